Context: an optimization exercise on an open-source flow, tuned for small area. The choices shown serve that exercise and are no tape-out recipe.
At most, simulation tests tie the RTL to the original design; equivalence was not proved.
Order is by start time. A run may have started before the one above it ended, and the first run may already hold edits.
Some runs may be left out. An edit can pass the tests and still lose a function that they never use.
Only the layout flow was run in runs 1 and 4 to 6; the RTL was not checked for function there.

==> flow/design.v <==
module LFSR(
  input clk,
  input audio_clk_en,
  input I_RSTn,
  output reg [7:0] LFSR    
);
wire feedback = LFSR[7];
always @(posedge clk, negedge I_RSTn) begin
  if(!I_RSTn)begin
    LFSR <= 255;
  end else if(audio_clk_en) begin
    LFSR[0] <= feedback;
    LFSR[1] <= LFSR[0];
    LFSR[2] <= LFSR[1] ^ feedback;
    LFSR[3] <= LFSR[2] ^ feedback;
    LFSR[4] <= LFSR[3] ^ feedback;
    LFSR[5] <= LFSR[4];
    LFSR[6] <= LFSR[5];
    LFSR[7] <= LFSR[6];
  end
end
endmodule
module Log2highacc
(
	input [23:0]	DIN_8_shifted,
	input			clk,
	output	[11:0]	DOUT_8_shifted
);
reg	[3:0]	priencout1;
reg	[3:0]	priencout2;
reg	[3:0]	priencout3;
reg	[5:0]	barrelout;
reg	[20:0]	barrelin;
reg	[7:0]	LUTout;
assign	DOUT_8_shifted	=	{priencout3, LUTout};	 
always @(posedge clk) 					
begin
	priencout2	<=	priencout1;
	priencout3	<=	priencout2;
	barrelin	<=	DIN_8_shifted[22:2];
end
wire [20:0] tmp1 =	(barrelin <<< ~priencout1);	 
always @(posedge clk)
begin
	barrelout	<=	tmp1[20:15];
end
wire	[15:0]	priencin = DIN_8_shifted[23:8];
always @(posedge clk)						 
casex (priencin)
	16'b1xxxxxxxxxxxxxxx:	priencout1	<=	15;
	16'b01xxxxxxxxxxxxxx:	priencout1	<=	14;
	16'b001xxxxxxxxxxxxx:	priencout1	<=	13;	
	16'b0001xxxxxxxxxxxx:	priencout1	<=	12;	
	16'b00001xxxxxxxxxxx:	priencout1	<=	11;	
	16'b000001xxxxxxxxxx:	priencout1	<=	10;	
	16'b0000001xxxxxxxxx:	priencout1	<=	9;	
	16'b00000001xxxxxxxx:	priencout1	<=	8;	
	16'b000000001xxxxxxx:	priencout1	<=	7;	
	16'b0000000001xxxxxx:	priencout1	<=	6;	
	16'b00000000001xxxxx:	priencout1	<=	5;	
	16'b000000000001xxxx:	priencout1	<=	4;	
	16'b0000000000001xxx:	priencout1	<=	3;	
	16'b00000000000001xx:	priencout1	<=	2;	
	16'b000000000000001x:	priencout1	<=	1;	
	16'b000000000000000x:	priencout1	<=	0;
endcase
always @(posedge clk)
case (barrelout)
	0:	LUTout	<=	0;
	1:	LUTout	<=	6;
	2:	LUTout	<=	11;
	3:	LUTout	<=	17;
	4:	LUTout	<=	22;
	5:	LUTout	<=	28;
	6:	LUTout	<=	33;
	7:	LUTout	<=	38;
	8:	LUTout	<=	44;
	9:	LUTout	<=	49;
	10:	LUTout	<=	54;
	11:	LUTout	<=	59;
	12:	LUTout	<=	63;
	13:	LUTout	<=	68;
	14:	LUTout	<=	73;
	15:	LUTout	<=	78;
	16:	LUTout	<=	82;
	17:	LUTout	<=	87;
	18:	LUTout	<=	92;
	19:	LUTout	<=	96;
	20:	LUTout	<=	100;
	21:	LUTout	<=	105;
	22:	LUTout	<=	109;
	23:	LUTout	<=	113;
	24:	LUTout	<=	118;
	25:	LUTout	<=	122;
	26:	LUTout	<=	126;
	27:	LUTout	<=	130;
	28:	LUTout	<=	134;
	29:	LUTout	<=	138;
	30:	LUTout	<=	142;
	31:	LUTout	<=	146;
	32:	LUTout	<=	150;
	33:	LUTout	<=	154;
	34:	LUTout	<=	157;
	35:	LUTout	<=	161;
	36:	LUTout	<=	165;
	37:	LUTout	<=	169;
	38:	LUTout	<=	172;
	39:	LUTout	<=	176;
	40:	LUTout	<=	179;
	41:	LUTout	<=	183;
	42:	LUTout	<=	186;
	43:	LUTout	<=	190;
	44:	LUTout	<=	193;
	45:	LUTout	<=	197;
	46:	LUTout	<=	200;
	47:	LUTout	<=	203;
	48:	LUTout	<=	207;
	49:	LUTout	<=	210;
	50:	LUTout	<=	213;
	51:	LUTout	<=	216;
	52:	LUTout	<=	220;
	53:	LUTout	<=	223;
	54:	LUTout	<=	226;
	55:	LUTout	<=	229;
	56:	LUTout	<=	232;
	57:	LUTout	<=	235;
	58:	LUTout	<=	238;
	59:	LUTout	<=	241;
	60:	LUTout	<=	244;
	61:	LUTout	<=	247;
	62:	LUTout	<=	250;
	63:	LUTout	<=	253;
endcase
endmodule
module natural_log(input clk, input[23:0] in_8_shifted, input I_RSTn, output reg[11:0] out_8_shifted);
    localparam RATIO_16_SHIFTED = 45426;  
    wire[11:0] log2_x;
    Log2highacc log2(
        .DIN_8_shifted(in_8_shifted < 24'h104 ? 24'h104 : in_8_shifted),  
        .clk(clk),
        .DOUT_8_shifted(log2_x)
    );
    always_ff @( posedge clk, negedge I_RSTn ) begin : blockName
        if(!I_RSTn)begin
            out_8_shifted <= 0;
        end else if(log2_x)begin
            out_8_shifted <= RATIO_16_SHIFTED * log2_x >>> 16; 
        end
    end
endmodule
module rate_of_change_limiter #(
    parameter VCC = 12,
    parameter SAMPLE_RATE = 48000,
    parameter MAX_CHANGE_RATE = 950  
) (
    input clk,
    input I_RSTn,
    input audio_clk_en,
    input signed[15:0] in,
    output reg signed[15:0] out
);
    localparam longint MAX_CHANGE_PER_SAMPLE = (MAX_CHANGE_RATE <<< 14) / VCC / SAMPLE_RATE;
    wire signed[16:0] difference;
    assign difference = in - out;
    always@(posedge clk, negedge I_RSTn) begin
        if(!I_RSTn)begin
            out <= 0;
        end else if(audio_clk_en) begin
            if(difference < -MAX_CHANGE_PER_SAMPLE)begin
                out <= out - MAX_CHANGE_PER_SAMPLE;
            end else if(difference > MAX_CHANGE_PER_SAMPLE) begin
                out <= out + MAX_CHANGE_PER_SAMPLE;
            end else begin
                out <= in; 
            end
        end
    end
endmodule
module invertor_square_wave_oscilator#(
    parameter longint CLOCK_RATE = 50000000,
    parameter SAMPLE_RATE = 48000,
    parameter R1 = 4300,
    parameter C_MICROFARADS_16_SHIFTED = 655360,  
    parameter VCC = 5,
    parameter V_SIGNAL = 5
) (
    input clk,
    input I_RSTn,
    input audio_clk_en,
    output signed[15:0] out
);
    localparam longint R1_K_OHM_16_SHIFTED = R1 * 16777 >>> 8;  
    localparam longint CONSTANT_RATIO_16_SHIFTED = 14895;  
    localparam longint FREQUENCY_16_SHIFTED = CONSTANT_RATIO_16_SHIFTED * (R1_K_OHM_16_SHIFTED * C_MICROFARADS_16_SHIFTED) >>> 32;
    localparam longint RATE_OF_CHANGE = 1000;
    localparam longint INVERTOR_SWITCHING_SLOWNESS = (CLOCK_RATE <<< 16) / ((RATE_OF_CHANGE <<< 16) / (V_SIGNAL * 2));
    localparam longint WAVE_LENGTH = (CLOCK_RATE <<< 16) / FREQUENCY_16_SHIFTED + INVERTOR_SWITCHING_SLOWNESS;
    localparam longint output_volume = (V_SIGNAL <<< 14) / VCC; 
    localparam HALF_WAVE_LENGTH = WAVE_LENGTH >>> 1;
    reg [63:0] wave_length_counter;
    reg signed[15:0] unfiltered_out;
    rate_of_change_limiter #(
        .SAMPLE_RATE(SAMPLE_RATE),
        .MAX_CHANGE_RATE(RATE_OF_CHANGE),
        .VCC(VCC)
    ) slew_rate (
        .clk(clk),
        .I_RSTn(I_RSTn),
        .audio_clk_en(audio_clk_en),
        .in(unfiltered_out),
        .out(out)
    );
    always@(posedge clk, negedge I_RSTn) begin
        if(!I_RSTn)begin
            wave_length_counter <= 0;
            unfiltered_out <= 0;
        end else begin
            if(wave_length_counter < WAVE_LENGTH)begin
                wave_length_counter <= wave_length_counter + 1;
            end else begin 
                wave_length_counter <= 0;
            end
            if (audio_clk_en) begin
                unfiltered_out <=  wave_length_counter < HALF_WAVE_LENGTH ? output_volume : 0;
            end
        end
    end
endmodule
module WalkEnAstable555 
( 
    input clk, 
    input audio_clk_en, 
    input I_RSTn, 
    input signed[0:15] walk_en,
    input signed[0:15] square_wave,
    output signed[0:15] v_control
);
    wire signed[0:28] tmp0;
    wire signed[0:28] tmp1;
    wire signed[0:28] tmp2;
    wire signed[0:28] tmp3;
    wire signed[0:28] tmp4;
    wire signed[0:28] tmp5;
    wire signed[0:28] tmp6;
    wire signed[0:16] walk_en_denormalized;  
    assign walk_en_denormalized = walk_en * 5 >> 2;
    wire signed[0:16] square_wave_denormalized;  
    assign square_wave_denormalized = square_wave * 5 >> 2;
    localparam signed[0:16] vcc_denormalized = 5 << 12;  
    reg signed[0:40] tmp_circ_4;   
    assign tmp0 = tmp_circ_4 * 4091 >> 12;   
    assign tmp1 = walk_en_denormalized * 2169 >> 12;   
    assign tmp2 = vcc_denormalized * 2646 >> 12;   
    assign tmp3 = square_wave_denormalized * 3615 >> 12;   
    assign tmp4 = tmp0 + ({ tmp1, { 1{'0} } });  
    assign tmp5 = ({ tmp2, { 2{'0} } }) + tmp3;  
    assign tmp6 = tmp4 + tmp5;  
    always @(posedge clk) begin
        if (~I_RSTn) begin
            tmp_circ_4 <= 17'b0;
        end else if (audio_clk_en) begin
            tmp_circ_4 <= tmp6 >> 0;
        end
    end
    assign v_control = tmp_circ_4 * 3276 >> 24;   
endmodule
module astable_555_vco#(
    parameter CLOCK_RATE = 50000000,
    parameter longint SAMPLE_RATE = 48000,
    parameter R1 = 47000,
    parameter R2 = 27000,
    parameter C_35_SHIFTED = 1134  
) (
    input clk,
    input I_RSTn,
    input audio_clk_en,
    input signed[15:0] v_control,
    output signed[15:0] out
);
    localparam VCC = 16384;
    localparam ln2_16_SHIFTED = 45426;
    localparam[63:0] C_R2_ln2_27_SHIFTED = C_35_SHIFTED * R2 * ln2_16_SHIFTED >>> 24;
    localparam[63:0] C_R1_R2_35_SHIFTED = C_35_SHIFTED * (R1 + R2);
    localparam[31:0] CYCLES_LOW = C_R2_ln2_27_SHIFTED * CLOCK_RATE >>> 27;
    localparam[31:0] CLOCK_RATE_C_R1_R2 = C_R1_R2_35_SHIFTED * CLOCK_RATE >>> 35;
    wire signed[15:0] v_control_safe;
    reg[15:0] v_control_divided_two_vcc_minus_vcontrol;
    reg[15:0] two_vcc_minus_vcontrol;
    wire [11:0] ln_vc_vcc_vc_8_shifted;
    reg[23:0] to_log_8_shifted;
    natural_log natlog(
        .in_8_shifted(to_log_8_shifted),
        .I_RSTn(I_RSTn),
        .clk(clk),
        .out_8_shifted(ln_vc_vcc_vc_8_shifted)
    );
    wire[32:0] WAVE_LENGTH;
    reg[31:0] CYCLES_HIGH;
    assign v_control_safe = v_control < 32767 ? (v_control > 0 ? v_control : 1) : 32766;
    assign WAVE_LENGTH = CYCLES_HIGH + CYCLES_LOW;
    reg[63:0] wave_length_counter;
    reg signed[15:0] unfiltered_out;
    rate_of_change_limiter #(
        .SAMPLE_RATE(SAMPLE_RATE),
        .MAX_CHANGE_RATE(200000)
    ) slew_rate (
        clk,
        I_RSTn,
        audio_clk_en,
        unfiltered_out,
        out
    );
    always @(posedge clk, negedge I_RSTn) begin
        if(!I_RSTn)begin
            unfiltered_out <= 0;
            to_log_8_shifted <= 0;
            wave_length_counter <= 0;
            CYCLES_HIGH <= 1000;
            v_control_divided_two_vcc_minus_vcontrol <= 3000;
            two_vcc_minus_vcontrol <= 3000;
        end else begin
            v_control_divided_two_vcc_minus_vcontrol <= v_control_safe / (two_vcc_minus_vcontrol >>> 8);
            two_vcc_minus_vcontrol <= (VCC <<< 1) - (v_control_safe <<< 1);
            to_log_8_shifted <= (1 <<< 8) + v_control_divided_two_vcc_minus_vcontrol;
            CYCLES_HIGH <= ((CLOCK_RATE_C_R1_R2 >> 4) * ln_vc_vcc_vc_8_shifted) >> 4;  
            if(wave_length_counter < WAVE_LENGTH)begin
            wave_length_counter <= wave_length_counter + 1;
            end else begin 
                wave_length_counter <= 0;
            end
            if(audio_clk_en)begin
                unfiltered_out <= wave_length_counter < CYCLES_HIGH ? 16384 : 0;
            end
        end
    end
endmodule
module resistor_capacitor_high_pass_filter #(
    parameter SAMPLE_RATE = 48000,
    parameter R = 47000,
    parameter C_35_SHIFTED = 1615  
) ( 
    input clk,
    input I_RSTn,
    input audio_clk_en,
    input signed[15:0] in,
    output reg signed[15:0] out
);
    /*verilator lint_off WIDTH*/
    localparam longint DELTA_T_32_SHIFTED = (1 <<< 32) / SAMPLE_RATE;
    localparam longint R_C_32_SHIFTED = R * C_35_SHIFTED >>> 3;
    localparam int SMOOTHING_FACTOR_ALPHA_16_SHIFTED = (R_C_32_SHIFTED <<< 16) / (R_C_32_SHIFTED + DELTA_T_32_SHIFTED);
    wire[7:0] random_number;
    LFSR lfsr(
        .clk(clk),
        .audio_clk_en(audio_clk_en),
        .I_RSTn(I_RSTn),
        .LFSR(random_number)
    );
    reg signed[15:0] last_in;
    always@(posedge clk, negedge I_RSTn) begin
        if(!I_RSTn)begin
            out <= 0;
            last_in <= 0;
        end else if(audio_clk_en)begin
            out <= SMOOTHING_FACTOR_ALPHA_16_SHIFTED * (out + in - last_in) >>> 16;
            last_in <= in + ((random_number >>> 6) - 2);  
        end
    end
endmodule
module resistor_capacitor_low_pass_filter #(
    /*verilator lint_off WIDTH*/
    parameter[63:0] SAMPLE_RATE = 48000 * 2,
    parameter R = 47000,
    parameter C_35_SHIFTED = 1615  
) ( 
    input clk,
    input I_RSTn,
    input audio_clk_en,
    input signed[15:0] in,
    output reg signed[15:0] out
);
    localparam longint DELTA_T_32_SHIFTED = (1 <<< 32) / SAMPLE_RATE;
    localparam longint R_C_32_SHIFTED = R * C_35_SHIFTED >>> 3;
    localparam longint LONG_SMOOTHING_FACTOR = (DELTA_T_32_SHIFTED <<< 16) / (R_C_32_SHIFTED + DELTA_T_32_SHIFTED);
    localparam signed [29:0] SMOOTHING_FACTOR_ALPHA_16_SHIFTED = {1'b0, LONG_SMOOTHING_FACTOR[28:0]};
    reg signed[15:0] difference_in_out;
    /*verilator lint_off UNUSED*/
    reg signed[29:0] smoothed;
    always@(posedge clk, negedge I_RSTn) begin
        if(!I_RSTn)begin
            out <= 0;
            difference_in_out <= 0;
            smoothed <= 0;
        end else if(audio_clk_en)begin
            out <= out + {smoothed[29], smoothed[14:0]};
        end else begin
            difference_in_out  <= in - out;
            smoothed  <= (SMOOTHING_FACTOR_ALPHA_16_SHIFTED * difference_in_out >>> 16);
        end
    end
endmodule 
module dk_walk #(
    parameter CLOCK_RATE = 1000000,
    parameter SAMPLE_RATE = 96000
)(
    input clk,
    input I_RSTn,
    input audio_clk_en,
    input walk_en,
    output reg signed[15:0] out
);
    localparam signed[15:0] VCC = 1 << 14;  
    wire signed[15:0] square_osc_out;
    wire signed[15:0] v_control;
    wire signed[15:0] mixer_input[1:0];
    wire signed[15:0] walk_en_5volts;
    wire signed[15:0] walk_en_5volts_filtered;
    assign walk_en_5volts =  walk_en ? 0 : VCC;
    rate_of_change_limiter #(
        .SAMPLE_RATE(SAMPLE_RATE),
        .MAX_CHANGE_RATE(1300)
    ) slew_rate (
        .clk(clk),
        .I_RSTn(I_RSTn),
        .audio_clk_en(audio_clk_en),
        .in(walk_en_5volts),
        .out(walk_en_5volts_filtered)
    );
    invertor_square_wave_oscilator#(
        .CLOCK_RATE(CLOCK_RATE),
        .SAMPLE_RATE(SAMPLE_RATE),
        .R1(4300),
        .C_MICROFARADS_16_SHIFTED(655360)
    ) square (
        .clk(clk),
        .I_RSTn(I_RSTn),
        .audio_clk_en(audio_clk_en),
        .out(square_osc_out)
    );
    WalkEnAstable555 walk_en_astable (
        .clk(clk),
        .audio_clk_en(audio_clk_en),
        .I_RSTn(I_RSTn),
        .walk_en(walk_en_5volts_filtered),
        .square_wave(square_osc_out),
        .v_control(v_control)
    );
    wire signed[15:0] astable_555_out;
    astable_555_vco #(
        .CLOCK_RATE(CLOCK_RATE),
        .SAMPLE_RATE(SAMPLE_RATE),
        .R1(47000),
        .R2(27000),
        .C_35_SHIFTED(1134)  
    ) vco (
        .clk(clk),
        .I_RSTn(I_RSTn),
        .audio_clk_en(audio_clk_en),
        .v_control(v_control),
        .out(astable_555_out)
    );
    wire signed[15:0] walk_en_high_passed;
    resistor_capacitor_high_pass_filter #(
        .SAMPLE_RATE(SAMPLE_RATE),
        .R(10000),  
        .C_35_SHIFTED(113387)  
    ) filter7 (
        .clk(clk),
        .I_RSTn(I_RSTn),
        .audio_clk_en(audio_clk_en),
        .in(walk_en_5volts_filtered),
        .out(walk_en_high_passed)
    );
    wire signed[15:0] walk_en_rectified;
    assign walk_en_rectified = walk_en_high_passed > 0 ? walk_en_high_passed : walk_en_high_passed >> 9;
    wire signed[15:0] walk_en_oscilated;
    assign walk_en_oscilated = astable_555_out > 820 ? walk_en_rectified : 0;
    wire signed[15:0] walk_en_oscilated_high_passed;
    resistor_capacitor_high_pass_filter #(
        .SAMPLE_RATE(SAMPLE_RATE),
        .R(5600),  
        .C_35_SHIFTED(161491)  
    ) filter8 (
        .clk(clk),
        .I_RSTn(I_RSTn),
        .audio_clk_en(audio_clk_en),
        .in(walk_en_oscilated <<< 1),  
        .out(walk_en_oscilated_high_passed)
    );
    wire signed[15:0] walk_en_oscilated_band_passed;
    resistor_capacitor_low_pass_filter #(
        .SAMPLE_RATE(SAMPLE_RATE),
        .R(5600),  
        .C_35_SHIFTED(1614)  
    ) filter3 (
        .clk(clk),
        .I_RSTn(I_RSTn),
        .audio_clk_en(audio_clk_en),
        .in(walk_en_oscilated_high_passed),
        .out(walk_en_oscilated_band_passed)
    );
    always @(posedge clk, negedge I_RSTn) begin
        if(!I_RSTn)begin
            out <= 0;
        end else if(audio_clk_en)begin
            out <= walk_en_oscilated_band_passed;
        end
    end
endmodule
==> flow/run.sh <==
#!/bin/bash
# synth_recipe.tcl (not shown) runs the flow's synth.tcl, then flattens the netlist and writes it again
# the make line also repeats each setting of config.mk as NAME=value (left out here)
make -C /OpenROAD-flow-scripts/flow DESIGN_CONFIG=/design/flow/config.mk WORK_HOME=/design/flow/orfs CLKGATE_MAP_FILE= SYNTH_SCRIPT=/design/flow/synth_recipe.tcl finish
==> flow/config.mk <==
export PLATFORM = sky130hd
export DESIGN_NAME = dk_walk
export DESIGN_NICKNAME = dk_walk
export VERILOG_FILES = /design/flow/design.v
export SDC_FILE = /design/flow/constraint.sdc
export NUM_CORES = 4
export LEC_CHECK = 0
export CAP_MARGIN = 20
export CORE_MARGIN = 2
export CORE_UTILIZATION = 40
export SLEW_MARGIN = 20
==> flow/constraint.sdc <==
create_clock -name core_clock -period 30.0 [get_ports {clk}]
set_input_delay 6.0000 -clock core_clock [delete_from_list [all_inputs] [get_ports {clk}]]
set_output_delay 6.0000 -clock core_clock [all_outputs]
set_load 0.01 [all_outputs]
==> key figures, run 1 <==
Logic synthesis
  – Synth Area in Adders: 0.451
  – Post-synth EDFFs: 0
  – Register area share after synthesis: 0.153
  – Compound-cell area share of the yosys netlist: 0.118
  – Warnings, synthesis: 13
  – Flops & latches, synth: 450
  – Syn Inst Count: 7,751
  – Synth unique cells: 121
  – Syn_area_per_cell: 9.26 um2
  – Synthesized area: 0.0718 mm2
  – Largest family of logic cells by synthesized area: adder cells
  – XOR/XNOR share of the synthesized area: 0.0522
  – Predominant post-synthesis flop cell: dfrtp_1
  – Synth async-reset ratio: 0.844
  – Multiplexer share of the synthesized area: 0.0224
  – Synth Area in Simple Gates: 0.0992

Layout
  – Commonest non-fill, non-tap cell in the layout: inv_1
  – Fill cells: 17,400
  – P&R area growth vs syn: 8.15%
  – Most frequent cells in the layout: 1,797 x inv_1, 1,024 x ha_1, 972 x fa_1, 380 x nor2_1, 355 x nand2_1
  – Fin cells: 10,200
  – Nets: 9,852
  – Share of cells above drive strength 1: 0.0581
  – Fin area: 0.0776 mm2

Floorplan
  – Die Y: 428 um
  – Die area: 0.183 mm2
  – CORE AREA: 0.178 mm2
  – I/O pins: 20
  – Rows: 155
  – Die W: 428 um
  – Starting Density: 0.402

GRT
  – Total GRT Usage: 0.178
  – Initial antenna violation count: 1
  – GRT overflow: 0
  – Pin count of the biggest net entering global routing: 108
  – Vias in the first global route: 53,400
  – First-pass GRT wire length: 269,000 um

Timing
  – Setup TNS: 0 ns
  – Final worst path period need: 28.28 ns
  – Max_slew headroom: 0.246
  – Final Worst Setup Slack: 1.72 ns
  – FMAX: 35.4 MHz
  – Final worst-path cycle share: 0.943
  – Final Max Tran Viols: 0
  – Clk_skew: 0.0532 ns
  – Slew @ Worst Pin: 1.12 ns
  – Final-report hold violation count: 0
  – Finish-stage setup viols: 0

Worst setup path
  – Worst Path Arrival: 28.81 ns
  – Slowest cell on crit path: fa_1
  – CP Class: reg -> reg
  – Setup crit start kind: flip-flop
  – CP endpoint kind: flip-flop
  – Critical path's largest stage delay: 0.53 ns
  – CP required: 30.53 ns
  – WP buf/inv: 13
  – Kind of cell adding the most delay to the critical path: compound AO/OA/AOI/OAI gates
  – Most used cell, CP: o21a_1
  – CP max FO: 10

Detailed routing
  – Pre-Repair DR Iteration Count: 6
  – Iter 0 DRT Violations: 2,219
  – Antenna-violating nets left: 0
  – Final WL: 158,000 um
  – Vias per cell: 5.01
  – DR WL/cell: 15.4 um
  – Via count: 51,300
  – # DRC: 0

Place
  – Placed Cells: 10,100
  – Post-DP Area: 0.0751 mm2
  – Pre-CTS setup slack: -0.177 ns
  – Gpl congestion: 0.883
  – Port bufs: 19
  – Hpwl dp: 132,000 um

Clocking
  – Hold_buf cts: 0
  – Clock sinks: 450
  – Skew-Pair Late Insertion Delay: 0.67 ns
  – Root Buffer: clkbuf_16
  – CTS max path bufs: 3
  – Clock H-tree levels: 2
  – CTS tree: yes
  – CTS buffer count: 55
  – Clock Pin Slew Worst Setup and Hold Paths: 0.06 ns

Min path
  – Hold crit path type: reg -> reg

Flow run
  – Max cap viols: 0

Run status
  – Status: complete, no violations
==> sequential cells by signal, summed over array words and instances, names as in the netlist, 14 cells and up <==
name                                          flops
vco.natlog.log2.barrelin                         15
vco.v_control_divided_two_vcc_minus_vcontrol     14
filter8.out                                      16
vco.slew_rate.out                                14
out                                              16
square.wave_length_counter                       64
filter7.last_in                                  16
slew_rate.out                                    15
vco.wave_length_counter                          64
vco.CYCLES_HIGH                                  16
filter3.difference_in_out                        16
square.slew_rate.out                             15
walk_en_astable.tmp_circ_4                       29
filter7.out                                      16
filter8.last_in                                  16
filter3.out                                      16
vco.to_log_8_shifted                             15
==> synth_stat cells (13+ instances only) <==
cell,count,share of area
a211oi_1,29,0.0030
a21boi_0,33,0.0035
a21o_1,106,0.011
a21oi_1,304,0.021
a31o_2,16,0.0020
a31oi_1,36,0.0031
and2_1,47,0.0041
and3_1,55,0.0048
buf_1,16,0.00084
clkbuf_1,129,0.0067
dfrtp_1,348,0.12
dfstp_2,32,0.012
dfxtp_1,70,0.020
fa_1,972,0.27
ha_1,1035,0.18
inv_1,1799,0.094
mux2_2,73,0.011
mux2i_1,49,0.0068
nand2_1,356,0.019
nand2b_1,46,0.0040
nand3_1,98,0.0068
nand3b_1,19,0.0020
nand4_1,43,0.0037
nor2_1,382,0.020
nor2b_1,75,0.0065
nor3_1,144,0.010
nor3b_1,13,0.0014
nor4_1,44,0.0038
o211ai_1,29,0.0030
o21a_1,94,0.0098
o21ai_0,342,0.024
o21bai_1,58,0.0061
o22ai_1,45,0.0039
o31ai_1,47,0.0049
o41ai_1,15,0.0018
or2_2,30,0.0026
or3_1,44,0.0038
xnor2_1,296,0.036
xor2_1,132,0.016
==> final timing paths <==
kind / from / endpoint / slack, ns / depth (start not counted)
max: walk_en_astable.tmp_circ_4[37] / vco.v_control_divided_two_vcc_minus_vcontrol[2] / 1.72 / 141
min: vco.natlog.log2.priencout2[3] / vco.natlog.log2.priencout3[3] / 0.33 / 0
max reg2reg: walk_en_astable.tmp_circ_4[37] / vco.v_control_divided_two_vcc_minus_vcontrol[2] / 1.72 / 141
min reg2reg: vco.natlog.log2.priencout2[3] / vco.natlog.log2.priencout3[3] / 0.33 / 0
max in group asynchronous: I_RSTn / out[5] / 22.33 / 3
min in group asynchronous: I_RSTn / vco.v_control_divided_two_vcc_minus_vcontrol[10] / 5.44 / 1
==> area by class of cell <==
cell class / instances / area, um2 / share of cell area
diodes: 1 / 2.50 / 0.0000322
clock buffers: 67 / 1470 / 0.0190
clock inverters: 36 / 577 / 0.00743
inverters: 1806 / 6790 / 0.0874
multi-input cells: 5430 / 54100 / 0.696
flip-flops and latches: 450 / 11000 / 0.142
well taps: 2355 / 2950 / 0.0380
repair buffers: 98 / 793 / 0.0102
==> per-layer routing <==
layer / GRT usage / wire [um] / vias up
met3: 0.0127 / 3760 / 164
met2: 0.316 / 78500 / 634
li1: - / - / 25200
met5: 0 / 0 / -
met4: 0.0378 / 3200 / 0
met1: 0.238 / 72400 / 25300
==> cell families (layout without fill, tap and decap cells) <==
family                     after synthesis  after routing
and+or+nand+nor                       1449           1449
other                                    2             97
xor gates and xnor gates               428            428
DFF                                    450            450
muxes                                  138            138
adders and majority gates             2007           2007
AOI/OAI and AO/OA                     1312           1312
buffers and inverters                 1965           2007
==> repair_timing <==
| action | in CTS | in global routing |
|---|---|---|
| buffers inserted | 0 | 23 |
| pin swaps | 0 | 12 |
| resized for setup | 6 | 75 |
| endpoints found under the setup margin | 1 | 2 |
| cloned | 0 | 0 |
| endpoints found under the hold margin | 0 | 0 |
==> worst register-to-register path, delay by kind of cell, from the launching register on <==
kind | cells | cell delay (ns)
AOI/OAI and AO/OA | 72 | 13.88
adders and majority gates | 19 | 6.49
and+or+nand+nor | 34 | 5.56
buffers and inverters | 13 | 1.16
muxes | 3 | 0.64
DFF | 1 | 0.40
==> metrics by stage <==
step                       util  hold WS, ns
after detailed placement  0.421        0.312
after global routing      0.435        0.330
final                     0.435        0.326
after global placement    0.421        0.311
after floorplan               -        0.310
after CTS                 0.432        0.325
Power of run 1 is left out: the tool's default activity adds up to more than one toggle a clock period on the data nets, which glitch-free logic cannot reach.
==> run 2: changes to the inputs <==
==> flow/design.v (replaced) <==
module dkw_add #(parameter W = 8) (
    input  [W-1:0] a,
    input  [W-1:0] b,
    input          ci,
    output [W-1:0] s,
    output         co
);
    wire [W:0] c;
    assign c[0] = ci;
    genvar i;
    generate for (i = 0; i < W; i = i + 1) begin : g
        assign s[i] = a[i] ^ b[i] ^ c[i];
        assign c[i+1] = (a[i] & b[i]) | (a[i] & c[i]) | (b[i] & c[i]);
    end endgenerate
    assign co = c[W];
endmodule
module dkw_inc #(parameter W = 8) (
    input  [W-1:0] a,
    input          ci,
    output [W-1:0] s
);
    wire [W:0] c;
    assign c[0] = ci;
    genvar i;
    generate for (i = 0; i < W; i = i + 1) begin : g
        assign s[i] = a[i] ^ c[i];
        assign c[i+1] = a[i] & c[i];
    end endgenerate
endmodule
module dk_walk #(
    parameter CLOCK_RATE = 1000000,
    parameter SAMPLE_RATE = 96000
)(
    input clk,
    input I_RSTn,
    input audio_clk_en,
    input walk_en,
    output reg signed[15:0] out
);
    wire en = audio_clk_en;
    reg [7:0] lfsr;
    always @(posedge clk, negedge I_RSTn) begin
        if (!I_RSTn) lfsr <= 8'd255;
        else if (en) lfsr <= {lfsr[6:4], lfsr[3] ^ lfsr[7], lfsr[2] ^ lfsr[7], lfsr[1] ^ lfsr[7], lfsr[0], lfsr[7]};
    end
    wire [2:0] noise = {1'b0, lfsr[7:6]} - 3'd2;    
    reg [13:0] w2;
    wire w_up = !walk_en;                      
    wire w_lt = w2 < 14'd8183;                 
    wire w_gt = w2 > 14'd9;                    
    wire [13:0] w2_pm;
    dkw_add #(14) u_wpm(.a(w2), .b(w_up ? 14'd9 : 14'h3ff7), .ci(1'b0), .s(w2_pm), .co());
    wire w_sat = w_up ? !w_lt : !w_gt;
    wire [13:0] w2_next = !w_sat ? w2_pm : (w_up ? 14'd8192 : 14'd0);
    wire [4:0] nw2 = -w2[4:0];
    wire [4:0] step_h = !w_sat ? (w_up ? 5'd9 : 5'h17) : nw2;    
    always @(posedge clk, negedge I_RSTn) begin
        if (!I_RSTn) w2 <= 14'd0;
        else if (en) w2 <= w2_next;
    end
    reg [16:0] sq_cnt;
    reg sq_unf;
    reg [13:0] sq2;
    wire [16:0] sq_cnt_inc;
    dkw_inc #(17) u_sqc(.a(sq_cnt), .ci(1'b1), .s(sq_cnt_inc));
    wire sq_wrap = sq_cnt == 17'd112323;
    wire sq_lt = sq2 < 14'd8175;               
    wire sq_gt = sq2 > 14'd17;                 
    wire [13:0] sq2_pm;
    dkw_add #(14) u_sqpm(.a(sq2), .b(sq_unf ? 14'd17 : 14'h3fef), .ci(1'b0), .s(sq2_pm), .co());
    wire sq_sat = sq_unf ? !sq_lt : !sq_gt;
    wire [13:0] sq2_next = !sq_sat ? sq2_pm : (sq_unf ? 14'd8192 : 14'd0);
    always @(posedge clk, negedge I_RSTn) begin
        if (!I_RSTn) begin
            sq_cnt <= 17'd0;
            sq_unf <= 1'b0;
            sq2 <= 14'd0;
        end else begin
            sq_cnt <= sq_wrap ? 17'd0 : sq_cnt_inc;
            if (en) begin
                sq_unf <= sq_cnt < 17'd56161;
                sq2 <= sq2_next;
            end
        end
    end
    reg [26:0] t;
    wire [14:0] wd;                            
    wire wd_c;
    dkw_add #(14) u_wd(.a({w2[12:0], 1'b0}), .b({1'b0, w2[13:1]}), .ci(1'b0), .s(wd[13:0]), .co(wd_c));
    assign wd[14] = wd_c | w2[13];
    wire [17:0] w9;                            
    dkw_add #(15) u_w9(.a(wd), .b({wd[11:0], 3'b0}), .ci(1'b0), .s(w9[14:0]), .co(w9[15]));
    wire [2:0] w9_hi;
    dkw_inc #(3) u_w9h(.a(wd[14:12]), .ci(w9[15]), .s(w9_hi));
    wire [17:0] w9f = {w9_hi, w9[14:0]};
    wire [25:0] w_a;                           
    dkw_add #(26) u_wa(.a({w9f, 8'd0}), .b({8'd0, w9f}), .ci(1'b0), .s(w_a), .co());
    wire [25:0] w_p;                           
    dkw_add #(26) u_wp(.a(w_a), .b(~{4'd0, w9f, 4'd0}), .ci(1'b1), .s(w_p), .co());
    wire [13:0] tmp1 = w_p[25:12];
    wire [14:0] sd;
    wire sd_c;
    dkw_add #(14) u_sd(.a({sq2[12:0], 1'b0}), .b({1'b0, sq2[13:1]}), .ci(1'b0), .s(sd[13:0]), .co(sd_c));
    assign sd[14] = sd_c | sq2[13];
    wire [18:0] s15;                           
    dkw_add #(19) u_s15(.a({sd, 4'd0}), .b(~{4'd0, sd}), .ci(1'b1), .s(s15), .co());
    wire [26:0] s_a;                           
    dkw_add #(27) u_sa(.a({s15, 8'd0}), .b({8'd0, s15}), .ci(1'b0), .s(s_a), .co());
    wire [26:0] s_p;                           
    dkw_add #(27) u_sp(.a(s_a), .b(~{4'd0, s15, 4'd0}), .ci(1'b1), .s(s_p), .co());
    wire [14:0] tmp3 = s_p[26:12];
    wire [15:0] c_a;
    wire c_a_c;
    dkw_add #(15) u_ca(.a({tmp1, 1'b0}), .b(tmp3), .ci(1'b0), .s(c_a[14:0]), .co(c_a_c));
    assign c_a[15] = c_a_c;
    wire [16:0] c_k;
    dkw_add #(17) u_ck(.a({1'b0, c_a}), .b(17'd52920), .ci(1'b0), .s(c_k), .co());
    wire [28:0] t5;
    dkw_add #(29) u_t5(.a({t, 2'b0}), .b({2'b0, t}), .ci(1'b0), .s(t5), .co());
    wire [16:0] H = t5[28:12];
    wire z = (t[11:0] == 12'd0);
    wire [26:0] t_u;
    dkw_add #(27) u_tu(.a(t), .b(~{10'd0, H}), .ci(z), .s(t_u), .co());
    wire [26:0] t_next;
    dkw_add #(27) u_tn(.a(t_u), .b({10'd0, c_k}), .ci(1'b0), .s(t_next), .co());
    always @(posedge clk) begin
        if (!I_RSTn) t <= 27'd0;
        else if (en) t <= t_next;
    end
    wire [28:0] t3;
    dkw_add #(28) u_t3(.a({t, 1'b0}), .b({1'b0, t}), .ci(1'b0), .s(t3[27:0]), .co(t3[28]));
    wire [36:0] t3a;                           
    dkw_add #(33) u_t3a(.a({t3, 4'd0}), .b({4'd0, t3}), .ci(1'b0), .s(t3a[32:0]), .co(t3a[33]));
    assign t3a[36:34] = 3'd0;
    wire [36:0] t819;                          
    dkw_add #(37) u_t819(.a(t3a), .b({t3, 8'd0}), .ci(1'b0), .s(t819), .co());
    wire [13:0] v_next = t819[35:22];
    reg [13:0] V;
    reg [6:0] D;
    wire d_dec = (V[6:0] == 7'd0) & (V[13:7] != 7'd0);
    wire [6:0] D_next;
    dkw_inc #(7) u_dn(.a(~V[13:7]), .ci(d_dec), .s(D_next));
    always @(posedge clk, negedge I_RSTn) begin
        if (!I_RSTn) begin
            V <= 14'd14849;                    
            D <= 7'd0;                         
        end else begin
            V <= v_next;
            D <= D_next;
        end
    end
    wire [11:0] N = V[13:2];
    wire [7:0] dr [0:9];
    wire [8:0] q4;
    assign dr[0] = {4'd0, N[11:8]};
    genvar gi;
    generate for (gi = 0; gi < 9; gi = gi + 1) begin : dv
        wire [7:0] a = (gi == 0) ? dr[0] : {dr[gi][6:0], N[8-gi]};
        wire [7:0] df;
        wire co;
        dkw_add #(8) u_s(.a(a), .b(~{1'b0, D}), .ci(1'b1), .s(df), .co(co));
        assign q4[8-gi] = co;
        assign dr[gi+1] = co ? df : a;
    end endgenerate
    wire [6:0] q4m48 = q4[8:2] - 7'd48;
    reg [7:0] code_next;
    always @* begin
        if (D == 7'd0)             code_next = {2'd3, 6'd37};    
        else if (q4[8:6] == 3'd0)  code_next = {2'd0, (q4[5:0] == 6'd0) ? 6'd1 : q4[5:0]};
        else if (q4 < 9'd192)      code_next = {2'd1, q4[7], q4[5:1]};
        else                       code_next = {2'd2, q4m48[5:0]};
    end
    reg [7:0] c2, c3, c4, c5, c6, c7;
    always @(posedge clk, negedge I_RSTn) begin
        if (!I_RSTn) begin
            c2 <= {2'd0, 6'd1};     
            c6 <= 8'd0;             
            c7 <= {2'd3, 6'd0};     
        end else begin
            c2 <= code_next;
            c6 <= c5;
            c7 <= c6;
        end
    end
    always @(posedge clk) begin
        c3 <= c2;
        c4 <= c3;
        c5 <= c4;
    end
    reg [12:0] ch;
    always @* begin
        case (c7)
            8'd0: ch = 13'd0;
            8'd1: ch = 13'd38;
            8'd2: ch = 13'd66;
            8'd3: ch = 13'd104;
            8'd4: ch = 13'd142;
            8'd5: ch = 13'd180;
            8'd6: ch = 13'd209;
            8'd7: ch = 13'd247;
            8'd8: ch = 13'd285;
            8'd9: ch = 13'd313;
            8'd10: ch = 13'd351;
            8'd11: ch = 13'd380;
            8'd12: ch = 13'd408;
            8'd13: ch = 13'd446;
            8'd14: ch = 13'd475;
            8'd15: ch = 13'd513;
            8'd16: ch = 13'd532;
            8'd17: ch = 13'd570;
            8'd18: ch = 13'd598;
            8'd19: ch = 13'd627;
            8'd20: ch = 13'd655;
            8'd21: ch = 13'd684;
            8'd22: ch = 13'd712;
            8'd23: ch = 13'd741;
            8'd24: ch = 13'd769;
            8'd25: ch = 13'd798;
            8'd26: ch = 13'd826;
            8'd27: ch = 13'd855;
            8'd28: ch = 13'd874;
            8'd29: ch = 13'd902;
            8'd30: ch = 13'd931;
            8'd31: ch = 13'd959;
            8'd32: ch = 13'd978;
            8'd33: ch = 13'd1007;
            8'd34: ch = 13'd1026;
            8'd35: ch = 13'd1054;
            8'd36: ch = 13'd1083;
            8'd37: ch = 13'd1111;
            8'd38: ch = 13'd1130;
            8'd39: ch = 13'd1149;
            8'd40: ch = 13'd1178;
            8'd41: ch = 13'd1197;
            8'd42: ch = 13'd1216;
            8'd43: ch = 13'd1244;
            8'd44: ch = 13'd1263;
            8'd45: ch = 13'd1292;
            8'd46: ch = 13'd1311;
            8'd47: ch = 13'd1330;
            8'd48: ch = 13'd1358;
            8'd49: ch = 13'd1377;
            8'd50: ch = 13'd1396;
            8'd51: ch = 13'd1415;
            8'd52: ch = 13'd1444;
            8'd53: ch = 13'd1463;
            8'd54: ch = 13'd1482;
            8'd55: ch = 13'd1501;
            8'd56: ch = 13'd1520;
            8'd57: ch = 13'd1539;
            8'd58: ch = 13'd1558;
            8'd59: ch = 13'd1586;
            8'd60: ch = 13'd1605;
            8'd61: ch = 13'd1624;
            8'd62: ch = 13'd1643;
            8'd63: ch = 13'd1662;
            8'd64: ch = 13'd1681;
            8'd65: ch = 13'd1719;
            8'd66: ch = 13'd1757;
            8'd67: ch = 13'd1795;
            8'd68: ch = 13'd1824;
            8'd69: ch = 13'd1862;
            8'd70: ch = 13'd1900;
            8'd71: ch = 13'd1928;
            8'd72: ch = 13'd1966;
            8'd73: ch = 13'd2004;
            8'd74: ch = 13'd2033;
            8'd75: ch = 13'd2071;
            8'd76: ch = 13'd2099;
            8'd77: ch = 13'd2128;
            8'd78: ch = 13'd2166;
            8'd79: ch = 13'd2194;
            8'd80: ch = 13'd2223;
            8'd81: ch = 13'd2251;
            8'd82: ch = 13'd2289;
            8'd83: ch = 13'd2308;
            8'd84: ch = 13'd2337;
            8'd85: ch = 13'd2375;
            8'd86: ch = 13'd2394;
            8'd87: ch = 13'd2422;
            8'd88: ch = 13'd2460;
            8'd89: ch = 13'd2489;
            8'd90: ch = 13'd2508;
            8'd91: ch = 13'd2536;
            8'd92: ch = 13'd2565;
            8'd93: ch = 13'd2593;
            8'd94: ch = 13'd2612;
            8'd95: ch = 13'd2641;
            8'd96: ch = 13'd2669;
            8'd97: ch = 13'd2698;
            8'd98: ch = 13'd2717;
            8'd99: ch = 13'd2745;
            8'd100: ch = 13'd2764;
            8'd101: ch = 13'd2793;
            8'd102: ch = 13'd2812;
            8'd103: ch = 13'd2840;
            8'd104: ch = 13'd2859;
            8'd105: ch = 13'd2888;
            8'd106: ch = 13'd2907;
            8'd107: ch = 13'd2935;
            8'd108: ch = 13'd2954;
            8'd109: ch = 13'd2973;
            8'd110: ch = 13'd3002;
            8'd111: ch = 13'd3021;
            8'd112: ch = 13'd3040;
            8'd113: ch = 13'd3068;
            8'd114: ch = 13'd3087;
            8'd115: ch = 13'd3106;
            8'd116: ch = 13'd3125;
            8'd117: ch = 13'd3154;
            8'd118: ch = 13'd3173;
            8'd119: ch = 13'd3192;
            8'd120: ch = 13'd3211;
            8'd121: ch = 13'd3230;
            8'd122: ch = 13'd3249;
            8'd123: ch = 13'd3268;
            8'd124: ch = 13'd3287;
            8'd125: ch = 13'd3306;
            8'd126: ch = 13'd3325;
            8'd127: ch = 13'd3344;
            8'd128: ch = 13'd3363;
            8'd129: ch = 13'd3410;
            8'd130: ch = 13'd3439;
            8'd131: ch = 13'd3477;
            8'd132: ch = 13'd3515;
            8'd133: ch = 13'd3553;
            8'd134: ch = 13'd3581;
            8'd135: ch = 13'd3619;
            8'd136: ch = 13'd3657;
            8'd137: ch = 13'd3686;
            8'd138: ch = 13'd3724;
            8'd139: ch = 13'd3752;
            8'd140: ch = 13'd3781;
            8'd141: ch = 13'd3819;
            8'd142: ch = 13'd3847;
            8'd143: ch = 13'd3876;
            8'd144: ch = 13'd3904;
            8'd145: ch = 13'd3942;
            8'd146: ch = 13'd3971;
            8'd147: ch = 13'd3999;
            8'd148: ch = 13'd4028;
            8'd149: ch = 13'd4056;
            8'd150: ch = 13'd4085;
            8'd151: ch = 13'd4113;
            8'd152: ch = 13'd4142;
            8'd153: ch = 13'd4170;
            8'd154: ch = 13'd4199;
            8'd155: ch = 13'd4218;
            8'd156: ch = 13'd4246;
            8'd157: ch = 13'd4275;
            8'd192: ch = 13'd1000;
            8'd229: ch = 13'd6165;
            default: ch = 13'd0;
        endcase
    end
    reg [12:0] vco_cnt;
    wire [13:0] S;
    dkw_add #(13) u_S(.a(ch), .b(~vco_cnt), .ci(1'b0), .s(S[12:0]), .co(S[13]));
    wire vco_lt_ch = S[13];
    wire vco_lt_wl = S >= 14'd7575;
    wire [12:0] vco_cnt_inc;
    dkw_inc #(13) u_vc(.a(vco_cnt), .ci(1'b1), .s(vco_cnt_inc));
    reg vco_unf;
    reg vco_c;           
    reg [2:0] vco_k;
    always @(posedge clk, negedge I_RSTn) begin
        if (!I_RSTn) begin
            vco_cnt <= 13'd0;
            vco_unf <= 1'b0;
            vco_c <= 1'b0;
            vco_k <= 3'd0;
        end else begin
            vco_cnt <= vco_lt_wl ? vco_cnt_inc : 13'd0;
            if (en) begin
                vco_unf <= vco_lt_ch;
                if (vco_unf != vco_c) begin
                    if (vco_k == 3'd5) begin vco_c <= vco_unf; vco_k <= 3'd0; end
                    else vco_k <= vco_k + 3'd1;
                end else if (vco_k != 3'd0) vco_k <= vco_k - 3'd1;
            end
        end
    end
    wire vco_on = vco_c | (vco_k != 3'd0);     
    reg signed [15:0] h7;
    reg signed [5:0] r7;
    wire [16:0] x7;                            
    wire x7_c;
    dkw_add #(16) u_x7(.a(h7), .b({{10{r7[5]}}, r7}), .ci(1'b0), .s(x7[15:0]), .co(x7_c));
    assign x7[16] = h7[15] ^ r7[5] ^ x7_c;
    wire [21:0] x7e = {{5{x7[16]}}, x7};
    wire [21:0] x7_5;                          
    dkw_add #(22) u_x75(.a(x7e), .b({x7e[19:0], 2'b0}), .ci(1'b0), .s(x7_5), .co());
    wire [21:0] x7_21;                         
    dkw_add #(22) u_x721(.a(x7_5), .b({x7e[17:0], 4'b0}), .ci(1'b0), .s(x7_21), .co());
    wire [5:0] y7 = x7_21[21:16];              
    wire nz7 = (x7[15:0] != 16'd0);            
    wire [15:0] h7_next;                       
    dkw_add #(16) u_h7(.a(x7[15:0]), .b(~{{10{y7[5]}}, y7}), .ci(!nz7), .s(h7_next), .co());
    wire [5:0] r7_next = {step_h, 1'b0} - {{3{noise[2]}}, noise};
    always @(posedge clk, negedge I_RSTn) begin
        if (!I_RSTn) begin
            h7 <= 16'sd0;
            r7 <= 6'sd0;
        end else if (en) begin
            h7 <= h7_next;
            r7 <= r7_next;
        end
    end
    wire [15:0] rect = (h7 > 16'sd0) ? h7 : {9'd0, h7[15:9]};
    wire [15:0] in8 = vco_on ? {rect[14:0], 1'b0} : 16'd0;
    reg signed [15:0] h8;
    reg [15:0] last8;
    wire [17:0] x8a;                           
    dkw_add #(18) u_x8a(.a({{2{h8[15]}}, h8}), .b({{2{in8[15]}}, in8}), .ci(1'b0), .s(x8a), .co());
    wire [17:0] x8;                            
    dkw_add #(18) u_x8(.a(x8a), .b(~{{2{last8[15]}}, last8}), .ci(1'b1), .s(x8), .co());
    wire [22:0] x8e = {{5{x8[17]}}, x8};
    wire [22:0] x8_13a;                        
    dkw_add #(23) u_x813a(.a(x8e), .b({x8e[20:0], 2'b0}), .ci(1'b0), .s(x8_13a), .co());
    wire [22:0] x8_13;                         
    dkw_add #(23) u_x813(.a(x8_13a), .b({x8e[19:0], 3'b0}), .ci(1'b0), .s(x8_13), .co());
    wire [6:0] y8f = x8_13[21:15];             
    wire nz8 = (x8[14:0] != 15'd0);            
    wire [15:0] h8_next;
    dkw_add #(16) u_h8(.a(x8[15:0]), .b(~{{9{y8f[6]}}, y8f}), .ci(!nz8), .s(h8_next), .co());
    wire [15:0] last8_next = in8 + {{13{noise[2]}}, noise};
    always @(posedge clk, negedge I_RSTn) begin
        if (!I_RSTn) begin
            h8 <= 16'sd0;
            last8 <= 16'd0;
        end else if (en) begin
            h8 <= h8_next;
            last8 <= last8_next;
        end
    end
    reg signed [15:0] lp;
    reg signed [11:0] g, sm;
    wire [15:0] dlp;
    dkw_add #(16) u_dlp(.a(h8), .b(~lp), .ci(1'b1), .s(dlp), .co());
    wire [21:0] dle = {{6{dlp[15]}}, dlp};
    wire [21:0] d40;                           
    dkw_add #(22) u_d40(.a({dle[16:0], 5'b0}), .b({dle[18:0], 3'b0}), .ci(1'b0), .s(d40), .co());
    wire [21:0] d39;                           
    dkw_add #(22) u_d39(.a(d40), .b(~dle), .ci(1'b1), .s(d39), .co());
    wire [15:0] lp_next;
    dkw_add #(16) u_lp(.a(lp), .b({{4{sm[11]}}, sm}), .ci(1'b0), .s(lp_next), .co());
    always @(posedge clk, negedge I_RSTn) begin
        if (!I_RSTn) begin
            lp <= 16'sd0;
            g <= 12'sd0;
            sm <= 12'sd0;
        end else if (en) begin
            lp <= lp_next;
        end else begin
            g <= d39[21:10];
            sm <= g;
        end
    end
    always @(posedge clk, negedge I_RSTn) begin
        if (!I_RSTn) out <= 16'sd0;
        else if (en) out <= lp;
    end
endmodule
==> run 2 against run 1 <==
  * Still clean
  * Utilization increased by 0.28 points
  * Non-clock buffer count fell by 68
  * Hold slack got worse by 0.022 ns
  * Flip-flop and latch count is 173 lower
  * Global-route usage fell by 0.076 points
  * Highest routed layer unchanged
  * Critical path depth shrank 54
  * Clock-buffer cell count shrank 17
  * Clock skew fell by 0.016 ns
  * Die area down 62%
  * Cell count down 66%
  * Worst setup slack gained 1.9 ns
  * Via count down 64%
==> key figures, run 2 <==
Clocking
  – CTS tree: yes
  – Skew-Pair Late Insertion Delay: 0.56 ns (-0.11 ns)
  – Clock Pin Slew Worst Setup and Hold Paths: 0.06 ns (about the same)
  – Resize count post-CTS: 0 (-6)
  – CTS max path bufs: 3 (unchanged)
  – CTS buffer count: 36 (-35%)
  – Clock H-tree levels: 2 (unchanged)
  – Hold_buf cts: 0 (unchanged)
  – Clock sinks: 277 (-38%)
  – Setup Fix Bufs, Post-CTS: 0 (unchanged)
  – Root Buffer: clkbuf_16

Logic synthesis
  – Synth top area cells: fa_1 33%, dfrtp_1 19%, ha_1 8.0%
  – Synthesized area: 0.0273 mm2 (-62%)
  – Largest family of logic cells by synthesized area: adder cells
  – Predominant post-synthesis flop cell: dfrtp_1
  – Commonest cells in the netlist: 452 x fa_1, 424 x inv_1, 210 x dfrtp_1
  – Warnings, synthesis: 1 (-12)
  – Syn Inst Count: 2,585 (-67%)
  – XOR/XNOR share of the synthesized area: 0.0154 (-0.0368)
  – Register area share after synthesis: 0.245 (+0.0927)
  – Post-synth top area share: 0.331 (+0.0603)
  – Syn_area_per_cell: 10.6 um2 (+14%)
  – Synth async-reset ratio: 0.816 (-0.0286)
  – Flops & latches, synth: 277 (-38%)
  – Post-synth EDFFs: 0 (unchanged)
  – Multiplexer share of the synthesized area: 0.0427 (+0.0202)
  – Synth unique cells: 90 (-26%)
  – Synth Area in Adders: 0.426 (-0.0258)
  – Most frequent cell after synthesis: fa_1
  – Largest area contributor in the netlist: fa_1
  – Compound-cell area share of the yosys netlist: 0.108 (-0.0101)
  – Synth Area in Simple Gates: 0.0889 (-0.0102)

Timing
  – Final Max Tran Viols: 0 (unchanged)
  – Max_slew headroom: 0.296 (+0.0499)
  – Setup TNS: 0 ns (unchanged)
  – FMAX: 38.0 MHz (+7.4%)
  – Finish-stage setup viols: 0 (unchanged)
  – Final-report hold violation count: 0 (unchanged)
  – Slew @ Worst Pin: 1.05 ns (-0.0614 ns)
  – Final Worst Setup Slack: 3.66 ns (+1.94 ns)
  – RSZ-0062 raised after global routing: no
  – Final worst-path cycle share: 0.878 (-0.0647)
  – Clk_skew: 0.0371 ns (-0.0161 ns)
  – Final worst path period need: 26.34 ns (-1.94 ns)

Floorplan
  – CORE AREA: 0.0674 mm2 (-62%)
  – I/O pins: 20 (unchanged)
  – Die Y: 265 um (-38%)
  – Die area: 0.0704 mm2 (-62%)
  – Starting Density: 0.405 (+0.00287)
  – Rows: 95 (-39%)
  – Die W: 265 um (-38%)

Min path
  – Hold path start: c5[4]
  – Hold crit path type: reg -> reg
  – Hold path cells: 0 (unchanged)
  – Hold EP: c6[4]

Layout
  – Max reg flops: 27
  – Most frequent cells in the layout: 452 x fa_1, 424 x inv_1, 207 x dfrtp_1, 175 x ha_1, 150 x nand2_1
  – Fin cells: 3,457 (-66%)
  – Top reg by flops: t
  – Regs by FF count: t x27, sq_cnt x17
  – Ant diodes: 0 (-1)
  – Commonest non-fill, non-tap cell in the layout: fa_1
  – Share of cells above drive strength 1: 0.0716 (+0.0135)
  – P&R area growth vs syn: 8.07% (about the same)
  – Nets: 3,187 (-68%)

Worst setup path
  – Most used cell, CP: fa_1
  – Worst R2R Setup Slack: 3.66 ns (+1.94 ns)
  – CP max FO: 22 (+12)
  – Slowest cell on crit path: dfrtp_1
  – WP depth: 87 (-38%)
  – CP Class: reg -> reg
  – Worst Path Arrival: 26.80 ns (-2.01 ns)
  – Setup crit start kind: flip-flop
  – WP buf/inv: 9 (-4)
  – Kind of cell adding the most delay to the critical path: adder cells
  – Crit Reg-Reg Endpoint: c2[0]
  – CP endpoint kind: flip-flop
  – Critical path's largest stage delay: 0.81 ns (+0.28 ns)
  – Reg2Reg Depth: 87 (-38%)
  – CP required: 30.46 ns (-0.07 ns)
  – Reg2reg start: D[1]

Place
  – Pre-CTS setup slack: 3.73 ns (+3.90 ns)
  – Port bufs: 19 (unchanged)
  – Placed Cells: 3,391 (-66%)
  – Gpl congestion: 0.905 (+2.4%)
  – Hpwl dp: 45,600 um (-65%)

Detailed routing
  – Pre-Repair DR Iteration Count: 5 (-1)
  – DR WL/cell: 17.2 um (+11%)
  – Iter 0 DRT Violations: 1,295 (-42%)
  – Final WL: 59,400 um (-62%)
  – Antenna-violating nets left: 0 (unchanged)
  – Via count: 18,200 (-64%)
  – # DRC: 0 (unchanged)
  – Vias per cell: 5.27 (+5.2%)

Run status
  – Status: complete, no violations

GRT
  – M2 GR Usage: 0.293 (-0.0228)
  – Total GRT Usage: 0.177 (-0.000760)
  – GRT overflow: 0 (unchanged)
  – First-pass GRT wire length: 102,000 um (-62%)
  – Met3 usage: 0.0223 (+0.00958)
  – Grt met1 use: 0.248 (+0.00959)
  – Pin count of the biggest net entering global routing: 151 (+40%)
  – Top Usage Layer GRT: met2
  – Initial antenna violation count: 0 (-1)
  – Vias in the first global route: 19,600 (-63%)

Flow run
  – Max cap viols: 0 (unchanged)
## run 2: worst reg2reg max path: cells and delay by family, from the launching register on
family | cells | cell delay (ns)
fa+ha+maj | 50 | 18.12
buf+inv | 9 | 0.87
flops | 1 | 0.81
compound gates | 17 | 3.33
simple gates | 8 | 2.05
mux | 3 | 0.99
## run 2: logic make-up after synthesis
group,after synthesis
buffers and inverters,524
DFF,277
AOI/OAI and AO/OA,461
xor gates and xnor gates,48
and+or+nand+nor,503
muxes,107
adders and majority gates,665
## run 2: worst max-delay path by stage
stage / start / end
detailed placement: D[1] / c2[0]
global placement: D[1] / c2[0]
CTS: D[1] / c2[0]
finish: D[1] / c2[0]
floorplan: D[1] / c2[0]
global route: D[1] / c2[0]
## run 2: through the flow
step                      utilization  hold WS (ns)  area, um2
after global routing            0.438         0.306      29500
after floorplan                     -         0.310      27300
after detailed placement        0.420         0.312      28300
after CTS                       0.438         0.297      29500
after global placement          0.420         0.312      28300
final                           0.438         0.304      29500
## run 2: layer usage
layer | vias up | wire, um
met5 | - | 0
met4 | 0 | 1340
met1 | 9230 | 26600
met3 | 99 | 2690
li1 | 8466 | -
met2 | 415 | 28700
## run 2: cell type report
cell class	instances	area [um2]
inverters	427	1610
multi-input cells	1784	18600
repair buffers	30	295
flip-flops and latches	277	6700
well taps	873	1090
fillers	6339	37900
clock buffers	50	1030
clock inverters	16	185
Power of run 2 is left out for the same reason.
==> run 3: changes to the inputs <==
==> flow/design.v (replaced) <==
module dkw_add #(parameter W = 8) (
    input  [W-1:0] a,
    input  [W-1:0] b,
    input          ci,
    output [W-1:0] s,
    output         co
);
    wire [W:0] c;
    assign c[0] = ci;
    genvar i;
    generate for (i = 0; i < W; i = i + 1) begin : g
        assign s[i] = a[i] ^ b[i] ^ c[i];
        assign c[i+1] = (a[i] & b[i]) | (a[i] & c[i]) | (b[i] & c[i]);
    end endgenerate
    assign co = c[W];
endmodule
module dkw_inc #(parameter W = 8) (
    input  [W-1:0] a,
    input          ci,
    output [W-1:0] s
);
    wire [W:0] c;
    assign c[0] = ci;
    genvar i;
    generate for (i = 0; i < W; i = i + 1) begin : g
        assign s[i] = a[i] ^ c[i];
        assign c[i+1] = a[i] & c[i];
    end endgenerate
endmodule
module dk_walk #(
    parameter CLOCK_RATE = 1000000,
    parameter SAMPLE_RATE = 96000
)(
    input clk,
    input I_RSTn,
    input audio_clk_en,
    input walk_en,
    output reg signed[15:0] out
);
    wire en = audio_clk_en;
    reg [7:0] lfsr;
    always @(posedge clk, negedge I_RSTn) begin
        if (!I_RSTn) lfsr <= 8'd255;
        else if (en) lfsr <= {lfsr[6:4], lfsr[3] ^ lfsr[7], lfsr[2] ^ lfsr[7], lfsr[1] ^ lfsr[7], lfsr[0], lfsr[7]};
    end
    wire [2:0] noise = {1'b0, lfsr[7:6]} - 3'd2;    
    reg [25:0] P1;
    reg w1;
    wire w_up = !walk_en;                                
    wire w_sat = w_up ? (P1 >= 26'd44371233)             
                      : (P1 <= 26'd47718);               
    wire [25:0] P1_add = w_up ? (w1 ? 26'd49887 : 26'd47718)
                              : (w1 ? -26'd47718 : -26'd49887);
    wire [25:0] P1_step;
    dkw_add #(26) u_p1(.a(P1_add), .b(P1), .ci(1'b0), .s(P1_step), .co());
    reg [4:0] step_h;
    always @* begin
        if (!w_sat)    step_h = w_up ? 5'd9 : 5'h17;
        else if (w_up) step_h = P1[0] ? (P1[1] ? 5'd2 : 5'd9) : 5'd0;
        else           step_h = P1[1] ? 5'h17 : (P1[0] ? 5'h1e : 5'd0);
    end
    always @(posedge clk, negedge I_RSTn) begin
        if (!I_RSTn) begin
            P1 <= 26'd0;
            w1 <= 1'b0;
        end else if (en) begin
            P1 <= w_sat ? (w_up ? 26'd44421120 : 26'd0) : P1_step;
            w1 <= !w_sat & !w1;
        end
    end
    wire [13:0] tmp1 = P1[25:12];              
    reg [16:0] sq_cnt;
    reg sq_unf;
    reg [26:0] P3;
    reg s1;
    wire [16:0] sq_cnt_inc;
    dkw_inc #(17) u_sqc(.a(sq_cnt), .ci(1'b1), .s(sq_cnt_inc));
    wire sq_wrap = sq_cnt == 17'd112323;
    wire sq_sat = sq_unf ? (P3 >= 27'd73879755)          
                         : (P3 <= 27'd151830);           
    wire [26:0] P3_add = sq_unf ? (s1 ? 27'd155445 : 27'd151830)
                                : (s1 ? -27'd151830 : -27'd155445);
    wire [26:0] P3_step;
    dkw_add #(27) u_p3(.a(P3_add), .b(P3), .ci(1'b0), .s(P3_step), .co());
    always @(posedge clk, negedge I_RSTn) begin
        if (!I_RSTn) begin
            sq_cnt <= 17'd0;
            sq_unf <= 1'b0;
            P3 <= 27'd0;
            s1 <= 1'b0;
        end else begin
            sq_cnt <= sq_wrap ? 17'd0 : sq_cnt_inc;
            if (en) begin
                sq_unf <= sq_cnt < 17'd56161;
                P3 <= sq_sat ? (sq_unf ? 27'd74035200 : 27'd0) : P3_step;
                s1 <= !sq_sat & !s1;
            end
        end
    end
    wire [14:0] tmp3 = P3[26:12];              
    reg [26:0] t;
    wire [15:0] c_a;                           
    dkw_add #(15) u_ca(.a({tmp1, 1'b0}), .b(tmp3), .ci(1'b0), .s(c_a[14:0]), .co(c_a[15]));
    wire [16:0] c_k;                           
    dkw_add #(17) u_ck(.a(17'd52920), .b({1'b0, c_a}), .ci(1'b0), .s(c_k), .co());
    wire [28:0] t5;
    dkw_add #(29) u_t5(.a({t, 2'b0}), .b({2'b0, t}), .ci(1'b0), .s(t5), .co());
    wire [16:0] H = t5[28:12];
    wire z = (t[11:0] == 12'd0);
    wire [26:0] t_u;
    dkw_add #(27) u_tu(.a({10'd0, c_k}), .b(t), .ci(z), .s(t_u), .co());
    wire [26:0] t_next;
    dkw_add #(27) u_tn(.a(~{10'd0, H}), .b(t_u), .ci(1'b0), .s(t_next), .co());
    always @(posedge clk) begin
        if (!I_RSTn) t <= 27'd0;
        else if (en) t <= t_next;
    end
    wire [28:0] t3;
    dkw_add #(28) u_t3(.a({t, 1'b0}), .b({1'b0, t}), .ci(1'b0), .s(t3[27:0]), .co(t3[28]));
    wire [36:0] t3a;                           
    dkw_add #(33) u_t3a(.a({t3, 4'd0}), .b({4'd0, t3}), .ci(1'b0), .s(t3a[32:0]), .co(t3a[33]));
    assign t3a[36:34] = 3'd0;
    wire [36:0] t819;                          
    dkw_add #(37) u_t819(.a({t3, 8'd0}), .b(t3a), .ci(1'b0), .s(t819), .co());
    wire [13:0] v_next = t819[35:22];
    reg [13:0] V;
    reg [6:0] E;
    wire e_dec = (V[6:0] == 7'd0) & (V[13:7] != 7'd0);
    wire [6:0] E_next = V[13:7] - {6'd0, e_dec};
    always @(posedge clk, negedge I_RSTn) begin
        if (!I_RSTn) begin
            V <= 14'd0;
            E <= 7'd0;
        end else begin
            V <= v_next;
            E <= E_next;
        end
    end
    wire [11:0] N = V[13:2];
    wire [6:0] dr [0:9];
    wire [8:0] q4;
    assign dr[0] = {3'd0, N[11:8]};
    genvar gi;
    generate for (gi = 0; gi < 9; gi = gi + 1) begin : dv
        wire [7:0] a = (gi == 0) ? {1'b0, dr[0]} : {dr[gi], N[8-gi]};
        wire [7:0] sm;
        dkw_add #(8) u_s(.a({1'b0, E}), .b(a), .ci(1'b1), .s(sm), .co());
        assign q4[8-gi] = sm[7];
        assign dr[gi+1] = sm[7] ? sm[6:0] : a[6:0];
    end endgenerate
    wire [6:0] q4m48 = q4[8:2] - 7'd48;
    reg [7:0] code_next;
    always @* begin
        if (q4[8:6] == 3'd0)  code_next = {2'd0, (q4[5:0] == 6'd0) ? 6'd1 : q4[5:0]};
        else if (q4 < 9'd192) code_next = {2'd1, q4[7], q4[5:1]};
        else                  code_next = {2'd2, q4m48[5:0]};
    end
    reg [7:0] c2, c3, c4, c5, c6, c7;
    always @(posedge clk, negedge I_RSTn) begin
        if (!I_RSTn) begin
            c2 <= {2'd0, 6'd1};     
            c6 <= 8'd0;             
            c7 <= {2'd0, 6'd1};     
        end else begin
            c2 <= code_next;
            c6 <= c5;
            c7 <= c6;
        end
    end
    always @(posedge clk) begin
        c3 <= c2;
        c4 <= c3;
        c5 <= c4;
    end
    reg [7:0] t0;
    always @* begin
        case (c7[5:0])
            6'd0: t0 = 8'd0;
            6'd1: t0 = 8'd4;
            6'd2: t0 = 8'd7;
            6'd3: t0 = 8'd11;
            6'd4: t0 = 8'd15;
            6'd5: t0 = 8'd19;
            6'd6: t0 = 8'd22;
            6'd7: t0 = 8'd26;
            6'd8: t0 = 8'd30;
            6'd9: t0 = 8'd33;
            6'd10: t0 = 8'd37;
            6'd11: t0 = 8'd40;
            6'd12: t0 = 8'd43;
            6'd13: t0 = 8'd47;
            6'd14: t0 = 8'd50;
            6'd15: t0 = 8'd54;
            6'd16: t0 = 8'd56;
            6'd17: t0 = 8'd60;
            6'd18: t0 = 8'd63;
            6'd19: t0 = 8'd66;
            6'd20: t0 = 8'd69;
            6'd21: t0 = 8'd72;
            6'd22: t0 = 8'd75;
            6'd23: t0 = 8'd78;
            6'd24: t0 = 8'd81;
            6'd25: t0 = 8'd84;
            6'd26: t0 = 8'd87;
            6'd27: t0 = 8'd90;
            6'd28: t0 = 8'd92;
            6'd29: t0 = 8'd95;
            6'd30: t0 = 8'd98;
            6'd31: t0 = 8'd101;
            6'd32: t0 = 8'd103;
            6'd33: t0 = 8'd106;
            6'd34: t0 = 8'd108;
            6'd35: t0 = 8'd111;
            6'd36: t0 = 8'd114;
            6'd37: t0 = 8'd117;
            6'd38: t0 = 8'd119;
            6'd39: t0 = 8'd121;
            6'd40: t0 = 8'd124;
            6'd41: t0 = 8'd126;
            6'd42: t0 = 8'd128;
            6'd43: t0 = 8'd131;
            6'd44: t0 = 8'd133;
            6'd45: t0 = 8'd136;
            6'd46: t0 = 8'd138;
            6'd47: t0 = 8'd140;
            6'd48: t0 = 8'd143;
            6'd49: t0 = 8'd145;
            6'd50: t0 = 8'd147;
            6'd51: t0 = 8'd149;
            6'd52: t0 = 8'd152;
            6'd53: t0 = 8'd154;
            6'd54: t0 = 8'd156;
            6'd55: t0 = 8'd158;
            6'd56: t0 = 8'd160;
            6'd57: t0 = 8'd162;
            6'd58: t0 = 8'd164;
            6'd59: t0 = 8'd167;
            6'd60: t0 = 8'd169;
            6'd61: t0 = 8'd171;
            6'd62: t0 = 8'd173;
            6'd63: t0 = 8'd175;
        endcase
    end
    reg bb;
    always @* begin
        case (c7)
            8'd66,
            8'd67,
            8'd70,
            8'd73,
            8'd75,
            8'd76,
            8'd78,
            8'd80,
            8'd82,
            8'd85,
            8'd88,
            8'd89,
            8'd92,
            8'd93,
            8'd96,
            8'd97,
            8'd98,
            8'd99,
            8'd103,
            8'd105,
            8'd106,
            8'd107,
            8'd108,
            8'd110,
            8'd111,
            8'd113,
            8'd114,
            8'd115,
            8'd117,
            8'd118,
            8'd119,
            8'd120,
            8'd121,
            8'd122,
            8'd129,
            8'd130,
            8'd131,
            8'd132,
            8'd133,
            8'd134,
            8'd135,
            8'd136,
            8'd137,
            8'd138,
            8'd139,
            8'd140,
            8'd141,
            8'd142,
            8'd144,
            8'd145,
            8'd146,
            8'd147,
            8'd148,
            8'd149,
            8'd150,
            8'd151,
            8'd152,
            8'd153,
            8'd154,
            8'd156,
            8'd157: bb = 1'b1;
            default: bb = 1'b0;
        endcase
    end
    wire [8:0] c177 = c7[7] ? 9'd354 : (c7[6] ? 9'd177 : 9'd0);
    wire [8:0] lnv;
    dkw_add #(9) u_ln(.a(c177), .b({1'b0, t0}), .ci(bb), .s(lnv), .co());
    reg [9:0] qc;
    reg [4:0] rc;
    wire [10:0] dq;                            
    dkw_add #(11) u_dq(.a(~{1'b0, qc}), .b({2'b0, lnv}), .ci(1'b1), .s(dq), .co());
    wire dq_zero = (dq == 11'd0);
    wire vco_lt_ch = !dq[10] & (!dq_zero | (rc == 5'd0));
    wire vco_lt_wl = !dq[10] | (dq[9:6] == 4'b1111);
    wire rc_wrap = rc >= 5'd17;
    wire [9:0] qc_inc;
    dkw_inc #(10) u_qc(.a(qc), .ci(rc_wrap), .s(qc_inc));
    reg vco_unf;
    reg vco_c;           
    reg [2:0] vco_k;
    always @(posedge clk, negedge I_RSTn) begin
        if (!I_RSTn) begin
            qc <= 10'd0;
            rc <= 5'd2;
            vco_unf <= 1'b0;
            vco_c <= 1'b0;
            vco_k <= 3'd0;
        end else begin
            if (vco_lt_wl) begin
                qc <= qc_inc;
                rc <= rc_wrap ? rc - 5'd17 : rc + 5'd2;
            end else begin
                qc <= 10'd0;
                rc <= 5'd2;
            end
            if (en) begin
                vco_unf <= vco_lt_ch;
                if (vco_unf != vco_c) begin
                    if (vco_k == 3'd5) begin vco_c <= vco_unf; vco_k <= 3'd0; end
                    else vco_k <= vco_k + 3'd1;
                end else if (vco_k != 3'd0) vco_k <= vco_k - 3'd1;
            end
        end
    end
    wire vco_on = vco_c | (vco_k != 3'd0);     
    reg signed [15:0] h7;
    reg signed [5:0] r7;
    wire [16:0] x7;                            
    wire x7_c;
    dkw_add #(16) u_x7(.a(h7), .b({{10{r7[5]}}, r7}), .ci(1'b0), .s(x7[15:0]), .co(x7_c));
    assign x7[16] = h7[15] ^ r7[5] ^ x7_c;
    wire [21:0] x7e = {{5{x7[16]}}, x7};
    wire [21:0] x7_5;                          
    dkw_add #(22) u_x75(.a(x7e), .b({x7e[19:0], 2'b0}), .ci(1'b0), .s(x7_5), .co());
    wire [21:0] x7_21;                         
    dkw_add #(22) u_x721(.a(x7_5), .b({x7e[17:0], 4'b0}), .ci(1'b0), .s(x7_21), .co());
    wire [5:0] y7 = x7_21[21:16];              
    wire nz7 = (x7[15:0] != 16'd0);            
    wire [15:0] h7_next;                       
    dkw_add #(16) u_h7(.a(x7[15:0]), .b(~{{10{y7[5]}}, y7}), .ci(!nz7), .s(h7_next), .co());
    wire [5:0] r7_next = {step_h, 1'b0} - {{3{noise[2]}}, noise};
    always @(posedge clk, negedge I_RSTn) begin
        if (!I_RSTn) begin
            h7 <= 16'sd0;
            r7 <= 6'sd0;
        end else if (en) begin
            h7 <= h7_next;
            r7 <= r7_next;
        end
    end
    wire [15:0] rect = (h7 > 16'sd0) ? h7 : {9'd0, h7[15:9]};
    wire [15:0] in8 = vco_on ? {rect[14:0], 1'b0} : 16'd0;
    reg signed [15:0] h8;
    reg [15:0] last8;
    wire [17:0] x8a;                           
    dkw_add #(18) u_x8a(.a({{2{h8[15]}}, h8}), .b({{2{in8[15]}}, in8}), .ci(1'b0), .s(x8a), .co());
    wire [17:0] x8;                            
    dkw_add #(18) u_x8(.a(x8a), .b(~{{2{last8[15]}}, last8}), .ci(1'b1), .s(x8), .co());
    wire [22:0] x8e = {{5{x8[17]}}, x8};
    wire [22:0] x8_13a;                        
    dkw_add #(23) u_x813a(.a(x8e), .b({x8e[20:0], 2'b0}), .ci(1'b0), .s(x8_13a), .co());
    wire [22:0] x8_13;                         
    dkw_add #(23) u_x813(.a(x8_13a), .b({x8e[19:0], 3'b0}), .ci(1'b0), .s(x8_13), .co());
    wire [6:0] y8f = x8_13[21:15];             
    wire nz8 = (x8[14:0] != 15'd0);            
    wire [15:0] h8_next;
    dkw_add #(16) u_h8(.a(x8[15:0]), .b(~{{9{y8f[6]}}, y8f}), .ci(!nz8), .s(h8_next), .co());
    wire [15:0] last8_next = in8 + {{13{noise[2]}}, noise};
    always @(posedge clk, negedge I_RSTn) begin
        if (!I_RSTn) begin
            h8 <= 16'sd0;
            last8 <= 16'd0;
        end else if (en) begin
            h8 <= h8_next;
            last8 <= last8_next;
        end
    end
    reg signed [15:0] lp;
    reg signed [11:0] g, sm;
    wire [15:0] dlp;
    dkw_add #(16) u_dlp(.a(h8), .b(~lp), .ci(1'b1), .s(dlp), .co());
    wire [21:0] dle = {{6{dlp[15]}}, dlp};
    wire [21:0] d40;                           
    dkw_add #(22) u_d40(.a({dle[16:0], 5'b0}), .b({dle[18:0], 3'b0}), .ci(1'b0), .s(d40), .co());
    wire [21:0] d39;                           
    dkw_add #(22) u_d39(.a(d40), .b(~dle), .ci(1'b1), .s(d39), .co());
    wire [15:0] lp_next;
    dkw_add #(16) u_lp(.a(lp), .b({{4{sm[11]}}, sm}), .ci(1'b0), .s(lp_next), .co());
    always @(posedge clk, negedge I_RSTn) begin
        if (!I_RSTn) begin
            lp <= 16'sd0;
            g <= 12'sd0;
            sm <= 12'sd0;
        end else if (en) begin
            lp <= lp_next;
        end else begin
            g <= d39[21:10];
            sm <= g;
        end
    end
    always @(posedge clk, negedge I_RSTn) begin
        if (!I_RSTn) out <= 16'sd0;
        else if (en) out <= lp;
    end
endmodule
==> run 3 against run 2 <==
  * Critical path depth up 10
  * Flip-flop and latch count up 29
  * Clock-buffer cell count up 6
  * First-iteration DRC count down 33%
  * Wire length down 15%
  * Sequential share of layout area up 3.7 points
  * Non-clock buffer count up 9
  * Register-to-register slack worse by 2.1 ns
==> key figures, run 3 <==
GRT
  – Total GRT Usage: 0.163 (-0.0142)
  – Vias in the first global route: 17,900 (-8.3%)
  – Top Usage Layer GRT: met2
  – GRT overflow: 0 (unchanged)
  – First-pass GRT wire length: 89,500 um (-12%)
  – Initial antenna violation count: 1 (+1)
  – Pin count of the biggest net entering global routing: 171 (+13%)
  – M2 GR Usage: 0.274 (-0.0188)
  – Grt met1 use: 0.222 (-0.0253)
  – Met3 usage: 0.0211 (-0.00123)

Timing
  – Max_slew headroom: 0.258 (-0.0383)
  – Final-report hold violation count: 0 (unchanged)
  – RSZ-0062 raised after global routing: no
  – FMAX: 35.1 MHz (-7.4%)
  – Finish-stage setup viols: 0 (unchanged)
  – Final worst-path cycle share: 0.948 (+0.0705)
  – Final Worst Setup Slack: 1.55 ns (-2.11 ns)
  – Final Max Tran Viols: 0 (unchanged)
  – Clk_skew: 0.0407 ns (+0.00355 ns)
  – Setup TNS: 0 ns (unchanged)
  – Slew @ Worst Pin: 1.11 ns (+0.0586 ns)
  – Final worst path period need: 28.45 ns (+2.11 ns)

Min path
  – Hold crit path type: reg -> reg
  – Hold path cells: 0 (unchanged)
  – Hold path start: c6[1]
  – Hold EP: c7[1]

Floorplan
  – Die area: 0.0662 mm2 (-6.0%)
  – I/O pins: 20 (unchanged)
  – Starting Density: 0.406 (+0.000777)
  – CORE AREA: 0.0632 mm2 (-6.2%)
  – Rows: 92 (-3.2%)
  – Die Y: 257 um (-3.0%)
  – Die W: 257 um (-3.0%)

Logic synthesis
  – Commonest cells in the netlist: 395 x fa_1, 388 x inv_1, 244 x dfrtp_1
  – Syn_area_per_cell: 10.9 um2 (+3.1%)
  – Register area share after synthesis: 0.289 (+0.0438)
  – Most frequent cell after synthesis: fa_1
  – Post-synth top area share: 0.308 (-0.0231)
  – Synthesized area: 0.0257 mm2 (-6.1%)
  – Warnings, synthesis: 1 (unchanged)
  – Synth async-reset ratio: 0.833 (+0.0174)
  – Syn Inst Count: 2,355 (-8.9%)
  – Post-synth EDFFs: 0 (unchanged)
  – Synth top area cells: fa_1 31%, dfrtp_1 24%, ha_1 6.7%
  – Flops & latches, synth: 306 (+10%)
  – Synth unique cells: 87 (-3.3%)
  – Largest area contributor in the netlist: fa_1
  – Predominant post-synthesis flop cell: dfrtp_1

Layout
  – Fill cells: 5,923 (-6.6%)
  – Fin cells: 3,240 (-6.3%)
  – Regs by FF count: P3 x27, t x27, P1 x26
  – Nets: 2,901 (-9.0%)
  – Ant diodes: 0 (unchanged)
  – Commonest non-fill, non-tap cell in the layout: fa_1
  – Area of the multi-input gates: 0.0165 mm2 (-11%)
  – P&R area growth vs syn: 9.66%
  – Most frequent cells in the layout: 395 x fa_1, 388 x inv_1, 243 x dfrtp_1, 144 x nand2_1, 138 x ha_1
  – Share of cells above drive strength 1: 0.0835 (+0.0119)
  – Register area: 0.00742 mm2 (+11%)

Detailed routing
  – Pre-Repair DR Iteration Count: 5 (unchanged)
  – Via count: 16,400 (-10%)
  – Antenna-violating nets left: 0 (unchanged)
  – Final WL: 50,700 um (-15%)
  – Iter 0 DRT Violations: 873 (-33%)
  – DR WL/cell: 15.6 um (-8.9%)
  – Vias per cell: 5.06 (-4.0%)
  – # DRC: 0 (unchanged)

Worst setup path
  – WP buf/inv: 13 (+4)
  – Reg2reg start: E[0]
  – Kind of cell adding the most delay to the critical path: adder cells
  – CP endpoint kind: flip-flop
  – CP required: 30.47 ns (about the same)
  – Slowest cell on crit path: fa_1
  – Setup crit start kind: flip-flop
  – WP depth: 97 (+11%)
  – Most used cell, CP: fa_1
  – Reg2Reg Depth: 97 (+11%)
  – Crit Reg-Reg Endpoint: c2[0]
  – CP max FO: 19 (-14%)
  – Worst R2R Setup Slack: 1.55 ns (-2.11 ns)
  – CP Class: reg -> reg
  – Worst Path Arrival: 28.92 ns (+2.12 ns)
  – Critical path's largest stage delay: 0.67 ns (-0.14 ns)

Place
  – Hpwl dp: 39,100 um (-14%)
  – Gpl congestion: 0.863 (-4.6%)
  – Port bufs: 19 (unchanged)
  – Placed Cells: 3,163 (-6.7%)
  – Pre-CTS setup slack: 1.04 ns (-2.69 ns)

Clocking
  – Clock sinks: 306 (+10%)
  – Root Buffer: clkbuf_16
  – Hold_buf cts: 0 (unchanged)
  – Skew-Pair Late Insertion Delay: 0.58 ns (+0.02 ns)
  – Clock Pin Slew Worst Setup and Hold Paths: 0.06 ns (about the same)
  – CTS buffer count: 38 (+5.6%)
  – CTS max path bufs: 3 (unchanged)
  – Clock H-tree levels: 2 (unchanged)
  – CTS tree: yes

Run status
  – Status: complete, no violations

Flow run
  – Max cap viols: 0 (unchanged)
run 3: changes by cell type in the layout (fill, tap and decap cells not counted), moves of 15 or more:
cell	before	now
fa_1	452	395
mux2i_1	44	23
inv_1	424	388
ha_1	175	138
nor2b_1	38	23
o211a_1	4	25
dfrtp_1	207	243
nor2_1	133	108
run 3: repair_timing:
item	in CTS	in global routing
setup endpoints to repair	0	1
resized for setup	0	4
buffers inserted	0	7
run 3: kinds of logic (layout without fill, tap and decap cells):
| group | count (synthesis) | count (layout) | share of synthesized area |
|---|---|---|---|
| adder cells (fa/ha/maj) | 574 | 574 | 0.392 |
| buffers and inverters | 461 | 500 | 0.0676 |
| AND/OR/NAND/NOR | 445 | 445 | 0.0840 |
| AO/OA/AOI/OAI | 422 | 422 | 0.109 |
| flip-flops | 306 | 306 | 0.289 |
| multiplexers | 94 | 94 | 0.0403 |
| XOR/XNOR | 53 | 53 | 0.0181 |
run 3: through the flow:
stage / hold slack (ns) / cell area [um2] / utilization
after global placement: 0.311 / 26800 / 0.423
after floorplan: 0.310 / 25700 / -
after detailed placement: 0.314 / 26800 / 0.423
after CTS: 0.299 / 28100 / 0.444
after global routing: 0.306 / 28100 / 0.445
final: 0.313 / 28100 / 0.445
run 3: how the worst max path moves through the flow:
stage | startpoint | slack [ns] | to
floorplan | E[1] | 2.97 | c2[0]
CTS | E[1] | 1.04 | c2[0]
finish | E[0] | 1.55 | c2[0]
global route | E[0] | 0.003 | c2[0]
global placement | E[1] | 1.72 | c2[0]
detailed placement | E[1] | 1.04 | c2[0]
run 3: metal layers:
metal / vias to the layer above / routed length (um) / part of all wire
met4: 2 / 1050 / 0.021
met1: 8336 / 23300 / 0.46
met5: - / 18 / 0.00036
met2: 224 / 24700 / 0.49
met3: 73 / 1640 / 0.032
li1: 7748 / - / -
run 3: area by class of cell:
type	count	area share
Clock inverter	14	0.00516
Sequential cell	306	0.264
Clock buffer	56	0.0413
Timing Repair Buffer	39	0.0129
Multi-Input combinational cell	1588	0.587
Tap cell	846	0.0376
Inverter	391	0.0522
run 3: worst register-to-register path, delay by kind of cell, from the launching register on:
kind / cells / cell delay (ns)
mux: 2 / 0.41
simple gates: 12 / 2.33
compound gates: 19 / 3.92
flops: 1 / 0.37
xor+xnor: 1 / 0.44
buf+inv: 13 / 1.75
fa+ha+maj: 50 / 19.24
Power of run 3 is left out for the same reason.
==> run 4: changes to the inputs <==
--- a/flow/design.v
+++ b/flow/design.v
@@ -51,3 +51,4 @@
                       : (P1 <= 26'd47718);               
-    wire [25:0] P1_add = w_up ? (w1 ? 26'd49887 : 26'd47718)
+    wire [25:0] P1_add = !en ? 26'd0
+                       : w_up ? (w1 ? 26'd49887 : 26'd47718)
                               : (w1 ? -26'd47718 : -26'd49887);
@@ -65,5 +66,5 @@
             w1 <= 1'b0;
-        end else if (en) begin
-            P1 <= w_sat ? (w_up ? 26'd44421120 : 26'd0) : P1_step;
-            w1 <= !w_sat & !w1;
+        end else begin
+            P1 <= (en & w_sat) ? (w_up ? 26'd44421120 : 26'd0) : P1_step;
+            if (en) w1 <= !w_sat & !w1;
         end
@@ -80,3 +81,4 @@
                          : (P3 <= 27'd151830);           
-    wire [26:0] P3_add = sq_unf ? (s1 ? 27'd155445 : 27'd151830)
+    wire [26:0] P3_add = !en ? 27'd0
+                       : sq_unf ? (s1 ? 27'd155445 : 27'd151830)
                                 : (s1 ? -27'd151830 : -27'd155445);
@@ -92,5 +94,5 @@
             sq_cnt <= sq_wrap ? 17'd0 : sq_cnt_inc;
+            P3 <= (en & sq_sat) ? (sq_unf ? 27'd74035200 : 27'd0) : P3_step;
             if (en) begin
                 sq_unf <= sq_cnt < 17'd56161;
-                P3 <= sq_sat ? (sq_unf ? 27'd74035200 : 27'd0) : P3_step;
                 s1 <= !sq_sat & !s1;
@@ -110,16 +112,13 @@
     wire [26:0] t_u;
-    dkw_add #(27) u_tu(.a({10'd0, c_k}), .b(t), .ci(z), .s(t_u), .co());
+    dkw_add #(27) u_tu(.a({10'd0, c_k & {17{en}}}), .b(t), .ci(z & en), .s(t_u), .co());
     wire [26:0] t_next;
-    dkw_add #(27) u_tn(.a(~{10'd0, H}), .b(t_u), .ci(1'b0), .s(t_next), .co());
+    dkw_add #(27) u_tn(.a(~{10'd0, H} & {27{en}}), .b(t_u), .ci(1'b0), .s(t_next), .co());
     always @(posedge clk) begin
         if (!I_RSTn) t <= 27'd0;
-        else if (en) t <= t_next;
+        else t <= t_next;
     end
-    wire [28:0] t3;
-    dkw_add #(28) u_t3(.a({t, 1'b0}), .b({1'b0, t}), .ci(1'b0), .s(t3[27:0]), .co(t3[28]));
-    wire [36:0] t3a;                           
-    dkw_add #(33) u_t3a(.a({t3, 4'd0}), .b({4'd0, t3}), .ci(1'b0), .s(t3a[32:0]), .co(t3a[33]));
-    assign t3a[36:34] = 3'd0;
-    wire [36:0] t819;                          
-    dkw_add #(37) u_t819(.a({t3, 8'd0}), .b(t3a), .ci(1'b0), .s(t819), .co());
+    wire [29:0] t13;                           
+    dkw_add #(30) u_t13(.a({t, 3'b0}), .b({1'b0, t5}), .ci(1'b0), .s(t13), .co());
+    wire [35:0] t819;                          
+    dkw_add #(36) u_t819(.a(~{6'd0, t13}), .b({t13, 6'd0}), .ci(1'b1), .s(t819), .co());
     wire [13:0] v_next = t819[35:22];
@@ -355,4 +354,5 @@
     wire x7_c;
-    dkw_add #(16) u_x7(.a(h7), .b({{10{r7[5]}}, r7}), .ci(1'b0), .s(x7[15:0]), .co(x7_c));
-    assign x7[16] = h7[15] ^ r7[5] ^ x7_c;
+    wire [5:0] r7g = r7 & {6{en}};            
+    dkw_add #(16) u_x7(.a({{10{r7g[5]}}, r7g}), .b(h7), .ci(1'b0), .s(x7[15:0]), .co(x7_c));
+    assign x7[16] = h7[15] ^ r7g[5] ^ x7_c;
     wire [21:0] x7e = {{5{x7[16]}}, x7};
@@ -365,3 +365,3 @@
     wire [15:0] h7_next;                       
-    dkw_add #(16) u_h7(.a(x7[15:0]), .b(~{{10{y7[5]}}, y7}), .ci(!nz7), .s(h7_next), .co());
+    dkw_add #(16) u_h7(.a(~{{10{y7[5]}}, y7} & {16{en}}), .b(x7[15:0]), .ci(!nz7 & en), .s(h7_next), .co());
     wire [5:0] r7_next = {step_h, 1'b0} - {{3{noise[2]}}, noise};
@@ -371,5 +371,5 @@
             r7 <= 6'sd0;
-        end else if (en) begin
+        end else begin
             h7 <= h7_next;
-            r7 <= r7_next;
+            if (en) r7 <= r7_next;
         end
@@ -379,3 +379,3 @@
     reg signed [15:0] h8;
-    reg [15:0] last8;
+    reg [15:0] nl8;                            
     wire [17:0] x8a;                           
@@ -383,3 +383,3 @@
     wire [17:0] x8;                            
-    dkw_add #(18) u_x8(.a(x8a), .b(~{{2{last8[15]}}, last8}), .ci(1'b1), .s(x8), .co());
+    dkw_add #(18) u_x8(.a({{2{nl8[15]}}, nl8}), .b(x8a), .ci(1'b1), .s(x8), .co());
     wire [22:0] x8e = {{5{x8[17]}}, x8};
@@ -393,3 +393,3 @@
     dkw_add #(16) u_h8(.a(x8[15:0]), .b(~{{9{y8f[6]}}, y8f}), .ci(!nz8), .s(h8_next), .co());
-    wire [15:0] last8_next = in8 + {{13{noise[2]}}, noise};
+    wire [15:0] nl8_next = ~(in8 + {{13{noise[2]}}, noise});
     always @(posedge clk, negedge I_RSTn) begin
@@ -397,6 +397,6 @@
             h8 <= 16'sd0;
-            last8 <= 16'd0;
+            nl8 <= 16'hffff;
         end else if (en) begin
             h8 <= h8_next;
-            last8 <= last8_next;
+            nl8 <= nl8_next;
         end
@@ -413,3 +413,3 @@
     wire [15:0] lp_next;
-    dkw_add #(16) u_lp(.a(lp), .b({{4{sm[11]}}, sm}), .ci(1'b0), .s(lp_next), .co());
+    dkw_add #(16) u_lp(.a({{4{sm[11]}}, sm} & {16{en}}), .b(lp), .ci(1'b0), .s(lp_next), .co());
     always @(posedge clk, negedge I_RSTn) begin
@@ -419,7 +419,8 @@
             sm <= 12'sd0;
-        end else if (en) begin
-            lp <= lp_next;
         end else begin
-            g <= d39[21:10];
-            sm <= g;
+            lp <= lp_next;
+            if (!en) begin
+                g <= d39[21:10];
+                sm <= g;
+            end
         end
--- a/flow/config.mk
+++ b/flow/config.mk
@@ -9,3 +9,6 @@
 export CORE_MARGIN = 2
-export CORE_UTILIZATION = 40
+export CORE_UTILIZATION = 65
+export CTS_BUF_LIST = sky130_fd_sc_hd__clkbuf_16
+export CTS_CLUSTER_DIAMETER = 100
+export CTS_CLUSTER_SIZE = 30
 export SLEW_MARGIN = 20
==> run 4 against run 3 <==
  * Register-to-register slack improved by 0.47 ns
  * Utilization up 24 points
  * Final area decreased by 7.9%
  * Non-clock buffer count is 10 lower
  * Wire length fell by 7.4%
  * Sequential share of layout area up 2.4 points
  * Worst setup slack better by 0.47 ns
  * Synthesized area is 3.8% lower
  * Critical path depth down 16
  * Global-route usage rose by 9.7 points
  * Synthesized cell count decreased by 3.0%
  * Critical path type unchanged
  * Critical endpoint unchanged
==> key figures, run 4 <==
Worst setup path
  – Crit Reg-Reg Endpoint: c2[0]
  – Setup crit start kind: flip-flop
  – Slowest cell on crit path: ha_1
  – Most used cell, CP: fa_1
  – Reg2Reg Depth: 81 (-16%)
  – CP Class: reg -> reg
  – Launch point of the critical path: E[1]
  – Worst Path Arrival: 28.45 ns (-0.47 ns)
  – CP max FO: 30 (+11)
  – CP required: 30.47 ns (about the same)
  – CP endpoint kind: flip-flop
  – Critical path's largest stage delay: 0.78 ns (+0.11 ns)
  – Reg2reg start: E[1]
  – Worst R2R Setup Slack: 2.02 ns (+0.47 ns)

Logic synthesis
  – Predominant post-synthesis flop cell: dfrtp_1
  – Synth async-reset ratio: 0.834 (about the same)
  – Post-synth top area share: 0.315 (+0.00641)
  – Synthesized area: 0.0247 mm2 (-3.8%)
  – Register area share after synthesis: 0.302 (+0.0132)
  – Syn Inst Count: 2,285 (-3.0%)
  – Flops & latches, synth: 307 (+0.33%)
  – Post-synth EDFFs: 0 (unchanged)
  – Warnings, synthesis: 1 (unchanged)
  – Synth unique cells: 80 (-8.0%)
  – Synth top area cells: fa_1 31%, dfrtp_1 23%, inv_1 6.5%
  – Most frequent cell after synthesis: inv_1
  – Largest area contributor in the netlist: fa_1
  – Syn_area_per_cell: 10.8 um2 (-0.83%)
  – Commonest cells in the netlist: 425 x inv_1, 388 x fa_1, 229 x dfrtp_1

Floorplan
  – CORE AREA: 0.0376 mm2 (-41%)
  – Die area: 0.0396 mm2 (-40%)
  – Die W: 199 um (-23%)
  – I/O pins: 20 (unchanged)
  – Starting Density: 0.657 (+0.251)
  – Rows: 71 (-23%)
  – Die Y: 199 um (-23%)

Clocking
  – Clock sinks: 307 (+0.33%)
  – Resize count post-CTS: 0 (unchanged)
  – Clock Pin Slew Worst Setup and Hold Paths: 0.10 ns (+0.04 ns)
  – CTS max path bufs: 3 (unchanged)
  – Setup Fix Bufs, Post-CTS: 0 (unchanged)
  – CTS tree: yes
  – Clock H-tree levels: 1 (-1)
  – Skew-Pair Late Insertion Delay: 0.54 ns (-0.04 ns)
  – CTS buffer count: 16 (-58%)
  – Hold_buf cts: 0 (unchanged)
  – Root Buffer: clkbuf_16

GRT
  – Total GRT Usage: 0.261 (+0.0974)
  – First-pass GRT wire length: 81,700 um (-8.7%)
  – Vias in the first global route: 16,500 (-7.9%)
  – GRT overflow: 0 (unchanged)
  – Pin count of the biggest net entering global routing: 102 (-40%)
  – Initial antenna violation count: 0 (-1)

Detailed routing
  – Pre-Repair DR Iteration Count: 5 (unchanged)
  – Final WL: 46,900 um (-7.4%)
  – DR WL/cell: 16.8 um (+7.4%)
  – Iter 0 DRT Violations: 798 (-8.6%)
  – Vias per cell: 5.46 (+7.9%)
  – Via count: 15,200 (-7.0%)
  – Antenna-violating nets left: 0 (unchanged)
  – # DRC: 0 (unchanged)

Place
  – Hpwl dp: 37,100 um (-5.0%)
  – Post-DP Area: 0.0254 mm2 (-5.2%)
  – Gpl congestion: 0.927 (+7.4%)
  – Port bufs: 19 (unchanged)

Timing
  – Setup TNS: 0 ns (unchanged)
  – FMAX: 35.7 MHz (+1.7%)
  – Finish-stage setup viols: 0 (unchanged)
  – Final worst path period need: 27.98 ns (-0.469 ns)
  – Final Max Tran Viols: 0 (unchanged)
  – Clk_skew: 0.0276 ns (-0.0130 ns)
  – Slew @ Worst Pin: 1.01 ns (-0.100 ns)
  – Final worst-path cycle share: 0.933 (-0.0156)
  – RSZ-0062 raised after global routing: no
  – Final-report hold violation count: 0 (unchanged)
  – Max_slew headroom: 0.324 (+0.0666)

Min path
  – Hold crit path type: reg -> reg
  – Hold EP: c6[6]
  – Hold path cells: 0 (unchanged)
  – Hold path start: c5[6]

Run status
  – Status: complete, no violations

Layout
  – Nets: 2,785 (-4.0%)
  – Fin area: 0.0259 mm2 (-7.9%)
  – Final Core Density: 0.689 (+0.244)
  – P&R area growth vs syn: 4.94%
  – Most frequent cells in the layout: 428 x inv_1, 388 x fa_1, 229 x dfrtp_1, 144 x nand2_1, 133 x nor2_1
  – Regs by FF count: P3 x27, t x27, P1 x26
  – Share of cells above drive strength 1: 0.0635 (-0.0200)
  – Ant diodes: 0 (unchanged)
  – Commonest non-fill, non-tap cell in the layout: inv_1

Flow run
  – Max cap viols: 0 (unchanged)
run 4: worst max-delay path by stage:
stage / endpoint / cells past startpoint
after global routing: c2[0] / 80
after floorplan: c2[0] / 90
final: c2[0] / 81
after global placement: c2[0] / 80
after detailed placement: c2[0] / 80
after CTS: c2[0] / 80
run 4: layout make-up:
class                   instances  area [um2]
fillers                      2929       11700
multi-input cells            1490       15400
well taps                     511         639
flip-flops and latches        307        7460
repair buffers                 29         272
inverters                     428        1610
clock buffers                  17         425
clock inverters                11         111
run 4: per-stage QoR:
stage,hold slack [ns],std cells,setup slack (ns)
floorplan,0.310,2285,4.57
global placement,0.314,2765,2.72
detailed placement,0.314,2765,2.21
CTS,0.336,2793,2.14
global route,0.339,2793,0.561
finish,0.335,2793,2.02
run 4: cells by family (layout without fill, tap and decap cells):
| kind of cell | after synthesis | after routing | share of synthesized area |
|---|---|---|---|
| AOI/OAI and AO/OA | 306 | 306 | 0.0785 |
| and+or+nand+nor | 516 | 516 | 0.103 |
| buffers and inverters | 488 | 485 | 0.0751 |
| muxes | 63 | 63 | 0.0283 |
| DFF | 307 | 307 | 0.302 |
| adders and majority gates | 544 | 544 | 0.390 |
| xor gates and xnor gates | 61 | 61 | 0.0227 |
run 4: routing by layer:
| metal | part of all wire | track usage | vias up | routed length, um |
|---|---|---|---|---|
| met5 | 0 | 0 | - | 0 |
| met1 | 0.46 | 0.372 | 7758 | 21700 |
| met3 | 0.033 | 0.0275 | 50 | 1530 |
| li1 | - | - | 7226 | - |
| met4 | 0.017 | 0.0605 | 0 | 807 |
| met2 | 0.49 | 0.437 | 205 | 22900 |
run 4: worst max-delay path: cells and delay by family (launching register included):
family / cells / cell delay (ns)
AND/OR/NAND/NOR: 4 / 1.11
buffers and inverters: 7 / 0.91
multiplexers: 5 / 1.30
AO/OA/AOI/OAI: 12 / 2.06
XOR/XNOR: 5 / 2.26
flip-flops: 1 / 0.73
adder cells (fa/ha/maj): 48 / 19.49
Power of run 4 is left out for the same reason.
==> run 5: changes to the inputs <==
--- a/flow/config.mk
+++ b/flow/config.mk
@@ -10,5 +10,5 @@
 export CORE_UTILIZATION = 65
-export CTS_BUF_LIST = sky130_fd_sc_hd__clkbuf_16
-export CTS_CLUSTER_DIAMETER = 100
-export CTS_CLUSTER_SIZE = 30
+export CTS_BUF_LIST = sky130_fd_sc_hd__clkbuf_8
+export CTS_CLUSTER_DIAMETER = 60
+export CTS_CLUSTER_SIZE = 16
 export SLEW_MARGIN = 20
==> run 5 against run 4 <==
  * Worst setup slack gained 0.00073 ns
  * Critical path depth shrank 1
  * Clock skew grew 0.019 ns
  * Utilization grew 0.28 points
  * Non-clock buffer count is the same
  * Largest cell class unchanged
==> key figures, run 5 <==
Run status
  – Status: complete, no violations

Clocking
  – CTS tree: yes
  – CTS buffer count: 30 (+14)
  – Skew-Pair Late Insertion Delay: 0.65 ns (+0.11 ns)
  – Clock H-tree levels: 1 (unchanged)
  – Hold_buf cts: 0 (unchanged)
  – Root Buffer: clkbuf_8
  – Clock sinks: 307 (unchanged)
  – Resize count post-CTS: 0 (unchanged)
  – CTS max path bufs: 3 (unchanged)
  – Clock Pin Slew Worst Setup and Hold Paths: 0.09 ns (about the same)
  – Setup Fix Bufs, Post-CTS: 0 (unchanged)

Floorplan
  – Starting Density: 0.657 (unchanged)
  – Die Y: 199 um (unchanged)
  – I/O pins: 20 (unchanged)
  – Die area: 0.0396 mm2 (unchanged)
  – Die W: 199 um (unchanged)
  – CORE AREA: 0.0376 mm2 (unchanged)
  – Rows: 71 (unchanged)

Logic synthesis
  – Most frequent cell after synthesis: inv_1
  – Register area share after synthesis: 0.302 (unchanged)
  – Predominant post-synthesis flop cell: dfrtp_1
  – Synth async-reset ratio: 0.834 (unchanged)
  – Synthesized area: 0.0247 mm2 (unchanged)
  – Syn Inst Count: 2,285 (unchanged)
  – Syn_area_per_cell: 10.8 um2 (unchanged)
  – Flops & latches, synth: 307 (unchanged)
  – Largest family of logic cells by synthesized area: adder cells
  – Synth Area in Adders: 0.390 (unchanged)
  – Synth unique cells: 80 (unchanged)
  – Synth top area cells: fa_1 31%, dfrtp_1 23%, inv_1 6.5%
  – Compound-cell area share of the yosys netlist: 0.0785 (unchanged)
  – Largest area contributor in the netlist: fa_1
  – Multiplexer share of the synthesized area: 0.0283 (unchanged)
  – Post-synth EDFFs: 0 (unchanged)
  – Commonest cells in the netlist: 425 x inv_1, 388 x fa_1, 229 x dfrtp_1
  – Warnings, synthesis: 1 (unchanged)
  – Post-synth top area share: 0.315 (unchanged)
  – XOR/XNOR share of the synthesized area: 0.0227 (unchanged)
  – Synth Area in Simple Gates: 0.103 (unchanged)

Timing
  – Finish-stage setup viols: 0 (unchanged)
  – FMAX: 35.7 MHz (about the same)
  – Setup TNS: 0 ns (unchanged)
  – Final Worst Setup Slack: 2.02 ns (+0.000730 ns)
  – Final worst-path cycle share: 0.933 (about the same)
  – Final Max Tran Viols: 0 (unchanged)
  – Final worst path period need: 27.98 ns (-0.000730 ns)
  – Max_slew headroom: 0.318 (-0.00597)
  – RSZ-0062 raised after global routing: no
  – Clk_skew: 0.0463 ns (+0.0186 ns)
  – Final-report hold violation count: 0 (unchanged)
  – Slew @ Worst Pin: 1.02 ns (+0.00895 ns)
  – Hold_ws: 0.332 ns (-0.00289 ns)

Detailed routing
  – Iter 0 DRT Violations: 804 (+0.75%)
  – Pre-Repair DR Iteration Count: 5 (unchanged)
  – Via count: 15,400 (+0.92%)
  – Final WL: 46,900 um (-0.12%)
  – # DRC: 0 (unchanged)
  – DR WL/cell: 16.6 um (-1.1%)
  – Antenna-violating nets left: 0 (unchanged)
  – Vias per cell: 5.45 (about the same)

Layout
  – Most frequent cells in the layout: 432 x inv_1, 388 x fa_1, 229 x dfrtp_1, 144 x nand2_1, 133 x nor2_1
  – Fin cells: 2,820 (+0.97%)
  – Share of cells above drive strength 1: 0.0728 (+0.00922)
  – Regs by FF count: P3 x27, t x27, P1 x26
  – Fill cells: 2,929 (unchanged)
  – Commonest non-fill, non-tap cell in the layout: inv_1
  – P&R area growth vs syn: 5.36%
  – Nets: 2,799 (+0.50%)
  – Ant diodes: 0 (unchanged)

GRT
  – Initial antenna violation count: 0 (unchanged)
  – Vias in the first global route: 16,600 (+0.73%)
  – Pin count of the biggest net entering global routing: 102 (unchanged)
  – GRT overflow: 0 (unchanged)
  – First-pass GRT wire length: 81,900 um (+0.21%)
  – Total GRT Usage: 0.260 (-0.000395)

Flow run
  – Max cap viols: 0 (unchanged)

Place
  – Placed Cells: 2,765 (unchanged)
  – Pre-CTS setup slack: 2.21 ns (unchanged)
  – Gpl congestion: 0.927 (unchanged)
  – Hpwl dp: 37,100 um (unchanged)
  – Port bufs: 19 (unchanged)

Worst setup path
  – Worst R2R Setup Slack: 2.02 ns (about the same)
  – Most used cell, CP: fa_1
  – CP required: 30.54 ns (+0.07 ns)
  – Crit Reg-Reg Endpoint: c2[0]
  – Reg2Reg Depth: 80 (-1.2%)
  – Worst Path Arrival: 28.52 ns (+0.07 ns)
  – Slowest cell on crit path: ha_1
  – Critical path's largest stage delay: 0.78 ns (about the same)
  – Setup crit start kind: flip-flop
  – CP max FO: 30 (unchanged)
  – CP endpoint kind: flip-flop
  – Launch point of the critical path: E[1]
  – CP Class: reg -> reg
  – Reg2reg start: E[1]

Min path
  – Hold path start: c3[3]
  – Hold path cells: 0 (unchanged)
  – Hold EP: c4[3]
  – Hold crit path type: reg -> reg
-- run 5: cell counts after synthesis --
No cell type changed its count.
-- run 5: how the worst max path moves through the flow --
stage / slack, ns / cells past startpoint / end
2_1_floorplan: 4.57 / 90 / c2[0]
3_3_place_gp: 2.72 / 80 / c2[0]
3_5_place_dp: 2.21 / 80 / c2[0]
4_1_cts: 2.15 / 80 / c2[0]
5_1_grt: 0.58 / 80 / c2[0]
6_report: 2.02 / 80 / c2[0]
-- run 5: layout make-up --
type,count,area (um2),share of cell area
Clock buffer,31,427,0.0164
Tap cell,511,639,0.0246
Inverter,428,1610,0.0618
Clock inverter,24,215,0.00827
Multi-Input combinational cell,1490,15400,0.592
Sequential cell,307,7460,0.287
Timing Repair Buffer,29,272,0.0104
-- run 5: stage by stage --
step           area (um2)   util
4_1_cts             26000  0.692
3_3_place_gp        25400  0.675
2_1_floorplan       24700      -
6_report            26000  0.692
5_1_grt             26000  0.692
3_5_place_dp        25400  0.675
-- run 5: critical path: cells and delay by family (launching register included) --
kind,cells,cell delay [ns]
AOI/OAI and AO/OA,11,2.04
DFF,1,0.73
and+or+nand+nor,4,1.14
xor gates and xnor gates,5,2.26
adders and majority gates,48,19.48
muxes,5,1.29
buffers and inverters,7,0.91
-- run 5: logic make-up after synthesis --
group	Yosys count
buf+inv	488
simple gates	516
compound gates	306
flops	307
xor+xnor	61
fa+ha+maj	544
mux	63
-- run 5: layer usage --
| metal | track usage | part of all wire |
|---|---|---|
| met5 | 0 | 0 |
| met2 | 0.434 | 0.49 |
| met4 | 0.0556 | 0.020 |
| met3 | 0.0319 | 0.037 |
| met1 | 0.372 | 0.46 |
Power of run 5 is left out for the same reason.
==> run 6: changes to the inputs <==
--- a/flow/design.v
+++ b/flow/design.v
@@ -49,4 +49,4 @@
     wire w_up = !walk_en;                                
-    wire w_sat = w_up ? (P1 >= 26'd44371233)             
-                      : (P1 <= 26'd47718);               
+    wire w_sat = w_up ? (P1[25:12] >= 14'd10832)
+                      : (P1[25:16] == 10'd0) & (P1[15:14] != 2'b11);
     wire [25:0] P1_add = !en ? 26'd0
@@ -79,4 +79,4 @@
     wire sq_wrap = sq_cnt == 17'd112323;
-    wire sq_sat = sq_unf ? (P3 >= 27'd73879755)          
-                         : (P3 <= 27'd151830);           
+    wire sq_sat = sq_unf ? (P3[26:17] >= 10'd563)
+                         : (P3[26:18] == 9'd0);
     wire [26:0] P3_add = !en ? 27'd0
@@ -128,10 +128,5 @@
     wire [6:0] E_next = V[13:7] - {6'd0, e_dec};
-    always @(posedge clk, negedge I_RSTn) begin
-        if (!I_RSTn) begin
-            V <= 14'd0;
-            E <= 7'd0;
-        end else begin
-            V <= v_next;
-            E <= E_next;
-        end
+    always @(posedge clk) begin
+        V <= v_next;
+        E <= E_next;
     end
@@ -143,7 +138,9 @@
     generate for (gi = 0; gi < 9; gi = gi + 1) begin : dv
+        localparam AW = (gi < 4) ? 4 + gi : 8;
         wire [7:0] a = (gi == 0) ? {1'b0, dr[0]} : {dr[gi], N[8-gi]};
+        wire [7:0] am = a & ((9'd1 << AW) - 9'd1);
         wire [7:0] sm;
-        dkw_add #(8) u_s(.a({1'b0, E}), .b(a), .ci(1'b1), .s(sm), .co());
+        dkw_add #(8) u_s(.a({1'b0, E}), .b(am), .ci(1'b1), .s(sm), .co());
         assign q4[8-gi] = sm[7];
-        assign dr[gi+1] = sm[7] ? sm[6:0] : a[6:0];
+        assign dr[gi+1] = (sm[7] ? sm[6:0] : am[6:0]) & ((8'd1 << ((AW < 7) ? AW : 7)) - 8'd1);
     end endgenerate
@@ -159,3 +156,2 @@
         if (!I_RSTn) begin
-            c2 <= {2'd0, 6'd1};     
             c6 <= 8'd0;             
@@ -163,3 +159,2 @@
         end else begin
-            c2 <= code_next;
             c6 <= c5;
@@ -169,2 +164,3 @@
     always @(posedge clk) begin
+        c2 <= code_next;
         c3 <= c2;
@@ -310,4 +306,4 @@
     wire [8:0] c177 = c7[7] ? 9'd354 : (c7[6] ? 9'd177 : 9'd0);
-    wire [8:0] lnv;
-    dkw_add #(9) u_ln(.a(c177), .b({1'b0, t0}), .ci(bb), .s(lnv), .co());
+    wire [9:0] lnv;                            
+    dkw_add #(9) u_ln(.a(c177), .b({1'b0, t0}), .ci(bb), .s(lnv[8:0]), .co(lnv[9]));
     reg [9:0] qc;
@@ -315,3 +311,3 @@
     wire [10:0] dq;                            
-    dkw_add #(11) u_dq(.a(~{1'b0, qc}), .b({2'b0, lnv}), .ci(1'b1), .s(dq), .co());
+    dkw_add #(11) u_dq(.a(~{1'b0, qc}), .b({1'b0, lnv}), .ci(1'b1), .s(dq), .co());
     wire dq_zero = (dq == 11'd0);
--- a/flow/config.mk
+++ b/flow/config.mk
@@ -10,5 +10,5 @@
 export CORE_UTILIZATION = 65
-export CTS_BUF_LIST = sky130_fd_sc_hd__clkbuf_8
-export CTS_CLUSTER_DIAMETER = 60
-export CTS_CLUSTER_SIZE = 16
+export CTS_BUF_LIST = sky130_fd_sc_hd__clkbuf_16
+export CTS_CLUSTER_DIAMETER = 80
+export CTS_CLUSTER_SIZE = 24
 export SLEW_MARGIN = 20
==> run 6 against run 5 <==
  * Worst setup slack gained 2.1 ns
  * Global-route usage shrank 1.0 points
  * Synthesized cell count shrank 3.2%
  * Synthesized area shrank 2.5%
  * Non-clock buffer count grew 1
  * Highest routed layer unchanged
  * Wire length shrank 5.2%
  * Register-to-register slack gained 2.1 ns
  * Hold slack lost 0.012 ns
  * Via count shrank 4.4%
  * Clock-buffer cell count shrank 8
  * Final area shrank 2.1%
==> key figures, run 6 <==
Run status
  – Status: complete, no violations

Floorplan
  – I/O pins: 20 (unchanged)
  – Die W: 196 um (-1.3%)
  – CORE AREA: 0.0365 mm2 (-2.8%)
  – Die Y: 196 um (-1.3%)
  – Starting Density: 0.659 (+0.00174)
  – Rows: 70 (-1.4%)
  – Die area: 0.0386 mm2 (-2.5%)

GRT
  – Pin count of the biggest net entering global routing: 107 (+4.9%)
  – GRT overflow: 0 (unchanged)
  – Vias in the first global route: 15,900 (-4.3%)
  – First-pass GRT wire length: 77,700 um (-5.1%)
  – Total GRT Usage: 0.250 (-0.00999)
  – Initial antenna violation count: 0 (unchanged)

Logic synthesis
  – Synthesized area: 0.0241 mm2 (-2.5%)
  – Largest family of logic cells by synthesized area: adder cells
  – Synth async-reset ratio: 0.739 (-0.0945)
  – Syn_area_per_cell: 10.9 um2 (+0.67%)
  – XOR/XNOR share of the synthesized area: 0.0203 (-0.00237)
  – Multiplexer share of the synthesized area: 0.0298 (+0.00152)
  – Register area share after synthesis: 0.304 (+0.00182)
  – Most frequent cell after synthesis: inv_1
  – Compound-cell area share of the yosys netlist: 0.0734 (-0.00507)
  – Synth Area in Adders: 0.394 (+0.00418)
  – Synth unique cells: 84 (+5.0%)
  – Synth top area cells: fa_1 32%, dfrtp_1 21%, dfxtp_1 6.7%
  – Syn Inst Count: 2,212 (-3.2%)
  – Post-synth top area share: 0.321 (+0.00657)
  – Warnings, synthesis: 1 (unchanged)
  – Post-synth EDFFs: 0 (unchanged)
  – Largest area contributor in the netlist: fa_1
  – Flops & latches, synth: 307 (unchanged)
  – Synth Area in Simple Gates: 0.102 (-0.000633)
  – Commonest cells in the netlist: 413 x inv_1, 386 x fa_1, 201 x dfrtp_1
  – Predominant post-synthesis flop cell: dfrtp_1

Layout
  – P&R area growth vs syn: 5.87%
  – Nets: 2,714 (-3.0%)
  – Share of cells above drive strength 1: 0.0666 (-0.00615)
  – Ant diodes: 0 (unchanged)
  – Commonest non-fill, non-tap cell in the layout: inv_1
  – Regs by FF count: P3 x27, t x27, P1 x26
  – Fill cells: 2,758 (-5.8%)
  – Most frequent cells in the layout: 412 x inv_1, 386 x fa_1, 201 x dfrtp_1, 141 x nor2_1, 140 x nand2_1
  – Fin cells: 2,690 (-4.6%)
  – Final Core Density: 0.697 (+0.00519)

Clocking
  – Root Buffer: clkbuf_16
  – Setup Fix Bufs, Post-CTS: 0 (unchanged)
  – CTS buffer count: 23 (-23%)
  – CTS max path bufs: 3 (unchanged)
  – Clock Pin Slew Worst Setup and Hold Paths: 0.09 ns (about the same)
  – Clock sinks: 307 (unchanged)
  – CTS tree: yes
  – Skew-Pair Late Insertion Delay: 0.56 ns (-0.09 ns)
  – Clock H-tree levels: 1 (unchanged)
  – Hold_buf cts: 0 (unchanged)
  – Resize count post-CTS: 0 (unchanged)

Place
  – Placed Cells: 2,649 (-4.2%)
  – Port bufs: 19 (unchanged)
  – Gpl congestion: 0.887 (-4.2%)
  – Hpwl dp: 34,700 um (-6.5%)

Timing
  – Clk_skew: 0.0301 ns (-0.0162 ns)
  – Slew @ Worst Pin: 0.979 ns (-0.0433 ns)
  – Finish-stage setup viols: 0 (unchanged)
  – Final worst-path cycle share: 0.864 (-0.0690)
  – Final Max Tran Viols: 0 (unchanged)
  – Final-report hold violation count: 0 (unchanged)
  – Final worst path period need: 25.91 ns (-2.07 ns)
  – RSZ-0062 raised after global routing: no
  – FMAX: 38.6 MHz (+8.0%)
  – Max_slew headroom: 0.345 (+0.0265)
  – Setup TNS: 0 ns (unchanged)

Worst setup path
  – CP max FO: 19 (-37%)
  – Most used cell, CP: fa_1
  – CP Class: reg -> reg
  – Reg2reg start: E[1]
  – Setup crit start kind: flip-flop
  – Launch point of the critical path: E[1]
  – Worst Path Arrival: 26.36 ns (-2.16 ns)
  – Worst R2R Setup Slack: 4.09 ns (+2.07 ns)
  – WP buf/inv: 5 (-2)
  – Slowest cell on crit path: dfxtp_1
  – Kind of cell adding the most delay to the critical path: adder cells
  – CP required: 30.45 ns (-0.09 ns)
  – Critical path's largest stage delay: 0.74 ns (-0.04 ns)
  – CP endpoint kind: flip-flop

Min path
  – Hold crit path type: reg -> reg
  – Hold path start: c2[3]

Detailed routing
  – Vias per cell: 5.47 (+0.27%)
  – Antenna-violating nets left: 0 (unchanged)
  – Final WL: 44,400 um (-5.2%)
  – Via count: 14,700 (-4.4%)
  – # DRC: 0 (unchanged)
  – Iter 0 DRT Violations: 529 (-34%)
  – DR WL/cell: 16.5 um (-0.63%)
  – Pre-Repair DR Iteration Count: 5 (unchanged)

Flow run
  – Max cap viols: 0 (unchanged)
==> run 6: worst paths after layout <==
| kind | to | cells past startpoint |
|---|---|---|
| max in group asynchronous | sq_cnt[3] | 3 |
| min in group asynchronous | c6[5] | 1 |
| setup reg to reg | c2[0] | 76 |
| hold / removal | c3[3] | 0 |
| hold reg to reg | c3[3] | 0 |
| setup / recovery | c2[0] | 76 |
==> run 6: cells by family after synthesis <==
| logic type | after synthesis |
|---|---|
| AO/OA/AOI/OAI | 280 |
| XOR/XNOR | 55 |
| adder cells (fa/ha/maj) | 532 |
| buffers and inverters | 476 |
| flip-flops | 307 |
| multiplexers | 62 |
| AND/OR/NAND/NOR | 500 |
==> run 6: per-stage QoR <==
step                cell area [um2]  setup WS [ns]  hold slack [ns]
floorplan                     24100           5.39            0.310
global placement              24700           4.64            0.310
detailed placement            24700           4.19            0.312
CTS                           25500           4.14            0.320
global route                  25500           2.63            0.327
finish                        25500           4.09            0.320
==> run 6: final cells by class <==
class | instances | area [um2] | share of cell area
clock buffer | 23 | 576 | 0.0226
clock inverter | 18 | 225 | 0.00884
inverter | 415 | 1560 | 0.0614
multi-input combinational | 1429 | 14900 | 0.586
sequential | 307 | 7310 | 0.287
tap | 468 | 586 | 0.0230
timing repair buffer | 30 | 283 | 0.0111
==> run 6: metal layers <==
metal | routed length (um) | GRT usage
met1 | 20200 | 0.351
met2 | 21800 | 0.423
met3 | 1350 | 0.0277
met4 | 1040 | 0.0648
met5 | 0 | 0
Power of run 6 is left out for the same reason.
==> run 7: changes to the inputs <==
--- a/flow/design.v
+++ b/flow/design.v
@@ -74,3 +74,3 @@
     reg sq_unf;
-    reg [26:0] P3;
+    reg [28:0] P3;
     reg s1;
@@ -79,9 +79,9 @@
     wire sq_wrap = sq_cnt == 17'd112323;
-    wire sq_sat = sq_unf ? (P3[26:17] >= 10'd563)
-                         : (P3[26:18] == 9'd0);
-    wire [26:0] P3_add = !en ? 27'd0
-                       : sq_unf ? (s1 ? 27'd155445 : 27'd151830)
-                                : (s1 ? -27'd151830 : -27'd155445);
-    wire [26:0] P3_step;
-    dkw_add #(27) u_p3(.a(P3_add), .b(P3), .ci(1'b0), .s(P3_step), .co());
+    wire sq_sat = sq_unf ? (P3[28:17] >= 12'd2217)
+                         : (P3[28:17] < 12'd1655);
+    wire [28:0] P3_add = !en ? 29'd0
+                       : sq_unf ? (s1 ? 29'd155445 : 29'd151830)
+                                : (s1 ? -29'd151830 : -29'd155445);
+    wire [28:0] P3_step;
+    dkw_add #(29) u_p3(.a(P3_add), .b(P3), .ci(1'b0), .s(P3_step), .co());
     always @(posedge clk, negedge I_RSTn) begin
@@ -90,3 +90,3 @@
             sq_unf <= 1'b0;
-            P3 <= 27'd0;
+            P3 <= 29'd216760320;
             s1 <= 1'b0;
@@ -94,3 +94,3 @@
             sq_cnt <= sq_wrap ? 17'd0 : sq_cnt_inc;
-            P3 <= (en & sq_sat) ? (sq_unf ? 27'd74035200 : 27'd0) : P3_step;
+            P3 <= (en & sq_sat) ? (sq_unf ? 29'd290795520 : 29'd216760320) : P3_step;
             if (en) begin
@@ -101,8 +101,6 @@
     end
-    wire [14:0] tmp3 = P3[26:12];              
+    wire [16:0] tmp3k = P3[28:12];             
     reg [26:0] t;
-    wire [15:0] c_a;                           
-    dkw_add #(15) u_ca(.a({tmp1, 1'b0}), .b(tmp3), .ci(1'b0), .s(c_a[14:0]), .co(c_a[15]));
     wire [16:0] c_k;                           
-    dkw_add #(17) u_ck(.a(17'd52920), .b({1'b0, c_a}), .ci(1'b0), .s(c_k), .co());
+    dkw_add #(17) u_ck(.a({2'b0, tmp1, 1'b0}), .b(tmp3k), .ci(1'b0), .s(c_k), .co());
     wire [28:0] t5;
--- a/flow/config.mk
+++ b/flow/config.mk
@@ -7,2 +7,3 @@
 export LEC_CHECK = 0
+export ABC_AREA = 1
 export CAP_MARGIN = 20
@@ -10,5 +11,5 @@
 export CORE_UTILIZATION = 65
-export CTS_BUF_LIST = sky130_fd_sc_hd__clkbuf_16
-export CTS_CLUSTER_DIAMETER = 80
-export CTS_CLUSTER_SIZE = 24
+export CTS_BUF_LIST = sky130_fd_sc_hd__clkbuf_8
+export CTS_CLUSTER_DIAMETER = 50
+export CTS_CLUSTER_SIZE = 18
 export SLEW_MARGIN = 20
==> run 7 against run 6 <==
  * Register-to-register slack improved by 1.5 ns
  * Still clean
  * Maximum frequency rose by 6.1%
  * Final area barely moved
  * Synthesized area fell by 0.60%
  * Utilization rose by 0.13 points
  * Clock-buffer cell count rose by 19
  * Via count rose by 6.5%
  * Worst setup slack improved by 1.5 ns
  * Sequential share of layout area rose by 0.26 points
  * First-iteration DRC count rose by 25%
  * Clock skew rose by 0.019 ns
  * Hold slack improved by 0.0033 ns
==> key figures, run 7 <==
Run status
  – Status: complete, no violations

Min path
  – Hold crit path type: reg -> reg

Floorplan
  – Die area: 0.0383 mm2 (-0.58%)
  – Starting Density: 0.656 (-0.00237)
  – CORE AREA: 0.0364 mm2 (-0.24%)
  – Die Y: 196 um (-0.29%)
  – Rows: 70 (unchanged)
  – Die W: 196 um (-0.29%)
  – I/O pins: 20 (unchanged)

Clocking
  – CTS tree: yes
  – Clock Pin Slew Worst Setup and Hold Paths: 0.09 ns (about the same)
  – CTS max path bufs: 3 (unchanged)
  – CTS buffer count: 41 (+78%)
  – Root Buffer: clkbuf_8
  – Setup Fix Bufs, Post-CTS: 0 (unchanged)
  – Clock sinks: 309 (+0.65%)
  – Clock H-tree levels: 2 (+1)
  – Resize count post-CTS: 0 (unchanged)
  – Skew-Pair Late Insertion Delay: 0.63 ns (+0.07 ns)
  – Hold_buf cts: 0 (unchanged)

Timing
  – Final Max Tran Viols: 0 (unchanged)
  – Final worst path period need: 24.41 ns (-1.50 ns)
  – Final-report hold violation count: 0 (unchanged)
  – RSZ-0062 raised after global routing: no
  – Final worst-path cycle share: 0.814 (-0.0500)
  – Finish-stage setup viols: 0 (unchanged)
  – Slew @ Worst Pin: 1.02 ns (+0.0370 ns)
  – Max_slew headroom: 0.319 (-0.0254)
  – Setup TNS: 0 ns (unchanged)
  – FMAX: 41.0 MHz (+6.1%)
  – Clk_skew: 0.0491 ns (+0.0190 ns)

Worst setup path
  – Slowest cell on crit path: dfxtp_1
  – CP Class: reg -> reg
  – Critical path's largest stage delay: 0.74 ns (about the same)
  – Worst Path Arrival: 24.94 ns (-1.42 ns)
  – CP endpoint kind: flip-flop
  – Setup crit start kind: flip-flop
  – Most used cell, CP: fa_1
  – Kind of cell adding the most delay to the critical path: adder cells
  – CP max FO: 14 (-5)
  – WP buf/inv: 6 (+1)
  – CP required: 30.53 ns (+0.08 ns)

Logic synthesis
  – Post-synth EDFFs: 0 (unchanged)
  – Most frequent cell after synthesis: inv_1
  – Syn Inst Count: 2,425 (+9.6%)
  – Post-synth top area share: 0.325 (+0.00361)
  – Synth unique cells: 63 (-25%)
  – Register area share after synthesis: 0.308 (+0.00439)
  – Synth top area cells: fa_1 32%, dfrtp_1 20%, inv_1 8.2%
  – Largest area contributor in the netlist: fa_1
  – Syn_area_per_cell: 9.86 um2 (-9.3%)
  – Commonest cells in the netlist: 522 x inv_1, 388 x fa_1, 371 x nand2_1
  – Warnings, synthesis: 1 (unchanged)
  – Synthesized area: 0.0239 mm2 (-0.60%)
  – Flops & latches, synth: 309 (+0.65%)
  – Predominant post-synthesis flop cell: dfrtp_1
  – Synth async-reset ratio: 0.741 (+0.00169)

Layout
  – Ant diodes: 0 (unchanged)
  – Fill cells: 2,897 (+5.0%)
  – Regs by FF count: P3 x29, t x27, P1 x26
  – P&R area growth vs syn: 6.45%
  – Most frequent cells in the layout: 524 x inv_1, 388 x fa_1, 371 x nand2_1, 194 x dfrtp_1, 162 x nor2_1
  – Max reg flops: 29
  – Nets: 2,944 (+8.5%)
  – Top reg by flops: P3
  – Commonest non-fill, non-tap cell in the layout: inv_1
  – Share of cells above drive strength 1: 0.0853 (+0.0186)

Detailed routing
  – Vias per cell: 5.32 (-2.6%)
  – # DRC: 0 (unchanged)
  – Iter 0 DRT Violations: 660 (+25%)
  – Pre-Repair DR Iteration Count: 5 (unchanged)
  – DR WL/cell: 15.8 um (-4.6%)
  – Final WL: 46,400 um (+4.4%)
  – Antenna-violating nets left: 0 (unchanged)
  – Via count: 15,700 (+6.5%)

Place
  – Gpl congestion: 0.884 (-0.43%)
  – Hpwl dp: 36,600 um (+5.4%)
  – Port bufs: 19 (unchanged)

GRT
  – Vias in the first global route: 16,800 (+5.3%)
  – Total GRT Usage: 0.264 (+0.0139)
  – First-pass GRT wire length: 80,800 um (+3.9%)
  – Pin count of the biggest net entering global routing: 82 (-23%)
  – GRT overflow: 0 (unchanged)
  – Initial antenna violation count: 0 (unchanged)

Flow run
  – Max cap viols: 0 (unchanged)
-- run 7: changes by cell type after synthesis, moves of 18 or more --
cell and change:
maj3_1 -24, or2_2 +41, a21oi_1 -39, o21ai_0 +44
a21o_1 -31, xnor2_1 -18, nor2b_1 -47, nor2_1 +22
nand2_1 +231, and2_1 -37, inv_1 +109, mux2_2 -39
nand2b_1 -34, nand3_1 +54
-- run 7: path summary, 6_finish.rpt --
check,depth (start not counted),endpoint,slack (ns),startpoint
max,86,c2[0],5.59,E[1]
min,0,c4[2],0.32,c3[2]
max reg2reg,86,c2[0],5.59,E[1]
min reg2reg,0,c4[2],0.32,c3[2]
max in group asynchronous,3,sq_cnt[16],22.73,I_RSTn
min in group asynchronous,1,c6[5],5.24,I_RSTn
-- run 7: worst register-to-register path, delay by kind of cell, from the launching register on --
kind            cells  cell delay (ns)
flops               1             0.74
compound gates      8             1.28
simple gates       30             3.21
buf+inv             6             1.07
fa+ha+maj          42            18.00
-- run 7: cells by family after synthesis --
| family | count (synthesis) | share of synthesized area |
|---|---|---|
| mux | 1 | 0.000471 |
| fa+ha+maj | 495 | 0.381 |
| buf+inv | 581 | 0.0923 |
| simple gates | 741 | 0.139 |
| compound gates | 263 | 0.0659 |
| flops | 309 | 0.308 |
| xor+xnor | 35 | 0.0128 |
-- run 7: area by class of cell --
class | instances | area, um2 | area share
clock buffers | 42 | 578 | 0.0227
repair buffers | 28 | 260 | 0.0102
flip-flops and latches | 309 | 7380 | 0.290
inverters | 530 | 2000 | 0.0784
clock inverters | 31 | 322 | 0.0126
well taps | 468 | 586 | 0.0230
multi-input cells | 1535 | 14300 | 0.563
-- run 7: metal layers --
layer  GRT usage  up-vias  wire, um
li1            -     7474         -
met1       0.372     7852     20600
met2       0.435      265     22800
met3      0.0376       75      1900
met4      0.0774        0      1040
met5           0        -         0
-- run 7: stage by stage --
stage               worst slack (ns)  instances  cell area, um2   util  hold WS, ns
floorplan                       7.46       2425           23900      -        0.310
global placement                6.17       2870           24600  0.674        0.310
detailed placement              5.64       2870           24600  0.674        0.312
CTS                             5.59       2943           25500  0.699        0.321
global route                    4.08       2943           25500  0.699        0.328
finish                          5.59       2943           25500  0.699        0.323
Power of run 7 is left out for the same reason.
==> run 8: changes to the inputs <==
==> flow/flow/run.sh (new file) <==
#!/bin/bash
# Layout flow: the standard synthesis, then a full-adder polarity pass on
# the synthesized netlist (flow/polopt.py: same logic, fewer inverters), then
# the standard ORFS steps, with clock tree synthesis told not to add dummy
# loads. Each step writes its own log here.
set -uo pipefail
R=orfs/results/${FLOW_PLATFORM}/dk_walk/base

bash standard.sh synth > synth.log 2>&1 || exit 1

cp "$R/1_2_yosys.v" yosys_standard.v
if python3 flow/polopt.py yosys_standard.v yosys_polopt.v > polopt.log 2>&1; then
    cp yosys_polopt.v "$R/1_2_yosys.v"
else
    echo "polopt failed, keeping the standard netlist" >> polopt.log
fi

bash standard.sh finish \
    "CTS_ARGS=-sink_clustering_enable -repair_clock_nets -sink_clustering_size 16 -sink_clustering_max_diameter 60 -buf_list sky130_fd_sc_hd__clkbuf_8 -dont_use_dummy_load" \
    > finish.log 2>&1
==> flow/flow/polopt.py (new file) <==
#!/usr/bin/env python3
"""Full-adder polarity optimisation on a flat sky130 gate-level netlist.

A full adder is self-dual: FA(~a, ~b, ~c) = (~sum, ~cout). Yosys's adder
extraction often leaves inverters around the fa cells; this pass picks, for
each fa cell, whether it computes its outputs in true or in complemented
form so that as few inverters as possible are needed, then rebuilds the
inverters. The logic function of the netlist does not change.

usage: polopt.py IN.v OUT.v
"""
import re, sys
from collections import defaultdict

src = open(sys.argv[1]).read()
m = re.search(r"module\s+(\w+)\s*\((.*?)\);", src, re.S)
top = m.group(1)
body = src[m.end():src.rindex("endmodule")]

# strip attributes
body_nc = re.sub(r"\(\*.*?\*\)", "", body, flags=re.S)
stmts = [s.strip() for s in body_nc.split(";") if s.strip()]

decls = []      # (kind, text)
cells = []      # [type, name, {pin: net}]
assigns = []
outputs = set(); inputs = set()
for s in stmts:
    if re.match(r"(input|output|wire|inout)\b", s):
        decls.append(s)
        mm = re.match(r"(input|output)\s*(\[\s*(\d+)\s*:\s*(\d+)\s*\])?\s*(\S+)", s)
        if mm:
            kind, rng, hi, lo, nm = mm.groups()
            nets = [nm] if not rng else ["%s[%d]" % (nm, i) for i in range(min(int(hi), int(lo)), max(int(hi), int(lo)) + 1)]
            (outputs if kind == "output" else inputs).update(nets)
        continue
    if s.startswith("assign"):
        assigns.append(s); continue
    mm = re.match(r"(\S+)\s+(\S+)\s*\((.*)\)\s*$", s, re.S)
    if not mm:
        raise SystemExit("cannot parse: " + s[:200])
    typ, name, pins = mm.groups()
    pm = {}
    for p, n in re.findall(r"\.(\w+)\s*\(\s*(.*?)\s*\)\s*(?:,|$)", pins, re.S):
        pm[p] = n.strip()
    cells.append([typ, name, pm])

if assigns:
    raise SystemExit("assign statements not supported: %d" % len(assigns))

def norm(n):
    return n.strip()

OUTPINS = {"X", "Y", "Q", "Q_N", "SUM", "COUT", "HI", "LO"}
driver = {}
for c in cells:
    for p, n in c[2].items():
        if p in OUTPINS:
            driver[norm(n)] = (c, p)

def is_inv(c):
    return re.match(r"sky130_fd_sc_hd__inv_\d+$", c[0]) is not None
def is_fa(c):
    return re.match(r"sky130_fd_sc_hd__fa_\d+$", c[0]) is not None

# inverters that drive output ports stay as ordinary cells
dissolve = set()
for c in cells:
    if is_inv(c) and norm(c[2]["Y"]) not in outputs:
        dissolve.add(id(c))

def literal(net):
    """(base net, parity) of a net after dissolving inverters."""
    par = 0
    net = norm(net)
    seen = 0
    while net in driver and id(driver[net][0]) in dissolve:
        net = norm(driver[net][0][2]["A"]); par ^= 1
        seen += 1
        if seen > 100: raise SystemExit("inverter loop")
    return net, par

fas = [c for c in cells if is_fa(c)]
fa_of_net = {}
for f in fas:
    fa_of_net[norm(f[2]["SUM"])] = f
    fa_of_net[norm(f[2]["COUT"])] = f
frozen = set(id(f) for f in fas if norm(f[2]["SUM"]) in outputs or norm(f[2]["COUT"]) in outputs)
pi = {id(f): 0 for f in fas}

# consumers: list of (cell, pin, base, parity)
cons = []
for c in cells:
    if id(c) in dissolve: continue
    for p, n in c[2].items():
        if p in OUTPINS: continue
        b, par = literal(n)
        cons.append((c, p, b, par))
port_cons = []
for o in outputs:
    if o in driver and id(driver[o][0]) in dissolve:
        raise SystemExit("port driven by dissolved inverter")

def phi(b):
    f = fa_of_net.get(b)
    return pi[id(f)] if f is not None else 0

def need(cp):
    c, p, b, par = cp
    return par ^ (pi[id(c)] if is_fa(c) else 0)

# per base net: consumers list
by_base = defaultdict(list)
for cp in cons:
    by_base[cp[2]].append(cp)
cons_of_cell = defaultdict(list)
for cp in cons:
    cons_of_cell[id(cp[0])].append(cp)

def net_cost(b):
    ph = phi(b)
    return 1 if any(need(cp) != ph for cp in by_base[b]) else 0

def local_nets(f):
    nets = set([norm(f[2]["SUM"]), norm(f[2]["COUT"])])
    for cp in cons_of_cell[id(f)]:
        nets.add(cp[2])
    return nets

total = sum(net_cost(b) for b in by_base)
print("inverters needed before:", total, "dissolved:", len(dissolve), file=sys.stderr)
# groups: single fa cells, and carry chains (cout -> cin through any inverters)
parent = {id(f): id(f) for f in fas}
def find(x):
    while parent[x] != x:
        parent[x] = parent[parent[x]]; x = parent[x]
    return x
for f in fas:
    b, par = literal(f[2]["CIN"])
    g = fa_of_net.get(b)
    if g is not None and norm(g[2]["COUT"]) == b:
        parent[find(id(f))] = find(id(g))
comp = defaultdict(list)
for f in fas:
    comp[find(id(f))].append(f)
groups = [[f] for f in fas] + [v for v in comp.values() if len(v) > 1]
# also chain prefixes/suffixes split at each position
for v in comp.values():
    if len(v) > 2:
        # order along the chain
        nxt = {}
        for f in v:
            b, par = literal(f[2]["CIN"])
            g = fa_of_net.get(b)
            if g is not None and norm(g[2]["COUT"]) == b and find(id(g)) == find(id(f)):
                nxt[id(g)] = f
        heads = [f for f in v if not any(nxt.get(id(g)) is f for g in v)]
        for h in heads:
            order = [h]
            while id(order[-1]) in nxt:
                order.append(nxt[id(order[-1])])
            for i in range(1, len(order)):
                groups.append(order[:i]); groups.append(order[i:])
def group_nets(gp):
    nets = set()
    for f in gp:
        nets |= local_nets(f)
    return nets
improved = True
it = 0
while improved and it < 100:
    improved = False; it += 1
    for gp in groups:
        if any(id(f) in frozen for f in gp): continue
        nets = group_nets(gp)
        before = sum(net_cost(b) for b in nets)
        for f in gp: pi[id(f)] ^= 1
        after = sum(net_cost(b) for b in nets)
        if after < before:
            improved = True; total += after - before
        else:
            for f in gp: pi[id(f)] ^= 1
print("inverters needed after:", total, "flipped:", sum(pi.values()), "groups:", len(groups), file=sys.stderr)

# rebuild
new_cells = []
new_wires = []
inv_net = {}
k = 0
def inv_of(b):
    global k
    if b not in inv_net:
        k += 1
        nn = "_polinv%d_" % k
        inv_net[b] = nn
        new_wires.append(nn)
        new_cells.append(["sky130_fd_sc_hd__inv_1", "_polinvc%d_" % k, {"A": b, "Y": nn}])
    return inv_net[b]
for c in cells:
    if id(c) in dissolve: continue
    pm = dict(c[2])
    for p, n in c[2].items():
        if p in OUTPINS: continue
        b, par = literal(n)
        want = par ^ (pi[id(c)] if is_fa(c) else 0)
        pm[p] = b if want == phi(b) else inv_of(b)
    new_cells.append([c[0], c[1], pm])

out = []
out.append("module %s(%s);" % (top, m.group(2).strip()))
for d in decls:
    out.append("  " + d + ";")
for w in new_wires:
    out.append("  wire %s;" % w)
for t, n, pm in new_cells:
    out.append("  %s %s (%s);" % (t, n, ", ".join(".%s(%s)" % (p, v) for p, v in pm.items())))
out.append("endmodule")
txt = "\n".join(out) + "\n"
txt = re.sub(r"(\\[^\s;,()]+(?:\[\d+\])?)", r"\1 ", txt)
open(sys.argv[2], "w").write(txt)
print("cells: %d -> %d" % (len(cells), len(new_cells)), file=sys.stderr)

==> flow/standard.sh (new file) <==
#!/bin/bash
# synth_recipe.tcl (not shown) runs the flow's synth.tcl, then flattens the netlist and writes it again
# the make line also repeats each setting of config.mk as NAME=value (left out here)
make -C /OpenROAD-flow-scripts/flow DESIGN_CONFIG=/design/flow/config.mk WORK_HOME=/design/flow/orfs CLKGATE_MAP_FILE= SYNTH_SCRIPT=/design/flow/synth_recipe.tcl "${@:-finish}"
--- a/flow/config.mk
+++ b/flow/config.mk
@@ -10,6 +10,3 @@
 export CORE_MARGIN = 2
-export CORE_UTILIZATION = 65
-export CTS_BUF_LIST = sky130_fd_sc_hd__clkbuf_8
-export CTS_CLUSTER_DIAMETER = 50
-export CTS_CLUSTER_SIZE = 18
+export CORE_UTILIZATION = 70
 export SLEW_MARGIN = 20
removed: flow/run.sh
==> run 8 against run 7 <==
  * Sequential share of layout area up 0.87 points
  * First-iteration DRC count up 36%
  * Maximum frequency up 0.36%
  * Non-clock buffer count down 1
  * Global-route usage up 2.8 points
  * Clock-buffer cell count down 7
  * Wire length up 0.17%
==> key figures, run 8 <==
Run status
  – Status: complete, no violations

Clocking
  – Hold_buf cts: 0 (unchanged)
  – CTS max path bufs: 3 (unchanged)
  – Clock Pin Slew Worst Setup and Hold Paths: 0.09 ns (about the same)
  – CTS tree: yes
  – CTS buffer count: 35 (-15%)
  – Skew-Pair Late Insertion Delay: 0.60 ns (-0.03 ns)
  – Setup Fix Bufs, Post-CTS: 0 (unchanged)
  – Resize count post-CTS: 0 (unchanged)
  – Clock sinks: 309 (unchanged)
  – Root Buffer: clkbuf_8
  – Clock H-tree levels: 2 (unchanged)

Layout
  – Regs by FF count: P3 x29, t x27, P1 x26
  – Ant diodes: 0 (unchanged)
  – Commonest non-fill, non-tap cell in the layout: inv_1
  – Fin cells: 2,806 (-4.7%)
  – Most frequent cells in the layout: 448 x inv_1, 388 x fa_1, 371 x nand2_1, 194 x dfrtp_1, 162 x nor2_1
  – Nets: 2,859 (-2.9%)
  – Max reg flops: 29 (unchanged)
  – Top reg by flops: P3
  – Fin area: 0.0247 mm2 (-2.9%)
  – Share of cells above drive strength 1: 0.0725 (-0.0127)
  – P&R area growth vs syn: 4.62%
  – Final Core Density: 0.741 (+0.0419)

Worst setup path
  – Worst Path Arrival: 24.83 ns (-0.11 ns)
  – Most used cell, CP: fa_1
  – WP depth: 86 (unchanged)
  – Reg2reg start: E[1]
  – CP required: 30.51 ns (-0.02 ns)
  – Slowest cell on crit path: dfxtp_1
  – Worst R2R Setup Slack: 5.67 ns (+0.09 ns)
  – CP max FO: 14 (unchanged)
  – CP endpoint kind: flip-flop
  – Critical path's largest stage delay: 0.70 ns (-0.04 ns)
  – WP buf/inv: 6 (unchanged)
  – Kind of cell adding the most delay to the critical path: adder cells
  – Setup crit start kind: flip-flop
  – Reg2Reg Depth: 86 (unchanged)
  – CP Class: reg -> reg
  – Crit Reg-Reg Endpoint: c2[0]

Timing
  – Max_slew headroom: 0.315 (-0.00492)
  – Final Max Tran Viols: 0 (unchanged)
  – Setup TNS: 0 ns (unchanged)
  – Clk_skew: 0.0636 ns (+0.0146 ns)
  – Final worst-path cycle share: 0.811 (-0.00295)
  – Slew @ Worst Pin: 1.02 ns (+0.00734 ns)
  – Final worst path period need: 24.33 ns (-0.0884 ns)
  – Finish-stage setup viols: 0 (unchanged)
  – RSZ-0062 raised after global routing: no
  – FMAX: 41.1 MHz (+0.36%)
  – Final-report hold violation count: 0 (unchanged)

Min path
  – Hold EP: c3[4]
  – Hold path start: c2[4]
  – Hold crit path type: reg -> reg
  – Hold path cells: 0 (unchanged)

Logic synthesis
  – Syn_area_per_cell: 10.1 um2 (+2.0%)
  – Syn Inst Count: 2,347 (-3.2%)
  – Warnings, synthesis: 1 (unchanged)
  – Synthesized area: 0.0236 mm2 (-1.2%)

Detailed routing
  – Vias per cell: 5.54 (+4.1%)
  – Iter 0 DRT Violations: 898 (+36%)
  – Antenna-violating nets left: 0 (unchanged)
  – Via count: 15,600 (-0.73%)
  – Pre-Repair DR Iteration Count: 5 (unchanged)
  – # DRC: 0 (unchanged)
  – DR WL/cell: 16.6 um (+5.1%)
  – Final WL: 46,500 um (+0.17%)

Place
  – Gpl congestion: 0.877 (-0.76%)
  – Hpwl dp: 36,900 um (+0.90%)
  – Port bufs: 19 (unchanged)
  – Placed Cells: 2,771 (-3.4%)
  – Post-DP Area: 0.0242 mm2 (-1.3%)

Floorplan
  – Rows: 67 (-4.3%)
  – CORE AREA: 0.0334 mm2 (-8.4%)
  – Die Y: 188 um (-4.1%)
  – Die W: 188 um (-4.1%)
  – I/O pins: 20 (unchanged)
  – Starting Density: 0.708 (+0.0516)
  – Die area: 0.0352 mm2 (-8.1%)

GRT
  – Initial antenna violation count: 0 (unchanged)
  – Grt met1 use: 0.412 (+0.0406)
  – Top Usage Layer GRT: met2
  – Total GRT Usage: 0.292 (+0.0279)
  – Vias in the first global route: 16,900 (+1.0%)
  – GRT overflow: 0 (unchanged)
  – Met3 usage: 0.0470 (+0.00933)
  – M2 GR Usage: 0.476 (+0.0407)
  – Pin count of the biggest net entering global routing: 102 (+24%)
  – First-pass GRT wire length: 82,200 um (+1.8%)

Flow run
  – Max cap viols: 0 (unchanged)
-- run 8: changes by cell type in the layout (fill, tap and decap cells not counted), sizes merged --
cell / previous run / this run
clkinvlp: 3 / 0
buf: 11 / 10
clkinv: 12 / 3
bufinv: 2 / 0
inv: 544 / 449
clkbuf: 42 / 35
-- run 8: how the worst max path moves through the flow --
stage / start / end / slack, ns
6_report: E[1] / c2[0] / 5.67
5_1_grt: E[1] / c2[0] / 4.01
4_1_cts: E[1] / c2[0] / 5.60
3_5_place_dp: E[1] / c2[0] / 5.58
3_3_place_gp: E[1] / c2[0] / 6.13
2_1_floorplan: E[1] / c2[0] / 7.47
-- run 8: stage by stage --
| step | hold WS [ns] | setup WS (ns) |
|---|---|---|
| after floorplan | 0.310 | 7.47 |
| after global placement | 0.311 | 6.13 |
| after detailed placement | 0.314 | 5.58 |
| after CTS | 0.329 | 5.60 |
| after global routing | 0.334 | 4.01 |
| final | 0.325 | 5.67 |
-- run 8: layout make-up --
| class | instances | area, um2 |
|---|---|---|
| Tap cell | 448 | 561 |
| Timing Repair Buffer | 27 | 253 |
| Fill cell | 2446 | 8650 |
| Sequential cell | 309 | 7380 |
| Clock buffer | 35 | 482 |
| Inverter | 452 | 1700 |
| Multi-Input combinational cell | 1535 | 14300 |
-- run 8: layer usage --
layer / share of wire / wire, um
met5: 0 / 0
met4: 0.029 / 1360
met3: 0.044 / 2030
met2: 0.49 / 22600
met1: 0.44 / 20500
Power of run 8 is left out for the same reason.
==> run 9: changes to the inputs <==
==> flow/run.sh (new file) <==
#!/bin/bash
# synth_recipe.tcl (not shown) runs the flow's synth.tcl, then flattens the netlist and writes it again
# the make line also repeats each setting of config.mk as NAME=value (left out here)
make -C /OpenROAD-flow-scripts/flow DESIGN_CONFIG=/design/flow/config.mk WORK_HOME=/design/flow/orfs CLKGATE_MAP_FILE= SYNTH_SCRIPT=/design/flow/synth_recipe.tcl finish
--- a/flow/config.mk
+++ b/flow/config.mk
@@ -11,2 +11,5 @@
 export CORE_UTILIZATION = 70
+export CTS_BUF_LIST = sky130_fd_sc_hd__clkbuf_8
+export CTS_CLUSTER_DIAMETER = 60
+export CTS_CLUSTER_SIZE = 16
 export SLEW_MARGIN = 20
removed: flow/flow/run.sh
removed: flow/flow/polopt.py
removed: flow/standard.sh
==> run 9 against run 8 <==
  * Largest cell class unchanged
  * Non-clock buffer count stayed put
  * Critical endpoint unchanged
  * Critical path depth did not move
  * Global-route usage shrank 1.4 points
==> key figures, run 9 <==
Run status
  – Status: complete, no violations

Clocking
  – Resize count post-CTS: 0 (unchanged)
  – Clock H-tree levels: 2 (unchanged)
  – Root Buffer: clkbuf_8
  – Clock sinks: 309 (unchanged)
  – CTS tree: yes
  – Hold_buf cts: 0 (unchanged)
  – CTS max path bufs: 3 (unchanged)
  – Setup Fix Bufs, Post-CTS: 0 (unchanged)
  – CTS buffer count: 34 (-2.9%)
  – Clock Pin Slew Worst Setup and Hold Paths: 0.09 ns (about the same)
  – Skew-Pair Late Insertion Delay: 0.57 ns (-0.03 ns)

Detailed routing
  – Via count: 15,800 (+1.3%)
  – Vias per cell: 5.41 (-2.4%)
  – Antenna-violating nets left: 0 (unchanged)
  – DR WL/cell: 15.5 um (-6.1%)
  – Pre-Repair DR Iteration Count: 5 (unchanged)
  – # DRC: 0 (unchanged)
  – Iter 0 DRT Violations: 848 (-5.6%)
  – Final WL: 45,300 um (-2.6%)

GRT
  – Total GRT Usage: 0.278 (-0.0140)
  – Pin count of the biggest net entering global routing: 97 (-4.9%)
  – Initial antenna violation count: 1 (+1)
  – Vias in the first global route: 16,900 (-0.030%)
  – First-pass GRT wire length: 79,900 um (-2.9%)
  – GRT overflow: 0 (unchanged)

Floorplan
  – Rows: 67 (unchanged)
  – Die area: 0.0357 mm2 (+1.2%)
  – Starting Density: 0.711 (+0.00349)
  – I/O pins: 20 (unchanged)
  – CORE AREA: 0.0336 mm2 (+0.75%)
  – Die W: 189 um (+0.61%)
  – Die Y: 189 um (+0.61%)

Worst setup path
  – CP Class: reg -> reg
  – CP max FO: 14 (unchanged)
  – Most used cell, CP: fa_1
  – Critical path's largest stage delay: 0.71 ns (about the same)
  – CP required: 30.45 ns (-0.06 ns)
  – Setup crit start kind: flip-flop
  – Slowest cell on crit path: dfxtp_1
  – CP endpoint kind: flip-flop
  – Worst Path Arrival: 24.74 ns (-0.09 ns)

Logic synthesis
  – Synth top area cells: fa_1 32%, dfrtp_1 20%, inv_1 8.2%
  – Post-synth EDFFs: 0
  – Post-synth top area share: 0.325
  – Synth unique cells: 63
  – Register area share after synthesis: 0.308
  – Syn Inst Count: 2,425 (+3.3%)
  – Predominant post-synthesis flop cell: dfrtp_1
  – Syn_area_per_cell: 9.86 um2 (-2.0%)
  – Flops & latches, synth: 309
  – Synthesized area: 0.0239 mm2 (+1.3%)
  – Synth async-reset ratio: 0.741
  – Largest area contributor in the netlist: fa_1
  – Warnings, synthesis: 1 (unchanged)
  – Most frequent cell after synthesis: inv_1
  – Commonest cells in the netlist: 522 x inv_1, 388 x fa_1, 371 x nand2_1

Place
  – Gpl congestion: 0.879 (+0.29%)
  – Placed Cells: 2,849 (+2.8%)
  – Post-DP Area: 0.0245 mm2 (+1.2%)
  – Hpwl dp: 35,800 um (-2.9%)
  – Port bufs: 19 (unchanged)

Layout
  – Top reg by flops: P3
  – Commonest non-fill, non-tap cell in the layout: inv_1
  – Most frequent cells in the layout: 528 x inv_1, 388 x fa_1, 371 x nand2_1, 194 x dfrtp_1, 162 x nor2_1
  – Nets: 2,936 (+2.7%)
  – Fill cells: 2,356 (-3.7%)
  – Fin cells: 2,911 (+3.7%)
  – Fin area: 0.0253 mm2 (+2.3%)
  – P&R area growth vs syn: 5.69%
  – Max reg flops: 29 (unchanged)
  – Regs by FF count: P3 x29, t x27, P1 x26
  – Share of cells above drive strength 1: 0.0792 (+0.00668)

Timing
  – Max_slew headroom: 0.322 (+0.00742)
  – FMAX: 41.2 MHz (+0.16%)
  – Final Max Tran Viols: 0 (unchanged)
  – Final-report hold violation count: 0 (unchanged)
  – Slew @ Worst Pin: 1.01 ns (-0.0111 ns)
  – Final worst-path cycle share: 0.810 (-0.00133)
  – Final worst path period need: 24.29 ns (-0.0400 ns)
  – Clk_skew: 0.0396 ns (-0.0240 ns)
  – Hold_ws: 0.324 ns (-0.00158 ns)
  – Finish-stage setup viols: 0 (unchanged)
  – RSZ-0062 raised after global routing: no
  – Setup TNS: 0 ns (unchanged)

Flow run
  – Max cap viols: 0 (unchanged)

Min path
  – Hold crit path type: reg -> reg
[run 9: worst paths after layout]
path / from / to / slack (ns) / depth (start not counted)
max: E[1] / c2[0] / 5.71 / 86
min: c3[3] / c4[3] / 0.32 / 0
max reg2reg: E[1] / c2[0] / 5.71 / 86
min reg2reg: c3[3] / c4[3] / 0.32 / 0
max in group asynchronous: I_RSTn / P3[24] / 22.61 / 3
min in group asynchronous: I_RSTn / rc[0] / 5.47 / 1
[run 9: final cells by class]
class | count | area [um2] | area share
diodes | 1 | 2.50 | 0.0000990
clock buffers | 40 | 551 | 0.0218
clock inverters | 21 | 194 | 0.00767
inverters | 530 | 2000 | 0.0790
multi-input cells | 1535 | 14300 | 0.567
flip-flops and latches | 309 | 7380 | 0.292
well taps | 448 | 561 | 0.0222
repair buffers | 27 | 256 | 0.0101
[run 9: kinds of logic after synthesis]
kind of cell,Yosys count,share of synthesized area
AOI/OAI and AO/OA,263,0.0659
xor gates and xnor gates,35,0.0128
adders and majority gates,495,0.381
buffers and inverters,581,0.0923
DFF,309,0.308
muxes,1,0.000471
and+or+nand+nor,741,0.139
[run 9: stage by stage]
stage,utilization,setup slack [ns]
after CTS,0.752,5.63
after global placement,0.730,6.20
after global routing,0.752,4.15
final,0.752,5.71
after detailed placement,0.730,5.64
after floorplan,-,7.46
[run 9: per-layer routing]
metal	share of wire	global-route usage
met1	0.43	0.387
met2	0.50	0.462
met3	0.045	0.0419
met4	0.024	0.0790
met5	0	0
[run 9: critical path, delay by kind of cell, from the launching register on]
kind                       cells  cell delay (ns)
and+or+nand+nor               30             3.18
AOI/OAI and AO/OA              8             1.25
adders and majority gates     42            17.95
buffers and inverters          6             1.04
DFF                            1             0.71
Power of run 9 is left out for the same reason.
==> run 10: changes to the inputs <==
==> flow/flow/run.sh (new file) <==
#!/bin/bash
# Layout flow: the standard synthesis; then two netlist passes that keep
# every register and the logic function: a full-adder polarity pass
# (flow/polopt.py) and an area re-mapping of the other combinational cells
# (flow/reabc.py); a yosys equivalence proof against the standard netlist
# (flow/equiv.sh) decides whether the new netlist is used. Then the standard
# ORFS steps, with clock tree synthesis told not to add dummy loads.
# Each step writes its own log here.
set -uo pipefail
R=orfs/results/${FLOW_PLATFORM}/dk_walk/base
L=orfs/logs/${FLOW_PLATFORM}/dk_walk/base
LIBF=${FLOW_HOME}/platforms/${FLOW_PLATFORM}/lib/sky130_fd_sc_hd__tt_025C_1v80.lib
Y=${FLOW_HOME}/../tools/install/yosys/bin/yosys
[ -x "$Y" ] || Y=yosys

bash standard.sh synth > synth.log 2>&1 || exit 1
cp "$R/1_2_yosys.v" yosys_standard.v

use=yosys_standard.v
if python3 flow/polopt.py yosys_standard.v yosys_polopt.v > polopt.log 2>&1; then
    use=yosys_polopt.v
    if python3 flow/reabc.py yosys_polopt.v yosys_reabc.v "$L/1_2_yosys.log" "$Y" "$LIBF" > reabc.log 2>&1; then
        use=yosys_reabc.v
    fi
fi
if [ "$use" != yosys_standard.v ]; then
    if bash flow/equiv.sh yosys_standard.v "$use" "$Y" "$LIBF" > equiv.log 2>&1; then
        cp "$use" "$R/1_2_yosys.v"
        echo "using $use" >> equiv.log
    else
        echo "equivalence not proven, keeping the standard netlist" >> equiv.log
    fi
fi

bash standard.sh finish \
    "CTS_ARGS=-sink_clustering_enable -repair_clock_nets -sink_clustering_size 16 -sink_clustering_max_diameter 60 -buf_list sky130_fd_sc_hd__clkbuf_8 -dont_use_dummy_load" \
    > finish.log 2>&1
==> flow/flow/equiv.sh (new file) <==
#!/bin/bash
# usage: equiv.sh A.v B.v YOSYS LIBERTY : proves two flat netlists of dk_walk equivalent
# (registers are paired by name; internal net names of B are renamed first)
A=$1; B=$2; Y=$3; LIB=$4
T=$(mktemp -d)
sed -E 's/\b_([0-9]+)_\b/_q\1_/g' "$B" > $T/b.v
python3 - "$LIB" "$A" $T/b.v > $T/used.lib <<'PY'
import re, sys
lib = open(sys.argv[1]).read()
used = set()
for f in sys.argv[2:]:
    used |= set(re.findall(r"(sky130_fd_sc_hd__\w+)\s+\S+\s*\(", open(f).read()))
out = [lib[:lib.index("cell (")]]
for m in re.finditer(r'\n\s*cell \("?(\w+)"?\)\s*\{', lib):
    if m.group(1) not in used: continue
    j = lib.index("{", m.start()); d = 0; k = j
    while True:
        c = lib[k]
        if c == "{": d += 1
        elif c == "}":
            d -= 1
            if d == 0: break
        k += 1
    out.append(lib[m.start():k + 1])
out.append("\n}\n")
sys.stdout.write("".join(out))
PY
$Y -p "read_liberty $T/used.lib; read_verilog $A; rename dk_walk gold; read_verilog $T/b.v; rename dk_walk gate; flatten gold gate; async2sync; opt_clean; equiv_make gold gate equiv; hierarchy -top equiv; equiv_simple -seq 2; equiv_induct; equiv_status -assert"
==> flow/flow/polopt.py: back to that of run 8 <==
==> flow/flow/reabc.py (new file) <==
#!/usr/bin/env python3
"""Re-map the combinational cells of a flat sky130 netlist with ABC (area).

Full adders, half adders and flip-flops are left as they are; every other
single-output combinational cell is turned back into logic and mapped again
with ABC's area mapper (strash; dch; map -a), honouring the same dont_use list
as the synthesis. Flip-flop instances keep their names.

usage: reabc.py IN.v OUT.v SYNTH_LOG YOSYS LIBERTY
"""
import re, subprocess, sys, tempfile, os

inp, outp, synth_log, yosys, libfile = sys.argv[1:6]
lib = open(libfile).read()
used = set(re.findall(r"(sky130_fd_sc_hd__\w+)\s+\S+\s*\(", open(inp).read()))

def cell_blocks():
    for m in re.finditer(r'\n\s*cell \("?(\w+)"?\)\s*\{', lib):
        j = lib.index("{", m.start()); depth = 0; k = j
        while True:
            c = lib[k]
            if c == "{": depth += 1
            elif c == "}":
                depth -= 1
                if depth == 0: break
            k += 1
        yield m.group(1), lib[m.start():k + 1]

head = lib[:lib.index("cell (")]
comb = [b for n, b in cell_blocks()
        if n in used and not re.search(r"__(fa|ha|df|dl|sdf|edf|conb)", n)]
tmp = tempfile.mkdtemp()
open(os.path.join(tmp, "comb.lib"), "w").write(head + "".join(comb) + "\n}\n")
subprocess.check_call([yosys, "-q", "-p", "read_liberty %s; write_verilog -noattr %s" %
                       (os.path.join(tmp, "comb.lib"), os.path.join(tmp, "models.v"))])
models = open(os.path.join(tmp, "models.v")).read()
models = re.sub(r"module (sky130_fd_sc_hd__\w+)\(",
                lambda m: '(* techmap_celltype = "%s" *)\nmodule _map_%s(' % (m.group(1), m.group(1)), models)
open(os.path.join(tmp, "map.v"), "w").write(models)

dont_use = sorted(set(re.findall(r"-dont_use (\S+)", open(synth_log).read())))
dont_use += ["sky130_fd_sc_hd__clkinv_*", "sky130_fd_sc_hd__clkbuf_*", "sky130_fd_sc_hd__clkdly*",
             "sky130_fd_sc_hd__dlygate*", "sky130_fd_sc_hd__dlymetal*"]
script = os.path.join(tmp, "area.abc")
open(script, "w").write("strash\ndch -f\nmap -a\ntopo\ndnsize\n")
cmd = ("read_liberty -lib {lib}; read_verilog {inp}; hierarchy -top dk_walk; "
       "techmap -map {map}; techmap; opt -purge; "
       "abc -liberty {lib} {du} -script {script}; opt_clean -purge; "
       "hilomap -singleton -hicell sky130_fd_sc_hd__conb_1 HI -locell sky130_fd_sc_hd__conb_1 LO; "
       "write_verilog -noattr -noexpr -nohex -nodec {out}; stat -liberty {lib}").format(
    lib=libfile, inp=inp, map=os.path.join(tmp, "map.v"),
    du=" ".join("-dont_use " + d for d in dont_use), script=script, out=outp)
subprocess.check_call([yosys, "-p", cmd])
==> flow/standard.sh (new file) <==
#!/bin/bash
# synth_recipe.tcl (not shown) runs the flow's synth.tcl, then flattens the netlist and writes it again
# the make line also repeats each setting of config.mk as NAME=value (left out here)
make -C /OpenROAD-flow-scripts/flow DESIGN_CONFIG=/design/flow/config.mk WORK_HOME=/design/flow/orfs CLKGATE_MAP_FILE= SYNTH_SCRIPT=/design/flow/synth_recipe.tcl "${@:-finish}"
--- a/flow/config.mk
+++ b/flow/config.mk
@@ -11,5 +11,2 @@
 export CORE_UTILIZATION = 70
-export CTS_BUF_LIST = sky130_fd_sc_hd__clkbuf_8
-export CTS_CLUSTER_DIAMETER = 60
-export CTS_CLUSTER_SIZE = 16
 export SLEW_MARGIN = 20
removed: flow/run.sh
==> run 10 against run 9 <==
  * Synthesized area decreased by 5.1%
  * Cell count decreased by 9.5%
  * Global-route usage increased by 1.3 points
  * Via count decreased by 5.9%
  * Synthesized cell count decreased by 11%
  * Wire length decreased by 1.5%
  * Register-to-register slack got worse by 1.5 ns
  * Final area decreased by 5.4%
  * Sequential share of layout area increased by 1.6 points
  * First-iteration DRC count increased by 23%
  * Worst setup slack got worse by 1.5 ns
  * Flip-flop and latch count unchanged
  * Highest routed layer unchanged
==> key figures, run 10 <==
Floorplan
  – Die W: 184 um (-2.5%)
  – I/O pins: 20 (unchanged)
  – Starting Density: 0.715 (+0.00403)
  – Die Y: 184 um (-2.5%)
  – CORE AREA: 0.0317 mm2 (-5.6%)
  – Rows: 65 (-3.0%)
  – Die area: 0.0339 mm2 (-5.0%)

Place
  – Port bufs: 19 (unchanged)
  – Gpl congestion: 0.912 (+3.8%)
  – Hpwl dp: 35,200 um (-1.7%)

Detailed routing
  – Vias per cell: 5.62 (+3.9%)
  – Via count: 14,800 (-5.9%)
  – DR WL/cell: 16.9 um (+8.8%)
  – # DRC: 0 (unchanged)
  – Iter 0 DRT Violations: 1,039 (+23%)
  – Antenna-violating nets left: 0 (unchanged)
  – Pre-Repair DR Iteration Count: 5 (unchanged)
  – Final WL: 44,600 um (-1.5%)

Worst setup path
  – Slowest cell on crit path: dfxtp_1
  – Setup crit start kind: flip-flop
  – CP required: 30.55 ns (+0.10 ns)
  – CP Class: reg -> reg
  – Kind of cell adding the most delay to the critical path: adder cells
  – CP endpoint kind: flip-flop
  – CP max FO: 15 (+1)
  – Worst Path Arrival: 26.35 ns (+1.61 ns)
  – WP buf/inv: 3 (-3)
  – Most used cell, CP: fa_1
  – Critical path's largest stage delay: 0.68 ns (-0.03 ns)

GRT
  – Initial antenna violation count: 1 (unchanged)
  – Vias in the first global route: 16,100 (-4.9%)
  – First-pass GRT wire length: 77,900 um (-2.4%)
  – GRT overflow: 0 (unchanged)
  – Pin count of the biggest net entering global routing: 74 (-24%)
  – Total GRT Usage: 0.291 (+0.0128)

Logic synthesis
  – Syn_area_per_cell: 10.5 um2 (+6.1%)
  – Warnings, synthesis: 1 (unchanged)
  – Syn Inst Count: 2,169 (-11%)
  – Synthesized area: 0.0227 mm2 (-5.1%)

Run status
  – Status: complete, no violations

Clocking
  – CTS buffer count: 31 (-8.8%)
  – Clock sinks: 309 (unchanged)
  – Resize count post-CTS: 0 (unchanged)
  – CTS max path bufs: 3 (unchanged)
  – Setup Fix Bufs, Post-CTS: 0 (unchanged)
  – Clock Pin Slew Worst Setup and Hold Paths: 0.10 ns (about the same)
  – CTS tree: yes
  – Clock H-tree levels: 1 (-1)
  – Hold_buf cts: 0 (unchanged)
  – Skew-Pair Late Insertion Delay: 0.68 ns (+0.11 ns)
  – Root Buffer: clkbuf_8

Layout
  – Max reg flops: 29 (unchanged)
  – Fill cells: 2,261 (-4.0%)
  – Most frequent cells in the layout: 394 x inv_1, 388 x fa_1, 262 x nand2_1, 254 x nor2_1, 194 x dfrtp_1
  – Top reg by flops: P3
  – Regs by FF count: P3 x29, t x27, P1 x26
  – Commonest non-fill, non-tap cell in the layout: inv_1
  – P&R area growth vs syn: 5.43%
  – Nets: 2,733 (-6.9%)
  – Share of cells above drive strength 1: 0.0596 (-0.0196)

Timing
  – Setup TNS: 0 ns (unchanged)
  – Slew @ Worst Pin: 0.934 ns (-0.0785 ns)
  – RSZ-0062 raised after global routing: no
  – Final worst path period need: 25.80 ns (+1.52 ns)
  – Final worst-path cycle share: 0.860 (+0.0506)
  – Final-report hold violation count: 0 (unchanged)
  – Clk_skew: 0.142 ns (+0.102 ns)
  – Final Max Tran Viols: 0 (unchanged)
  – Max_slew headroom: 0.371 (+0.0489)
  – Finish-stage setup viols: 0 (unchanged)
  – FMAX: 38.8 MHz (-5.9%)

Min path
  – Hold crit path type: reg -> reg

Flow run
  – Max cap viols: 0 (unchanged)
[run 10: final cells by class]
cell class              instances  area, um2  area share
multi-input cells            1465      13800       0.579
flip-flops and latches        309       7380       0.308
inverters                     395       1480      0.0620
well taps                     402        503      0.0210
clock buffers                  31        427      0.0178
repair buffers                 32        290      0.0121
diodes                          1       2.50    0.000105
[run 10: through the flow]
step / cells / setup slack, ns / hold slack [ns] / util / cell area, um2
after floorplan: 2169 / 5.33 / 0.310 / - / 22700
after global placement: 2603 / 4.60 / 0.311 / 0.741 / 23500
after detailed placement: 2603 / 4.14 / 0.312 / 0.741 / 23500
after CTS: 2634 / 4.16 / 0.307 / 0.754 / 23900
after global routing: 2634 / 2.73 / 0.313 / 0.754 / 23900
final: 2635 / 4.20 / 0.303 / 0.754 / 23900
[run 10: metal layers]
layer / share of wire / GRT usage / vias to the layer above
met2: 0.50 / 0.487 / 325
met3: 0.043 / 0.0382 / 79
met1: 0.43 / 0.411 / 7508
met5: 0 / 0 / -
li1: - / - / 6907
met4: 0.025 / 0.0730 / 0
[run 10: worst paths after layout]
path                       slack, ns    end  cells after the start  startpoint
setup / recovery                4.20  c2[0]                     77        E[1]
hold / removal                  0.30  c3[3]                      0       c2[3]
setup reg to reg                4.20  c2[0]                     77        E[1]
hold reg to reg                 0.30  c3[3]                      0       c2[3]
max in group asynchronous      23.50  h7[0]                      2      I_RSTn
min in group asynchronous       5.26  rc[2]                      1      I_RSTn
[run 10: worst reg2reg max path, delay by kind of cell, from the launching register on]
kind | cells | cell delay, ns
buf+inv | 3 | 0.46
flops | 1 | 0.68
xor+xnor | 1 | 0.08
simple gates | 12 | 2.98
compound gates | 14 | 2.02
fa+ha+maj | 47 | 19.50
Power of run 10 is left out for the same reason.
==> run 11: changes to the inputs <==
--- a/flow/design.v
+++ b/flow/design.v
@@ -72,3 +72,4 @@
     wire [13:0] tmp1 = P1[25:12];              
-    reg [16:0] sq_cnt;
+    reg [16:0] sq_st;
+    reg sq_lo;
     reg sq_unf;
@@ -76,5 +77,4 @@
     reg s1;
-    wire [16:0] sq_cnt_inc;
-    dkw_inc #(17) u_sqc(.a(sq_cnt), .ci(1'b1), .s(sq_cnt_inc));
-    wire sq_wrap = sq_cnt == 17'd112323;
+    wire sq_wrap = sq_st == 17'd94666;         
+    wire sq_half = sq_st == 17'd126077;        
     wire sq_sat = sq_unf ? (P3[28:17] >= 12'd2217)
@@ -88,3 +88,4 @@
         if (!I_RSTn) begin
-            sq_cnt <= 17'd0;
+            sq_st <= 17'd1;
+            sq_lo <= 1'b1;
             sq_unf <= 1'b0;
@@ -93,6 +94,7 @@
         end else begin
-            sq_cnt <= sq_wrap ? 17'd0 : sq_cnt_inc;
+            sq_st <= sq_wrap ? 17'd1 : {sq_st[15:0], sq_st[16] ^ sq_st[13]};
+            sq_lo <= sq_wrap | (sq_lo & !sq_half);
             P3 <= (en & sq_sat) ? (sq_unf ? 29'd290795520 : 29'd216760320) : P3_step;
             if (en) begin
-                sq_unf <= sq_cnt < 17'd56161;
+                sq_unf <= sq_lo;
                 s1 <= !sq_sat & !s1;
==> run 11 against run 10 <==
  * Clock skew down 0.071 ns
  * Flip-flop and latch count increased by 1
  * Non-clock buffer count unchanged
  * Register-to-register slack improved by 1.2 ns
  * First-iteration DRC count decreased by 9.8%
  * Maximum frequency is 4.8% higher
  * Hold slack improved by 0.0047 ns
  * Sequential share of layout area up 0.34 points
  * Die area down 0.90%
  * Critical path depth up 3
  * Critical path type unchanged
==> key figures, run 11 <==
Clocking
  – CTS buffer count: 34 (+9.7%)
  – Clock sinks: 310 (+0.32%)
  – Setup Fix Bufs, Post-CTS: 0 (unchanged)
  – Root Buffer: clkbuf_8
  – CTS max path bufs: 3 (unchanged)
  – Skew-Pair Late Insertion Delay: 0.58 ns (-0.10 ns)
  – Resize count post-CTS: 0 (unchanged)
  – Clock Pin Slew Worst Setup and Hold Paths: 0.09 ns (about the same)
  – CTS tree: yes
  – Clock H-tree levels: 2 (+1)
  – Hold_buf cts: 0 (unchanged)

Worst setup path
  – Slowest cell on crit path: dfxtp_1
  – CP required: 30.46 ns (-0.09 ns)
  – Critical path's largest stage delay: 0.68 ns (about the same)
  – WP buf/inv: 5 (+2)
  – Reg2reg start: E[1]
  – Worst Path Arrival: 25.08 ns (-1.27 ns)
  – Setup crit start kind: flip-flop
  – Crit Reg-Reg Endpoint: c2[0]
  – CP endpoint kind: flip-flop
  – CP max FO: 14 (-1)
  – Kind of cell adding the most delay to the critical path: adder cells
  – Worst R2R Setup Slack: 5.38 ns (+1.18 ns)
  – Reg2Reg Depth: 80 (+3.9%)
  – CP Class: reg -> reg
  – Most used cell, CP: fa_1

Floorplan
  – Starting Density: 0.712 (-0.00293)
  – Rows: 65 (unchanged)
  – Die Y: 183 um (-0.45%)
  – Die area: 0.0336 mm2 (-0.90%)
  – CORE AREA: 0.0316 mm2 (-0.51%)
  – Die W: 183 um (-0.45%)
  – I/O pins: 20 (unchanged)

Min path
  – Hold path start: c2[1]
  – Hold path cells: 0 (unchanged)
  – Hold EP: c3[1]
  – Hold crit path type: reg -> reg

Timing
  – Final worst path period need: 24.62 ns (-1.18 ns)
  – Final Max Tran Viols: 0 (unchanged)
  – Setup TNS: 0 ns (unchanged)
  – Max_slew headroom: 0.430 (+0.0595)
  – Clk_skew: 0.0708 ns (-0.0711 ns)
  – FMAX: 40.6 MHz (+4.8%)
  – Final-report hold violation count: 0 (unchanged)
  – Slew @ Worst Pin: 0.851 ns (-0.0825 ns)
  – Final worst-path cycle share: 0.821 (-0.0394)
  – RSZ-0062 raised after global routing: no
  – Finish-stage setup viols: 0 (unchanged)

Detailed routing
  – Final WL: 43,300 um (-2.9%)
  – Antenna-violating nets left: 0 (unchanged)
  – Via count: 14,800 (-0.43%)
  – Pre-Repair DR Iteration Count: 5 (unchanged)
  – Iter 0 DRT Violations: 937 (-9.8%)
  – Vias per cell: 5.64 (+0.22%)
  – DR WL/cell: 16.5 um (-2.2%)
  – # DRC: 0 (unchanged)

Layout
  – Area of the multi-input gates: 0.0136 mm2 (-1.6%)
  – Regs by FF count: P3 x29, t x27, P1 x26
  – P&R area growth vs syn: 5.63%
  – Commonest non-fill, non-tap cell in the layout: inv_1
  – Fill cells: 2,194 (-3.0%)
  – Nets: 2,702 (-1.1%)
  – Share of cells above drive strength 1: 0.0618 (+0.00224)
  – Top reg by flops: P3
  – Max reg flops: 29 (unchanged)
  – Most frequent cells in the layout: 390 x inv_1, 388 x fa_1, 249 x nand2_1, 249 x nor2_1, 193 x dfrtp_1
  – Ant diodes: 0 (-1)
  – Register area: 0.00740 mm2 (+0.37%)

Logic synthesis
  – Syn Inst Count: 2,150 (-0.88%)
  – Warnings, synthesis: 1 (unchanged)
  – Synthesized area: 0.0225 mm2 (-0.92%)
  – Syn_area_per_cell: 10.5 um2 (about the same)

GRT
  – Vias in the first global route: 16,000 (-0.92%)
  – Total GRT Usage: 0.287 (-0.00395)
  – Pin count of the biggest net entering global routing: 68 (-8.1%)
  – Initial antenna violation count: 0 (-1)
  – GRT overflow: 0 (unchanged)
  – First-pass GRT wire length: 76,600 um (-1.7%)

Flow run
  – Max cap viols: 0 (unchanged)

Place
  – Hpwl dp: 34,300 um (-2.6%)
  – Gpl congestion: 0.881 (-3.5%)
  – Port bufs: 19 (unchanged)

Run status
  – Status: complete, no violations
run 11: worst register-to-register path: cells and delay by family, from the launching register on:
| kind | cells | cell delay [ns] |
|---|---|---|
| buf+inv | 5 | 0.84 |
| compound gates | 17 | 2.15 |
| fa+ha+maj | 42 | 17.65 |
| flops | 1 | 0.68 |
| simple gates | 16 | 3.19 |
run 11: routing by layer:
layer  vias to the layer above  track usage  part of all wire
li1                       6856            -                 -
met1                      7484        0.397              0.42
met2                       335        0.486              0.50
met3                        81       0.0393             0.046
met4                         0       0.0797             0.024
met5                         -            0                 0
run 11: metrics by stage:
stage / cell area, um2 / hold WS, ns / util / instances / setup slack, ns
global placement: 23300 / 0.310 / 0.738 / 2584 / 5.76
CTS: 23700 / 0.302 / 0.753 / 2618 / 5.23
floorplan: 22500 / 0.310 / - / 2150 / 6.54
global route: 23700 / 0.299 / 0.753 / 2618 / 3.91
finish: 23700 / 0.307 / 0.753 / 2618 / 5.38
detailed placement: 23300 / 0.313 / 0.738 / 2584 / 5.18
run 11: worst max path at each step:
stage | cells after the start | from | slack [ns] | end
after floorplan | 79 | E[1] | 6.54 | c2[0]
after global placement | 80 | E[1] | 5.76 | c2[0]
after detailed placement | 80 | E[1] | 5.18 | c2[0]
after CTS | 80 | E[1] | 5.23 | c2[0]
after global routing | 80 | E[1] | 3.91 | c2[0]
final | 80 | E[1] | 5.38 | c2[0]
run 11: final cells by class:
type | instances | share of cell area
clock buffers | 34 | 0.0197
inverters | 391 | 0.0619
multi-input cells | 1449 | 0.573
flip-flops and latches | 310 | 0.312
well taps | 402 | 0.0212
repair buffers | 32 | 0.0122
Power of run 11 is left out for the same reason.
==> run 12: changes to the inputs <==
--- a/flow/flow/run.sh
+++ b/flow/flow/run.sh
@@ -35,3 +35,3 @@
 bash standard.sh finish \
-    "CTS_ARGS=-sink_clustering_enable -repair_clock_nets -sink_clustering_size 16 -sink_clustering_max_diameter 60 -buf_list sky130_fd_sc_hd__clkbuf_8 -dont_use_dummy_load" \
+    "CTS_ARGS=-sink_clustering_enable -repair_clock_nets -sink_clustering_size 10 -sink_clustering_max_diameter 40 -buf_list sky130_fd_sc_hd__clkbuf_4 -dont_use_dummy_load" \
     > finish.log 2>&1
==> run 12 against run 11 <==
  * Synthesized area unchanged
  * Hold slack got worse by 0.024 ns
  * Sequential share of layout area increased by 0.14 points
  * Die area unchanged
  * Maximum frequency about the same
  * Synthesized cell count unchanged
  * Non-clock buffer count unchanged
  * Highest routed layer unchanged
  * Worst setup slack got worse by 0.0094 ns
==> key figures, run 12 <==
Run status
  – Status: complete, no violations

Clocking
  – CTS buffer count: 48 (+41%)
  – Root Buffer: clkbuf_4
  – CTS max path bufs: 3 (unchanged)
  – CTS tree: yes
  – Setup Fix Bufs, Post-CTS: 0 (unchanged)
  – Skew-Pair Late Insertion Delay: 0.77 ns (+0.19 ns)
  – Clock sinks: 310 (unchanged)
  – Resize count post-CTS: 0 (unchanged)
  – Clock Pin Slew Worst Setup and Hold Paths: 0.09 ns (about the same)
  – Clock H-tree levels: 2 (unchanged)
  – Hold_buf cts: 0 (unchanged)

Worst setup path
  – Critical path's largest stage delay: 0.70 ns (+0.02 ns)
  – CP Class: reg -> reg
  – CP required: 30.67 ns (+0.21 ns)
  – Worst Path Arrival: 25.30 ns (+0.22 ns)
  – CP max FO: 14 (unchanged)
  – Setup crit start kind: flip-flop
  – Most used cell, CP: fa_1
  – CP endpoint kind: flip-flop
  – Slowest cell on crit path: dfxtp_1

GRT
  – Initial antenna violation count: 1 (+1)
  – GRT overflow: 0 (unchanged)
  – First-pass GRT wire length: 76,800 um (+0.30%)
  – Vias in the first global route: 16,100 (+0.80%)
  – Pin count of the biggest net entering global routing: 68 (unchanged)
  – Total GRT Usage: 0.289 (+0.00206)

Layout
  – P&R area growth vs syn: 5.16%
  – Commonest non-fill, non-tap cell in the layout: inv_1
  – Top reg by flops: P3
  – Most frequent cells in the layout: 390 x inv_1, 388 x fa_1, 249 x nand2_1, 249 x nor2_1, 193 x dfrtp_1
  – Nets: 2,716 (+0.52%)
  – Share of cells above drive strength 1: 0.0677 (+0.00589)
  – Regs by FF count: P3 x29, t x27, P1 x26
  – Max reg flops: 29 (unchanged)
  – Final Core Density: 0.749 (-0.00333)

Floorplan
  – Die W: 183 um (unchanged)
  – Rows: 65 (unchanged)
  – Die Y: 183 um (unchanged)
  – Starting Density: 0.712 (unchanged)
  – I/O pins: 20 (unchanged)
  – CORE AREA: 0.0316 mm2 (unchanged)
  – Die area: 0.0336 mm2 (unchanged)

Min path
  – Hold crit path type: reg -> reg

Place
  – Pre-CTS setup slack: 5.18 ns (unchanged)
  – Gpl congestion: 0.881 (unchanged)
  – Hpwl dp: 34,300 um (unchanged)
  – Port bufs: 19 (unchanged)

Detailed routing
  – DR WL/cell: 16.5 um (-0.37%)
  – Antenna-violating nets left: 0 (unchanged)
  – # DRC: 0 (unchanged)
  – Pre-Repair DR Iteration Count: 5 (unchanged)
  – Via count: 14,800 (+0.095%)
  – Vias per cell: 5.61 (-0.48%)
  – Final WL: 43,400 um (+0.21%)
  – Iter 0 DRT Violations: 940 (+0.32%)

Timing
  – Clk_skew: 0.0836 ns (+0.0128 ns)
  – Final Worst Setup Slack: 5.37 ns (-0.00937 ns)
  – Final Max Tran Viols: 0 (unchanged)
  – Finish-stage setup viols: 0 (unchanged)
  – Final-report hold violation count: 0 (unchanged)
  – RSZ-0062 raised after global routing: no
  – Final worst-path cycle share: 0.821 (about the same)
  – Setup TNS: 0 ns (unchanged)
  – Slew @ Worst Pin: 0.871 ns (+0.0198 ns)
  – Max_slew headroom: 0.417 (-0.0132)
  – Hold_ws: 0.284 ns (-0.0236 ns)
  – FMAX: 40.6 MHz (about the same)
  – Final worst path period need: 24.63 ns (+0.00937 ns)

Logic synthesis
  – Warnings, synthesis: 1 (unchanged)
  – Synthesized area: 0.0225 mm2 (unchanged)
  – Syn_area_per_cell: 10.5 um2 (unchanged)
  – Syn Inst Count: 2,150 (unchanged)

Flow run
  – Max cap viols: 0 (unchanged)
## run 12: cell types whose count changed in the layout (fill, tap and decap cells not counted)
cell / delta
clkbuf_8: -34
clkbuf_4: +48
diode_2: +1
## run 12: critical path: cells and delay by family, from the launching register on
| kind | cells | cell delay [ns] |
|---|---|---|
| AND/OR/NAND/NOR | 16 | 3.18 |
| adder cells (fa/ha/maj) | 42 | 17.65 |
| flip-flops | 1 | 0.70 |
| buffers and inverters | 5 | 0.84 |
| AO/OA/AOI/OAI | 17 | 2.16 |
## run 12: cell type report
class / instances / area [um2]
clock buffers: 48 / 360
inverters: 391 / 1470
well taps: 402 / 503
multi-input cells: 1449 / 13600
diodes: 1 / 2.50
fillers: 2233 / 7910
flip-flops and latches: 310 / 7400
repair buffers: 32 / 290
## run 12: layer usage
| metal | wire length [um] | part of all wire | global-route usage |
|---|---|---|---|
| met1 | 18400 | 0.42 | 0.396 |
| met2 | 21800 | 0.50 | 0.484 |
| met3 | 2090 | 0.048 | 0.0421 |
| met4 | 1140 | 0.026 | 0.0963 |
| met5 | 0 | 0 | 0 |
## run 12: per-stage QoR
step	cells	cell area (um2)
after detailed placement	2584	23300
after global routing	2633	23600
after floorplan	2150	22500
final	2633	23600
after global placement	2584	23300
after CTS	2632	23600
## run 12: path summary, 6_finish.rpt
check / from / endpoint / slack (ns) / cells after the start
max in group asynchronous: I_RSTn / h8[6] / 23.63 / 2
worst min-delay path: c3[0] / c4[0] / 0.28 / 0
worst min register to register: c3[0] / c4[0] / 0.28 / 0
worst max-delay path: E[1] / c2[0] / 5.37 / 80
worst max register to register: E[1] / c2[0] / 5.37 / 80
min in group asynchronous: I_RSTn / c6[5] / 5.18 / 1
Power of run 12 is left out for the same reason.
==> run 13: changes to the inputs <==
==> flow/flow/run.sh (replaced) <==
#!/bin/bash
# Layout flow: the standard synthesis; then netlist passes that keep
# every register and the logic function: a full-adder polarity pass
# (flow/polopt.py) and an area re-mapping of the other combinational cells
# with ABC (flow/reabc.py), repeated for a few rounds, keeping the smallest
# netlist; a yosys equivalence proof against the standard netlist
# (flow/equiv.sh) decides whether it is used. Then the standard ORFS steps,
# with clock tree synthesis told not to add dummy loads.
# Each step writes its own log here.
set -uo pipefail
R=orfs/results/${FLOW_PLATFORM}/dk_walk/base
L=orfs/logs/${FLOW_PLATFORM}/dk_walk/base
LIBF=${FLOW_HOME}/platforms/${FLOW_PLATFORM}/lib/sky130_fd_sc_hd__tt_025C_1v80.lib
Y=${FLOW_HOME}/../tools/install/yosys/bin/yosys
[ -x "$Y" ] || Y=yosys

bash standard.sh synth > synth.log 2>&1 || exit 1
cp "$R/1_2_yosys.v" yosys_standard.v

best=yosys_standard.v
best_area=999999999
prev=yosys_standard.v
S1="strash;dch -f;map -a;topo;dnsize"
S2="strash;dch -f;&get -n;&nf -R 1000 -p;&put;topo;dnsize"
for r in 1 2 3 4 5 6; do
    if [ $((r % 2)) -eq 1 ]; then S="$S2"; else S="$S1"; fi
    python3 flow/polopt.py "$prev" round${r}_pol.v > round${r}_polopt.log 2>&1 || break
    python3 flow/reabc.py round${r}_pol.v round${r}.v "$L/1_2_yosys.log" "$Y" "$LIBF" "$S" > round${r}_reabc.log 2>&1 || break
    a=$(grep "Chip area" round${r}_reabc.log | tail -1 | awk '{printf "%d", $NF * 1000}')
    echo "round $r: area $a" >> rounds.log
    if [ -n "$a" ] && [ "$a" -lt "$best_area" ]; then best_area=$a; best=round${r}.v; fi
    prev=round${r}.v
done
echo "best: $best" >> rounds.log

if [ "$best" != yosys_standard.v ]; then
    if bash flow/equiv.sh yosys_standard.v "$best" "$Y" "$LIBF" > equiv.log 2>&1; then
        cp "$best" "$R/1_2_yosys.v"
        echo "using $best" >> equiv.log
    else
        echo "equivalence not proven, keeping the standard netlist" >> equiv.log
    fi
fi

bash standard.sh finish \
    "CTS_ARGS=-sink_clustering_enable -repair_clock_nets -sink_clustering_size 10 -sink_clustering_max_diameter 40 -buf_list sky130_fd_sc_hd__clkbuf_4 -dont_use_dummy_load" \
    "BUFFER_PORTS_ARGS=-buffer_cell sky130_fd_sc_hd__buf_1" \
    > finish.log 2>&1
--- a/flow/flow/polopt.py
+++ b/flow/flow/polopt.py
@@ -208,2 +208,18 @@
 
+# half adders with an unused output are plain gates
+nload = defaultdict(int)
+for t, n, pm in new_cells:
+    for p, v in pm.items():
+        if p not in OUTPINS: nload[norm(v)] += 1
+for c in new_cells:
+    t, n, pm = c
+    if re.match(r"sky130_fd_sc_hd__ha_\d+$", t):
+        s_used = norm(pm.get("SUM", "")) in outputs or nload[norm(pm.get("SUM", ""))] > 0
+        c_used = norm(pm.get("COUT", "")) in outputs or nload[norm(pm.get("COUT", ""))] > 0
+        if c_used and not s_used:
+            c[0] = "sky130_fd_sc_hd__and2_1"; c[2] = {"A": pm["A"], "B": pm["B"], "X": pm["COUT"]}
+        elif s_used and not c_used:
+            c[0] = "sky130_fd_sc_hd__xor2_1"; c[2] = {"A": pm["A"], "B": pm["B"], "X": pm["SUM"]}
+
+
 out = []
--- a/flow/flow/reabc.py
+++ b/flow/flow/reabc.py
@@ -44,3 +44,4 @@
 script = os.path.join(tmp, "area.abc")
-open(script, "w").write("strash\ndch -f\nmap -a\ntopo\ndnsize\n")
+abc_cmds = sys.argv[6] if len(sys.argv) > 6 else "strash;dch -f;map -a;topo;dnsize"
+open(script, "w").write("\n".join(abc_cmds.split(";")) + "\n")
 cmd = ("read_liberty -lib {lib}; read_verilog {inp}; hierarchy -top dk_walk; "
==> run 13 against run 12 <==
  * Worst setup slack worse by 0.0091 ns
  * Highest routed layer unchanged
  * Sequential share of layout area down 1.1 points
  * Critical path type unchanged
  * Die area up 5.1%
  * Utilization down 1.7 points
  * Maximum frequency about the same
  * Via count up 5.0%
  * Critical endpoint unchanged
==> key figures, run 13 <==
Run status
  – Status: complete, no violations

Place
  – Port bufs: 19 (unchanged)
  – Post-DP Area: 0.0241 mm2 (+3.6%)
  – Pre-CTS setup slack: 5.47 ns (+0.288 ns)
  – Gpl congestion: 0.901 (+2.4%)
  – Hpwl dp: 36,300 um (+5.9%)

Timing
  – RSZ-0062 raised after global routing: no
  – FMAX: 40.6 MHz (about the same)
  – Final Max Tran Viols: 0 (unchanged)
  – Final Worst Setup Slack: 5.36 ns (-0.00912 ns)
  – Hold_ws: 0.270 ns (-0.0139 ns)
  – Clk_skew: 0.149 ns (+0.0652 ns)
  – Max_slew headroom: 0.384 (-0.0333)
  – Final worst-path cycle share: 0.821 (about the same)
  – Setup TNS: 0 ns (unchanged)
  – Slew @ Worst Pin: 0.920 ns (+0.0488 ns)
  – Final worst path period need: 24.64 ns (+0.00912 ns)
  – Final-report hold violation count: 0 (unchanged)
  – Finish-stage setup viols: 0 (unchanged)

GRT
  – Initial antenna violation count: 2 (+1)
  – Total GRT Usage: 0.283 (-0.00614)
  – First-pass GRT wire length: 79,700 um (+3.7%)
  – GRT overflow: 0 (unchanged)
  – Vias in the first global route: 16,700 (+3.6%)
  – Pin count of the biggest net entering global routing: 81 (+19%)

Layout
  – Share of cells above drive strength 1: 0.0762 (+0.00848)
  – P&R area growth vs syn: 3.47%
  – Regs by FF count: P3 x29, t x27, P1 x26
  – Most frequent cells in the layout: 516 x inv_1, 388 x fa_1, 381 x nand2_1, 193 x dfrtp_1, 150 x nor2_1
  – Max reg flops: 29 (unchanged)
  – Commonest non-fill, non-tap cell in the layout: inv_1
  – Top reg by flops: P3
  – Fin area: 0.0245 mm2 (+3.5%)
  – Nets: 2,901 (+6.8%)

Clocking
  – Root Buffer: clkbuf_4
  – Setup Fix Bufs, Post-CTS: 0 (unchanged)
  – Clock Pin Slew Worst Setup and Hold Paths: 0.10 ns (about the same)
  – Skew-Pair Late Insertion Delay: 0.83 ns (+0.06 ns)
  – Resize count post-CTS: 0 (unchanged)
  – CTS tree: yes
  – Clock sinks: 310 (unchanged)
  – CTS max path bufs: 3 (unchanged)
  – Hold_buf cts: 0 (unchanged)
  – Clock H-tree levels: 2 (unchanged)
  – CTS buffer count: 48 (unchanged)

Worst setup path
  – CP required: 30.60 ns (-0.07 ns)
  – Kind of cell adding the most delay to the critical path: adder cells
  – Critical path's largest stage delay: 0.71 ns (about the same)
  – CP endpoint kind: flip-flop
  – Slowest cell on crit path: dfxtp_1
  – WP buf/inv: 8 (+3)
  – CP max FO: 14 (unchanged)
  – Most used cell, CP: fa_1
  – Worst Path Arrival: 25.24 ns (-0.06 ns)
  – CP Class: reg -> reg
  – Setup crit start kind: flip-flop

Detailed routing
  – DR WL/cell: 15.7 um (-4.6%)
  – Via count: 15,500 (+5.0%)
  – Pre-Repair DR Iteration Count: 5 (unchanged)
  – # DRC: 0 (unchanged)
  – Iter 0 DRT Violations: 801 (-15%)
  – Vias per cell: 5.41 (-3.5%)
  – Antenna-violating nets left: 0 (unchanged)
  – Final WL: 45,100 um (+3.8%)

Logic synthesis
  – Syn_area_per_cell: 9.87 um2 (-5.6%)
  – Synth unique cells: 60
  – Flops & latches, synth: 310
  – Register area share after synthesis: 0.313
  – Synthesized area: 0.0237 mm2 (+5.2%)
  – Warnings, synthesis: 1 (unchanged)
  – Post-synth top area share: 0.328
  – Commonest cells in the netlist: 517 x inv_1, 388 x fa_1, 381 x nand2_1
  – Synth async-reset ratio: 0.742
  – Synth top area cells: fa_1 33%, dfrtp_1 20%, inv_1 8.2%
  – Syn Inst Count: 2,397 (+11%)
  – Largest area contributor in the netlist: fa_1
  – Post-synth EDFFs: 0
  – Predominant post-synthesis flop cell: dfrtp_1
  – Most frequent cell after synthesis: inv_1

Floorplan
  – Starting Density: 0.707 (-0.00516)
  – CORE AREA: 0.0334 mm2 (+6.0%)
  – I/O pins: 20 (unchanged)
  – Die Y: 188 um (+2.5%)
  – Rows: 67 (+3.1%)
  – Die W: 188 um (+2.5%)
  – Die area: 0.0353 mm2 (+5.1%)

Min path
  – Hold crit path type: reg -> reg

Flow run
  – Max cap viols: 0 (unchanged)
-- run 13: worst register-to-register path, delay by kind of cell, from the launching register on --
| family | cells | cell delay, ns |
|---|---|---|
| flops | 1 | 0.71 |
| simple gates | 21 | 2.74 |
| compound gates | 9 | 1.43 |
| mux | 1 | 0.23 |
| buf+inv | 8 | 1.14 |
| fa+ha+maj | 42 | 18.25 |
-- run 13: worst paths after layout --
path	startpoint	endpoint	slack, ns	cells past startpoint
setup / recovery	E[1]	c2[0]	5.36	81
hold / removal	c5[2]	c6[2]	0.27	0
setup reg to reg	E[1]	c2[0]	5.36	81
hold reg to reg	c5[2]	c6[2]	0.27	0
max in group asynchronous	I_RSTn	lp[10]	23.10	3
min in group asynchronous	I_RSTn	h7[4]	5.62	2
-- run 13: routing by layer --
metal	up-vias	global-route usage	wire, um
met5	-	0	0
met3	95	0.0477	2160
met2	336	0.469	22100
met1	7740	0.384	19300
met4	0	0.0990	1460
li1	7340	-	-
-- run 13: kinds of logic after synthesis --
group	count (synthesis)	share of synthesized area
multiplexers	1	0.000423
adder cells (fa/ha/maj)	480	0.377
XOR/XNOR	36	0.0133
AND/OR/NAND/NOR	718	0.134
AO/OA/AOI/OAI	272	0.0686
buffers and inverters	580	0.0939
flip-flops	310	0.313
-- run 13: area by class of cell --
cell class                      instances  area, um2
Clock buffer                           48        360
Multi-Input combinational cell       1507      14000
Antenna cell                            2       5.00
Tap cell                              448        561
Fill cell                            2478       8970
Sequential cell                       310       7400
Inverter                              523       1980
Timing Repair Buffer                   27        139
-- run 13: metrics by stage --
| step | utilization | instances |
|---|---|---|
| finish | 0.732 | 2865 |
| global route | 0.732 | 2865 |
| CTS | 0.732 | 2863 |
| detailed placement | 0.721 | 2815 |
| global placement | 0.721 | 2815 |
| floorplan | - | 2397 |
Power of run 13 is left out for the same reason.
==> run 14: changes to the inputs <==
--- a/flow/flow/run.sh
+++ b/flow/flow/run.sh
@@ -45,3 +45,3 @@
 bash standard.sh finish \
-    "CTS_ARGS=-sink_clustering_enable -repair_clock_nets -sink_clustering_size 10 -sink_clustering_max_diameter 40 -buf_list sky130_fd_sc_hd__clkbuf_4 -dont_use_dummy_load" \
+    "CTS_ARGS=-sink_clustering_enable -repair_clock_nets -sink_clustering_size 30 -sink_clustering_max_diameter 80 -buf_list sky130_fd_sc_hd__clkbuf_16 -dont_use_dummy_load" \
     "BUFFER_PORTS_ARGS=-buffer_cell sky130_fd_sc_hd__buf_1" \
==> run 14 against run 13 <==
  * Still clean on timing, DRC and antenna
  * Clock-buffer cell count decreased by 28
  * Cell count decreased by 1.0%
  * Hold slack improved by 0.032 ns
  * Sequential share of layout area decreased by 0.17 points
  * Final area increased by 0.55%
  * Via count decreased by 1.0%
  * First-iteration DRC count increased by 15%
  * Utilization increased by 0.40 points
  * Flip-flop and latch count unchanged
  * Register-to-register slack improved by 0.03 ns
  * Critical path type unchanged
==> key figures, run 14 <==
Run status
  – Status: complete, no violations

Worst setup path
  – CP max FO: 14 (unchanged)
  – CP required: 30.38 ns (-0.22 ns)
  – CP Class: reg -> reg
  – Most used cell, CP: fa_1
  – Critical path's largest stage delay: 0.71 ns (about the same)
  – CP endpoint kind: flip-flop
  – Slowest cell on crit path: dfxtp_1
  – Setup crit start kind: flip-flop
  – Worst Path Arrival: 24.99 ns (-0.25 ns)

Layout
  – Nets: 2,873 (-0.97%)
  – Ant diodes: 0 (-2)
  – Regs by FF count: P3 x29, t x27, P1 x26
  – Commonest non-fill, non-tap cell in the layout: inv_1
  – P&R area growth vs syn: 4.04%
  – Most frequent cells in the layout: 516 x inv_1, 388 x fa_1, 381 x nand2_1, 193 x dfrtp_1, 150 x nor2_1
  – Max reg flops: 29 (unchanged)
  – Share of cells above drive strength 1: 0.0654 (-0.0108)
  – Top reg by flops: P3
  – Fin area: 0.0246 mm2 (+0.55%)

Timing
  – FMAX: 40.6 MHz (+0.11%)
  – Clk_skew: 0.0587 ns (-0.0900 ns)
  – Setup TNS: 0 ns (unchanged)
  – Final worst path period need: 24.61 ns (-0.0279 ns)
  – Slew @ Worst Pin: 0.936 ns (+0.0156 ns)
  – Final worst-path cycle share: 0.820 (-0.000929)
  – Max_slew headroom: 0.373 (-0.0104)
  – Finish-stage setup viols: 0 (unchanged)
  – Final Max Tran Viols: 0 (unchanged)
  – Final-report hold violation count: 0 (unchanged)
  – RSZ-0062 raised after global routing: no

Logic synthesis
  – Synthesized area: 0.0237 mm2 (unchanged)
  – Post-synth EDFFs: 0 (unchanged)
  – Syn Inst Count: 2,397 (unchanged)
  – Commonest cells in the netlist: 517 x inv_1, 388 x fa_1, 381 x nand2_1
  – Syn_area_per_cell: 9.87 um2 (unchanged)
  – Register area share after synthesis: 0.313 (unchanged)
  – Synth async-reset ratio: 0.742 (unchanged)
  – Warnings, synthesis: 1 (unchanged)
  – Most frequent cell after synthesis: inv_1
  – Largest area contributor in the netlist: fa_1
  – Synth unique cells: 60 (unchanged)
  – Predominant post-synthesis flop cell: dfrtp_1
  – Post-synth top area share: 0.328 (unchanged)
  – Flops & latches, synth: 310 (unchanged)
  – Synth top area cells: fa_1 33%, dfrtp_1 20%, inv_1 8.2%

Clocking
  – Clock H-tree levels: 1 (-1)
  – Skew-Pair Late Insertion Delay: 0.54 ns (-0.29 ns)
  – Clock sinks: 310 (unchanged)
  – Resize count post-CTS: 0 (unchanged)
  – Hold_buf cts: 0 (unchanged)
  – Setup Fix Bufs, Post-CTS: 0 (unchanged)
  – CTS buffer count: 20 (-58%)
  – Clock Pin Slew Worst Setup and Hold Paths: 0.10 ns (about the same)
  – CTS tree: yes
  – CTS max path bufs: 3 (unchanged)
  – Root Buffer: clkbuf_16

Place
  – Gpl congestion: 0.901 (unchanged)
  – Post-DP Area: 0.0241 mm2 (unchanged)
  – Port bufs: 19 (unchanged)
  – Hpwl dp: 36,300 um (unchanged)

Floorplan
  – Starting Density: 0.707 (unchanged)
  – Die W: 188 um (unchanged)
  – CORE AREA: 0.0334 mm2 (unchanged)
  – Die Y: 188 um (unchanged)
  – Die area: 0.0353 mm2 (unchanged)
  – Rows: 67 (unchanged)
  – I/O pins: 20 (unchanged)

Detailed routing
  – # DRC: 0 (unchanged)
  – DR WL/cell: 15.9 um (+1.4%)
  – Iter 0 DRT Violations: 921 (+15%)
  – Via count: 15,300 (-1.0%)
  – Final WL: 45,200 um (+0.31%)
  – Antenna-violating nets left: 0 (unchanged)
  – Vias per cell: 5.41 (about the same)
  – Pre-Repair DR Iteration Count: 5 (unchanged)

GRT
  – Initial antenna violation count: 0 (-2)
  – GRT overflow: 0 (unchanged)
  – Total GRT Usage: 0.280 (-0.00325)
  – Vias in the first global route: 16,400 (-1.3%)
  – First-pass GRT wire length: 79,700 um (about the same)
  – Pin count of the biggest net entering global routing: 81 (unchanged)

Flow run
  – Max cap viols: 0 (unchanged)

Min path
  – Hold crit path type: reg -> reg
## run 14: cell counts after synthesis
Identical to the previous run, type by type.
## run 14: cells by family after synthesis
kind of cell,synth area share
flip-flops,0.313
buffers and inverters,0.0939
AO/OA/AOI/OAI,0.0686
multiplexers,0.000423
adder cells (fa/ha/maj),0.377
XOR/XNOR,0.0133
AND/OR/NAND/NOR,0.134
## run 14: path summary, 6_finish.rpt
path                              from      to  slack, ns  depth (start not counted)
worst max-delay path              E[1]   c2[0]       5.39                         81
worst min-delay path             c4[1]   c5[1]       0.30                          0
worst max register to register    E[1]   c2[0]       5.39                         81
worst min register to register   c4[1]   c5[1]       0.30                          0
max in group asynchronous       I_RSTn  P1[22]      22.86                          3
min in group asynchronous       I_RSTn   c6[4]       5.81                          2
## run 14: metal layers
metal / wire (um) / track usage
met1: 19600 / 0.390
met2: 22500 / 0.476
met3: 1780 / 0.0288
met4: 1320 / 0.0769
met5: 0 / 0
## run 14: critical path, delay by kind of cell (launching register included)
family	cells	cell delay [ns]
AND/OR/NAND/NOR	21	2.73
AO/OA/AOI/OAI	9	1.42
adder cells (fa/ha/maj)	42	18.21
multiplexers	1	0.23
buffers and inverters	8	1.14
flip-flops	1	0.71
## run 14: cell type report
class,count,area (um2)
fillers,2449,8830
well taps,448,561
clock buffers,20,500
multi-input cells,1507,14000
flip-flops and latches,310,7400
repair buffers,27,139
inverters,523,1980
## run 14: through the flow
stage / hold WS [ns] / worst slack, ns / cells / util
2_1_floorplan: 0.310 / 7.49 / 2397 / -
3_3_place_gp: 0.310 / 6.10 / 2815 / 0.721
3_5_place_dp: 0.312 / 5.47 / 2815 / 0.721
4_1_cts: 0.309 / 5.30 / 2835 / 0.736
5_1_grt: 0.303 / 3.91 / 2835 / 0.736
6_report: 0.302 / 5.39 / 2835 / 0.736
Power of run 14 is left out for the same reason.
==> run 15: changes to the inputs <==
--- a/flow/design.v
+++ b/flow/design.v
@@ -56,8 +56,2 @@
     dkw_add #(26) u_p1(.a(P1_add), .b(P1), .ci(1'b0), .s(P1_step), .co());
-    reg [4:0] step_h;
-    always @* begin
-        if (!w_sat)    step_h = w_up ? 5'd9 : 5'h17;
-        else if (w_up) step_h = P1[0] ? (P1[1] ? 5'd2 : 5'd9) : 5'd0;
-        else           step_h = P1[1] ? 5'h17 : (P1[0] ? 5'h1e : 5'd0);
-    end
     always @(posedge clk, negedge I_RSTn) begin
@@ -111,6 +105,14 @@
     wire z = (t[11:0] == 12'd0);
-    wire [26:0] t_u;
-    dkw_add #(27) u_tu(.a({10'd0, c_k & {17{en}}}), .b(t), .ci(z & en), .s(t_u), .co());
-    wire [26:0] t_next;
-    dkw_add #(27) u_tn(.a(~{10'd0, H} & {27{en}}), .b(t_u), .ci(1'b0), .s(t_next), .co());
+    wire [16:0] tl_a = c_k & {17{en}};
+    wire [16:0] tl_b = ~H & {17{en}};
+    wire [16:0] cs_s = t[16:0] ^ tl_a ^ tl_b;
+    wire [17:0] cs_c = {(t[16:0] & tl_a) | (t[16:0] & tl_b) | (tl_a & tl_b), z & en};
+    wire [16:0] tl_s;
+    wire tl_co;
+    dkw_add #(17) u_tl(.a(cs_c[16:0]), .b(cs_s), .ci(1'b0), .s(tl_s), .co(tl_co));
+    wire t_inc = cs_c[17] & tl_co;             
+    wire t_dec = en & !cs_c[17] & !tl_co;      
+    wire [9:0] th_s;
+    dkw_add #(10) u_th(.a({10{t_dec}}), .b(t[26:17]), .ci(t_inc), .s(th_s), .co());
+    wire [26:0] t_next = {th_s, tl_s};
     always @(posedge clk) begin
@@ -347,3 +349,21 @@
     reg signed [15:0] h7;
-    reg signed [5:0] r7;
+    reg [2:0] sc7;
+    reg [5:0] st7;
+    always @* begin
+        case (sc7)
+            3'd1: st7 = 6'd4;
+            3'd2: st7 = 6'd18;
+            3'd3: st7 = 6'h3c;       
+            3'd4: st7 = 6'h2e;       
+            default: st7 = 6'd0;
+        endcase
+    end
+    wire [2:0] nprev = {1'b0, lfsr[0], lfsr[7]} - 3'd2;
+    wire [5:0] r7 = (sc7 == 3'd5) ? 6'd0 : st7 - {{3{nprev[2]}}, nprev};
+    reg [2:0] sc7_next;
+    always @* begin
+        if (!w_sat)    sc7_next = w_up ? 3'd2 : 3'd4;
+        else if (w_up) sc7_next = P1[0] ? (P1[1] ? 3'd1 : 3'd2) : 3'd0;
+        else           sc7_next = P1[1] ? 3'd4 : (P1[0] ? 3'd3 : 3'd0);
+    end
     wire [16:0] x7;                            
@@ -362,3 +382,2 @@
     dkw_add #(16) u_h7(.a(~{{10{y7[5]}}, y7} & {16{en}}), .b(x7[15:0]), .ci(!nz7 & en), .s(h7_next), .co());
-    wire [5:0] r7_next = {step_h, 1'b0} - {{3{noise[2]}}, noise};
     always @(posedge clk, negedge I_RSTn) begin
@@ -366,6 +385,6 @@
             h7 <= 16'sd0;
-            r7 <= 6'sd0;
+            sc7 <= 3'd5;               
         end else begin
             h7 <= h7_next;
-            if (en) r7 <= r7_next;
+            if (en) sc7 <= sc7_next;
         end
--- a/flow/flow/run.sh
+++ b/flow/flow/run.sh
@@ -7,3 +7,4 @@
 # (flow/equiv.sh) decides whether it is used. Then the standard ORFS steps,
-# with clock tree synthesis told not to add dummy loads.
+# with clock tree synthesis told not to add dummy loads and small port
+# buffers (buf_1).
 # Each step writes its own log here.
@@ -45,3 +46,3 @@
 bash standard.sh finish \
-    "CTS_ARGS=-sink_clustering_enable -repair_clock_nets -sink_clustering_size 30 -sink_clustering_max_diameter 80 -buf_list sky130_fd_sc_hd__clkbuf_16 -dont_use_dummy_load" \
+    "CTS_ARGS=-sink_clustering_enable -repair_clock_nets -sink_clustering_size 10 -sink_clustering_max_diameter 40 -buf_list sky130_fd_sc_hd__clkbuf_4 -dont_use_dummy_load" \
     "BUFFER_PORTS_ARGS=-buffer_cell sky130_fd_sc_hd__buf_1" \
--- a/flow/flow/polopt.py
+++ b/flow/flow/polopt.py
@@ -198,2 +198,23 @@
     return inv_net[b]
+# a flipped fa cell drives the complement of its old output nets: those
+# nets get fresh names, so no name ends up on a net of the other polarity
+phys = {}
+for f in fas:
+    if pi[id(f)]:
+        for o in ("SUM", "COUT"):
+            b = norm(f[2][o])
+            k += 1
+            phys[b] = "_polf%d_" % k
+            new_wires.append(phys[b])
+def pnet(b):
+    return phys.get(b, b)
+def inv_of(b):
+    global k
+    if b not in inv_net:
+        k += 1
+        nn = "_polinv%d_" % k
+        inv_net[b] = nn
+        new_wires.append(nn)
+        new_cells.append(["sky130_fd_sc_hd__inv_1", "_polinvc%d_" % k, {"A": pnet(b), "Y": nn}])
+    return inv_net[b]
 for c in cells:
@@ -202,6 +223,9 @@
     for p, n in c[2].items():
-        if p in OUTPINS: continue
+        if p in OUTPINS:
+            if is_fa(c) and pi[id(c)]:
+                pm[p] = pnet(norm(n))
+            continue
         b, par = literal(n)
         want = par ^ (pi[id(c)] if is_fa(c) else 0)
-        pm[p] = b if want == phi(b) else inv_of(b)
+        pm[p] = pnet(b) if want == phi(b) else inv_of(b)
     new_cells.append([c[0], c[1], pm])
==> run 15 against run 14 <==
  * Non-clock buffer count increased by 1
  * Critical endpoint unchanged
  * Sequential share of layout area grew 0.15 points
  * Largest cell class unchanged
  * Flip-flop and latch count is 3 lower
  * Clock-buffer cell count grew 31
  * Global-route usage is 1.1 points higher
  * Utilization grew 0.57 points
  * First-iteration DRC count fell by 5.2%
  * Highest routed layer unchanged
  * Clock skew is 0.012 ns higher
  * Die area shrank 1.1%
  * Cell count rose by 0.85%
  * Worst setup slack gained 0.098 ns
  * Via count increased by 2.0%
==> key figures, run 15 <==
Run status
  – Status: complete, no violations

Detailed routing
  – Vias per cell: 5.47 (+1.1%)
  – DR WL/cell: 16.0 um (+0.56%)
  – # DRC: 0 (unchanged)
  – Antenna-violating nets left: 0 (unchanged)
  – Via count: 15,700 (+2.0%)
  – Iter 0 DRT Violations: 873 (-5.2%)
  – Pre-Repair DR Iteration Count: 5 (unchanged)
  – Final WL: 45,800 um (+1.4%)

Layout
  – Nets: 2,893 (+0.70%)
  – Regs by FF count: P3 x29, t x27, P1 x26
  – Commonest non-fill, non-tap cell in the layout: inv_1
  – Most frequent cells in the layout: 529 x inv_1, 388 x nand2_1, 388 x fa_1, 188 x dfrtp_1, 158 x nor2_1
  – P&R area growth vs syn: 3.64%
  – Fin cells: 2,859 (+0.85%)
  – Fin area: 0.0243 mm2 (-1.5%)
  – Top reg by flops: P3
  – Share of cells above drive strength 1: 0.0666 (+0.00129)
  – Max reg flops: 29 (unchanged)

Worst setup path
  – Reg2reg start: E[1]
  – CP endpoint kind: flip-flop
  – Most used cell, CP: fa_1
  – Setup crit start kind: flip-flop
  – Launch point of the critical path: E[1]
  – CP Class: reg -> reg
  – Slowest cell on crit path: dfxtp_1
  – Worst Path Arrival: 25.14 ns (+0.15 ns)
  – CP required: 30.63 ns (+0.25 ns)
  – CP max FO: 14 (unchanged)
  – Critical path's largest stage delay: 0.70 ns (about the same)

Clocking
  – CTS max path bufs: 3 (unchanged)
  – Hold_buf cts: 0 (unchanged)
  – CTS tree: yes
  – Clock Pin Slew Worst Setup and Hold Paths: 0.09 ns (about the same)
  – Clock H-tree levels: 2 (+1)
  – Skew-Pair Late Insertion Delay: 0.77 ns (+0.23 ns)
  – Resize count post-CTS: 0 (unchanged)
  – Clock sinks: 307 (-0.97%)
  – Setup Fix Bufs, Post-CTS: 0 (unchanged)
  – CTS buffer count: 51 (+160%)
  – Root Buffer: clkbuf_4

Timing
  – Finish-stage setup viols: 0 (unchanged)
  – Final Worst Setup Slack: 5.49 ns (+0.0983 ns)
  – Max_slew headroom: 0.321 (-0.0524)
  – RSZ-0062 raised after global routing: no
  – Final-report hold violation count: 0 (unchanged)
  – Setup TNS: 0 ns (unchanged)
  – Clk_skew: 0.0707 ns (+0.0120 ns)
  – FMAX: 40.8 MHz (+0.40%)
  – Final Max Tran Viols: 0 (unchanged)
  – Final worst path period need: 24.51 ns (-0.0983 ns)
  – Final worst-path cycle share: 0.817 (-0.00328)
  – Slew @ Worst Pin: 1.02 ns (+0.0830 ns)

Flow run
  – Max cap viols: 0 (unchanged)

GRT
  – Pin count of the biggest net entering global routing: 108 (+33%)
  – First-pass GRT wire length: 81,800 um (+2.6%)
  – Vias in the first global route: 16,800 (+1.9%)
  – GRT overflow: 0 (unchanged)
  – Initial antenna violation count: 1 (+1)
  – Total GRT Usage: 0.291 (+0.0113)

Logic synthesis
  – Most frequent cell after synthesis: inv_1
  – Synth top area cells: fa_1 33%, dfrtp_1 20%, inv_1 8.5%
  – Post-synth top area share: 0.332 (+0.00363)
  – Post-synth EDFFs: 0 (unchanged)
  – Syn_area_per_cell: 9.78 um2 (-0.93%)
  – Predominant post-synthesis flop cell: dfrtp_1
  – Warnings, synthesis: 1 (unchanged)
  – Register area share after synthesis: 0.313 (+0.000362)
  – Largest area contributor in the netlist: fa_1
  – Synth async-reset ratio: 0.739 (-0.00252)
  – Synthesized area: 0.0234 mm2 (-1.1%)
  – Synth unique cells: 59 (-1.7%)
  – Flops & latches, synth: 307 (-0.97%)
  – Commonest cells in the netlist: 529 x inv_1, 388 x fa_1, 388 x nand2_1
  – Syn Inst Count: 2,393 (-0.17%)

Floorplan
  – Die Y: 187 um (-0.54%)
  – Starting Density: 0.716 (+0.00824)
  – CORE AREA: 0.0327 mm2 (-2.2%)
  – Die W: 187 um (-0.54%)
  – Die area: 0.0349 mm2 (-1.1%)
  – I/O pins: 20 (unchanged)
  – Rows: 66 (-1.5%)

Place
  – Placed Cells: 2,807 (-0.28%)
  – Gpl congestion: 0.891 (-1.1%)
  – Pre-CTS setup slack: 5.41 ns (-0.0587 ns)
  – Hpwl dp: 36,500 um (+0.39%)
  – Port bufs: 19 (unchanged)
  – Post-DP Area: 0.0239 mm2 (-1.0%)

Min path
  – Hold crit path type: reg -> reg
  – Hold path start: c2[2]
run 15: logic make-up after synthesis:
kind of cell,count (synthesis),share of synthesized area
compound gates,268,0.0689
flops,307,0.313
simple gates,721,0.132
buf+inv,593,0.0968
fa+ha+maj,471,0.376
xor+xnor,31,0.0116
mux,2,0.000909
run 15: layout make-up:
type                    count  area, um2
flip-flops and latches    307       7330
well taps                 442        553
multi-input cells        1493      13800
diodes                      1       2.50
repair buffers             28        150
clock buffers              51        383
fillers                  2380       8450
inverters                 537       2030
run 15: per-stage QoR:
| step | utilization | hold WS, ns |
|---|---|---|
| floorplan | - | 0.310 |
| global placement | 0.730 | 0.310 |
| detailed placement | 0.730 | 0.312 |
| CTS | 0.741 | 0.304 |
| global route | 0.742 | 0.300 |
| finish | 0.742 | 0.300 |
run 15: per-layer routing:
layer,vias up,global-route usage,part of all wire
li1,7338,-,-
met1,7895,0.413,0.44
met2,341,0.474,0.49
met3,77,0.0403,0.045
met4,0,0.0931,0.027
met5,-,0,0
run 15: critical path: cells and delay by family (launching register included):
| kind | cells | cell delay (ns) |
|---|---|---|
| buffers and inverters | 7 | 1.06 |
| adders and majority gates | 42 | 17.99 |
| DFF | 1 | 0.70 |
| and+or+nand+nor | 27 | 3.28 |
| AOI/OAI and AO/OA | 8 | 1.34 |
run 15: worst paths after layout:
kind | endpoint | slack (ns) | depth (start not counted)
max reg2reg | c2[0] | 5.49 | 84
min | c3[2] | 0.30 | 0
max in group asynchronous | h7[5] | 22.63 | 3
min reg2reg | c3[2] | 0.30 | 0
max | c2[0] | 5.49 | 84
min in group asynchronous | g[10] | 5.27 | 1
Power of run 15 is left out for the same reason.
==> run 16: changes to the inputs <==
--- a/flow/flow/run.sh
+++ b/flow/flow/run.sh
@@ -25,3 +25,3 @@
 S2="strash;dch -f;&get -n;&nf -R 1000 -p;&put;topo;dnsize"
-for r in 1 2 3 4 5 6; do
+for r in 1; do
     if [ $((r % 2)) -eq 1 ]; then S="$S2"; else S="$S1"; fi
==> run 16 against run 15 <==
  * Cell count decreased by 17%
  * Clock skew is 0.0050 ns lower
  * Register-to-register slack lost 0.90 ns
  * Flip-flop and latch count unchanged
  * Critical path depth fell by 12
  * Worst setup slack worse by 0.90 ns
  * Maximum frequency is 3.5% lower
  * Non-clock buffer count rose by 1
  * Sequential share of layout area is 1.4 points higher
  * Critical endpoint unchanged
==> key figures, run 16 <==
Detailed routing
  – Iter 0 DRT Violations: 708 (-19%)
  – Pre-Repair DR Iteration Count: 6 (+1)
  – DR WL/cell: 16.8 um (+4.8%)
  – Final WL: 40,000 um (-13%)
  – Antenna-violating nets left: 0 (unchanged)
  – # DRC: 0 (unchanged)
  – Via count: 13,600 (-13%)
  – Vias per cell: 5.69 (+4.0%)

Timing
  – Final worst-path cycle share: 0.847 (+0.0301)
  – Final Max Tran Viols: 0 (unchanged)
  – FMAX: 39.3 MHz (-3.5%)
  – Setup TNS: 0 ns (unchanged)
  – Clk_skew: 0.0657 ns (-0.00497 ns)
  – Final-report hold violation count: 0 (unchanged)
  – Final worst path period need: 25.41 ns (+0.902 ns)
  – Slew @ Worst Pin: 1.00 ns (-0.0178 ns)
  – Max_slew headroom: 0.326 (+0.00481)
  – Finish-stage setup viols: 0 (unchanged)
  – RSZ-0062 raised after global routing: no

Clocking
  – Resize count post-CTS: 0 (unchanged)
  – Clock sinks: 307 (unchanged)
  – CTS max path bufs: 3 (unchanged)
  – CTS tree: yes
  – Clock Pin Slew Worst Setup and Hold Paths: 0.09 ns (about the same)
  – CTS buffer count: 51 (unchanged)
  – Skew-Pair Late Insertion Delay: 0.72 ns (-0.05 ns)
  – Setup Fix Bufs, Post-CTS: 0 (unchanged)
  – Hold_buf cts: 0 (unchanged)
  – Clock H-tree levels: 2 (unchanged)
  – Root Buffer: clkbuf_4

Min path
  – Hold crit path type: reg -> reg

Logic synthesis
  – Synthesized area: 0.0221 mm2 (-5.5%)
  – Syn Inst Count: 1,897 (-21%)
  – Warnings, synthesis: 1 (unchanged)
  – Syn_area_per_cell: 11.7 um2 (+19%)

GRT
  – First-pass GRT wire length: 71,400 um (-13%)
  – Total GRT Usage: 0.271 (-0.0200)
  – Pin count of the biggest net entering global routing: 174 (+61%)
  – GRT overflow: 0 (unchanged)
  – Vias in the first global route: 14,900 (-11%)
  – Initial antenna violation count: 2 (+1)

Flow run
  – Max cap viols: 0 (unchanged)

Layout
  – Fill cells: 2,207 (-7.3%)
  – Commonest non-fill, non-tap cell in the layout: fa_1
  – Fin area: 0.0232 mm2 (-4.5%)
  – P&R area growth vs syn: 4.82%
  – Most frequent cells in the layout: 388 x fa_1, 278 x inv_1, 188 x dfrtp_1, 150 x nor2_1, 94 x nand2_1
  – Top reg by flops: P3
  – Regs by FF count: P3 x29, t x27, P1 x26
  – Share of cells above drive strength 1: 0.0521 (-0.0145)
  – Max reg flops: 29 (unchanged)
  – Final Core Density: 0.740 (-0.00164)
  – Nets: 2,440 (-16%)

Floorplan
  – Starting Density: 0.706 (-0.00963)
  – Die Y: 182 um (-2.7%)
  – CORE AREA: 0.0313 mm2 (-4.3%)
  – I/O pins: 20 (unchanged)
  – Rows: 65 (-1.5%)
  – Die W: 182 um (-2.7%)
  – Die area: 0.0330 mm2 (-5.4%)

Place
  – Post-DP Area: 0.0228 mm2 (-4.5%)
  – Port bufs: 19 (unchanged)
  – Gpl congestion: 0.859 (-3.6%)
  – Hpwl dp: 31,500 um (-14%)

Worst setup path
  – CP max FO: 13 (-1)
  – Slowest cell on crit path: dfxtp_1
  – Worst Path Arrival: 26.06 ns (+0.92 ns)
  – Setup crit start kind: flip-flop
  – Most used cell, CP: fa_1
  – Critical path's largest stage delay: 0.73 ns (+0.03 ns)
  – CP required: 30.65 ns (+0.02 ns)
  – CP endpoint kind: flip-flop
  – CP Class: reg -> reg

Run status
  – Status: complete, no violations
==> run 16: area by class of cell <==
type,instances,area (um2),area share
multi-input combinational,1312,13700,0.593
clock buffer,51,383,0.0165
inverter,278,1040,0.0450
antenna,2,5.00,0.000216
sequential,307,7330,0.316
timing repair buffer,29,166,0.00718
tap,402,503,0.0217
==> run 16: per-stage QoR <==
stage                     cells  hold WS, ns  setup slack [ns]
after global placement     2328        0.312              4.97
after floorplan            1897        0.310              6.07
after global routing       2381        0.313              3.05
after detailed placement   2328        0.312              4.59
final                      2381        0.324              4.59
after CTS                  2379        0.325              4.55
==> run 16: final timing paths <==
check	from	endpoint	slack, ns	cells after the start
worst max-delay path	E[1]	c2[0]	4.59	72
min in group asynchronous	I_RSTn	qc[3]	5.14	1
max in group asynchronous	I_RSTn	g[1]	22.95	3
worst min register to register	c2[4]	c3[4]	0.32	0
worst min-delay path	c2[4]	c3[4]	0.32	0
worst max register to register	E[1]	c2[0]	4.59	72
==> run 16: worst max-delay path, delay by kind of cell, from the launching register on <==
family	cells	cell delay, ns
and+or+nand+nor	7	1.70
xor gates and xnor gates	4	2.20
DFF	1	0.73
muxes	2	0.59
buffers and inverters	4	0.50
AOI/OAI and AO/OA	13	1.82
adders and majority gates	42	17.82
==> run 16: layer usage <==
metal / part of all wire / track usage
met3: 0.040 / 0.0387
met4: 0.026 / 0.0784
met2: 0.50 / 0.450
met5: 0 / 0
met1: 0.44 / 0.381
Power of run 16 is left out for the same reason.
==> run 17: changes to the inputs <==
--- a/flow/design.v
+++ b/flow/design.v
@@ -130,5 +130,10 @@
     wire [6:0] E_next = V[13:7] - {6'd0, e_dec};
-    always @(posedge clk) begin
-        V <= v_next;
-        E <= E_next;
+    always @(posedge clk, negedge I_RSTn) begin
+        if (!I_RSTn) begin
+            V <= 14'd0;
+            E <= 7'd0;
+        end else begin
+            V <= v_next;
+            E <= E_next;
+        end
     end
--- a/flow/flow/run.sh
+++ b/flow/flow/run.sh
@@ -4,3 +4,3 @@
 # (flow/polopt.py) and an area re-mapping of the other combinational cells
-# with ABC (flow/reabc.py), repeated for a few rounds, keeping the smallest
+# with ABC (flow/reabc.py), repeated for five rounds, keeping the smallest
 # netlist; a yosys equivalence proof against the standard netlist
@@ -25,3 +25,3 @@
 S2="strash;dch -f;&get -n;&nf -R 1000 -p;&put;topo;dnsize"
-for r in 1; do
+for r in 1 2 3 4 5; do
     if [ $((r % 2)) -eq 1 ]; then S="$S2"; else S="$S1"; fi
--- a/flow/flow/equiv.sh
+++ b/flow/flow/equiv.sh
@@ -4,3 +4,3 @@
 A=$1; B=$2; Y=$3; LIB=$4
-T=$(mktemp -d)
+T=$(mktemp -d -p .)
 sed -E 's/\b_([0-9]+)_\b/_q\1_/g' "$B" > $T/b.v
--- a/flow/flow/polopt.py
+++ b/flow/flow/polopt.py
@@ -189,2 +189,7 @@
 k = 0
+# new net and cell names must not clash with names from an earlier pass
+tag = 0
+while re.search(r"_p%d[fic]" % tag, src):
+    tag += 1
+PFX = "_p%d" % tag
 def inv_of(b):
@@ -193,6 +198,6 @@
         k += 1
-        nn = "_polinv%d_" % k
+        nn = PFX + "i%d_" % k
         inv_net[b] = nn
         new_wires.append(nn)
-        new_cells.append(["sky130_fd_sc_hd__inv_1", "_polinvc%d_" % k, {"A": b, "Y": nn}])
+        new_cells.append(["sky130_fd_sc_hd__inv_1", PFX + "c%d_" % k, {"A": b, "Y": nn}])
     return inv_net[b]
@@ -206,3 +211,3 @@
             k += 1
-            phys[b] = "_polf%d_" % k
+            phys[b] = PFX + "f%d_" % k
             new_wires.append(phys[b])
@@ -214,6 +219,6 @@
         k += 1
-        nn = "_polinv%d_" % k
+        nn = PFX + "i%d_" % k
         inv_net[b] = nn
         new_wires.append(nn)
-        new_cells.append(["sky130_fd_sc_hd__inv_1", "_polinvc%d_" % k, {"A": pnet(b), "Y": nn}])
+        new_cells.append(["sky130_fd_sc_hd__inv_1", PFX + "c%d_" % k, {"A": pnet(b), "Y": nn}])
     return inv_net[b]
--- a/flow/flow/reabc.py
+++ b/flow/flow/reabc.py
@@ -31,3 +31,3 @@
         if n in used and not re.search(r"__(fa|ha|df|dl|sdf|edf|conb)", n)]
-tmp = tempfile.mkdtemp()
+tmp = tempfile.mkdtemp(dir=".")
 open(os.path.join(tmp, "comb.lib"), "w").write(head + "".join(comb) + "\n}\n")
==> run 17 against run 16 <==
  * Hold slack worse by 0.012 ns
  * Largest cell class unchanged
  * Sequential share of layout area is 0.58 points higher
  * Final area decreased by 0.41%
  * Clock-buffer cell count fell by 3
  * Flip-flop and latch count did not move
  * Via count rose by 1.0%
  * Cell count is 1.8% lower
  * Synthesized cell count decreased by 2.0%
  * First-iteration DRC count increased by 42%
  * Critical path type unchanged
  * Register-to-register slack improved by 1.3 ns
  * Synthesized area down 0.42%
==> key figures, run 17 <==
Floorplan
  – I/O pins: 20 (unchanged)
  – Die W: 181 um (-0.21%)
  – Die area: 0.0329 mm2 (-0.42%)
  – Die Y: 181 um (-0.21%)
  – CORE AREA: 0.0307 mm2 (-1.8%)
  – Starting Density: 0.716 (+0.00985)
  – Rows: 64 (-1.5%)

Timing
  – FMAX: 41.5 MHz (+5.5%)
  – Final worst-path cycle share: 0.803 (-0.0441)
  – Finish-stage setup viols: 0 (unchanged)
  – Slew @ Worst Pin: 1.03 ns (+0.0335 ns)
  – RSZ-0062 raised after global routing: no
  – Clk_skew: 0.0763 ns (+0.0106 ns)
  – Final-report hold violation count: 0 (unchanged)
  – Max_slew headroom: 0.305 (-0.0206)
  – Final worst path period need: 24.09 ns (-1.32 ns)
  – Final Max Tran Viols: 0 (unchanged)
  – Setup TNS: 0 ns (unchanged)

Clocking
  – Setup Fix Bufs, Post-CTS: 0 (unchanged)
  – Resize count post-CTS: 0 (unchanged)
  – CTS max path bufs: 3 (unchanged)
  – Root Buffer: clkbuf_4
  – Clock sinks: 307 (unchanged)
  – Skew-Pair Late Insertion Delay: 0.72 ns (about the same)
  – CTS tree: yes
  – Clock Pin Slew Worst Setup and Hold Paths: 0.10 ns (about the same)
  – CTS buffer count: 48 (-5.9%)
  – Clock H-tree levels: 2 (unchanged)
  – Hold_buf cts: 0 (unchanged)

Layout
  – Commonest non-fill, non-tap cell in the layout: fa_1
  – Nets: 2,404 (-1.5%)
  – Regs by FF count: P3 x29, t x27, P1 x26
  – Max reg flops: 29 (unchanged)
  – Share of cells above drive strength 1: 0.0536 (+0.00148)
  – Most frequent cells in the layout: 388 x fa_1, 239 x inv_1, 209 x dfrtp_1, 167 x nor2_1, 114 x nand2_1
  – Top reg by flops: P3
  – Fin cells: 2,339 (-1.8%)
  – P&R area growth vs syn: 4.84% (about the same)

GRT
  – Total GRT Usage: 0.282 (+0.0111)
  – Vias in the first global route: 15,200 (+2.1%)
  – Met3 usage: 0.0419 (+0.00322)
  – GRT overflow: 0 (unchanged)
  – Initial antenna violation count: 2 (unchanged)
  – Top Usage Layer GRT: met2
  – First-pass GRT wire length: 73,900 um (+3.5%)
  – Grt met1 use: 0.403 (+0.0216)
  – M2 GR Usage: 0.457 (+0.00736)
  – Pin count of the biggest net entering global routing: 81 (-53%)

Worst setup path
  – Worst Path Arrival: 24.72 ns (-1.34 ns)
  – Reg2reg start: E[0]
  – CP endpoint kind: flip-flop
  – Launch point of the critical path: E[0]
  – CP Class: reg -> reg
  – Reg2Reg Depth: 75 (+4.2%)
  – Critical path's largest stage delay: 0.62 ns (-0.11 ns)
  – Setup crit start kind: flip-flop
  – Slowest cell on crit path: fa_1
  – CP required: 30.63 ns (-0.02 ns)
  – CP max FO: 12 (-1)
  – Most used cell, CP: fa_1

Min path
  – Hold path cells: 0 (unchanged)
  – Hold path start: c4[2]
  – Hold crit path type: reg -> reg

Logic synthesis
  – Syn_area_per_cell: 11.8 um2 (+1.6%)
  – Syn Inst Count: 1,860 (-2.0%)
  – Synthesized area: 0.0220 mm2 (-0.42%)
  – Warnings, synthesis: 1 (unchanged)

Detailed routing
  – Final WL: 41,700 um (+4.3%)
  – Iter 0 DRT Violations: 1,003 (+42%)
  – Via count: 13,700 (+1.0%)
  – Pre-Repair DR Iteration Count: 6 (unchanged)
  – Vias per cell: 5.85 (+2.8%)
  – Antenna-violating nets left: 0 (unchanged)
  – # DRC: 0 (unchanged)
  – DR WL/cell: 17.8 um (+6.1%)

Flow run
  – Max cap viols: 0 (unchanged)

Place
  – Placed Cells: 2,288 (-1.7%)
  – Hpwl dp: 32,500 um (+3.2%)
  – Gpl congestion: 0.878 (+2.2%)
  – Port bufs: 19 (unchanged)

Run status
  – Status: complete, no violations
-- run 17: cell type report --
class	instances	area (um2)
clock buffers	48	360
repair buffers	33	204
fillers	2130	7670
well taps	396	495
inverters	240	901
multi-input cells	1313	13700
diodes	2	5.00
flip-flops and latches	307	7440
-- run 17: final timing paths --
path / end / slack, ns
max: c2[0] / 5.91
min: c5[2] / 0.31
max reg2reg: c2[0] / 5.91
min reg2reg: c5[2] / 0.31
max in group asynchronous: E[2] / 22.53
min in group asynchronous: qc[4] / 5.33
-- run 17: metrics by stage --
step           hold slack (ns)  setup WS (ns)  utilization  instance area, um2
3_3_place_gp             0.313           6.23        0.738               22700
2_1_floorplan            0.310           5.96            -               22000
5_1_grt                  0.300           4.34        0.750               23100
6_report                 0.311           5.91        0.750               23100
3_5_place_dp             0.312           5.79        0.738               22700
4_1_cts                  0.304           5.83        0.749               23000
-- run 17: layer usage --
| layer | part of all wire | wire [um] |
|---|---|---|
| met1 | 0.44 | 18200 |
| met2 | 0.49 | 20400 |
| met3 | 0.044 | 1840 |
| met4 | 0.031 | 1280 |
| met5 | 0 | 0 |
-- run 17: worst max-delay path, delay by kind of cell, from the launching register on --
family | cells | cell delay, ns
buf+inv | 6 | 1.00
compound gates | 12 | 2.05
fa+ha+maj | 43 | 17.73
xor+xnor | 4 | 1.09
simple gates | 6 | 1.17
mux | 4 | 0.60
flops | 1 | 0.39
Power of run 17 is left out for the same reason.
==> run 18: changes to the inputs <==
--- a/flow/flow/run.sh
+++ b/flow/flow/run.sh
@@ -4,3 +4,3 @@
 # (flow/polopt.py) and an area re-mapping of the other combinational cells
-# with ABC (flow/reabc.py), repeated for five rounds, keeping the smallest
+# with ABC (flow/reabc.py), repeated for eight rounds, keeping the smallest
 # netlist; a yosys equivalence proof against the standard netlist
@@ -25,3 +25,3 @@
 S2="strash;dch -f;&get -n;&nf -R 1000 -p;&put;topo;dnsize"
-for r in 1 2 3 4 5; do
+for r in 1 2 3 4 5 6 7 8; do
     if [ $((r % 2)) -eq 1 ]; then S="$S2"; else S="$S1"; fi
==> run 18 against run 17 <==
  * Still clean
  * Wire length unchanged
  * Final area unchanged
  * Clock-buffer cell count unchanged
  * Synthesized cell count unchanged
  * Global-route usage unchanged
  * Synthesized area unchanged
  * Flip-flop and latch count unchanged
  * First-iteration DRC count unchanged
  * Clock skew unchanged
  * Sequential share of layout area unchanged
  * Critical path type unchanged
  * Highest routed layer unchanged
==> key figures, run 18 <==
Run status
  – Status: complete, no violations

Worst setup path
  – Slowest cell on crit path: fa_1
  – Worst Path Arrival: 24.72 ns (about the same)
  – Setup crit start kind: flip-flop
  – CP endpoint kind: flip-flop
  – Critical path's largest stage delay: 0.62 ns (about the same)
  – Most used cell, CP: fa_1
  – CP required: 30.63 ns (about the same)
  – CP Class: reg -> reg
  – CP max FO: 12 (unchanged)

Timing
  – Finish-stage setup viols: 0 (unchanged)
  – Setup TNS: 0 ns (unchanged)
  – Max_slew headroom: 0.305 (unchanged)
  – Final worst path period need: 24.09 ns (unchanged)
  – Slew @ Worst Pin: 1.03 ns (unchanged)
  – Final-report hold violation count: 0 (unchanged)
  – Final worst-path cycle share: 0.803 (unchanged)
  – RSZ-0062 raised after global routing: no
  – Clk_skew: 0.0763 ns (unchanged)
  – FMAX: 41.5 MHz (unchanged)
  – Hold_ws: 0.311 ns (unchanged)
  – Final Max Tran Viols: 0 (unchanged)
  – Final Worst Setup Slack: 5.91 ns (unchanged)

Floorplan
  – Rows: 64 (unchanged)
  – Die area: 0.0329 mm2 (unchanged)
  – Starting Density: 0.716 (unchanged)
  – CORE AREA: 0.0307 mm2 (unchanged)
  – Die W: 181 um (unchanged)
  – Die Y: 181 um (unchanged)
  – I/O pins: 20 (unchanged)

Clocking
  – Resize count post-CTS: 0 (unchanged)
  – CTS tree: yes
  – Hold_buf cts: 0 (unchanged)
  – CTS max path bufs: 3 (unchanged)
  – CTS buffer count: 48 (unchanged)
  – Skew-Pair Late Insertion Delay: 0.72 ns (about the same)
  – Root Buffer: clkbuf_4
  – Clock H-tree levels: 2 (unchanged)
  – Clock Pin Slew Worst Setup and Hold Paths: 0.10 ns (about the same)
  – Clock sinks: 307 (unchanged)
  – Setup Fix Bufs, Post-CTS: 0 (unchanged)

Layout
  – Nets: 2,404 (unchanged)
  – Max reg flops: 29 (unchanged)
  – Regs by FF count: P3 x29, t x27, P1 x26
  – Fin cells: 2,339 (unchanged)
  – Share of cells above drive strength 1: 0.0536 (unchanged)
  – P&R area growth vs syn: 4.84% (unchanged)
  – Commonest non-fill, non-tap cell in the layout: fa_1
  – Top reg by flops: P3
  – Most frequent cells in the layout: 388 x fa_1, 239 x inv_1, 209 x dfrtp_1, 167 x nor2_1, 114 x nand2_1

Place
  – Placed Cells: 2,288 (unchanged)
  – Gpl congestion: 0.878 (unchanged)
  – Hpwl dp: 32,500 um (unchanged)
  – Pre-CTS setup slack: 5.79 ns (unchanged)
  – Port bufs: 19 (unchanged)

GRT
  – First-pass GRT wire length: 73,900 um (unchanged)
  – Vias in the first global route: 15,200 (unchanged)
  – Pin count of the biggest net entering global routing: 81 (unchanged)
  – Initial antenna violation count: 2 (unchanged)
  – GRT overflow: 0 (unchanged)
  – Total GRT Usage: 0.282 (unchanged)

Detailed routing
  – Vias per cell: 5.85 (unchanged)
  – # DRC: 0 (unchanged)
  – Antenna-violating nets left: 0 (unchanged)
  – Iter 0 DRT Violations: 1,003 (unchanged)
  – DR WL/cell: 17.8 um (unchanged)
  – Via count: 13,700 (unchanged)
  – Final WL: 41,700 um (unchanged)
  – Pre-Repair DR Iteration Count: 6 (unchanged)

Logic synthesis
  – Syn Inst Count: 1,860 (unchanged)
  – Syn_area_per_cell: 11.8 um2 (unchanged)
  – Warnings, synthesis: 1 (unchanged)
  – Synthesized area: 0.0220 mm2 (unchanged)

Min path
  – Hold crit path type: reg -> reg

Flow run
  – Max cap viols: 0 (unchanged)
==> run 18: area by class of cell <==
class / instances / area [um2]
antenna: 2 / 5.00
clock buffer: 48 / 360
fill: 2130 / 7670
inverter: 240 / 901
multi-input combinational: 1313 / 13700
sequential: 307 / 7440
tap: 396 / 495
timing repair buffer: 33 / 204
==> run 18: metrics by stage <==
stage | util | cell area (um2)
after global placement | 0.738 | 22700
after CTS | 0.749 | 23000
after global routing | 0.750 | 23100
after detailed placement | 0.738 | 22700
final | 0.750 | 23100
after floorplan | - | 22000
==> run 18: worst max-delay path, delay by kind of cell, from the launching register on <==
kind	cells	cell delay, ns
buffers and inverters	6	1.00
XOR/XNOR	4	1.09
AND/OR/NAND/NOR	6	1.17
adder cells (fa/ha/maj)	43	17.73
flip-flops	1	0.39
multiplexers	4	0.60
AO/OA/AOI/OAI	12	2.05
==> run 18: worst paths after layout <==
kind	start	end	slack (ns)	cells after the start
max reg2reg	E[0]	c2[0]	5.91	75
min	c4[2]	c5[2]	0.31	0
max	E[0]	c2[0]	5.91	75
min reg2reg	c4[2]	c5[2]	0.31	0
min in group asynchronous	I_RSTn	qc[4]	5.33	1
max in group asynchronous	I_RSTn	E[2]	22.53	4
==> run 18: routing by layer <==
| layer | global-route usage | part of all wire |
|---|---|---|
| met3 | 0.0419 | 0.044 |
| met2 | 0.457 | 0.49 |
| met1 | 0.403 | 0.44 |
| met4 | 0.0885 | 0.031 |
| met5 | 0 | 0 |
Power of run 18 is left out for the same reason.
==> run 19: changes to the inputs <==
--- a/flow/flow/run.sh
+++ b/flow/flow/run.sh
@@ -4,3 +4,3 @@
 # (flow/polopt.py) and an area re-mapping of the other combinational cells
-# with ABC (flow/reabc.py), repeated for eight rounds, keeping the smallest
+# with ABC (flow/reabc.py), repeated for five rounds, keeping the smallest
 # netlist; a yosys equivalence proof against the standard netlist
@@ -25,3 +25,3 @@
 S2="strash;dch -f;&get -n;&nf -R 1000 -p;&put;topo;dnsize"
-for r in 1 2 3 4 5 6 7 8; do
+for r in 1 2 3 4 5; do
     if [ $((r % 2)) -eq 1 ]; then S="$S2"; else S="$S1"; fi
--- a/flow/config.mk
+++ b/flow/config.mk
@@ -10,3 +10,3 @@
 export CORE_MARGIN = 2
-export CORE_UTILIZATION = 70
+export CORE_UTILIZATION = 78
 export SLEW_MARGIN = 20
==> run 19 against run 18 <==
  * Cell count down 1.0%
  * Clock skew is 0.021 ns higher
  * Worst setup slack got worse by 1.9 ns
  * Register-to-register slack got worse by 1.9 ns
  * Hold slack better by 0.014 ns
  * Largest cell class unchanged
  * Flip-flop and latch count is the same
  * Maximum frequency down 7.3%
==> key figures, run 19 <==
GRT
  – GRT overflow: 0 (unchanged)
  – Initial antenna violation count: 1 (-1)
  – Vias in the first global route: 15,600 (+2.7%)
  – First-pass GRT wire length: 73,600 um (-0.41%)
  – Total GRT Usage: 0.318 (+0.0358)
  – Pin count of the biggest net entering global routing: 80 (-1.2%)

Floorplan
  – Die area: 0.0296 mm2 (-10%)
  – Starting Density: 0.792 (+0.0765)
  – Rows: 61 (-4.7%)
  – Die Y: 172 um (-5.2%)
  – I/O pins: 20 (unchanged)
  – Die W: 172 um (-5.2%)
  – CORE AREA: 0.0278 mm2 (-9.7%)

Worst setup path
  – Slowest cell on crit path: xnor2_1
  – CP Class: reg -> reg
  – Crit path to: c2[0]
  – Launch point of the critical path: E[0]
  – Worst Path Arrival: 26.60 ns (+1.88 ns)
  – Worst R2R Setup Slack: 4.02 ns (-1.89 ns)
  – Critical path's largest stage delay: 0.87 ns (+0.25 ns)
  – Crit Reg-Reg Endpoint: c2[0]
  – Reg2reg start: E[0]
  – WP buf/inv: 3 (-3)
  – CP endpoint kind: flip-flop
  – WP depth: 72 (-4.0%)
  – Setup crit start kind: flip-flop
  – CP max FO: 12 (unchanged)
  – Most used cell, CP: fa_1
  – CP required: 30.62 ns (about the same)
  – Reg2Reg Depth: 72 (-4.0%)
  – Kind of cell adding the most delay to the critical path: adder cells

Detailed routing
  – Pre-Repair DR Iteration Count: 7 (+1)
  – Vias per cell: 6.03 (+3.0%)
  – DR WL/cell: 18.2 um (+2.0%)
  – # DRC: 0 (unchanged)
  – Final WL: 42,100 um (+0.96%)
  – Iter 0 DRT Violations: 828 (-17%)
  – Antenna-violating nets left: 0 (unchanged)
  – Via count: 14,000 (+2.0%)

Place
  – Port bufs: 19 (unchanged)
  – Gpl congestion: 0.875 (-0.40%)
  – Hpwl dp: 32,900 um (+1.1%)

Timing
  – Slew @ Worst Pin: 1.09 ns (+0.0566 ns)
  – Final-report hold violation count: 0 (unchanged)
  – Clk_skew: 0.0975 ns (+0.0212 ns)
  – RSZ-0062 raised after global routing: no
  – Final Max Tran Viols: 0 (unchanged)
  – Max_slew headroom: 0.268 (-0.0377)
  – Final worst-path cycle share: 0.866 (+0.0631)
  – Setup TNS: 0 ns (unchanged)
  – Finish-stage setup viols: 0 (unchanged)
  – FMAX: 38.5 MHz (-7.3%)
  – Final worst path period need: 25.98 ns (+1.89 ns)

Clocking
  – CTS max path bufs: 3 (unchanged)
  – Resize count post-CTS: 0 (unchanged)
  – Setup Fix Bufs, Post-CTS: 0 (unchanged)
  – Clock Pin Slew Worst Setup and Hold Paths: 0.09 ns (about the same)
  – Root Buffer: clkbuf_4
  – Hold_buf cts: 0 (unchanged)
  – Skew-Pair Late Insertion Delay: 0.71 ns (about the same)
  – CTS buffer count: 48 (unchanged)
  – Clock sinks: 307 (unchanged)
  – Clock H-tree levels: 2 (unchanged)
  – CTS tree: yes

Logic synthesis
  – Syn Inst Count: 1,860 (unchanged)
  – Synthesized area: 0.0220 mm2 (unchanged)
  – Syn_area_per_cell: 11.8 um2 (unchanged)
  – Warnings, synthesis: 1 (unchanged)

Layout
  – Share of cells above drive strength 1: 0.0522 (-0.00141)
  – Max reg flops: 29 (unchanged)
  – Fill cells: 1,630 (-23%)
  – Regs by FF count: P3 x29, t x27, P1 x26
  – Nets: 2,399 (-0.21%)
  – Commonest non-fill, non-tap cell in the layout: fa_1
  – Most frequent cells in the layout: 388 x fa_1, 239 x inv_1, 209 x dfrtp_1, 167 x nor2_1, 114 x nand2_1
  – Top reg by flops: P3
  – P&R area growth vs syn: 4.53%

Min path
  – Hold crit path type: reg -> reg

Flow run
  – Max cap viols: 0 (unchanged)

Run status
  – Status: complete, no violations
[run 19: how the worst min path moves through the flow]
stage	slack [ns]	depth (start not counted)	to	start
6_report	0.32	0	c5[4]	c4[4]
3_5_place_dp	0.31	0	c3[3]	c2[3]
3_3_place_gp	0.31	0	c5[2]	c4[2]
5_1_grt	0.32	0	c5[4]	c4[4]
2_1_floorplan	0.31	0	c3[0]	c2[0]
4_1_cts	0.32	0	c5[4]	c4[4]
[run 19: final cells by class]
| cell class | count | area [um2] | area share |
|---|---|---|---|
| multi-input combinational | 1313 | 13700 | 0.595 |
| sequential | 307 | 7440 | 0.323 |
| inverter | 240 | 901 | 0.0392 |
| tap | 378 | 473 | 0.0206 |
| clock buffer | 48 | 360 | 0.0157 |
| timing repair buffer | 28 | 146 | 0.00636 |
| antenna | 1 | 2.50 | 0.000109 |
[run 19: through the flow]
step	hold slack [ns]	std cells	util	cell area [um2]	worst slack, ns
2_1_floorplan	0.310	1860	-	22000	5.96
3_3_place_gp	0.311	2266	0.815	22600	4.41
3_5_place_dp	0.312	2266	0.815	22600	3.66
4_1_cts	0.320	2314	0.828	23000	3.64
5_1_grt	0.324	2315	0.828	23000	2.53
6_report	0.325	2315	0.828	23000	4.02
[run 19: metal layers]
layer  vias up  GRT usage  wire (um)
met1      7210      0.418      16600
met2       398      0.552      22200
li1       6231          -          -
met4         0      0.112       1360
met3       117     0.0453       1970
met5         -          0          0
Power of run 19 is left out for the same reason.

[port drivers added, routing unchanged]
In the flow no input, the clock included, has a driving cell. The finished layouts below were timed again as built, in two steps. Step 1: set_driving_cell puts a clkbuf_16 on clk and a buf_2 on each other input, an assumption about the parent block. Step 2, shift: input delay + t, output delay - t, t = (earliest + latest rising clock arrival at the registers) / 2. This alone moves slack from input paths to output paths. a / b / c = ideal / step 1 / step 2; a / b = the first two.
run | t (ns) | slack for setup (ns) | worst setup path after step 2 | slew at the worst register clock pin (ns) | pins driven straight from the clock port
run 1 | 0.719 | 1.719 / 1.719 / 1.719 | register to register | 0.06 / 0.06 | 1
run 2 | 0.604 | 3.660 / 3.660 / 3.660 | register to register | 0.07 / 0.07 | 1
run 3 | 0.623 | 1.546 / 1.546 / 1.546 | register to register | 0.06 / 0.06 | 1
run 4 | 0.585 | 2.015 / 2.015 / 2.015 | register to register | 0.12 / 0.12 | 1
run 5 | 0.675 | 2.016 / 2.016 / 2.016 | register to register | 0.10 / 0.10 | 1
run 6 | 0.605 | 4.087 / 4.087 / 4.087 | register to register | 0.09 / 0.09 | 1
run 7 | 0.661 | 5.586 / 5.586 / 5.586 | register to register | 0.10 / 0.10 | 1
run 8 | 0.622 | 5.674 / 5.674 / 5.674 | register to register | 0.10 / 0.10 | 1
run 9 | 0.603 | 5.714 / 5.714 / 5.714 | register to register | 0.11 / 0.11 | 1
run 10 | 0.659 | 4.197 / 4.197 / 4.197 | register to register | 0.10 / 0.10 | 1
run 11 | 0.598 | 5.380 / 5.380 / 5.380 | register to register | 0.10 / 0.10 | 1
run 12 | 0.779 | 5.370 / 5.370 / 5.370 | register to register | 0.11 / 0.11 | 1
run 13 | 0.802 | 5.361 / 5.361 / 5.361 | register to register | 0.11 / 0.11 | 1
run 14 | 0.570 | 5.389 / 5.389 / 5.389 | register to register | 0.11 / 0.11 | 1
run 15 | 0.770 | 5.487 / 5.487 / 5.487 | register to register | 0.11 / 0.11 | 1
run 16 | 0.735 | 4.586 / 4.586 / 4.586 | register to register | 0.11 / 0.11 | 1
run 17 | 0.734 | 5.910 / 5.910 / 5.910 | register to register | 0.11 / 0.11 | 1
run 18 | 0.734 | 5.910 / 5.910 / 5.910 | register to register | 0.11 / 0.11 | 1
run 19 | 0.710 | 4.017 / 4.017 / 4.017 | register to register | 0.11 / 0.11 | 1
After both steps setup and hold are still met in every run listed.
